This design comes from an exercise in tuning for small area on the open sky130 flow, not from production work.
Where RTL was checked, it was by simulation tests only, not by an equivalence proof against the original.
The runs stand in the order in which they began. Some may have run side by side, so a run need not build on the results above it, and the first need not be the original design.
Some runs may be left out. An edit can pass the tests and still lose a function that they never use.
The RTL of runs 3, 4, 6, 8 and 9 was laid out without a check of its function.
In runs 6 and 8 to 15 the design's own scripts or RTL, not TritonCTS, make the clock network.
The flow treats the clock pin as an ideal source. Dropping or thinning the clock tree relies on that and would not hold on a real chip.
Power and IR drop assume default switching activity.

===== run.sh =====
#!/bin/bash
# synth_recipe.tcl (not shown) runs the flow's synth.tcl, then flattens the netlist and writes it again
# the make line also repeats each setting of config.mk as NAME=value (left out here)
make -C /OpenROAD-flow-scripts/flow DESIGN_CONFIG=/design/flow/config.mk WORK_HOME=/design/flow/orfs CLKGATE_MAP_FILE= SYNTH_SCRIPT=/design/flow/synth_recipe.tcl finish

===== config.mk =====
export PLATFORM = sky130hd
export DESIGN_NAME = digital_takvim
export DESIGN_NICKNAME = digital_takvim
export VERILOG_FILES = /design/flow/design.v
export SDC_FILE = /design/flow/constraint.sdc
export NUM_CORES = 4
export LEC_CHECK = 0
export CAP_MARGIN = 20
export CORE_MARGIN = 2
export CORE_UTILIZATION = 40
export SLEW_MARGIN = 20

===== constraint.sdc =====
create_clock -name core_clock -period 16.0 [get_ports {clk}]
set_input_delay 3.2000 -clock core_clock [delete_from_list [all_inputs] [get_ports {clk}]]
set_output_delay 3.2000 -clock core_clock [all_outputs]
set_load 0.01 [all_outputs]

===== design.v =====
`timescale 1ns / 1ps
module seven_segment_display (
    input wire [3:0] num,
    output reg [6:0] segments
);
    always @(*) begin
        case (num)
            4'b0000: segments = 7'b1000000;  
            4'b0001: segments = 7'b1111001;  
            4'b0010: segments = 7'b0100100;  
            4'b0011: segments = 7'b0110000;  
            4'b0100: segments = 7'b0011001;  
            4'b0101: segments = 7'b0010010;  
            4'b0110: segments = 7'b0000010;  
            4'b0111: segments = 7'b1111000;  
            4'b1000: segments = 7'b0000000;  
            4'b1001: segments = 7'b0010000;  
            default: segments = 7'b1111111;
        endcase
    end
endmodule
`timescale 1ns / 1ps
module debouncer (
    input clk,           
    input reset,
    input btn_in,         
    output reg btn_out    
);
    localparam BEKLE = 16'd31;
    reg [15:0] counter;   
    reg btn_sync_0, btn_sync_1; 
    always @(posedge clk or posedge reset) begin
        if (reset) begin
            btn_sync_0 <= 0;
            btn_sync_1 <= 0;
        end else begin
            btn_sync_0 <= btn_in;
            btn_sync_1 <= btn_sync_0;
        end
    end
    always @(posedge clk or posedge reset) begin
        if (reset) begin
            counter <= 0;
            btn_out <= 0;
        end else if (btn_sync_1 == btn_out) begin
            counter <= 0; 
        end else begin
            counter <= counter + 1; 
            if (counter == BEKLE) begin
                btn_out <= ~btn_out; 
            end
        end
    end
endmodule
`timescale 1ns / 1ps
module saniye(
    input clk,
    input reset,
    input [5:0] ledSwitch,
    input stop,
    input speed,
    output reg dakika_arttir,
    output reg [5:0] saniye
    );
    localparam YAVAS_YARIM = 600;
    localparam HIZLI_YARIM = 10;
    reg [5:0] saniye_next;
    reg ledSwitch_before;
    reg [31:0] sayac;
    reg saniye_clk;
    reg saniye_tick;     
    always@* begin
        if(!speed) begin
            saniye_tick = (sayac >= YAVAS_YARIM) && !saniye_clk;
        end else begin
            saniye_tick = (sayac >= HIZLI_YARIM) && !saniye_clk;
        end
    end
    always@ (posedge clk or posedge reset) begin
        if(reset) begin
            sayac <= 0;
            saniye_clk <= 0;
        end else if(!speed) begin
            if(sayac >= YAVAS_YARIM) begin     
                sayac <= 1;
                saniye_clk <= ~saniye_clk;
            end else begin
                sayac <= sayac + 1;
            end
        end else begin
            if(sayac >= HIZLI_YARIM) begin     
                sayac <= 1;
                saniye_clk <= ~saniye_clk;
            end else begin
                sayac <= sayac + 1;
            end
        end
    end
    always@* begin
        saniye_next = saniye;
        dakika_arttir = 0;
        if(stop) begin
            if( ledSwitch!=0 ) begin
                saniye_next = ledSwitch;
            end
        end else begin
            if(saniye >= 59) begin
                saniye_next = 0;
                dakika_arttir = 1;
            end
            else begin
                saniye_next = saniye + 1;
            end
        end
    end
    always@ (posedge clk or posedge reset) begin
        if(reset) begin
            saniye <= 0;
        end else if(saniye_tick) begin
            saniye <= saniye_next;
        end
    end
endmodule
`timescale 1ns / 1ps
module dakika(
    input clk,
    input dakika_arttir,
    input reset,
    input stop,
    input arttir_buton,
    input azalt_buton,
    output reg saat_arttir,
    output reg saat_azalt,
    output reg [5:0] dakika
    );
    reg [5:0] dakika_next;
    reg kontrol, kontrol_next;
    always@* begin
        dakika_next = dakika;
        saat_arttir = 0;
        saat_azalt = 0;
        kontrol_next=kontrol;
        if(stop) begin
            if(arttir_buton && !azalt_buton && kontrol) begin
                if(dakika>=59)begin
                    dakika_next = 0;
                    saat_arttir = 1;
                end else begin
                    dakika_next = dakika + 1;
                end
                kontrol_next =0;
            end
            else if(azalt_buton && !arttir_buton && kontrol) begin
                if(dakika<=0)begin
                    dakika_next = 59;
                    saat_azalt = 1;
                end else begin
                    dakika_next = dakika - 1;
                end
                kontrol_next=0;
            end 
        end
         if(dakika_arttir && kontrol) begin
            if(dakika>=59)begin
                dakika_next = 0;
                saat_arttir = 1;
            end else begin
                dakika_next = dakika + 1;
            end
            kontrol_next=0;            
        end 
        if(!arttir_buton && !azalt_buton && !dakika_arttir) begin
            kontrol_next=1;
        end
    end
    always@(posedge clk or posedge reset) begin   
        if(reset) begin
            dakika <= 30;
            kontrol <= 1;
        end else begin
            dakika <= dakika_next;
            kontrol <= kontrol_next;
        end
    end
endmodule
`timescale 1ns / 1ps
module saat(
    input clk,
    input saat_arttir,
    input saat_azalt,
    input reset,
    input stop,
    input arttir_buton,
    input azalt_buton,
    output reg gun_arttir,
    output reg gun_azalt,
    output reg [5:0] saat
    );
    reg [5:0]saat_next;
    reg kontrol, kontrol_next;
    always@* begin
        saat_next = saat;
        gun_arttir = 0;
        gun_azalt = 0;
        kontrol_next = kontrol;
        if(stop) begin
            if(arttir_buton && !azalt_buton && kontrol) begin
                if(saat>=23)begin
                    saat_next = 0;
                    gun_arttir = 1;
                end else begin
                    saat_next = saat + 1;
                end
                kontrol_next=0;
            end
            if(((azalt_buton && !arttir_buton) || saat_azalt) && kontrol) begin
                if(saat<=0)begin
                    saat_next = 23;
                    gun_azalt = 1;
                end else begin
                    saat_next = saat - 1;
                end
                kontrol_next=0;
            end
        end
         if(saat_arttir && kontrol) begin
            if(saat>=23)begin
                saat_next = 0;
                gun_arttir = 1;
            end else begin
                saat_next = saat + 1;
            end
            kontrol_next=0;
        end
        if(!arttir_buton && !azalt_buton && !saat_arttir && !saat_azalt) begin
            kontrol_next=1;
        end
    end
    always@(posedge clk or posedge reset) begin     
        if(reset) begin
            saat <= 18;
            kontrol <= 1;
        end else begin
            saat <= saat_next;
            kontrol <= kontrol_next;
        end
    end
endmodule
`timescale 1ns / 1ps
module gun(
    input clk,
    input reset,
    input stop,
    input gun_azalt,
    input gun_arttir,
    output reg ay_arttir,
    output reg ay_azalt,
    output reg [5:0]gun
    );
    reg [5:0] gun_next;
    reg kontrol, kontrol_next;
    always @* begin
        kontrol_next = kontrol;
        gun_next = gun;
        ay_arttir = 0;
        ay_azalt = 0;
        if(gun_arttir && kontrol) begin
            if(gun>=30)begin
                gun_next = 1;
                ay_arttir = 1;
            end else begin
                gun_next = gun + 1;
            end
            kontrol_next=0;            
        end 
         if(gun_azalt && kontrol) begin
            if(gun<=1)begin
                gun_next = 30;
                ay_azalt = 1;
            end else begin
                gun_next = gun - 1;
            end
            kontrol_next=0;            
        end 
        if(!gun_arttir && !gun_azalt) begin
            kontrol_next=1;
        end
    end
    always @(posedge clk or posedge reset) begin
        if(reset) begin
            kontrol <= 1;
            gun <= 1;
        end
        else begin
            kontrol <= kontrol_next;
            gun <= gun_next;
        end
    end
endmodule
`timescale 1ns / 1ps
module ay( 
    input clk,
    input reset,
    input stop,
    input ay_azalt,
    input ay_arttir,
    output reg yil_arttir,
    output reg yil_azalt,
    output reg [5:0] ay
    );
    reg [5:0] ay_next;
    reg kontrol, kontrol_next;
    always @* begin
        kontrol_next = kontrol;
        ay_next = ay;
        yil_arttir = 0;
        yil_azalt = 0;
        if(ay_arttir && kontrol) begin
            if(ay>=12)begin
                ay_next = 1;
                yil_arttir = 1;
            end else begin
                ay_next = ay + 1;
            end
            kontrol_next=0;            
        end 
         if(ay_azalt && kontrol) begin
            if(ay<=1)begin
                ay_next = 12;
                yil_azalt = 1;
            end else begin
                ay_next = ay - 1;
            end
            kontrol_next=0;            
        end 
        if(!ay_arttir && !ay_azalt) begin
            kontrol_next=1;
        end
    end
    always @(posedge clk or posedge reset) begin
        if(reset) begin
            kontrol <= 1;
            ay <= 1;
        end
        else begin
            kontrol <= kontrol_next;
            ay <= ay_next;
        end
    end
endmodule
`timescale 1ns / 1ps
module yil(
    input clk,
    input reset,
    input stop,
    input yil_azalt,
    input yil_arttir,
    output reg [15:0] yil
    );
    reg [15:0] yil_next;
    reg kontrol, kontrol_next;
    always @* begin
        kontrol_next = kontrol;
        yil_next = yil;
        if(yil_arttir && kontrol) begin
                yil_next = yil + 1;
                kontrol_next=0;            
        end 
         if(yil_azalt && kontrol) begin
                yil_next = yil - 1;
                kontrol_next=0;            
        end 
        if(!yil_arttir && !yil_azalt) begin
            kontrol_next=1;
        end
    end
    always @(posedge clk or posedge reset) begin
        if(reset) begin
            kontrol <= 1;
            yil <= 1;
        end
        else begin
            kontrol <= kontrol_next;
            yil <= yil_next;
        end
    end
endmodule
`timescale 1ns / 1ps
module digital_takvim(
    input clk,
    input reset,
    input [5:0] LedSwitch,
    input speed,
    input Stop_buton,
    input Dakika_arttir_buton,
    input Dakika_azalt_buton,
    input Saat_arttir_buton,
    input Saat_azalt_buton,
    output reg [6:0] segment,
    output [3:0] sayac,
    output [5:0] saniye
    );
    wire [5:0] dakika, saat, gun, ay; 
    wire [15:0]yil;
    reg stop, stop_next, kontrol, kontrol_next;
    wire Dar, Sar, Saz, Gar, Gaz, Aar, Aaz, Yar, Yaz;
    reg [3:0] bcd_dakika [1:0];
    reg [3:0] bcd_saat [1:0];
    wire Saat_azalt_buton_c, Saat_arttir_buton_c, Dakika_azalt_buton_c, Dakika_arttir_buton_c, Stop_buton_c;
    saniye u_saniye(
        .clk(clk),
        .reset(reset),
        .ledSwitch(LedSwitch),
        .stop(stop),
        .speed(speed),
        .dakika_arttir(Dar),
        .saniye(saniye)
        );
    dakika u_dakika(
        .clk(clk),
        .dakika_arttir(Dar),
        .reset(reset),
        .stop(stop),
        .arttir_buton(Dakika_arttir_buton_c),
        .azalt_buton(Dakika_azalt_buton_c),
        .saat_arttir(Sar),
        .saat_azalt(Saz),
        .dakika(dakika)
        );
    saat u_saat(
        .clk(clk),
        .saat_arttir(Sar),
        .saat_azalt(Saz),
        .reset(reset),
        .stop(stop),
        .arttir_buton(Saat_arttir_buton_c),
        .azalt_buton(Saat_azalt_buton_c),
        .gun_arttir(Gar),
        .gun_azalt(Gaz),
        .saat(saat)
        );
    gun u_gun(
        .clk(clk),
        .reset(reset),
        .stop(stop),
        .gun_azalt(Gaz),
        .gun_arttir(Gar),
        .ay_arttir(Aar),
        .ay_azalt(Aaz),
        .gun(gun)
        );
    ay u_ay(
        .clk(clk),
        .reset(reset),
        .stop(stop),
        .ay_azalt(Aaz),
        .ay_arttir(Aar),
        .yil_arttir(Yar),
        .yil_azalt(Yaz),
        .ay(ay)
        );
    yil u_yil(
        .clk(clk),
        .reset(reset),
        .stop(stop),
        .yil_azalt(Yaz),
        .yil_arttir(Yar),
        .yil(yil)
        );
    wire [6:0] segD0, segD1, segS0, segS1;
    reg [3:0] sayac_next;
    reg [31:0] milisayac, milisayac_next;
    reg [3:0] sayac_r;
    assign sayac = ~sayac_r;
    seven_segment_display D0(
        .num( bcd_dakika[0] ),
        .segments(segD0)
    );
    seven_segment_display D1(
        .num( bcd_dakika[1] ),
        .segments(segD1)
    );
    seven_segment_display S0(
        .num( bcd_saat[0] ),
        .segments(segS0)
    );
    seven_segment_display S1(
        .num( bcd_saat[1] ),
        .segments(segS1)
    );
    debouncer d1(
        .clk(clk),           
        .reset(reset),
        .btn_in(Stop_buton),         
        . btn_out(Stop_buton_c)
    );
    debouncer d2(
        .clk(clk),           
        .reset(reset),
        .btn_in(Dakika_arttir_buton),         
        . btn_out(Dakika_arttir_buton_c)
    );
    debouncer d3(
        .clk(clk),           
        .reset(reset),
        .btn_in(Dakika_azalt_buton),         
        . btn_out(Dakika_azalt_buton_c)
    );
    debouncer d4(
        .clk(clk),           
        .reset(reset),
        .btn_in(Saat_arttir_buton),         
        . btn_out(Saat_arttir_buton_c)
    );
    debouncer d5(
        .clk(clk),           
        .reset(reset),
        .btn_in(Saat_azalt_buton),         
        . btn_out(Saat_azalt_buton_c)
    );
    localparam MILI = 50;
    always@* begin
        milisayac_next = milisayac;
        stop_next = stop;
        kontrol_next = kontrol;
        sayac_next = sayac_r;
        if(Stop_buton_c && kontrol) begin
            stop_next = ~stop;
            kontrol_next = 0;
        end
        else if(!Stop_buton_c) begin
            kontrol_next = 1;
        end
        bcd_dakika[0] = dakika%10;
        bcd_dakika[1] = (dakika - (dakika%10))/10;
        bcd_saat[0] = saat%10;
        bcd_saat[1] = (saat - (saat%10))/10;
        case(sayac_r)
            1:segment = segD0;
            2:segment = segD1;
            4:segment = segS0;
            8:segment = segS1;
            default:segment = 7'b1111111;
        endcase
        if(milisayac >= MILI)begin
            milisayac_next = 1;
        end else begin
            milisayac_next = milisayac + 1;
        end
        if(sayac_r==8 && milisayac == 1)begin
            sayac_next = 1;
        end else if(milisayac == 1) begin
            sayac_next = sayac_r*2;
        end
    end
    always@(posedge clk or posedge reset) begin
        if(reset) begin
            milisayac <= 1;
            stop <= 0;
            kontrol <= 1;
            sayac_r <= 1;
        end else begin
            milisayac <= milisayac_next;
            stop <= stop_next;
            kontrol <= kontrol_next;
            sayac_r <= sayac_next;
        end
    end
endmodule

==> results of run 1 <==
[worst max-delay path, delay by kind of cell, from the launching register on]
kind,cells,cell delay (ps)
buffers and inverters,4,830
adder cells (fa/ha/maj),6,1980
XOR/XNOR,1,400
AO/OA/AOI/OAI,13,3810
multiplexers,2,640
flip-flops,1,790
AND/OR/NAND/NOR,7,2380
[Yosys cell counts (8+ instances only)]
master | number | share of area [%]
nand3_1 | 78 | 2.9
and3_1 | 31 | 1.4
buf_2 | 13 | 0.48
nand2b_1 | 16 | 0.75
dfstp_2 | 11 | 2.2
nor3_1 | 34 | 1.3
clkbuf_1 | 45 | 1.3
xor2_1 | 63 | 4.1
a211oi_1 | 24 | 1.3
nand2_1 | 149 | 4.2
a21boi_0 | 9 | 0.50
dfrtp_1 | 175 | 33
xnor2_1 | 61 | 4.0
a21o_1 | 8 | 0.45
o21ai_0 | 75 | 2.8
or3_1 | 11 | 0.51
and2_1 | 10 | 0.47
o31ai_1 | 11 | 0.62
a21oi_1 | 86 | 3.2
a22oi_1 | 11 | 0.62
nor4_1 | 37 | 1.7
nor2_1 | 193 | 5.4
a31oi_1 | 21 | 0.98
or2_2 | 11 | 0.51
nand4_1 | 22 | 1.0
o21a_1 | 9 | 0.50
o211ai_1 | 15 | 0.84
inv_1 | 60 | 1.7
o22ai_1 | 13 | 0.61
o21ai_1 | 11 | 0.41
o31a_1 | 8 | 0.52
ha_1 | 61 | 5.7
nor2b_1 | 20 | 0.93
a211o_1 | 8 | 0.52
o221ai_1 | 12 | 0.78
mux2i_1 | 10 | 0.75
[metrics by stage]
step / utilization (%) / setup slack, ps
after detailed placement: 42.9 / 2060
after floorplan: - / 4280
after global routing: 44.8 / 674
final: 44.8 / 1530
after global placement: 42.9 / 2380
after CTS: 44.7 / 1600
[routing by layer]
layer  GRT usage [%]  share of wire (%)
met3            2.01                3.5
met4            3.82                1.0
met2            27.4                 45
met1            24.5                 50
met5               0                  0
[kinds of logic after synthesis]
kind of cell,Yosys count
AO/OA/AOI/OAI,429
XOR/XNOR,124
adder cells (fa/ha/maj),65
buffers and inverters,127
flip-flops,186
multiplexers,18
other,1
AND/OR/NAND/NOR,636
[sequential cells by signal, summed over array words and instances, names as in the netlist, 4 cells and up]
register	count
d1.counter	16
d2.counter	16
d3.counter	16
d4.counter	16
d5.counter	16
milisayac	32
sayac_r	4
u_dakika.dakika	6
u_saat.saat	6
u_saniye.saniye	6
u_saniye.sayac	32
[how the worst max path moves through the flow]
| stage | end | startpoint | slack [ps] | depth (start not counted) |
|---|---|---|---|---|
| after floorplan | segment[4] | u_dakika.dakika[4]$_DFFE_PP1P_ | 4280 | 36 |
| after global placement | segment[4] | u_dakika.dakika[3]$_DFFE_PP1P_ | 2380 | 33 |
| after detailed placement | segment[4] | u_dakika.dakika[3]$_DFFE_PP1P_ | 2060 | 33 |
| after CTS | segment[4] | u_dakika.dakika[3]$_DFFE_PP1P_ | 1600 | 33 |
| after global routing | segment[4] | u_dakika.dakika[3]$_DFFE_PP1P_ | 670 | 34 |
| final | segment[4] | u_dakika.dakika[3]$_DFFE_PP1P_ | 1530 | 33 |
[area by class of cell]
class | count | area [um2] | area share, %
clock buffer | 19 | 453 | 3.04
timing repair buffer | 45 | 413 | 2.77
tap | 448 | 561 | 3.76
multi-input combinational | 1320 | 8420 | 56.5
inverter | 60 | 233 | 1.56
sequential | 186 | 4670 | 31.3
clock inverter | 13 | 154 | 1.03
==> flow_metrics.tcl, run 1 <==
set metrics [dict create \
    clockRootBuffer "clkbuf_16" \
    synth_top_family_by_area "compound AO/OA/AOI/OAI gates" \
    cts_buffer_depth 2 \
    cts_setup_buffers 0 \
    ys_seq_area_share_pct 34.8 \
    worst_pin_slew_ps 1080 \
    vias 11505 \
    yosys.area_share.simple_pct 22.6 \
    ctsResizeCount 0 \
    rsz0062_at_grt "no" \
    hp-start "d1.btn_sync_0$_DFF_PP0_" \
    final_cell_area_um2 14900 \
    path_class "reg -> out" \
    layout_commonest_cell "nor2_1" \
    synth_mux_area_share_pct 1.42 \
    hold_buffers 0 \
    port_buffers 30 \
    grt_max_degree 142 \
    maxSlewViolCount 0 \
    synth_edf_count 0 \
    placed_area_um2 14300 \
    wirelength_um 29000 \
    synth-compound-area-share_pct 23.2 \
    yosysWarnings 13 \
    drt_iter0_drc 855 \
    synthToLayoutAreaGrowth_pct 11.0 \
    crit_path_start_kind "flip-flop" \
    grt_pass1_vias 10962 \
    antenna_found_initial 0 \
    reg2reg_from "u_saniye.saniye[0]$_DFFE_PP0P_" \
    clkLatencyLatePin_ps 420 \
    synthFlopType "dfrtp_1" \
    cts_tree "done" \
    place.gp.congestion 0.853 \
    critPathMaxStageDelay_ps 790 \
    reg2reg_to "u_saat.saat[3]$_DFFE_PP0P_" \
    status "complete, no violations" \
    cts_sinks 186 \
    ant_nets 0 \
    finalCritPeriodShare_pct 90.4 \
    yosys.area_share.adder_pct 6.01 \
    end_kind "output pin" \
    die-height_um 187 \
    cts_buffers 17 \
    layout_common_cells "nor2_1, dfrtp_1, nand2_1" \
    fmax_ghz 0.0691 \
    drt_first_pass_iters 5 \
    synth-xor-area-share_pct 8.10 \
    hold_viol 0 \
    finalCriticalPeriod_ps 14470 \
    synth_seq_cells 186 \
    htreeDepth 4 \
    drc 0 \
    timing.critical_path.mode_cell "ha_1" \
    whs_ps 349 \
    die_width_um 187 \
    hold_class "reg -> reg" \
    wl_per_cell_um 13.9 \
    r2r_slack_ps 12580 \
    drv_cap 0 \
    gr-total-overflow 0 \
    slowest_stage "dfstp_2" \
    nets 1705 \
    placed_cells 2059 \
    crit_required_ps 12800 \
    rr_worst_depth 11 \
    cp_max_fo 24 \
    antennaDiodeCount 0 \
    async_reset_ff_share_pct 100 \
    hpwl_um 20800 \
    row_count 67 \
    finalNonFillerCells 2091 \
    avgViaCountPerCell 5.50 \
    setup_tns_ps 0 \
    grt_pass1_wl_um 51800 \
    coreArea_um2 33300 \
    die_area_um2 35000 \
    grt_usage_pct 17.0 \
    relSlewSlack_pct 27.7 \
    whs_path_depth 0 \
    ys_types 101 \
    start_util_pct 40.3 \
    skew_ps 8.32 \
    clkTransAtPathRegs_ps 70 \
    drive_gt1_share_pct 6.94 \
    setup_viol 0 \
    io_pins 31 \
    syn-instance-count 1586 \
    min_to "d1.btn_sync_1$_DFF_PP0_" \
    worstPathArrival_ps 11270 \
    fillers 3259 \
    syn-mean-instance-area_um2 8.46 \
    syn_area_um2 13400 \
]
Power of run 1 is left out: the tool's default activity adds up to more than one toggle a clock period on the data nets, which glitch-free logic cannot reach.
==> run 2: changes to the inputs <==
==> design.v (replaced) <==
`timescale 1ns / 1ps
module debouncer (
    input clk,
    input reset,
    input btn_in,
    output reg btn_out
);
    reg btn_sync_0, btn_sync_1;
    reg [15:0] q;    
    wire clr = (btn_sync_1 == btn_out);
    wire [15:0] b = q ^ 16'hAAAA;
    wire fb = b[15] ^ b[13] ^ b[12] ^ b[10] ^ (b[14:0] == 15'd0);
    wire hit = (q == 16'hABEF);
    always @(posedge clk or posedge reset) begin
        if (reset) begin
            btn_sync_0 <= 0;
            btn_sync_1 <= 0;
            btn_out <= 0;
        end else begin
            btn_sync_0 <= btn_in;
            btn_sync_1 <= btn_sync_0;
            if (!clr && hit)
                btn_out <= ~btn_out;
        end
    end
    always @(posedge clk) begin
        q[0] <= ~clr & fb;
        q[15:1] <= ~({15{clr}} | q[14:0]);
    end
endmodule
`timescale 1ns / 1ps
module digital_takvim(
    input clk,
    input reset,
    input [5:0] LedSwitch,
    input speed,
    input Stop_buton,
    input Dakika_arttir_buton,
    input Dakika_azalt_buton,
    input Saat_arttir_buton,
    input Saat_azalt_buton,
    output reg [6:0] segment,
    output [3:0] sayac,
    output reg [5:0] saniye
    );
    wire stop_c, dA, dZ, hA, hZ;
    debouncer d1(.clk(clk), .reset(reset), .btn_in(Stop_buton),          .btn_out(stop_c));
    debouncer d2(.clk(clk), .reset(reset), .btn_in(Dakika_arttir_buton), .btn_out(dA));
    debouncer d3(.clk(clk), .reset(reset), .btn_in(Dakika_azalt_buton),  .btn_out(dZ));
    debouncer d4(.clk(clk), .reset(reset), .btn_in(Saat_arttir_buton),   .btn_out(hA));
    debouncer d5(.clk(clk), .reset(reset), .btn_in(Saat_azalt_buton),    .btn_out(hZ));
    reg stop, stop_prev;
    always @(posedge clk or posedge reset)
        if (reset) begin
            stop <= 0;
            stop_prev <= 0;
        end else begin
            stop <= stop ^ (stop_c & ~stop_prev);
            stop_prev <= stop_c;
        end
    reg [9:0] pre;
    reg half;
    wire ge600 = pre[9] & pre[6] & pre[4] & pre[3];    
    wire ge10 = (|pre[9:4]) | (pre[3] & (pre[2] | pre[1]));
    wire wrap = speed ? ge10 : ge600;
    wire tick = wrap & ~half;
    always @(posedge clk or posedge reset)
        if (reset) begin
            pre <= 0;
            half <= 0;
        end else begin
            pre <= wrap ? 10'd1 : pre + 10'd1;
            half <= half ^ wrap;
        end
    wire sec_hi = (saniye >= 6'd59);
    wire Dar = ~stop & sec_hi;
    always @(posedge clk or posedge reset)
        if (reset)
            saniye <= 0;
        else if (tick) begin
            if (stop) begin
                if (LedSwitch != 0) saniye <= LedSwitch;
            end else
                saniye <= sec_hi ? 6'd0 : saniye + 6'd1;
        end
    reg [2:0] mt;
    reg [3:0] mu;
    reg kd;
    wire d_inc = kd & (stop ? (dA & ~dZ) : Dar);
    wire d_dec = kd & stop & dZ & ~dA;
    wire mu9 = mu[3] & mu[0];
    wire mu0 = ~|mu;
    wire d_max = mu9 & mt[2] & mt[0];
    wire d_zero = mu0 & ~|mt;
    wire Sar = d_inc & d_max;
    wire Saz = d_dec & d_zero;
    always @(posedge clk or posedge reset)
        if (reset) begin
            mt <= 3'd3;
            mu <= 4'd0;
            kd <= 1;
        end else begin
            if (d_inc) begin
                mu <= mu9 ? 4'd0 : mu + 4'd1;
                if (mu9) mt <= d_max ? 3'd0 : mt + 3'd1;
            end else if (d_dec) begin
                mu <= mu0 ? 4'd9 : mu - 4'd1;
                if (mu0) mt <= d_zero ? 3'd5 : mt - 3'd1;
            end
            kd <= ~(dA | dZ | Dar) | (kd & ~(d_inc | d_dec));
        end
    reg [1:0] ht;
    reg [3:0] hu;
    reg kh;
    wire h_inc = kh & (Sar | (stop & hA & ~hZ & ~Saz));
    wire h_dec = kh & ~Sar & stop & ((hZ & ~hA) | Saz);
    wire hu9 = hu[3] & hu[0];
    wire hu0 = ~|hu;
    wire h_max = ht[1] & hu[1] & hu[0];
    wire h_zero = hu0 & ~|ht;
    always @(posedge clk or posedge reset)
        if (reset) begin
            ht <= 2'd1;
            hu <= 4'd8;
            kh <= 1;
        end else begin
            if (h_inc) begin
                if (h_max) begin
                    ht <= 2'd0; hu <= 4'd0;
                end else begin
                    hu <= hu9 ? 4'd0 : hu + 4'd1;
                    if (hu9) ht <= ht + 2'd1;
                end
            end else if (h_dec) begin
                if (h_zero) begin
                    ht <= 2'd2; hu <= 4'd3;
                end else begin
                    hu <= hu0 ? 4'd9 : hu - 4'd1;
                    if (hu0) ht <= ht - 2'd1;
                end
            end
            kh <= ~(hA | hZ | Sar | Saz) | (kh & ~(h_inc | h_dec));
        end
    reg [5:0] m;
    reg [1:0] sel;
    wire m_wrap = (m == 6'd49);
    always @(posedge clk or posedge reset)
        if (reset) begin
            m <= 6'd49;
            sel <= 0;
        end else begin
            m <= m_wrap ? 6'd0 : m + 6'd1;
            if (m_wrap) sel <= sel + 2'd1;
        end
    assign sayac = ~(4'b0001 << sel);
    reg [3:0] digit;
    always @* begin
        case (sel)
            2'd0: digit = mu;
            2'd1: digit = {1'b0, mt};
            2'd2: digit = hu;
            default: digit = {2'b0, ht};
        endcase
        case (digit)
            4'd0: segment = 7'b1000000;
            4'd1: segment = 7'b1111001;
            4'd2: segment = 7'b0100100;
            4'd3: segment = 7'b0110000;
            4'd4: segment = 7'b0011001;
            4'd5: segment = 7'b0010010;
            4'd6: segment = 7'b0000010;
            4'd7: segment = 7'b1111000;
            4'd8: segment = 7'b0000000;
            default: segment = 7'b0010000;
        endcase
    end
endmodule
==> run 2 against run 1 <==
  * Setup slack better by 8300 ps
  * Sequential share of layout area is 14 points higher
  * Global-route usage shrank 1.9 points
  * Area after synthesis fell by 58%
  * Flip-flop and latch count is 49 lower
==> flow_metrics.tcl, run 2 <==
set metrics [dict create \
    vias 4131 \
    ctsResizeCount 0 \
    ys_types 54 \
    grt_pass1_vias 4054 \
    synthToLayoutAreaGrowth_pct 19.8 \
    wirelength_um 10400 \
    gr-total-overflow 0 \
    fmax_ghz 0.163 \
    layout_common_cells "nor2_1, dfxtp_1, dfrtp_1" \
    io_pins 31 \
    fillers 1308 \
    cts_buffers 17 \
    total_power_uw 1040 \
    hold_class "reg -> reg" \
    drv_cap 0 \
    setup_viol 0 \
    rsz0062_at_grt "no" \
    critPathCapture "segment[1]" \
    ys_seq_area_share_pct 54.1 \
    r2r_slack_ps 13300 \
    clkTransAtPathRegs_ps 50 \
    cts_setup_buffers 0 \
    drc 0 \
    layout_commonest_cell "nor2_1" \
    relSlewSlack_pct 39.6 \
    cts_sinks 137 \
    syn-mean-instance-area_um2 9.67 \
    yosysWarnings 2 \
    wl_per_cell_um 12.8 \
    drt_iter0_drc 215 \
    maxSlewViolCount 0 \
    clockRootBuffer "clkbuf_16" \
    nets 651 \
    yosys.area.top_type "dfxtp_1" \
    die_area_um2 15000 \
    crit_required_ps 12800 \
    syn-instance-count 581 \
    setup_tns_ps 0 \
    finalCriticalPeriod_ps 6140 \
    grt_pass1_wl_um 17900 \
    rr_worst_depth 5 \
    finalCritPeriodShare_pct 38.4 \
    synthFlopType "dfxtp_1" \
    start_util_pct 40.8 \
    skew_ps 6.18 \
    fin_util_pct 48.9 \
    row_count 43 \
    grt_max_degree 58 \
    place.gp.congestion 0.772 \
    status "complete, no violations" \
    critPathMaxStageDelay_ps 570 \
    drive_gt1_share_pct 9.55 \
    cts_tree "done" \
    synth_most_common_cell "nor2_1" \
    synth_edf_count 0 \
    syn_area_um2 5620 \
    synth_top_area_share_pct 28.5 \
    worst_pin_slew_ps 902 \
    finalNonFillerCells 808 \
    antenna_found_initial 0 \
    ant_nets 0 \
    slowest_stage "clkdlybuf4s50_1" \
    end_kind "output pin" \
    synth_area_leaders "dfxtp_1, dfrtp_1, nor2_1" \
    reg2reg_from "stop$_DFF_PP0_" \
    final_cell_area_um2 6730 \
    drt_first_pass_iters 5 \
    clkLatencyLatePin_ps 410 \
    synth_seq_cells 137 \
    vdd_drop_max_mv 0.0717 \
    coreArea_um2 13800 \
    grt_usage_pct 15.2 \
    hold_viol 0 \
    path_class "reg -> out" \
    async_reset_ff_share_pct 41.6 \
    port_buffers 30 \
    htreeDepth 4 \
    avgViaCountPerCell 5.11 \
    placed_area_um2 6080 \
    reg2reg_to "hu[2]$_DFFE_PP0P_" \
    p_leak_uw 0.00284 \
    hold_buffers 0 \
    synth_common_cells "nor2_1, dfxtp_1, dfrtp_1" \
    hpwl_um 7120 \
    crit_path_start_kind "flip-flop" \
    cts_buffer_depth 2 \
    placed_cells 776 \
    cellPowerDensity_nw_per_um2 154 \
    crit_start "sel[0]$_DFFE_PP0N_" \
    die-height_um 123 \
    die_width_um 123 \
    antennaDiodeCount 0 \
    cp_max_fo 5 \
    crit_chain "inv_1 -> ha_1 -> a222oi_1 -> mux2_2 -> inv_1 -> ha_1 -> nor3b_1 -> clkdlybuf4s50_1" \
    worstPathArrival_ps 2940 \
]
run 2: changes by cell type after synthesis, moves of 55 or more:
cell / previous run / this run
nand3_1: 78 / 23
a21oi_1: 86 / 28
dfxtp_1: 0 / 80
dfrtp_1: 175 / 48
nor2_1: 193 / 118
o21ai_0: 75 / 19
nand2_1: 149 / 30
run 2: through the flow:
stage	worst slack, ps	hold slack, ps
after global placement	10380	332
after detailed placement	10310	335
after global routing	9620	357
after floorplan	10910	331
after CTS	9830	347
final	9860	346
run 2: cell families after synthesis:
group / share of synthesized area [%]
muxes: 1.92
adders and majority gates: 4.90
and+or+nand+nor: 20.2
buffers and inverters: 3.25
DFF: 54.1
xor gates and xnor gates: 4.99
AOI/OAI and AO/OA: 10.6
run 2: worst min-delay path by stage:
stage	startpoint	endpoint	slack (ps)	cells after the start
3_5_place_dp	d2.btn_sync_0$_DFF_PP0_	d2.btn_sync_1$_DFF_PP0_	330	0
3_3_place_gp	d1.btn_sync_0$_DFF_PP0_	d1.btn_sync_1$_DFF_PP0_	330	0
4_1_cts	d2.btn_sync_0$_DFF_PP0_	d2.btn_sync_1$_DFF_PP0_	350	0
2_1_floorplan	d1.btn_sync_0$_DFF_PP0_	d1.btn_sync_1$_DFF_PP0_	330	0
6_report	d2.btn_sync_0$_DFF_PP0_	d2.btn_sync_1$_DFF_PP0_	350	0
5_1_grt	d5.btn_sync_0$_DFF_PP0_	d5.btn_sync_1$_DFF_PP0_	360	0
run 2: report_power, final:
part | switching (uW) | total (uW) | leakage, uW | internal (uW)
clock network | 140 | 390 | 0.000300 | 251
logic | 110 | 214 | 0.00116 | 104
registers | 47.3 | 434 | 0.00138 | 387
total | 297 | 1040 | 0.00284 | 742
run 2: worst max-delay path: cells and delay by family (launching register included):
| family | cells | cell delay (ps) |
|---|---|---|
| buffers and inverters | 3 | 740 |
| multiplexers | 1 | 250 |
| AND/OR/NAND/NOR | 1 | 200 |
| adder cells (fa/ha/maj) | 2 | 560 |
| AO/OA/AOI/OAI | 1 | 380 |
| flip-flops | 1 | 400 |
run 2: area by class of cell:
| class | instances | area, um2 | share of cell area (%) |
|---|---|---|---|
| Inverter | 29 | 109 | 1.62 |
| Tap cell | 180 | 225 | 3.35 |
| Sequential cell | 137 | 3040 | 45.1 |
| Clock buffer | 23 | 498 | 7.40 |
| Multi-Input combinational cell | 398 | 2430 | 36.1 |
| Clock inverter | 9 | 113 | 1.67 |
| Timing Repair Buffer | 32 | 315 | 4.68 |
run 2: metal layers:
layer,vias to the layer above,GRT usage [%],wire (um)
met4,0,6.11,42
met1,1992,18.5,4900
met5,-,0,0
li1,2080,-,-
met2,57,24.6,5010
met3,2,5.11,408
==> run 3: changes to the inputs <==
--- a/design.v
+++ b/design.v
@@ -5,12 +5,14 @@
     input btn_in,
     output reg btn_out
 );
+    localparam [15:0] P = 16'hAA4A;
     reg btn_sync_0, btn_sync_1;
     reg [15:0] q;    
     wire clr = (btn_sync_1 == btn_out);
-    wire [15:0] b = q ^ 16'hAAAA;
-    wire fb = b[15] ^ b[13] ^ b[12] ^ b[10] ^ (b[14:0] == 15'd0);
-    wire hit = (q == 16'hABEF);
+    wire [15:0] b = q ^ P;
+    wire z = (b[14:0] == 15'd0);
+    wire f = b[15] ^ b[13] ^ b[8] ^ b[0] ^ z;
+    wire hit = z & ~b[15];
     always @(posedge clk or posedge reset) begin
         if (reset) begin
             btn_sync_0 <= 0;
@@ -23,10 +25,8 @@
                 btn_out <= ~btn_out;
         end
     end
-    always @(posedge clk) begin
-        q[0] <= ~clr & fb;
-        q[15:1] <= ~({15{clr}} | q[14:0]);
-    end
+    always @(posedge clk)
+        q <= clr ? 16'd0 : ({b[14:0], f} ^ P);
 endmodule
 `timescale 1ns / 1ps
 module digital_takvim(
@@ -83,63 +83,68 @@
             end else
                 saniye <= sec_hi ? 6'd0 : saniye + 6'd1;
         end
+    reg [3:0] mu;
     reg [2:0] mt;
-    reg [3:0] mu;
-    reg kd;
+    reg [3:0] hu;
+    reg [1:0] ht;
+    reg kd, kh;
     wire d_inc = kd & (stop ? (dA & ~dZ) : Dar);
     wire d_dec = kd & stop & dZ & ~dA;
+    wire d_any = d_inc | d_dec;
+    wire mu_up1 = mu[0] & ~mu[3];
+    wire mu_up2 = mu[0] & mu[1];
+    wire mu_up3 = mu[0] & ((mu[1] & mu[2]) | mu[3]);
+    wire mu_dn1 = ~mu[0] & (mu[1] | mu[2] | mu[3]);
+    wire mu_dn2 = ~mu[0] & ~mu[1] & (mu[2] | mu[3]);
+    wire mu_dn3 = ~mu[0] & ~mu[1] & ~mu[2];
     wire mu9 = mu[3] & mu[0];
-    wire mu0 = ~|mu;
-    wire d_max = mu9 & mt[2] & mt[0];
-    wire d_zero = mu0 & ~|mt;
-    wire Sar = d_inc & d_max;
-    wire Saz = d_dec & d_zero;
+    wire mu0 = mu_dn3 & ~mu[3];
+    wire mc = d_inc & mu9;           
+    wire mb = d_dec & mu0;           
+    wire mt_up1 = mt[0] & ~mt[2];
+    wire mt_up2 = (mt[0] & mt[1]) | (mt[0] & mt[2]);
+    wire mt_dn1 = ~mt[0] & (mt[1] | mt[2]);
+    wire mt_dn2 = ~mt[0] & ~mt[1];
+    wire Sar = mc & mt[2] & mt[0];
+    wire Saz = mb & ~mt[2] & ~mt[1] & ~mt[0];
+    wire h_inc = kh & (Sar | (stop & hA & ~hZ & ~Saz));
+    wire h_dec = kh & ~Sar & stop & ((hZ & ~hA) | Saz);
+    wire h_any = h_inc | h_dec;
+    wire h23 = ht[1] & hu[1] & hu[0];
+    wire h00 = ~ht[1] & ~ht[0] & ~hu[0] & ~hu[1] & ~hu[2] & ~hu[3];
+    wire hu_up1 = hu[0] & ~hu[3];
+    wire hu_up2 = hu[0] & hu[1];
+    wire hu_up3 = hu[0] & ((hu[1] & hu[2]) | hu[3]);
+    wire hu_dn1 = ~hu[0] & (hu[1] | hu[2] | hu[3]);
+    wire hu_dn2 = ~hu[0] & ~hu[1] & (hu[2] | hu[3]);
+    wire hu_dn3 = ~hu[0] & ~hu[1] & ~hu[2];
+    wire hu9 = hu[3] & hu[0];
+    wire hu0 = hu_dn3 & ~hu[3];
     always @(posedge clk or posedge reset)
         if (reset) begin
-            mt <= 3'd3;
-            mu <= 4'd0;
-            kd <= 1;
+            mt <= 3'd3; mu <= 4'd0; kd <= 1;
+            ht <= 2'd1; hu <= 4'd8; kh <= 1;
         end else begin
-            if (d_inc) begin
-                mu <= mu9 ? 4'd0 : mu + 4'd1;
-                if (mu9) mt <= d_max ? 3'd0 : mt + 3'd1;
-            end else if (d_dec) begin
-                mu <= mu0 ? 4'd9 : mu - 4'd1;
-                if (mu0) mt <= d_zero ? 3'd5 : mt - 3'd1;
+            mu[0] <= mu[0] ^ d_any;
+            mu[1] <= mu[1] ^ ((d_inc & mu_up1) | (d_dec & mu_dn1));
+            mu[2] <= mu[2] ^ ((d_inc & mu_up2) | (d_dec & mu_dn2));
+            mu[3] <= mu[3] ^ ((d_inc & mu_up3) | (d_dec & mu_dn3));
+            mt[0] <= mt[0] ^ (mc | mb);
+            mt[1] <= mt[1] ^ ((mc & mt_up1) | (mb & mt_dn1));
+            mt[2] <= mt[2] ^ ((mc & mt_up2) | (mb & mt_dn2));
+            kd <= ~(dA | dZ | Dar) | (kd & ~d_any);
+            if (h_inc & h23) begin
+                ht <= 2'd0; hu <= 4'd0;
+            end else if (h_dec & h00) begin
+                ht <= 2'd2; hu <= 4'd3;
+            end else begin
+                hu[0] <= hu[0] ^ h_any;
+                hu[1] <= hu[1] ^ ((h_inc & hu_up1) | (h_dec & hu_dn1));
+                hu[2] <= hu[2] ^ ((h_inc & hu_up2) | (h_dec & hu_dn2));
+                hu[3] <= hu[3] ^ ((h_inc & hu_up3) | (h_dec & hu_dn3));
+                ht <= ht + {1'b0, h_inc & hu9} - {1'b0, h_dec & hu0};
             end
-            kd <= ~(dA | dZ | Dar) | (kd & ~(d_inc | d_dec));
-        end
-    reg [1:0] ht;
-    reg [3:0] hu;
-    reg kh;
-    wire h_inc = kh & (Sar | (stop & hA & ~hZ & ~Saz));
-    wire h_dec = kh & ~Sar & stop & ((hZ & ~hA) | Saz);
-    wire hu9 = hu[3] & hu[0];
-    wire hu0 = ~|hu;
-    wire h_max = ht[1] & hu[1] & hu[0];
-    wire h_zero = hu0 & ~|ht;
-    always @(posedge clk or posedge reset)
-        if (reset) begin
-            ht <= 2'd1;
-            hu <= 4'd8;
-            kh <= 1;
-        end else begin
-            if (h_inc) begin
-                if (h_max) begin
-                    ht <= 2'd0; hu <= 4'd0;
-                end else begin
-                    hu <= hu9 ? 4'd0 : hu + 4'd1;
-                    if (hu9) ht <= ht + 2'd1;
-                end
-            end else if (h_dec) begin
-                if (h_zero) begin
-                    ht <= 2'd2; hu <= 4'd3;
-                end else begin
-                    hu <= hu0 ? 4'd9 : hu - 4'd1;
-                    if (hu0) ht <= ht - 2'd1;
-                end
-            end
-            kh <= ~(hA | hZ | Sar | Saz) | (kh & ~(h_inc | h_dec));
+            kh <= ~(hA | hZ | Sar | Saz) | (kh & ~h_any);
         end
     reg [5:0] m;
     reg [1:0] sel;
--- a/config.mk
+++ b/config.mk
@@ -7,5 +7,6 @@
 export LEC_CHECK = 0
 export CAP_MARGIN = 20
 export CORE_MARGIN = 2
-export CORE_UTILIZATION = 40
+export CORE_UTILIZATION = 60
+export CTS_BUF_LIST = sky130_fd_sc_hd__clkbuf_2 sky130_fd_sc_hd__clkbuf_4 sky130_fd_sc_hd__clkbuf_8
 export SLEW_MARGIN = 20
==> run 3 against run 2 <==
  * Clock skew up 6.1 ps
  * Maximum frequency down 1.1%
  * Via count down 6.0%
  * Critical endpoint is now segment[3]
  * Highest routed layer unchanged
==> flow_metrics.tcl, run 3 <==
set metrics [dict create \
    clkPwrFrac_pct 36.5 \
    vias 3882 \
    setup_viol 0 \
    top_layer "met4" \
    drive_gt1_share_pct 10.8 \
    min_to "d1.btn_sync_1$_DFF_PP0_" \
    nets 608 \
    syn-instance-count 543 \
    total_power_uw 776 \
    layout_common_cells "nor2_1, dfxtp_1, dfrtp_1" \
    p_switching_uw 214 \
    synth-xor-area-share_pct 5.32 \
    crit_path_start_kind "flip-flop" \
    hold_viol 0 \
    finalCritPeriodShare_pct 38.8 \
    ant_nets 0 \
    worstPathArrival_ps 3000 \
    grt_max_degree 58 \
    synthToLayoutAreaGrowth_pct 15.0 \
    syn-mean-instance-area_um2 10.0 \
    fmax_ghz 0.161 \
    htreeDepth 4 \
    fin_util_pct 71.2 \
    rsz0062_at_grt "no" \
    met2_length_um 4650 \
    reg2reg_to "ht[1]$_DFF_PP0_" \
    end_kind "output pin" \
    whs_ps 356 \
    status "complete, no violations" \
    cts_setup_buffers 0 \
    skew_ps 12.3 \
    r2r_slack_ps 12780 \
    cts_sinks 137 \
    cts_buffers 17 \
    intPower_uw 561 \
    die_width_um 99.1 \
    antennaDiodeCount 0 \
    finalCriticalPeriod_ps 6200 \
    hold_buffers 0 \
    yosys.area_share.simple_pct 21.0 \
    drt_first_pass_iters 5 \
    comb_power_share_pct 11.3 \
    async_reset_ff_share_pct 41.6 \
    vdd_drop_max_mv 0.0949 \
    rr_worst_depth 11 \
    drt_iter0_drc 191 \
    synth_seq_cells 137 \
    avgViaCountPerCell 5.56 \
    p_leak_uw 0.00273 \
    layout_commonest_cell "nor2_1" \
    ctsResizeCount 0 \
    die-height_um 99.1 \
    maxSlewViolCount 0 \
    synth-compound-area-share_pct 9.54 \
    whs_path_depth 0 \
    synth_mux_area_share_pct 1.80 \
    swShare_pct 27.6 \
    relSlewSlack_pct 39.5 \
    synth_edf_count 0 \
    grt_usage_pct 22.0 \
    yosysWarnings 2 \
    row_count 34 \
    clkTransAtPathRegs_ps 90 \
    clkLatencyLatePin_ps 430 \
    crit_required_ps 12800 \
    synth_top_family_by_area "simple AND/OR/NAND/NOR gates" \
    die_area_um2 9830 \
    wl_met1_um 4670 \
    syn_area_um2 5430 \
    synth_most_common_cell "nor2_1" \
    synth_area_leaders "dfxtp_1, dfrtp_1, nor2_1" \
    wirelength_um 9870 \
    hp-start "d1.btn_sync_0$_DFF_PP0_" \
    hold_class "reg -> reg" \
    yosys.area.top_type "dfxtp_1" \
    worst_pin_slew_ps 904 \
    drc 0 \
    start_util_pct 62.0 \
    path_class "reg -> out" \
    synth_common_cells "nor2_1, dfxtp_1, dfrtp_1" \
    cts_buffer_depth 2 \
    antenna_found_initial 0 \
    drv_cap 0 \
    clockRootBuffer "clkbuf_8" \
    reg2reg_from "stop$_DFF_PP0_" \
    grt_pass1_wl_um 17400 \
    io_pins 31 \
    place.gp.congestion 0.854 \
    synthFlopType "dfxtp_1" \
    cellPowerDensity_nw_per_um2 124 \
    ys_types 58 \
    grt_pass1_vias 3797 \
    dr_wl_met3_um 400 \
    coreArea_um2 8760 \
    gr-total-overflow 0 \
    ys_seq_area_share_pct 56.0 \
    p_seq_share_pct 52.2 \
    hpwl_um 6480 \
    fillers 671 \
    port_buffers 30 \
    cp_max_fo 5 \
    cts_tree "done" \
    wl_per_cell_um 14.1 \
    setup_tns_ps 0 \
    synth_top_area_share_pct 29.5 \
    yosys.area_share.adder_pct 3.69 \
]
[run 3: cell types whose count changed after synthesis, moves of 6 or more]
cell	change
nand4b_1	+6
a21oi_1	-12
nor2b_1	+13
nor2_1	-13
nand3_1	-7
nand2_1	+7
inv_1	-9
ha_1	-6
and3_1	-9
[run 3: cell families after synthesis]
family,Yosys count
AO/OA/AOI/OAI,78
XOR/XNOR,33
adder cells (fa/ha/maj),16
buffers and inverters,36
flip-flops,137
multiplexers,9
AND/OR/NAND/NOR,234
[run 3: worst max-delay path: stages (launching register included)]
cell and delay (ps):
dfrtp_1 410, inv_1 110, ha_1 270, a222oi_1 330, nand2_1 90, o21ai_0 140
inv_1 140, ha_1 320, nand2_1 60, a21oi_1 160, clkdlybuf4s50_1 550
[run 3: routing by layer]
metal,global-route usage (%),up-vias
met5,0,-
met4,7.69,0
met3,6.39,15
met2,34.8,101
met1,29.1,1836
li1,-,1930
[run 3: per-stage QoR]
stage / cells / setup WS [ps] / area [um2]
floorplan: 543 / 10910 / 5430
global placement: 667 / 10420 / 5810
detailed placement: 667 / 10270 / 5810
CTS: 698 / 9780 / 6200
global route: 698 / 9540 / 6240
finish: 698 / 9800 / 6240
[run 3: how the worst max path moves through the flow]
stage                        from    endpoint  slack, ps  cells past startpoint
5_1_grt        sel[1]$_DFFE_PP0N_  segment[3]       9540                     10
3_3_place_gp   sel[0]$_DFFE_PP0N_  segment[3]      10420                     10
4_1_cts        sel[0]$_DFFE_PP0N_  segment[3]       9780                     10
2_1_floorplan  sel[1]$_DFFE_PP0N_  segment[1]      10910                      8
6_report       sel[0]$_DFFE_PP0N_  segment[3]       9800                     10
3_5_place_dp   sel[0]$_DFFE_PP0N_  segment[3]      10270                     10
[run 3: cell type report]
type | count | area [um2] | area share (%)
Timing Repair Buffer | 32 | 315 | 5.05
Clock buffer | 17 | 234 | 3.75
Sequential cell | 137 | 3040 | 48.7
Multi-Input combinational cell | 370 | 2280 | 36.6
Clock inverter | 14 | 161 | 2.59
Tap cell | 108 | 135 | 2.16
Inverter | 20 | 75.1 | 1.20
[run 3: power groups by stage]
stage	Combinational [uW]	Clock (uW)	Sequential [uW]
detailed placement	88.1	0	411
floorplan	60.7	0	405
global route	102	305	410
CTS	89.1	290	404
global placement	84.5	0	410
finish	88.0	283	405
==> run 4: changes to the inputs <==
--- a/config.mk
+++ b/config.mk
@@ -8,5 +8,6 @@
 export CAP_MARGIN = 20
 export CORE_MARGIN = 2
 export CORE_UTILIZATION = 60
-export CTS_BUF_LIST = sky130_fd_sc_hd__clkbuf_2 sky130_fd_sc_hd__clkbuf_4 sky130_fd_sc_hd__clkbuf_8
+export CTS_BUF_LIST = sky130_fd_sc_hd__clkbuf_8
+export CTS_CLUSTER_SIZE = 30
 export SLEW_MARGIN = 20
==> run 4 against run 3 <==
  * Still clean
  * Routed wire length is the same
  * Global-route usage is the same
  * Cell count is the same
  * Maximum frequency is the same
  * Setup slack is the same
  * Utilization is the same
  * Non-clock buffer count is the same
  * Combinational power is essentially flat
  * Largest cell class unchanged
  * Highest routed layer unchanged
==> flow_metrics.tcl, run 4 <==
set metrics [dict create \
    status "complete, no violations" \
    gr-total-overflow 0 \
    setup_viol 0 \
    syn-instance-count 543 \
    synthToLayoutAreaGrowth_pct 15.0 \
    wirelength_um 9870 \
    worstPathArrival_ps 3000 \
    yosysWarnings 2 \
    synth_top_area_share_pct 29.5 \
    rsz0062_at_grt "no" \
    vias 3882 \
    avgViaCountPerCell 5.56 \
    layout_common_cells "nor2_1, dfxtp_1, dfrtp_1" \
    synth_seq_cells 137 \
    antenna_found_initial 0 \
    hp-start "d1.btn_sync_0$_DFF_PP0_" \
    end_kind "output pin" \
    synth_edf_count 0 \
    grt_pass1_vias 3797 \
    ctsResizeCount 0 \
    io_pins 31 \
    p_leak_uw 0.00273 \
    cts_sinks 137 \
    cts_buffer_depth 2 \
    rr_worst_depth 11 \
    ys_seq_area_share_pct 56.0 \
    finalCriticalPeriod_ps 6200 \
    grt_max_degree 58 \
    hpwl_um 6480 \
    cellPowerDensity_nw_per_um2 124 \
    wl_per_cell_um 14.1 \
    hold_class "reg -> reg" \
    clkLatencyLatePin_ps 430 \
    reg2reg_to "ht[1]$_DFF_PP0_" \
    clkPwrFrac_pct 36.5 \
    vdd_drop_max_mv 0.0949 \
    hold_viol 0 \
    synth_area_leaders "dfxtp_1, dfrtp_1, nor2_1" \
    crit_required_ps 12800 \
    grt_pass1_wl_um 17400 \
    port_buffers 30 \
    syn-mean-instance-area_um2 10.0 \
    cp_max_fo 5 \
    htreeDepth 4 \
    yosys.area.top_type "dfxtp_1" \
    finalCritPeriodShare_pct 38.8 \
    grt_usage_pct 22.0 \
    layout_commonest_cell "nor2_1" \
    fin_util_pct 71.2 \
    drc 0 \
    drt_iter0_drc 191 \
    synthFlopType "dfxtp_1" \
    path_class "reg -> out" \
    coreArea_um2 8760 \
    nets 608 \
    p_switching_uw 214 \
    swShare_pct 27.6 \
    drt_first_pass_iters 5 \
    relSlewSlack_pct 39.5 \
    drive_gt1_share_pct 10.8 \
    async_reset_ff_share_pct 41.6 \
    start_util_pct 62.0 \
    crit_path_start_kind "flip-flop" \
    drv_cap 0 \
    hold_buffers 0 \
    crit_start "sel[0]$_DFFE_PP0N_" \
    clkTransAtPathRegs_ps 90 \
    ys_types 58 \
    r2r_slack_ps 12780 \
    place.gp.congestion 0.854 \
    fmax_ghz 0.161 \
    setup_tns_ps 0 \
    cts_setup_buffers 0 \
    whs_path_depth 0 \
    cts_buffers 17 \
    ant_nets 0 \
    fillers 671 \
    die_area_um2 9830 \
    reg2reg_from "stop$_DFF_PP0_" \
    intPower_uw 561 \
    worst_pin_slew_ps 904 \
    cts_tree "done" \
    synth_common_cells "nor2_1, dfxtp_1, dfrtp_1" \
    maxSlewViolCount 0 \
    row_count 34 \
    comb_power_share_pct 11.3 \
    die-height_um 99.1 \
    min_to "d1.btn_sync_1$_DFF_PP0_" \
    skew_ps 12.3 \
    clockRootBuffer "clkbuf_8" \
    die_width_um 99.1 \
    syn_area_um2 5430 \
    antennaDiodeCount 0 \
    synth_most_common_cell "nor2_1" \
    p_seq_share_pct 52.2 \
]
run 4: cell counts in the layout (fill, tap and decap cells not counted):
Identical to the previous run, type by type.
run 4: worst max-delay path: stages, from the launching register on:
cell and delay, ps:
dfrtp_1 410, inv_1 110, ha_1 270, a222oi_1 330, nand2_1 90, o21ai_0 140, inv_1 140, ha_1 320
nand2_1 60, a21oi_1 160, clkdlybuf4s50_1 550
run 4: area by class of cell:
class / instances / area (um2) / share of cell area (%)
sequential: 137 / 3040 / 48.7
clock inverter: 14 / 161 / 2.59
tap: 108 / 135 / 2.16
timing repair buffer: 32 / 315 / 5.05
inverter: 20 / 75.1 / 1.20
multi-input combinational: 370 / 2280 / 36.6
clock buffer: 17 / 234 / 3.75
run 4: power groups by stage:
stage	Sequential, uW	Clock, uW	Combinational [uW]
2_1_floorplan	405	0	60.7
5_1_grt	410	305	102
3_5_place_dp	411	0	88.1
6_report	405	283	88.0
3_3_place_gp	410	0	84.5
4_1_cts	404	290	89.1
run 4: worst max path at each step:
stage,to,slack (ps),cells past startpoint
5_1_grt,segment[3],9540,10
3_5_place_dp,segment[3],10270,10
4_1_cts,segment[3],9780,10
2_1_floorplan,segment[1],10910,8
6_report,segment[3],9800,10
3_3_place_gp,segment[3],10420,10
run 4: per-layer routing:
layer | vias up | global-route usage [%] | routed length, um
met3 | 15 | 6.39 | 400
met2 | 101 | 34.8 | 4650
met5 | - | 0 | 0
li1 | 1930 | - | -
met1 | 1836 | 29.1 | 4670
met4 | 0 | 7.69 | 150
run 4: through the flow:
| step | area [um2] | setup slack (ps) | total power (uW) | hold WS, ps | std cells |
|---|---|---|---|---|---|
| finish | 6240 | 9800 | 776 | 356 | 698 |
| CTS | 6200 | 9780 | 784 | 358 | 698 |
| floorplan | 5430 | 10910 | 466 | 331 | 543 |
| detailed placement | 5810 | 10270 | 499 | 337 | 667 |
| global placement | 5810 | 10420 | 495 | 334 | 667 |
| global route | 6240 | 9540 | 817 | 360 | 698 |
run 4: kinds of logic (layout without fill, tap and decap cells):
logic type / count (synthesis) / count (layout) / synth area share [%]
flops: 137 / 137 / 56.0
fa+ha+maj: 16 / 16 / 3.69
compound gates: 78 / 78 / 9.54
buf+inv: 36 / 83 / 2.70
simple gates: 234 / 234 / 21.0
xor+xnor: 33 / 33 / 5.32
mux: 9 / 9 / 1.80
==> run 5: changes to the inputs <==
--- a/design.v
+++ b/design.v
@@ -146,15 +146,17 @@
             end
             kh <= ~(hA | hZ | Sar | Saz) | (kh & ~h_any);
         end
+    localparam [5:0] MP = 6'b101010;
     reg [5:0] m;
     reg [1:0] sel;
-    wire m_wrap = (m == 6'd49);
+    wire [5:0] ml = m ^ MP;
+    wire m_wrap = (m == 6'b000111);
     always @(posedge clk or posedge reset)
         if (reset) begin
-            m <= 6'd49;
+            m <= 6'b000111;
             sel <= 0;
         end else begin
-            m <= m_wrap ? 6'd0 : m + 6'd1;
+            m <= m_wrap ? 6'd0 : ({ml[4:0], ml[5] ^ ml[4]} ^ MP);
             if (m_wrap) sel <= sel + 2'd1;
         end
     assign sayac = ~(4'b0001 << sel);
--- a/config.mk
+++ b/config.mk
@@ -9,5 +9,4 @@
 export CORE_MARGIN = 2
 export CORE_UTILIZATION = 60
 export CTS_BUF_LIST = sky130_fd_sc_hd__clkbuf_8
-export CTS_CLUSTER_SIZE = 30
 export SLEW_MARGIN = 20
==> run 5 against run 4 <==
  * Still clean on timing, DRC and antenna
  * Utilization down 0.23 points
  * Maximum frequency up 0.45%
  * First-iteration DRC count up 5.8%
  * Global-route usage down 1.4 points
  * Non-clock buffer count up 1
  * Die area down 1.0%
  * Critical path depth down 1
==> flow_metrics.tcl, run 5 <==
set metrics [dict create \
    synth_edf_count 0 \
    hold_viol 0 \
    syn-instance-count 536 \
    cts_buffer_depth 2 \
    die_area_um2 9730 \
    reg2reg_from "stop$_DFF_PP0_" \
    gr-total-overflow 0 \
    status "complete, no violations" \
    synthToLayoutAreaGrowth_pct 15.2 \
    rsz0062_at_grt "no" \
    drt_iter0_drc 202 \
    hold_class "reg -> reg" \
    syn_area_um2 5370 \
    ant_nets 0 \
    die_width_um 98.6 \
    yosysWarnings 2 \
    end_kind "output pin" \
    ys_seq_area_share_pct 56.6 \
    hold_buffers 0 \
    io_pins 31 \
    min_to "d3.btn_sync_1$_DFF_PP0_" \
    comb_power_share_pct 11.7 \
    layout_common_cells "nor2_1, dfxtp_1, dfrtp_1" \
    placed_area_um2 5760 \
    ys_types 61 \
    worstPathArrival_ps 2980 \
    clkPwrFrac_pct 36.3 \
    drive_gt1_share_pct 11.1 \
    whs_path_depth 0 \
    ctsResizeCount 0 \
    maxSlewViolCount 0 \
    avgViaCountPerCell 5.45 \
    synth_seq_cells 137 \
    rr_worst_depth 11 \
    total_power_uw 778 \
    async_reset_ff_share_pct 41.6 \
    yosys.area.top_type "dfxtp_1" \
    setup_viol 0 \
    htreeDepth 4 \
    antennaDiodeCount 0 \
    cp_max_fo 5 \
    fin_ws_ps 9820 \
    cellPowerDensity_nw_per_um2 126 \
    nets 601 \
    finalCritPeriodShare_pct 38.6 \
    start_util_pct 61.6 \
    syn-mean-instance-area_um2 10.0 \
    p_leak_uw 0.00274 \
    relSlewSlack_pct 51.7 \
    crit_path_start_kind "flip-flop" \
    finalCriticalPeriod_ps 6180 \
    crit_required_ps 12800 \
    place.gp.congestion 0.846 \
    intPower_uw 565 \
    fillers 682 \
    grt_pass1_wl_um 16300 \
    clkTransAtPathRegs_ps 80 \
    synth_most_common_cell "nor2_1" \
    port_buffers 30 \
    clkLatencyLatePin_ps 420 \
    skew_ps 13.5 \
    pre_cts_slack_ps 10270 \
    cts_buffers 17 \
    drc 0 \
    grt_usage_pct 20.6 \
    reg2reg_to "ht[1]$_DFF_PP0_" \
    hp-start "d3.btn_sync_0$_DFF_PP0_" \
    drv_cap 0 \
    cts_setup_buffers 0 \
    synth_top_area_share_pct 29.8 \
    grt_pass1_vias 3635 \
    drt_first_pass_iters 5 \
    path_class "reg -> out" \
    grt_max_degree 58 \
    setup_tns_ps 0 \
    hpwl_um 6430 \
    vdd_drop_max_mv 0.0916 \
    p_seq_share_pct 51.9 \
    crit_start "sel[0]$_DFFE_PP0P_" \
    die-height_um 98.6 \
    row_count 34 \
    wirelength_um 9320 \
    wl_per_cell_um 13.4 \
    antenna_found_initial 0 \
    synth_area_leaders "dfxtp_1, dfrtp_1, nor2_1" \
    fmax_ghz 0.162 \
    synthFlopType "dfxtp_1" \
    worst_pin_slew_ps 724 \
    final_cell_area_um2 6190 \
    swShare_pct 27.3 \
    vias 3781 \
    coreArea_um2 8720 \
    cts_tree "done" \
    r2r_slack_ps 12530 \
    cts_sinks 137 \
    p_switching_uw 212 \
    clockRootBuffer "clkbuf_8" \
    layout_commonest_cell "nor2_1" \
    synth_common_cells "nor2_1, dfxtp_1, dfrtp_1" \
]
==> run 5: cells by family after synthesis <==
| logic type | synth area share (%) |
|---|---|
| buffers and inverters | 2.89 |
| flip-flops | 56.6 |
| AO/OA/AOI/OAI | 8.45 |
| XOR/XNOR | 5.22 |
| adder cells (fa/ha/maj) | 3.26 |
| multiplexers | 2.00 |
| AND/OR/NAND/NOR | 21.6 |
==> run 5: final cells by class <==
type	instances	area [um2]	share of cell area (%)
clock inverter	15	161	2.61
inverter	22	82.6	1.33
clock buffer	17	234	3.78
multi-input combinational	362	2220	35.8
tap	108	135	2.18
sequential	137	3040	49.1
timing repair buffer	33	323	5.21
==> run 5: through the flow <==
stage / hold slack, ps / utilization, % / cells
6_report: 357 / 71.0 / 694
5_1_grt: 362 / 71.0 / 694
4_1_cts: 360 / 70.6 / 694
3_5_place_dp: 339 / 66.0 / 662
3_3_place_gp: 333 / 66.0 / 662
2_1_floorplan: 331 / - / 536
==> run 5: layer usage <==
metal,track usage (%),part of all wire [%],vias up
li1,-,-,1903
met1,27.6,49,1816
met2,33.0,47,55
met3,6.45,3.2,7
met4,4.95,0.92,0
met5,0,0,-
==> run 5: worst max-delay path by stage <==
stage	endpoint	slack [ps]	depth (start not counted)
after floorplan	segment[1]	10880	8
after global placement	segment[3]	10360	10
after detailed placement	segment[1]	10270	9
after CTS	segment[1]	9800	9
after global routing	segment[1]	9570	9
final	segment[1]	9820	9
==> run 5: power by group through the flow <==
stage / Clock [uW] / Sequential [uW] / Combinational [uW]
after floorplan: 0 / 405 / 62.2
final: 283 / 404 / 91.1
after CTS: 288 / 404 / 92.4
after global placement: 0 / 410 / 88.8
after detailed placement: 0 / 411 / 91.4
after global routing: 303 / 409 / 104
==> run 5: critical path, stage by stage, from the launching register on <==
cell,delay (ps)
dfrtp_1,400
inv_1,100
ha_1,260
a222oi_1,350
nand2_1,90
o21ai_0,150
inv_1,140
ha_1,310
nor3b_1,200
clkdlybuf4s50_1,560
==> run 6: changes to the inputs <==
--- a/design.v
+++ b/design.v
@@ -51,13 +51,12 @@
     debouncer d5(.clk(clk), .reset(reset), .btn_in(Saat_azalt_buton),    .btn_out(hZ));
     reg stop, stop_prev;
     always @(posedge clk or posedge reset)
-        if (reset) begin
+        if (reset)
             stop <= 0;
-            stop_prev <= 0;
-        end else begin
+        else
             stop <= stop ^ (stop_c & ~stop_prev);
-            stop_prev <= stop_c;
-        end
+    always @(posedge clk)
+        stop_prev <= stop_c;
     reg [9:0] pre;
     reg half;
     wire ge600 = pre[9] & pre[6] & pre[4] & pre[3];    
@@ -122,8 +121,8 @@
     wire hu0 = hu_dn3 & ~hu[3];
     always @(posedge clk or posedge reset)
         if (reset) begin
-            mt <= 3'd3; mu <= 4'd0; kd <= 1;
-            ht <= 2'd1; hu <= 4'd8; kh <= 1;
+            mt <= 3'd3; mu <= 4'd0;
+            ht <= 2'd1; hu <= 4'd8;
         end else begin
             mu[0] <= mu[0] ^ d_any;
             mu[1] <= mu[1] ^ ((d_inc & mu_up1) | (d_dec & mu_dn1));
@@ -132,7 +131,6 @@
             mt[0] <= mt[0] ^ (mc | mb);
             mt[1] <= mt[1] ^ ((mc & mt_up1) | (mb & mt_dn1));
             mt[2] <= mt[2] ^ ((mc & mt_up2) | (mb & mt_dn2));
-            kd <= ~(dA | dZ | Dar) | (kd & ~d_any);
             if (h_inc & h23) begin
                 ht <= 2'd0; hu <= 4'd0;
             end else if (h_dec & h00) begin
@@ -144,8 +142,11 @@
                 hu[3] <= hu[3] ^ ((h_inc & hu_up3) | (h_dec & hu_dn3));
                 ht <= ht + {1'b0, h_inc & hu9} - {1'b0, h_dec & hu0};
             end
-            kh <= ~(hA | hZ | Sar | Saz) | (kh & ~h_any);
         end
+    always @(posedge clk) begin
+        kd <= ~(dA | dZ | Dar) | (kd & ~d_any);
+        kh <= ~(hA | hZ | Sar | Saz) | (kh & ~h_any);
+    end
     localparam [5:0] MP = 6'b101010;
     reg [5:0] m;
     reg [1:0] sel;
==> flow/run.sh (new file) <==
#!/bin/bash
# The standard layout with these changes:
#  - synthesis is ORFS's own (flow/synth_area.tcl wraps it like synth_recipe.tcl)
#    but ABC maps with the area-oriented script flow/area.abc;
#  - the port buffers are buf_1 cells;
#  - CTS is a two-level tree built by flow/cts_tree.tcl (one root buffer,
#    CTS_NLEAF leaf buffers over k-means clusters of the flip-flops).
# Output of the ORFS run goes to standard.log; ORFS keeps per-step logs
# under orfs/logs.
set -euo pipefail
F=$(pwd)/flow
export MY_ABC_SCRIPT=$F/area.abc
export BUFFER_PORTS_ARGS="-buffer_cell sky130_fd_sc_hd__buf_1"
export PRE_CTS_TCL=$F/cts_tree.tcl
export CTS_NLEAF=8
export CTS_LEAF_BUF=sky130_fd_sc_hd__clkbuf_8
export CTS_ROOT_BUF=sky130_fd_sc_hd__clkbuf_8
bash standard.sh SYNTH_SCRIPT=$F/synth_area.tcl finish > standard.log 2>&1
==> flow/area.abc (new file) <==
strash
&get -n
&fraig -x
&put
scorr
dc2
strash
&get -n
&dch -f
&nf -a -R 1000
&put
topo
==> flow/cts_tree.tcl (new file) <==
# Sourced by ORFS's cts.tcl as its PRE CTS hook. It replaces the
# clock_tree_synthesis command with a small two-level tree: the clock port
# drives one root buffer, which drives CTS_NLEAF leaf buffers, each driving
# one cluster of clock sinks found by balanced k-means on their positions.
# Everything else in cts.tcl (legalisation, timing repair, writing the
# results) runs unchanged.

proc clock_tree_synthesis {args} {
  set block [ord::get_db_block]
  set db [ord::get_db]
  set clknet [$block findNet clk]
  set nleaf $::env(CTS_NLEAF)
  set leaf_master [$db findMaster $::env(CTS_LEAF_BUF)]
  set root_master [$db findMaster $::env(CTS_ROOT_BUF)]

  set sinks {}
  foreach it [$clknet getITerms] {
    set loc [[$it getInst] getLocation]
    lappend sinks [list $it [lindex $loc 0] [lindex $loc 1]]
  }
  set n [llength $sinks]
  puts "manual CTS: $n sinks, $nleaf leaves"

  # initial centres: sinks spread along x
  set sorted [lsort -integer -index 1 $sinks]
  set cx {}; set cy {}
  for {set k 0} {$k < $nleaf} {incr k} {
    set s [lindex $sorted [expr {int(($k + 0.5) * $n / $nleaf)}]]
    lappend cx [lindex $s 1]; lappend cy [lindex $s 2]
  }
  set cap [expr {int(ceil(double($n) / $nleaf)) + 1}]
  for {set iter 0} {$iter < 40} {incr iter} {
    # balanced assignment: nearest centre first, with a size cap
    set pairs {}
    set i 0
    foreach s $sinks {
      for {set k 0} {$k < $nleaf} {incr k} {
        set d [expr {abs([lindex $s 1] - [lindex $cx $k]) + abs([lindex $s 2] - [lindex $cy $k])}]
        lappend pairs [list $d $i $k]
      }
      incr i
    }
    set pairs [lsort -integer -index 0 $pairs]
    set assign [lrepeat $n -1]
    set cnt [lrepeat $nleaf 0]
    foreach p $pairs {
      lassign $p d i k
      if {[lindex $assign $i] >= 0 || [lindex $cnt $k] >= $cap} continue
      lset assign $i $k
      lset cnt $k [expr {[lindex $cnt $k] + 1}]
    }
    set sx [lrepeat $nleaf 0]; set sy [lrepeat $nleaf 0]
    for {set i 0} {$i < $n} {incr i} {
      set k [lindex $assign $i]
      lset sx $k [expr {[lindex $sx $k] + [lindex $sinks $i 1]}]
      lset sy $k [expr {[lindex $sy $k] + [lindex $sinks $i 2]}]
    }
    for {set k 0} {$k < $nleaf} {incr k} {
      set c [lindex $cnt $k]
      if {$c > 0} {
        lset cx $k [expr {[lindex $sx $k] / $c}]
        lset cy $k [expr {[lindex $sy $k] / $c}]
      }
    }
  }
  puts "manual CTS: cluster sizes $cnt"

  set root [odb::dbInst_create $block $root_master "clkbuf_root"]
  set rootnet [odb::dbNet_create $block "clknet_root"]
  $rootnet setSigType CLOCK
  [$root findITerm A] connect $clknet
  [$root findITerm X] connect $rootnet
  set rx 0; set ry 0
  for {set k 0} {$k < $nleaf} {incr k} {
    set inst [odb::dbInst_create $block $leaf_master "clkbuf_leaf_$k"]
    $inst setLocation [lindex $cx $k] [lindex $cy $k]
    $inst setPlacementStatus PLACED
    set net [odb::dbNet_create $block "clknet_leaf_$k"]
    $net setSigType CLOCK
    [$inst findITerm A] connect $rootnet
    [$inst findITerm X] connect $net
    set leafnet($k) $net
    set rx [expr {$rx + [lindex $cx $k]}]; set ry [expr {$ry + [lindex $cy $k]}]
  }
  $root setLocation [expr {$rx / $nleaf}] [expr {$ry / $nleaf}]
  $root setPlacementStatus PLACED
  for {set i 0} {$i < $n} {incr i} {
    set it [lindex $sinks $i 0]
    $it disconnect
    $it connect $leafnet([lindex $assign $i])
  }
  $clknet setSigType CLOCK
  set_propagated_clock [all_clocks]
}
==> flow/synth_area.tcl (new file) <==
proc synth {args} { yosys synth -nofsm -noshare {*}$args }
# ABC with an area-oriented script in place of ORFS's speed script
proc abc {args} {
  set out {}
  set skip 0
  foreach a $args {
    if {$skip} { set skip 0; continue }
    if {$a eq "-script" || $a eq "-D" || $a eq "-constr"} { set skip 1; continue }
    lappend out $a
  }
  if {[info exists ::env(MY_ABC_SCRIPT)] && $::env(MY_ABC_SCRIPT) ne ""} {
    yosys abc -script $::env(MY_ABC_SCRIPT) {*}$out
  } else {
    yosys abc {*}$out
  }
}
source $::env(SCRIPTS_DIR)/synth.tcl
# left out here: clear keep_hierarchy, flatten, clean up, hide names made inside functions, write 1_2_yosys.v
==> standard.sh (new file) <==
#!/bin/bash
# synth_recipe.tcl (not shown) runs the flow's synth.tcl, then flattens the netlist and writes it again
# the make line also repeats each setting of config.mk as NAME=value (left out here)
make -C /OpenROAD-flow-scripts/flow DESIGN_CONFIG=/design/flow/config.mk WORK_HOME=/design/flow/orfs CLKGATE_MAP_FILE= SYNTH_SCRIPT=/design/flow/synth_recipe.tcl "${@:-finish}"
removed: run.sh
==> run 6 against run 5 <==
  * Still clean on timing, DRC and antenna
  * Cell area decreased by 12%
  * Sequential share of layout area increased by 6.3 points
  * Synthesized cell count decreased by 8.0%
  * Critical path depth increased by 1
  * Global-route usage decreased by 2.5 points
  * Critical path type unchanged
==> flow_metrics.tcl, run 6 <==
set metrics [dict create \
    synthToLayoutAreaGrowth_pct 8.35 \
    vias 3441 \
    synth_top_area_share_pct 33.0 \
    drt_iter0_drc 146 \
    swShare_pct 27.3 \
    ff_latch_area_um2 3020 \
    syn-instance-count 493 \
    crit_chain "clkinv_1 -> ha_1 -> a222oi_1 -> nor2_1 -> a21oi_1 -> clkinv_1 -> ha_1 -> nor2_1 -> and2_0 -> buf_1" \
    drive_gt1_share_pct 4.49 \
    layout_commonest_cell "nor2_1" \
    end_kind "output pin" \
    grt_pass1_vias 3173 \
    reg2reg_from "saniye[0]$_DFFE_PP0P_" \
    grt_pass1_wl_um 13900 \
    finalCriticalPeriod_ps 6020 \
    antennaDiodeCount 0 \
    fin_ws_ps 9980 \
    crit_family "compound AO/OA/AOI/OAI gates" \
    clkLatencyLatePin_ps 380 \
    skew_ps 12.0 \
    cellPowerDensity_nw_per_um2 118 \
    yosys.area.top_type "dfxtp_1" \
    whs_ps 360 \
    crit_required_ps 12800 \
    ys_seq_area_share_pct 60.0 \
    yosysWarnings 2 \
    multi_input_area_um2 1960 \
    die_width_um 95.6 \
    fillers 685 \
    ys_types 44 \
    intPower_uw 470 \
    crit_buf_inv 3 \
    syn-mean-instance-area_um2 10.2 \
    p_switching_uw 176 \
    p_seq_share_pct 62.8 \
    placed_area_um2 5290 \
    clkPwrFrac_pct 22.0 \
    avgViaCountPerCell 5.38 \
    grt_usage_pct 18.1 \
    io_pins 31 \
    drt_first_pass_iters 4 \
    p_leak_uw 0.00239 \
    ant_nets 0 \
    crit_start "sel[0]$_DFFE_PP0P_" \
    pre_cts_slack_ps 10420 \
    slowest_stage "dfrtp_1" \
    clkTransAtPathRegs_ps 100 \
    rsz0062_at_grt "no" \
    relSlewSlack_pct 52.3 \
    setup_viol 0 \
    hold_viol 0 \
    start_util_pct 61.6 \
    gr-total-overflow 0 \
    comb_power_share_pct 15.2 \
    ctsResizeCount 0 \
    nets 564 \
    syn_area_um2 5030 \
    wl_per_cell_um 12.3 \
    critPathMaxStageDelay_ps 420 \
    coreArea_um2 8180 \
    total_power_uw 646 \
    path_class "reg -> out" \
    synth_seq_cells 137 \
    place.gp.congestion 0.800 \
    die-height_um 95.6 \
    row_count 33 \
    fmax_ghz 0.166 \
    drv_cap 0 \
    hold_class "reg -> reg" \
    die_area_um2 9140 \
    finalCritPeriodShare_pct 37.7 \
    hpwl_um 5670 \
    synth_most_common_cell "nor2_1" \
    synth_area_leaders "dfxtp_1, dfrtp_1, nor2_1" \
    port_buffers 30 \
    wirelength_um 7870 \
    setup_tns_ps 0 \
    cts_setup_buffers 0 \
    grt_max_degree 55 \
    async_reset_ff_share_pct 39.4 \
    hold_buffers 0 \
    final_cell_area_um2 5450 \
    crit_path_start_kind "flip-flop" \
    drc 0 \
    synth_common_cells "nor2_1, dfxtp_1, dfrtp_1" \
    synth_edf_count 0 \
    worstPathArrival_ps 2820 \
    antenna_found_initial 0 \
    maxSlewViolCount 0 \
    cp_max_fo 5 \
    synthFlopType "dfxtp_1" \
    hp-start "d3.btn_sync_0$_DFF_PP0_" \
    layout_common_cells "nor2_1, dfxtp_1, dfrtp_1" \
    worst_pin_slew_ps 712 \
    vdd_drop_max_mv 0.116 \
    status "complete, no violations" \
]
==> run 6: path summary, 6_finish.rpt <==
kind,slack [ps],to,depth (start not counted)
min,360,d3.btn_sync_1$_DFF_PP0_,0
max in group asynchronous,12590,ht[1]$_DFF_PP0_,3
min in group asynchronous,2960,pre[5]$_DFF_PP0_,3
max,9980,segment[1],10
min reg2reg,360,d3.btn_sync_1$_DFF_PP0_,0
max reg2reg,12020,ht[1]$_DFF_PP0_,17
==> run 6: cell type report <==
type,instances,area share [%]
buffer,9,2.27
inverter,24,1.65
multi-input combinational,332,35.9
sequential,137,55.4
tap,105,2.41
timing repair buffer,32,2.34
==> run 6: cells by family after synthesis <==
group | share of synthesized area, %
simple gates | 19.6
flops | 60.0
compound gates | 9.05
xor+xnor | 4.70
buf+inv | 1.79
fa+ha+maj | 3.48
mux | 1.32
==> run 6: routing by layer <==
metal	wire (um)	global-route usage [%]	share of wire (%)	vias up
met5	0	0	0	-
met4	145	2.98	1.8	0
met3	337	1.90	4.3	13
met2	3400	28.3	43	66
met1	3990	27.7	51	1603
li1	-	-	-	1759
==> run 6: power by group through the flow <==
stage          registers, uW  logic, uW  clock network [uW]
3_5_place_dp             412       99.5                   0
6_report                 405       98.4                 142
3_3_place_gp             411       95.3                   0
4_1_cts                  405       99.6                 149
2_1_floorplan            407       73.5                   0
5_1_grt                  411        117                 161
==> run 6: metrics by stage <==
| step | utilization (%) | std cells |
|---|---|---|
| after CTS | 66.3 | 639 |
| after global placement | 64.7 | 630 |
| final | 66.7 | 639 |
| after floorplan | - | 493 |
| after detailed placement | 64.7 | 630 |
| after global routing | 66.7 | 639 |
==> run 7: changes to the inputs <==
--- a/design.v
+++ b/design.v
@@ -51,12 +51,13 @@
     debouncer d5(.clk(clk), .reset(reset), .btn_in(Saat_azalt_buton),    .btn_out(hZ));
     reg stop, stop_prev;
     always @(posedge clk or posedge reset)
-        if (reset)
+        if (reset) begin
             stop <= 0;
-        else
+            stop_prev <= 0;
+        end else begin
             stop <= stop ^ (stop_c & ~stop_prev);
-    always @(posedge clk)
-        stop_prev <= stop_c;
+            stop_prev <= stop_c;
+        end
     reg [9:0] pre;
     reg half;
     wire ge600 = pre[9] & pre[6] & pre[4] & pre[3];    
@@ -121,8 +122,8 @@
     wire hu0 = hu_dn3 & ~hu[3];
     always @(posedge clk or posedge reset)
         if (reset) begin
-            mt <= 3'd3; mu <= 4'd0;
-            ht <= 2'd1; hu <= 4'd8;
+            mt <= 3'd3; mu <= 4'd0; kd <= 1;
+            ht <= 2'd1; hu <= 4'd8; kh <= 1;
         end else begin
             mu[0] <= mu[0] ^ d_any;
             mu[1] <= mu[1] ^ ((d_inc & mu_up1) | (d_dec & mu_dn1));
@@ -131,6 +132,7 @@
             mt[0] <= mt[0] ^ (mc | mb);
             mt[1] <= mt[1] ^ ((mc & mt_up1) | (mb & mt_dn1));
             mt[2] <= mt[2] ^ ((mc & mt_up2) | (mb & mt_dn2));
+            kd <= ~(dA | dZ | Dar) | (kd & ~d_any);
             if (h_inc & h23) begin
                 ht <= 2'd0; hu <= 4'd0;
             end else if (h_dec & h00) begin
@@ -142,11 +144,8 @@
                 hu[3] <= hu[3] ^ ((h_inc & hu_up3) | (h_dec & hu_dn3));
                 ht <= ht + {1'b0, h_inc & hu9} - {1'b0, h_dec & hu0};
             end
+            kh <= ~(hA | hZ | Sar | Saz) | (kh & ~h_any);
         end
-    always @(posedge clk) begin
-        kd <= ~(dA | dZ | Dar) | (kd & ~d_any);
-        kh <= ~(hA | hZ | Sar | Saz) | (kh & ~h_any);
-    end
     localparam [5:0] MP = 6'b101010;
     reg [5:0] m;
     reg [1:0] sel;
==> flow/run.sh (replaced) <==
#!/bin/bash
# The standard layout with three changes:
#  - synthesis is ORFS's own (flow/synth_area.tcl wraps it like synth_recipe.tcl)
#    but ABC maps with the area-oriented script flow/area.abc;
#  - the port buffers are buf_1 cells;
#  - CTS inserts no dummy loads.
set -euo pipefail
F=$(pwd)/flow
export MY_ABC_SCRIPT=$F/area.abc
export BUFFER_PORTS_ARGS="-buffer_cell sky130_fd_sc_hd__buf_1"
export CTS_ARGS="-sink_clustering_enable -repair_clock_nets -buf_list sky130_fd_sc_hd__clkbuf_8 -dont_use_dummy_load"
bash standard.sh SYNTH_SCRIPT=$F/synth_area.tcl finish > standard.log 2>&1
removed: flow/cts_tree.tcl
==> run 7 against run 6 <==
  * Critical path depth is the same
  * Largest power group unchanged
  * Worst hold slack got worse by 12 ps
  * Global-route usage is 1.9 points higher
  * Flip-flop and latch count stayed put
  * Utilization up 1.6 points
  * Cell area increased by 2.4%
  * Area after synthesis up 0.40%
  * Setup slack worse by 28 ps
  * Sequential share of layout area down 0.98 points
  * Routed wire length up 6.6%
  * Register-to-register slack got worse by 90 ps
  * Clock power up 37%
  * Critical path type unchanged
==> flow_metrics.tcl, run 7 <==
set metrics [dict create \
    status "complete, no violations" \
    yosys.area.top_type "dfxtp_1" \
    ys_seq_area_share_pct 60.1 \
    setup_tns_ps 0 \
    path_class "reg -> out" \
    crit_required_ps 12800 \
    vdd_drop_max_mv 0.0954 \
    coreArea_um2 8180 \
    worst_pin_slew_ps 746 \
    finalCriticalPeriod_ps 6050 \
    die-height_um 95.8 \
    fillers 651 \
    p_switching_uw 189 \
    p_leak_uw 0.00247 \
    synth_common_cells "nor2_1, dfxtp_1, dfrtp_1" \
    cts_setup_buffers 0 \
    drive_gt1_share_pct 6.26 \
    fmax_ghz 0.165 \
    layout_commonest_cell "nor2_1" \
    row_count 33 \
    ys_types 43 \
    crit_buf_inv 3 \
    gr-total-overflow 0 \
    clockRootBuffer "clkbuf_8" \
    place.gp.congestion 0.797 \
    io_pins 31 \
    start_util_pct 61.8 \
    crit_path_start_kind "flip-flop" \
    drv_cap 0 \
    die_width_um 95.8 \
    layout_common_cells "nor2_1, dfxtp_1, dfrtp_1" \
    crit_chain "clkinv_1 -> ha_1 -> a222oi_1 -> nor2_1 -> a21oi_1 -> clkinv_1 -> ha_1 -> nor2_1 -> and2_0 -> buf_1" \
    ant_nets 0 \
    synthFlopType "dfxtp_1" \
    cellPowerDensity_nw_per_um2 126 \
    synth_area_leaders "dfxtp_1, dfrtp_1, nor2_1" \
    wl_per_cell_um 12.9 \
    hold_buffers 0 \
    antenna_found_initial 0 \
    vias 3457 \
    cp_max_fo 5 \
    intPower_uw 513 \
    ff_latch_area_um2 3040 \
    drc 0 \
    syn-instance-count 494 \
    fin_util_pct 68.3 \
    comb_power_share_pct 14.2 \
    grt_pass1_wl_um 14100 \
    swShare_pct 26.9 \
    crit_family "compound AO/OA/AOI/OAI gates" \
    rsz0062_at_grt "no" \
    cts_buffer_depth 2 \
    maxSlewViolCount 0 \
    wirelength_um 8390 \
    clkTransAtPathRegs_ps 50 \
    clkPwrFrac_pct 27.9 \
    worstPathArrival_ps 2850 \
    placed_cells 631 \
    synth_top_area_share_pct 31.7 \
    synth_edf_count 0 \
    nets 573 \
    grt_max_degree 58 \
    synth_seq_cells 137 \
    grt_pass1_vias 3306 \
    grt_usage_pct 19.9 \
    cts_sinks 137 \
    synthToLayoutAreaGrowth_pct 10.5 \
    hold_viol 0 \
    finalNonFillerCells 648 \
    async_reset_ff_share_pct 41.6 \
    skew_ps 33.1 \
    hpwl_um 5820 \
    port_buffers 30 \
    cts_buffers 17 \
    clkLatencyLatePin_ps 420 \
    multi_input_area_um2 1960 \
    avgViaCountPerCell 5.33 \
    synth_most_common_cell "nor2_1" \
    yosysWarnings 2 \
    drt_iter0_drc 130 \
    p_seq_share_pct 57.9 \
    ctsResizeCount 0 \
    antennaDiodeCount 0 \
    relSlewSlack_pct 49.9 \
    syn_area_um2 5050 \
    die_area_um2 9170 \
    hold_class "reg -> reg" \
    setup_viol 0 \
    htreeDepth 4 \
    finalCritPeriodShare_pct 37.8 \
    slowest_stage "dfrtp_1" \
    end_kind "output pin" \
    cts_tree "done" \
    drt_first_pass_iters 4 \
    syn-mean-instance-area_um2 10.2 \
    critPathMaxStageDelay_ps 410 \
]
-- run 7: cell types whose count changed after synthesis, sizes merged --
| cell | before | now |
|---|---|---|
| a311oi | 1 | 0 |
| dfstp | 7 | 9 |
| nor3 | 17 | 18 |
| and3 | 12 | 13 |
| dfrtp | 47 | 48 |
| dfxtp | 83 | 80 |
-- run 7: stage by stage --
stage / hold slack [ps] / cell area, um2 / power [uW] / worst slack [ps]
2_1_floorplan: 331 / 5050 / 480 / 10720
3_3_place_gp: 333 / 5310 / 507 / 10540
3_5_place_dp: 335 / 5310 / 512 / 10360
4_1_cts: 352 / 5550 / 709 / 9920
5_1_grt: 360 / 5580 / 743 / 9730
6_report: 348 / 5580 / 702 / 9950
-- run 7: worst register-to-register path, stage by stage (launching register included) --
cell	delay, ps
dfrtp_1	430
ha_1	260
o2111ai_1	350
nand2b_1	180
and3_1	220
and2_0	220
and3_1	220
and2_0	200
a211oi_1	180
nand3_1	170
or3_1	400
nor3_1	230
ha_1	280
clkinv_1	50
ha_1	140
xor2_1	200
a21o_1	160
a21oi_1	40
-- run 7: cells by family after synthesis --
family / after synthesis / share of synthesized area (%)
AOI/OAI and AO/OA: 73 / 8.84
buffers and inverters: 24 / 1.78
and+or+nand+nor: 213 / 19.8
adders and majority gates: 14 / 3.47
DFF: 137 / 60.1
muxes: 6 / 1.31
xor gates and xnor gates: 27 / 4.68
-- run 7: power groups by stage --
stage | Combinational [uW] | Clock, uW | Sequential, uW
after floorplan | 73.6 | 0 | 407
after global placement | 96.2 | 0 | 411
after detailed placement | 100 | 0 | 412
after CTS | 101 | 202 | 406
after global routing | 116 | 216 | 412
final | 99.8 | 195 | 406
-- run 7: path summary, 6_finish.rpt --
kind | from | end | slack [ps] | depth (start not counted)
min | d5.btn_sync_0$_DFF_PP0_ | d5.btn_sync_1$_DFF_PP0_ | 350 | 0
max reg2reg | saniye[0]$_DFFE_PP0P_ | ht[1]$_DFF_PP0_ | 11930 | 17
max | sel[0]$_DFFE_PP0P_ | segment[1] | 9950 | 10
min in group asynchronous | reset | pre[0]$_DFF_PP0_ | 2940 | 3
max in group asynchronous | reset | hu[2]$_DFF_PP0_ | 12560 | 3
min reg2reg | d5.btn_sync_0$_DFF_PP0_ | d5.btn_sync_1$_DFF_PP0_ | 350 | 0
-- run 7: layer usage --
metal / GRT usage, % / wire (um)
met3: 5.32 / 303
met2: 32.3 / 3880
met4: 9.05 / 111
met1: 25.1 / 4090
met5: 0 / 0
-- run 7: cell type report --
type                            count  area share [%]
Inverter                           24            1.61
Tap cell                          105            2.35
Sequential cell                   137            54.4
Timing Repair Buffer               32            2.29
Multi-Input combinational cell    333            35.1
Clock buffer                       17            4.19
==> run 8: changes to the inputs <==
--- a/design.v
+++ b/design.v
@@ -39,7 +39,7 @@
     input Dakika_azalt_buton,
     input Saat_arttir_buton,
     input Saat_azalt_buton,
-    output reg [6:0] segment,
+    output [6:0] segment,
     output [3:0] sayac,
     output reg [5:0] saniye
     );
@@ -51,13 +51,12 @@
     debouncer d5(.clk(clk), .reset(reset), .btn_in(Saat_azalt_buton),    .btn_out(hZ));
     reg stop, stop_prev;
     always @(posedge clk or posedge reset)
-        if (reset) begin
+        if (reset)
             stop <= 0;
-            stop_prev <= 0;
-        end else begin
+        else
             stop <= stop ^ (stop_c & ~stop_prev);
-            stop_prev <= stop_c;
-        end
+    always @(posedge clk)
+        stop_prev <= stop_c;
     reg [9:0] pre;
     reg half;
     wire ge600 = pre[9] & pre[6] & pre[4] & pre[3];    
@@ -122,8 +121,8 @@
     wire hu0 = hu_dn3 & ~hu[3];
     always @(posedge clk or posedge reset)
         if (reset) begin
-            mt <= 3'd3; mu <= 4'd0; kd <= 1;
-            ht <= 2'd1; hu <= 4'd8; kh <= 1;
+            mt <= 3'd3; mu <= 4'd0;
+            ht <= 2'd1; hu <= 4'd8;
         end else begin
             mu[0] <= mu[0] ^ d_any;
             mu[1] <= mu[1] ^ ((d_inc & mu_up1) | (d_dec & mu_dn1));
@@ -132,20 +131,17 @@
             mt[0] <= mt[0] ^ (mc | mb);
             mt[1] <= mt[1] ^ ((mc & mt_up1) | (mb & mt_dn1));
             mt[2] <= mt[2] ^ ((mc & mt_up2) | (mb & mt_dn2));
-            kd <= ~(dA | dZ | Dar) | (kd & ~d_any);
-            if (h_inc & h23) begin
-                ht <= 2'd0; hu <= 4'd0;
-            end else if (h_dec & h00) begin
-                ht <= 2'd2; hu <= 4'd3;
-            end else begin
-                hu[0] <= hu[0] ^ h_any;
-                hu[1] <= hu[1] ^ ((h_inc & hu_up1) | (h_dec & hu_dn1));
-                hu[2] <= hu[2] ^ ((h_inc & hu_up2) | (h_dec & hu_dn2));
-                hu[3] <= hu[3] ^ ((h_inc & hu_up3) | (h_dec & hu_dn3));
-                ht <= ht + {1'b0, h_inc & hu9} - {1'b0, h_dec & hu0};
-            end
-            kh <= ~(hA | hZ | Sar | Saz) | (kh & ~h_any);
+            hu[0] <= hu[0] ^ h_any;
+            hu[1] <= hu[1] ^ ((h_inc & hu_up1) | (h_dec & (hu_dn1 | h00)));
+            hu[2] <= hu[2] ^ ((h_inc & hu_up2 & ~ht[1]) | (h_dec & hu_dn2));
+            hu[3] <= hu[3] ^ ((h_inc & hu_up3) | (h_dec & hu_dn3 & ~h00));
+            ht[0] <= ht[0] ^ ((h_inc & hu9) | (h_dec & hu0 & ~h00));
+            ht[1] <= ht[1] ^ ((h_inc & ((hu9 & ht[0]) | h23)) | (h_dec & ((hu0 & ht[1]) | h00)));
         end
+    always @(posedge clk) begin
+        kd <= ~(dA | dZ | Dar) | (kd & ~d_any);
+        kh <= ~(hA | hZ | Sar | Saz) | (kh & ~h_any);
+    end
     localparam [5:0] MP = 6'b101010;
     reg [5:0] m;
     reg [1:0] sel;
@@ -159,26 +155,21 @@
             m <= m_wrap ? 6'd0 : ({ml[4:0], ml[5] ^ ml[4]} ^ MP);
             if (m_wrap) sel <= sel + 2'd1;
         end
-    assign sayac = ~(4'b0001 << sel);
-    reg [3:0] digit;
-    always @* begin
-        case (sel)
-            2'd0: digit = mu;
-            2'd1: digit = {1'b0, mt};
-            2'd2: digit = hu;
-            default: digit = {2'b0, ht};
-        endcase
-        case (digit)
-            4'd0: segment = 7'b1000000;
-            4'd1: segment = 7'b1111001;
-            4'd2: segment = 7'b0100100;
-            4'd3: segment = 7'b0110000;
-            4'd4: segment = 7'b0011001;
-            4'd5: segment = 7'b0010010;
-            4'd6: segment = 7'b0000010;
-            4'd7: segment = 7'b1111000;
-            4'd8: segment = 7'b0000000;
-            default: segment = 7'b0010000;
-        endcase
-    end
+    assign sayac[0] = sel[1] | sel[0];
+    assign sayac[1] = sel[1] | ~sel[0];
+    assign sayac[2] = ~sel[1] | sel[0];
+    assign sayac[3] = ~sel[1] | ~sel[0];
+    wire [3:0] dg;
+    assign dg[0] = sel[0] ? (sel[1] ? ht[0] : mt[0]) : (sel[1] ? hu[0] : mu[0]);
+    assign dg[1] = sel[0] ? (sel[1] ? ht[1] : mt[1]) : (sel[1] ? hu[1] : mu[1]);
+    assign dg[2] = sel[0] ? (~sel[1] & mt[2]) : (sel[1] ? hu[2] : mu[2]);
+    assign dg[3] = ~sel[0] & (sel[1] ? hu[3] : mu[3]);
+    wire D = dg[3], C = dg[2], B = dg[1], A = dg[0];
+    assign segment[0] = ~(D | B | (C & A) | (~C & ~A));
+    assign segment[1] = ~(~C | (B & A) | (~B & ~A));
+    assign segment[2] = ~(C | ~B | A);
+    assign segment[3] = ~(D | (~C & ~A) | (B & ~A) | (~C & B) | (C & ~B & A));
+    assign segment[4] = ~((~C & ~A) | (B & ~A));
+    assign segment[5] = ~(D | (~B & ~A) | (C & ~B) | (C & ~A));
+    assign segment[6] = ~(D | (C & ~B) | (~C & B) | (B & ~A));
 endmodule
==> flow/run.sh (replaced) <==
#!/bin/bash
# The standard layout with these changes:
#  - synthesis is ORFS's own (flow/synth_area.tcl wraps it like synth_recipe.tcl)
#    but ABC maps with the area-oriented script flow/area.abc;
#  - the port buffers are buf_1 cells;
#  - CTS is a two-level tree built by flow/cts_tree.tcl (one root buffer,
#    CTS_NLEAF leaf buffers over k-means clusters of the flip-flops).
# Output of the ORFS run goes to standard.log; ORFS keeps per-step logs
# under orfs/logs.
set -euo pipefail
F=$(pwd)/flow
export MY_ABC_SCRIPT=$F/area.abc
export BUFFER_PORTS_ARGS="-buffer_cell sky130_fd_sc_hd__buf_1"
export PRE_CTS_TCL=$F/cts_tree.tcl
export CTS_NLEAF=8
export CTS_LEAF_BUF=sky130_fd_sc_hd__clkbuf_8
export CTS_ROOT_BUF=sky130_fd_sc_hd__clkbuf_8
bash standard.sh SYNTH_SCRIPT=$F/synth_area.tcl finish > standard.log 2>&1
==> flow/cts_tree.tcl: back to that of run 6 <==
==> config.mk (replaced) <==
export PLATFORM = sky130hd
export DESIGN_NAME = digital_takvim
export DESIGN_NICKNAME = digital_takvim
export VERILOG_FILES = /design/flow/design.v
export SDC_FILE = /design/flow/constraint.sdc
export NUM_CORES = 4
export LEC_CHECK = 0
export CAP_MARGIN = 5
export CORE_MARGIN = 2
export CORE_UTILIZATION = 60
export SLEW_MARGIN = 5
==> run 8 against run 7 <==
  * Sequential share of layout area up 2.1 points
  * Synthesized cell count down 2.2%
  * First-iteration DRC count down 20%
  * Sequential power about the same
  * Cell area down 4.3%
  * Highest routed layer unchanged
  * Die area down 1.7%
  * Clock skew down 19 ps
  * Utilization down 2.6 points
  * Maximum frequency up 9.3%
  * Routed wire length down 2.0%
  * Critical path depth down 2
  * Via count down 1.4%
==> flow_metrics.tcl, run 8 <==
set metrics [dict create \
    path_class "reg -> out" \
    crit_buf_inv 4 \
    port_buffers 30 \
    start_util_pct 61.0 \
    pre_cts_slack_ps 10960 \
    fin_util_pct 65.7 \
    hold_buffers 0 \
    p_leak_uw 0.00226 \
    synth_area_leaders "dfxtp_1, dfrtp_1, nor2_1" \
    vdd_drop_max_mv 0.0993 \
    cts_setup_buffers 0 \
    setup_tns_ps 0 \
    gr-total-overflow 0 \
    rr_worst_depth 11 \
    finalCriticalPeriod_ps 5540 \
    maxSlewViolCount 0 \
    drt_iter0_drc 104 \
    die_area_um2 9010 \
    grt_pass1_vias 3154 \
    whs_path_depth 0 \
    relSlewSlack_pct 21.3 \
    crit_family "compound AO/OA/AOI/OAI gates" \
    drc 0 \
    clkTransAtPathRegs_ps 110 \
    hold_class "reg -> reg" \
    die_width_um 94.9 \
    grt_max_degree 34 \
    slowest_stage "dfrtp_1" \
    wl_per_cell_um 13.1 \
    synthFlopType "dfxtp_1" \
    row_count 33 \
    crit_chain "clkinv_1 -> a21oi_1 -> a211oi_1 -> clkinv_1 -> nor2_1 -> clkinv_1 -> a21oi_1 -> buf_1" \
    skew_ps 14.6 \
    cellPowerDensity_nw_per_um2 121 \
    synth_edf_count 0 \
    crit_start "sel[1]$_DFFE_PP0P_" \
    reg2reg_to "ht[0]$_DFF_PP1_" \
    synth_common_cells "nor2_1, dfxtp_1, dfrtp_1" \
    worst_pin_slew_ps 1170 \
    layout_commonest_cell "nor2_1" \
    drv_cap 0 \
    fin_ws_ps 10460 \
    ant_nets 0 \
    cp_max_fo 8 \
    die-height_um 94.9 \
    reg2reg_from "saniye[0]$_DFFE_PP0P_" \
    drt_first_pass_iters 6 \
    ys_types 39 \
    hp-start "d4.btn_sync_0$_DFF_PP0_" \
    finalNonFillerCells 629 \
    setup_viol 0 \
    synth_most_common_cell "nor2_1" \
    status "complete, no violations" \
    critPathMaxStageDelay_ps 500 \
    r2r_slack_ps 12670 \
    yosys.area.top_type "dfxtp_1" \
    synth_top_area_share_pct 33.5 \
    worstPathArrival_ps 2340 \
    antennaDiodeCount 0 \
    syn-instance-count 483 \
    antenna_found_initial 0 \
    place.gp.congestion 0.807 \
    fmax_ghz 0.181 \
    grt_pass1_wl_um 13900 \
    end_kind "output pin" \
    ys_seq_area_share_pct 60.9 \
    async_reset_ff_share_pct 39.4 \
    vias 3409 \
    ctsResizeCount 0 \
    syn_area_um2 4960 \
    min_to "d4.btn_sync_1$_DFF_PP0_" \
    avgViaCountPerCell 5.42 \
    crit_required_ps 12800 \
    crit_path_start_kind "flip-flop" \
    hpwl_um 5890 \
    coreArea_um2 8130 \
    clkLatencyLatePin_ps 390 \
    grt_usage_pct 18.7 \
    rsz0062_at_grt "no" \
    wirelength_um 8220 \
    timing.critical_path.mode_cell "clkinv_1" \
    syn-mean-instance-area_um2 10.3 \
    io_pins 31 \
    synth_seq_cells 137 \
    whs_ps 354 \
    yosysWarnings 2 \
    nets 547 \
    drive_gt1_share_pct 4.01 \
    hold_viol 0 \
    placed_cells 620 \
    synthToLayoutAreaGrowth_pct 7.72 \
    fillers 693 \
    finalCritPeriodShare_pct 34.6 \
    layout_common_cells "nor2_1, dfxtp_1, dfrtp_1" \
]
## run 8: changes by cell type after synthesis, sizes merged, moves of 4 or more
cell	previous run	this run
and2	5	1
ha	14	7
nor2	98	94
xnor2	16	21
## run 8: report_power, final
group	total, uW	internal, uW	switching [uW]
clock network	145	51.0	94.0
registers	407	375	31.6
logic	97.3	42.1	55.2
total	649	468	181
## run 8: worst reg2reg max path, stage by stage, from the launching register on
cell	delay (ps)
dfrtp_1	450
ha_1	270
o2111ai_1	380
nand2b_1	180
and3_1	260
and3_1	220
and3_1	210
nand3b_1	150
a211oi_1	470
o2111ai_1	260
o21ai_0	260
xnor2_1	150
## run 8: worst max-delay path by stage
stage	end	depth (start not counted)
2_1_floorplan	saniye[5]$_DFFE_PP0P_	6
3_3_place_gp	segment[1]	8
3_5_place_dp	segment[1]	8
4_1_cts	segment[1]	8
5_1_grt	segment[1]	8
6_report	segment[1]	8
## run 8: layer usage
metal	up-vias	GRT usage, %	wire (um)
met5	-	0	0
met4	0	2.66	112
met3	11	2.71	349
met2	62	32.0	3810
met1	1605	26.0	3950
li1	1731	-	-
## run 8: area by class of cell
type / count / area (um2) / area share (%)
buffer: 9 / 124 / 2.32
tap: 105 / 131 / 2.46
timing repair buffer: 32 / 128 / 2.39
multi-input combinational: 320 / 1840 / 34.5
inverter: 26 / 97.6 / 1.83
sequential: 137 / 3020 / 56.5
## run 8: per-stage QoR
step | area [um2] | power [uW]
floorplan | 4960 | 478
global placement | 5220 | 507
detailed placement | 5220 | 512
CTS | 5350 | 657
global route | 5350 | 689
finish | 5350 | 649
## run 8: cells by family after synthesis
kind of cell,synth area share (%)
AO/OA/AOI/OAI,7.54
buffers and inverters,1.97
AND/OR/NAND/NOR,19.7
adder cells (fa/ha/maj),1.76
multiplexers,2.62
XOR/XNOR,5.47
flip-flops,60.9
==> run 9: changes to the inputs <==
--- a/config.mk
+++ b/config.mk
@@ -5,7 +5,8 @@
 export SDC_FILE = /design/flow/constraint.sdc
 export NUM_CORES = 4
 export LEC_CHECK = 0
-export CAP_MARGIN = 5
+export CAP_MARGIN = 20
 export CORE_MARGIN = 2
-export CORE_UTILIZATION = 60
-export SLEW_MARGIN = 5
+export CORE_UTILIZATION = 75
+export PLACE_DENSITY = 0.8
+export SLEW_MARGIN = 20
==> run 9 against run 8 <==
  * Critical endpoint is now segment[3]
  * Clock power hardly changed
  * Largest power group unchanged
  * Cell count is 4.5% lower
  * Flip-flop and latch count stayed put
==> flow_metrics.tcl, run 9 <==
set metrics [dict create \
    status "complete, no violations" \
    ys_types 39 \
    worstPathArrival_ps 2210 \
    r2r_slack_ps 12570 \
    die-height_um 85.3 \
    port_buffers 30 \
    fillers 371 \
    crit_chain "clkinv_1 -> a21oi_1 -> a211oi_1 -> nand2_1 -> xnor2_1 -> nor3_1 -> buf_1" \
    place.gp.congestion 0.841 \
    grt_max_degree 35 \
    setup_viol 0 \
    wl_per_cell_um 14.3 \
    grt_usage_pct 24.2 \
    drive_gt1_share_pct 4.96 \
    end_kind "output pin" \
    vdd_drop_max_mv 0.115 \
    synth_most_common_cell "nor2_1" \
    gr-total-overflow 0 \
    layout_common_cells "nor2_1, dfxtp_1, dfrtp_1" \
    syn-instance-count 483 \
    antennaDiodeCount 0 \
    synth_area_leaders "dfxtp_1, dfrtp_1, nor2_1" \
    final_cell_area_um2 5360 \
    synth_top_area_share_pct 33.5 \
    layout_commonest_cell "nor2_1" \
    avgViaCountPerCell 5.80 \
    crit_path_start_kind "flip-flop" \
    syn_area_um2 4960 \
    drv_cap 0 \
    die_area_um2 7280 \
    drc 0 \
    setup_tns_ps 0 \
    ctsResizeCount 0 \
    grt_pass1_wl_um 14800 \
    synth_common_cells "nor2_1, dfxtp_1, dfrtp_1" \
    clkLatencyLatePin_ps 380 \
    die_width_um 85.3 \
    row_count 29 \
    path_class "reg -> out" \
    fin_util_pct 83.9 \
    wirelength_um 8600 \
    multi_input_area_um2 1880 \
    crit_family "compound AO/OA/AOI/OAI gates" \
    ff_latch_area_um2 3020 \
    vias 3488 \
    p_leak_uw 0.00229 \
    rsz0062_at_grt "no" \
    finalCritPeriodShare_pct 33.8 \
    cellPowerDensity_nw_per_um2 121 \
    maxSlewViolCount 0 \
    synthFlopType "dfxtp_1" \
    syn-mean-instance-area_um2 10.3 \
    fmax_ghz 0.185 \
    async_reset_ff_share_pct 39.4 \
    worst_pin_slew_ps 703 \
    ant_nets 0 \
    hold_class "reg -> reg" \
    start_util_pct 77.7 \
    hold_viol 0 \
    placed_area_um2 5200 \
    hpwl_um 6210 \
    crit_buf_inv 2 \
    synth_edf_count 0 \
    cts_setup_buffers 0 \
    critPathMaxStageDelay_ps 490 \
    finalCriticalPeriod_ps 5410 \
    slowest_stage "dfrtp_1" \
    coreArea_um2 6390 \
    nets 547 \
    grt_pass1_vias 3367 \
    yosysWarnings 2 \
    drt_first_pass_iters 4 \
    cp_max_fo 8 \
    io_pins 31 \
    drt_iter0_drc 132 \
    yosys.area.top_type "dfxtp_1" \
    hold_buffers 0 \
    antenna_found_initial 0 \
    synth_seq_cells 137 \
    total_power_uw 651 \
    relSlewSlack_pct 52.9 \
    crit_required_ps 12800 \
    synthToLayoutAreaGrowth_pct 8.02 \
    ys_seq_area_share_pct 60.9 \
    skew_ps 20.0 \
    clkTransAtPathRegs_ps 100 \
]
run 9: cell counts after synthesis:
No cell type changed its count.
run 9: where the power goes:
group | internal, uW | total, uW | switching (uW)
Clock | 51.0 | 144 | 92.5
Sequential | 375 | 407 | 31.7
Combinational | 42.7 | 100 | 57.4
run 9: cell families after synthesis:
kind of cell,count (synthesis),share of synthesized area (%)
AO/OA/AOI/OAI,62,7.54
AND/OR/NAND/NOR,210,19.7
flip-flops,137,60.9
multiplexers,10,2.62
buffers and inverters,26,1.97
adder cells (fa/ha/maj),7,1.76
XOR/XNOR,31,5.47
run 9: cell type report:
class / instances / share of cell area (%)
sequential: 137 / 56.4
timing repair buffer: 32 / 2.61
tap: 77 / 1.80
buffer: 9 / 2.31
inverter: 26 / 1.82
multi-input combinational: 320 / 35.1
run 9: final timing paths:
| check | to | from | depth (start not counted) |
|---|---|---|---|
| setup reg to reg | ht[0]$_DFF_PP1_ | saniye[0]$_DFFE_PP0P_ | 11 |
| hold / removal | d4.btn_sync_1$_DFF_PP0_ | d4.btn_sync_0$_DFF_PP0_ | 0 |
| max in group asynchronous | mt[0]$_DFF_PP1_ | reset | 3 |
| min in group asynchronous | d5.btn_sync_0$_DFF_PP0_ | reset | 2 |
| hold reg to reg | d4.btn_sync_1$_DFF_PP0_ | d4.btn_sync_0$_DFF_PP0_ | 0 |
| setup / recovery | segment[3] | sel[1]$_DFFE_PP0P_ | 7 |
run 9: stage by stage:
step	cells	setup WS, ps	hold slack [ps]
CTS	601	10580	348
finish	601	10590	350
floorplan	483	11050	331
detailed placement	592	11020	336
global route	601	10300	366
global placement	591	11100	334
run 9: per-layer routing:
| metal | GRT usage, % | routed length, um | vias up |
|---|---|---|---|
| li1 | - | - | 1743 |
| met1 | 33.8 | 3840 | 1640 |
| met2 | 42.3 | 4250 | 95 |
| met3 | 2.82 | 422 | 10 |
| met4 | 3.32 | 93 | 0 |
| met5 | 0 | 0 | - |
==> run 10: changes to the inputs <==
--- a/design.v
+++ b/design.v
@@ -71,17 +71,17 @@
             pre <= wrap ? 10'd1 : pre + 10'd1;
             half <= half ^ wrap;
         end
-    wire sec_hi = (saniye >= 6'd59);
+    wire sec_hi = saniye[5] & saniye[4] & saniye[3] & (saniye[2] | (saniye[1] & saniye[0]));
     wire Dar = ~stop & sec_hi;
+    wire s_load = tick & stop & (|LedSwitch);
+    wire s_cnt = tick & ~stop;
+    wire [5:0] s_carry = {&saniye[4:0], &saniye[3:0], &saniye[2:0], &saniye[1:0], saniye[0], 1'b1};
+    wire [5:0] s_tog = sec_hi ? saniye : s_carry;
     always @(posedge clk or posedge reset)
         if (reset)
             saniye <= 0;
-        else if (tick) begin
-            if (stop) begin
-                if (LedSwitch != 0) saniye <= LedSwitch;
-            end else
-                saniye <= sec_hi ? 6'd0 : saniye + 6'd1;
-        end
+        else
+            saniye <= s_load ? LedSwitch : (saniye ^ ({6{s_cnt}} & s_tog));
     reg [3:0] mu;
     reg [2:0] mt;
     reg [3:0] hu;
==> config.mk (replaced) <==
export PLATFORM = sky130hd
export DESIGN_NAME = digital_takvim
export DESIGN_NICKNAME = digital_takvim
export VERILOG_FILES = /design/flow/design.v
export SDC_FILE = /design/flow/constraint.sdc
export NUM_CORES = 4
export LEC_CHECK = 0
export CAP_MARGIN = 5
export CORE_MARGIN = 2
export CORE_UTILIZATION = 60
export SLEW_MARGIN = 5
==> run 10 against run 9 <==
  * Clock power about the same
  * Via count decreased by 4.8%
  * First-iteration DRC count fell by 45%
==> flow_metrics.tcl, run 10 <==
set metrics [dict create \
    synth_most_common_cell "nor2_1" \
    crit_start "sel[1]$_DFFE_PP0P_" \
    fin_util_pct 65.6 \
    synth_top_area_share_pct 33.7 \
    drt_iter0_drc 73 \
    avgViaCountPerCell 5.34 \
    coreArea_um2 8090 \
    clkTransAtPathRegs_ps 110 \
    drv_cap 0 \
    crit_path_start_kind "flip-flop" \
    fillers 693 \
    p_leak_uw 0.00227 \
    syn-mean-instance-area_um2 10.4 \
    antenna_found_initial 0 \
    worst_pin_slew_ps 1160 \
    status "complete, no violations" \
    worstPathArrival_ps 2140 \
    hold_viol 0 \
    synth_edf_count 0 \
    r2r_slack_ps 13000 \
    swShare_pct 25.6 \
    end_kind "output pin" \
    grt_pass1_vias 3122 \
    hpwl_um 5540 \
    synth_area_leaders "dfxtp_1, dfrtp_1, nor2_1" \
    reg2reg_to "ht[0]$_DFF_PP1_" \
    hold_class "reg -> reg" \
    antennaDiodeCount 0 \
    reg2reg_from "mu[3]$_DFF_PP0_" \
    syn-instance-count 476 \
    relSlewSlack_pct 22.2 \
    grt_pass1_wl_um 13200 \
    crit_required_ps 12800 \
    port_buffers 30 \
    synthFlopType "dfxtp_1" \
    clkPwrFrac_pct 23.5 \
    synth_common_cells "nor2_1, dfxtp_1, dfrtp_1" \
    grt_max_degree 46 \
    place.gp.congestion 0.775 \
    gr-total-overflow 0 \
    vdd_drop_max_mv 0.0872 \
    setup_tns_ps 0 \
    yosys.area.top_type "dfxtp_1" \
    grt_usage_pct 17.4 \
    vias 3319 \
    wl_per_cell_um 12.2 \
    wirelength_um 7600 \
    p_switching_uw 157 \
    met2_usage_pct 29.8 \
    async_reset_ff_share_pct 39.4 \
    layout_common_cells "nor2_1, dfxtp_1, dfrtp_1" \
    fmax_ghz 0.187 \
    final_cell_area_um2 5310 \
    cellPowerDensity_nw_per_um2 115 \
    grtUsageMet1_pct 24.7 \
    path_class "reg -> out" \
    rsz0062_at_grt "no" \
    placed_area_um2 5180 \
    drc 0 \
    syn_area_um2 4930 \
    ctsResizeCount 0 \
    p_seq_share_pct 65.5 \
    start_util_pct 61.0 \
    synthToLayoutAreaGrowth_pct 7.61 \
    setup_viol 0 \
    cts_setup_buffers 0 \
    cp_max_fo 10 \
    top_usage_layer "met2" \
    yosysWarnings 2 \
    layout_commonest_cell "nor2_1" \
    clkLatencyLatePin_ps 380 \
    maxSlewViolCount 0 \
    ys_types 44 \
    comb_power_share_pct 11.0 \
    met3_usage_pct 1.76 \
    die_area_um2 8960 \
    finalCriticalPeriod_ps 5340 \
    io_pins 31 \
    intPower_uw 455 \
    ys_seq_area_share_pct 61.2 \
    rr_worst_depth 9 \
    ant_nets 0 \
    die_width_um 94.7 \
    row_count 33 \
    synth_seq_cells 137 \
    hp-start "d3.btn_sync_0$_DFF_PP0_" \
    die-height_um 94.7 \
    min_to "d3.btn_sync_1$_DFF_PP0_" \
    hold_buffers 0 \
    drive_gt1_share_pct 3.68 \
    whs_path_depth 0 \
    nets 538 \
    skew_ps 35.3 \
    finalCritPeriodShare_pct 33.4 \
    drt_first_pass_iters 4 \
]
## run 10: changes by cell type after synthesis, sizes merged, moves of 3 or more
| cell | delta |
|---|---|
| nand2 | +8 |
| a31oi | +3 |
| a21oi | -4 |
| mux2i | -3 |
| o31ai | +5 |
| clkinv | -8 |
| o2111ai | -3 |
| nor2 | -5 |
## run 10: kinds of logic after synthesis
group / after synthesis / synth area share, %
buffers and inverters: 18 / 1.37
and+or+nand+nor: 212 / 20.1
adders and majority gates: 6 / 1.52
DFF: 137 / 61.2
muxes: 8 / 2.03
AOI/OAI and AO/OA: 63 / 8.07
xor gates and xnor gates: 32 / 5.68
## run 10: area by class of cell
cell class              count  area, um2  area share (%)
inverters                  18       67.6            1.27
well taps                 105        131            2.47
repair buffers             31        120            2.26
multi-input cells         321       1840            34.7
flip-flops and latches    137       3020            56.9
plain buffers               9        124            2.33
## run 10: metal layers
metal	share of wire, %	vias to the layer above
li1	-	1706
met3	2.9	12
met5	0	-
met1	49	1563
met2	47	38
met4	1.6	0
## run 10: worst max-delay path by stage
stage	end	slack (ps)	cells past startpoint
2_1_floorplan	saniye[4]$_DFF_PP0_	11110	9
6_report	segment[3]	10660	7
5_1_grt	segment[3]	10370	7
3_3_place_gp	saniye[4]$_DFF_PP0_	10760	10
3_5_place_dp	saniye[4]$_DFF_PP0_	10680	10
4_1_cts	segment[3]	10640	7
## run 10: metrics by stage
stage                     hold slack [ps]  power (uW)  cells  worst slack (ps)
after floorplan                       331         454    476             11110
after global placement                331         473    612             10760
after detailed placement              335         476    612             10680
after CTS                             356         618    621             10640
after global routing                  362         644    621             10370
final                                 355         612    621             10660
## run 10: worst max-delay path, stage by stage, from the launching register on
cell and delay, ps:
dfrtp_1 500, clkinv_1 160, a21oi_1 80, nor3_1 410
a21oi_1 150, and3_1 190, a21o_1 150, buf_1 120
## run 10: power by group through the flow
| stage | logic (uW) | registers (uW) | clock network, uW |
|---|---|---|---|
| after floorplan | 50.4 | 404 | 0 |
| after global placement | 66.3 | 407 | 0 |
| after detailed placement | 68.5 | 407 | 0 |
| after CTS | 68.5 | 401 | 149 |
| after global routing | 77.9 | 405 | 162 |
| final | 67.4 | 401 | 144 |
==> run 11: changes to the inputs <==
--- a/flow/run.sh
+++ b/flow/run.sh
@@ -1,7 +1,8 @@
 #!/bin/bash
 # The standard layout with these changes:
 #  - synthesis is ORFS's own (flow/synth_area.tcl wraps it like synth_recipe.tcl)
-#    but ABC maps with the area-oriented script flow/area.abc;
+#    but ABC maps with the area-oriented script flow/area.abc (a few
+#    rounds of &deepsyn, then area-recovering mapping);
 #  - the port buffers are buf_1 cells;
 #  - CTS is a two-level tree built by flow/cts_tree.tcl (one root buffer,
 #    CTS_NLEAF leaf buffers over k-means clusters of the flip-flops).
@@ -14,5 +15,5 @@
 export PRE_CTS_TCL=$F/cts_tree.tcl
 export CTS_NLEAF=8
 export CTS_LEAF_BUF=sky130_fd_sc_hd__clkbuf_8
-export CTS_ROOT_BUF=sky130_fd_sc_hd__clkbuf_8
+export CTS_ROOT_BUF=sky130_fd_sc_hd__clkbuf_4
 bash standard.sh SYNTH_SCRIPT=$F/synth_area.tcl finish > standard.log 2>&1
==> flow/area.abc (replaced) <==
strash
&get -n
&fraig -x
&put
scorr
dc2
strash
&get -n
&deepsyn -T 20 -S 1
&deepsyn -T 20 -S 2
&deepsyn -T 20 -S 3
&deepsyn -T 20 -S 4
&put
strash
&get -n
&dch -f
&nf -a -R 1000
&put
topo
==> run 11 against run 10 <==
  * Still clean
  * Cell area is 1.5% lower
  * Routed wire length is 7.0% higher
  * Total power is 0.77% higher
  * Utilization is 1.7 points higher
  * Setup slack worse by 840 ps
  * Register-to-register slack worse by 1100 ps
  * Critical path type unchanged
==> flow_metrics.tcl, run 11 <==
set metrics [dict create \
    ys_types 39 \
    vdd_drop_max_mv 0.104 \
    r2r_slack_ps 11860 \
    path_class "reg -> out" \
    grt_max_degree 55 \
    cts_setup_buffers 0 \
    status "complete, no violations" \
    layout_common_cells "nor2_1, dfxtp_1, dfrtp_1" \
    grt_pass1_vias 3255 \
    worst_pin_slew_ps 1130 \
    worstPathArrival_ps 2980 \
    synth_common_cells "nor2_1, dfxtp_1, dfrtp_1" \
    syn-instance-count 471 \
    multi_input_area_um2 1770 \
    place.gp.congestion 0.830 \
    drt_iter0_drc 115 \
    synthToLayoutAreaGrowth_pct 7.68 \
    avgViaCountPerCell 5.41 \
    drc 0 \
    drv_cap 0 \
    hold_buffers 0 \
    p_leak_uw 0.00223 \
    skew_ps 23.8 \
    port_buffers 30 \
    antenna_found_initial 0 \
    finalNonFillerCells 614 \
    vias 3324 \
    synth_area_leaders "dfxtp_1, dfrtp_1, nor2_1" \
    async_reset_ff_share_pct 39.4 \
    grt_usage_pct 19.3 \
    drt_first_pass_iters 5 \
    rr_worst_depth 16 \
    antennaDiodeCount 0 \
    coreArea_um2 7770 \
    placed_cells 605 \
    fillers 632 \
    whs_path_depth 0 \
    pre_cts_slack_ps 10400 \
    cp_max_fo 7 \
    synth_edf_count 0 \
    synth_top_area_share_pct 34.2 \
    setup_tns_ps 0 \
    die-height_um 94.0 \
    setup_viol 0 \
    final_cell_area_um2 5230 \
    wl_per_cell_um 13.2 \
    synthFlopType "dfxtp_1" \
    synth_seq_cells 137 \
    cellPowerDensity_nw_per_um2 118 \
    yosys.area.top_type "dfxtp_1" \
    row_count 32 \
    finalCritPeriodShare_pct 38.6 \
    gr-total-overflow 0 \
    maxSlewViolCount 0 \
    crit_required_ps 12800 \
    drive_gt1_share_pct 3.71 \
    ctsResizeCount 0 \
    syn_area_um2 4860 \
    ff_latch_area_um2 3020 \
    ant_nets 0 \
    wirelength_um 8130 \
    fin_ws_ps 9820 \
    grt_pass1_wl_um 14300 \
    die_area_um2 8830 \
    placed_area_um2 5110 \
    clkTransAtPathRegs_ps 100 \
    end_kind "output pin" \
    hold_class "reg -> reg" \
    rsz0062_at_grt "no" \
    fmax_ghz 0.162 \
    syn-mean-instance-area_um2 10.3 \
    clkLatencyLatePin_ps 470 \
    ys_seq_area_share_pct 62.2 \
    finalCriticalPeriod_ps 6180 \
    die_width_um 94.0 \
    nets 534 \
    crit_path_start_kind "flip-flop" \
    layout_commonest_cell "nor2_1" \
    io_pins 31 \
    relSlewSlack_pct 24.4 \
    yosysWarnings 2 \
    hpwl_um 5750 \
    hold_viol 0 \
    start_util_pct 62.5 \
    synth_most_common_cell "nor2_1" \
]
## run 11: changes by cell type after synthesis, moves of 3 or more
cell,change
nor2_1,+6
nand3_1,-3
a31oi_1,-4
nand2_1,-3
o31ai_1,-5
o21ai_0,+10
xor2_1,-5
nand3b_1,+6
o21bai_1,-6
a22oi_1,+3
## run 11: stage by stage
step | total power (uW) | util, % | hold slack (ps)
after global placement | 480 | 65.8 | 333
after detailed placement | 483 | 65.8 | 336
after floorplan | 458 | - | 331
final | 617 | 67.3 | 358
after global routing | 651 | 67.3 | 370
after CTS | 622 | 67.3 | 360
## run 11: area by class of cell
| cell class | count | share of cell area [%] |
|---|---|---|
| inverters | 18 | 1.29 |
| repair buffers | 32 | 2.44 |
| multi-input cells | 316 | 33.8 |
| flip-flops and latches | 137 | 57.8 |
| plain buffers | 9 | 2.25 |
| well taps | 102 | 2.44 |
## run 11: cell families (layout without fill, tap and decap cells)
logic type      after synthesis  count (layout)  share of synthesized area [%]
xor+xnor                     25              25                           4.51
flops                       137             137                           62.2
fa+ha+maj                     6               6                           1.55
buf+inv                      18              59                           1.39
simple gates                219             219                           21.5
mux                           6               6                           1.39
compound gates               60              60                           7.44
## run 11: worst max-delay path: stages (launching register included)
cell	delay (ps)
dfrtp_1	460
clkinv_1	130
nor2_1	80
a221o_1	350
a21oi_1	220
clkinv_1	160
nor3_1	280
o21ai_0	150
a21boi_0	160
nor3_1	250
nand2b_1	130
buf_1	150
## run 11: where the power goes
part | switching (uW) | internal, uW
Clock | 94.1 | 47.6
Sequential | 27.3 | 376
Combinational | 39.5 | 32.4
Total | 161 | 456
## run 11: per-layer routing
layer / routed length (um) / GRT usage, % / vias up
li1: - / - / 1685
met1: 3820 / 26.4 / 1560
met5: 0 / 0 / -
met4: 205 / 4.35 / 0
met3: 349 / 2.49 / 18
met2: 3760 / 33.0 / 61
## run 11: worst paths after layout
check	end	start
max in group asynchronous	half$_DFF_PP0_	reset
worst min register to register	d2.btn_sync_1$_DFF_PP0_	d2.btn_sync_0$_DFF_PP0_
worst min-delay path	d2.btn_sync_1$_DFF_PP0_	d2.btn_sync_0$_DFF_PP0_
worst max-delay path	segment[3]	sel[0]$_DFFE_PP0P_
worst max register to register	ht[1]$_DFF_PP0_	stop$_DFF_PP0_
min in group asynchronous	pre[0]$_DFF_PP0_	reset
==> run 12: changes to the inputs <==
--- a/design.v
+++ b/design.v
@@ -57,18 +57,24 @@
             stop <= stop ^ (stop_c & ~stop_prev);
     always @(posedge clk)
         stop_prev <= stop_c;
-    reg [9:0] pre;
+    localparam [3:0] LP = 4'b1010;
+    reg [3:0] pl;
+    reg [5:0] ph;
     reg half;
-    wire ge600 = pre[9] & pre[6] & pre[4] & pre[3];    
-    wire ge10 = (|pre[9:4]) | (pre[3] & (pre[2] | pre[1]));
+    wire [3:0] ll = pl ^ LP;
+    wire l10 = (pl == 4'b1000);
+    wire ge10 = (|ph) | l10;
+    wire ge600 = l10 & (&ph[5:3]) & ph[1] & ph[0];    
     wire wrap = speed ? ge10 : ge600;
     wire tick = wrap & ~half;
     always @(posedge clk or posedge reset)
         if (reset) begin
-            pre <= 0;
+            pl <= 4'b0111;
+            ph <= 0;
             half <= 0;
         end else begin
-            pre <= wrap ? 10'd1 : pre + 10'd1;
+            pl <= (l10 | wrap) ? 4'd0 : ({ll[2:0], ll[3] ^ ll[2]} ^ LP);
+            ph <= wrap ? 6'd0 : ph + {5'd0, l10};
             half <= half ^ wrap;
         end
     wire sec_hi = saniye[5] & saniye[4] & saniye[3] & (saniye[2] | (saniye[1] & saniye[0]));
--- a/flow/area.abc
+++ b/flow/area.abc
@@ -14,6 +14,6 @@
 strash
 &get -n
 &dch -f
-&nf -a -R 1000
+&nf -a -R 1000 -p -C 32 -F 8 -A 8
 &put
 topo
==> run 12 against run 11 <==
  * Register-to-register slack better by 440 ps
  * Cell area barely moved
  * Critical endpoint is now segment[6]
  * Total power about the same
  * Sequential power hardly changed
  * First-iteration DRC count is 19% lower
  * Combinational power hardly changed
  * Global-route usage is 1.1 points lower
  * Largest power group unchanged
==> flow_metrics.tcl, run 12 <==
set metrics [dict create \
    drive_gt1_share_pct 4.34 \
    ctsResizeCount 0 \
    setup_tns_ps 0 \
    path_class "reg -> out" \
    layout_commonest_cell "nor2_1" \
    io_pins 31 \
    skew_ps 27.6 \
    synth_top_area_share_pct 34.2 \
    clkPwrFrac_pct 22.8 \
    grtUsageMet1_pct 25.2 \
    die_width_um 94.0 \
    intPower_uw 460 \
    final_cell_area_um2 5230 \
    die-height_um 94.0 \
    placed_area_um2 5110 \
    hold_class "reg -> reg" \
    worst_pin_slew_ps 1210 \
    wirelength_um 7720 \
    met3_usage_pct 1.85 \
    crit_path_start_kind "flip-flop" \
    avgViaCountPerCell 5.30 \
    ys_types 40 \
    setup_viol 0 \
    grt_pass1_vias 3149 \
    synthFlopType "dfxtp_1" \
    hold_viol 0 \
    rr_worst_depth 16 \
    finalNonFillerCells 609 \
    fin_util_pct 66.9 \
    rsz0062_at_grt "no" \
    ant_nets 0 \
    end_kind "output pin" \
    syn-instance-count 467 \
    syn_area_um2 4860 \
    crit_required_ps 12800 \
    finalCriticalPeriod_ps 5760 \
    comb_power_share_pct 11.7 \
    place.gp.congestion 0.848 \
    grt_usage_pct 18.2 \
    p_switching_uw 156 \
    vias 3227 \
    fmax_ghz 0.174 \
    nets 531 \
    hold_buffers 0 \
    synth_common_cells "nor2_1, dfxtp_1, dfrtp_1" \
    swShare_pct 25.4 \
    finalCritPeriodShare_pct 36.0 \
    wl_per_cell_um 12.7 \
    async_reset_ff_share_pct 39.4 \
    cts_setup_buffers 0 \
    synth_edf_count 0 \
    row_count 32 \
    port_buffers 30 \
    maxSlewViolCount 0 \
    synth_seq_cells 137 \
    start_util_pct 62.3 \
    hpwl_um 5550 \
    cellPowerDensity_nw_per_um2 118 \
    met2_usage_pct 32.1 \
    coreArea_um2 7810 \
    clkTransAtPathRegs_ps 110 \
    drt_first_pass_iters 4 \
    p_seq_share_pct 65.5 \
    antenna_found_initial 0 \
    status "complete, no violations" \
    yosysWarnings 2 \
    syn-mean-instance-area_um2 10.4 \
    drc 0 \
    worstPathArrival_ps 2560 \
    grt_pass1_wl_um 13600 \
    vdd_drop_max_mv 0.108 \
    layout_common_cells "nor2_1, dfxtp_1, dfrtp_1" \
    top_usage_layer "met2" \
    whs_path_depth 0 \
    ys_seq_area_share_pct 62.2 \
    clkLatencyLatePin_ps 480 \
    cp_max_fo 7 \
    synthToLayoutAreaGrowth_pct 7.52 \
    gr-total-overflow 0 \
    synth_area_leaders "dfxtp_1, dfrtp_1, nor2_1" \
    yosys.area.top_type "dfxtp_1" \
    grt_max_degree 55 \
    drv_cap 0 \
    p_leak_uw 0.00227 \
    synth_most_common_cell "nor2_1" \
    drt_iter0_drc 93 \
    placed_cells 600 \
    die_area_um2 8840 \
    relSlewSlack_pct 18.8 \
    antennaDiodeCount 0 \
]
-- run 12: cell types whose count changed after synthesis, moves of 3 or more --
cell / previous run / this run
dfstp_2: 7 / 10
nand4b_1: 2 / 5
a21oi_1: 18 / 12
nor3_1: 16 / 10
nor4b_1: 3 / 0
nand2_1: 36 / 40
nand3b_1: 6 / 2
nor2_1: 95 / 99
and3_1: 8 / 4
nor2b_1: 15 / 18
dfrtp_1: 47 / 44
-- run 12: cell families after synthesis --
group	after synthesis	share of synthesized area, %
simple gates	219	21.4
fa+ha+maj	8	2.06
flops	137	62.2
compound gates	50	6.15
buf+inv	20	1.54
xor+xnor	24	4.32
mux	9	2.29
-- run 12: power by group through the flow --
| stage | Combinational (uW) | Clock [uW] | Sequential, uW |
|---|---|---|---|
| final | 72.0 | 141 | 403 |
| after global routing | 84.0 | 158 | 408 |
| after CTS | 73.8 | 147 | 403 |
| after detailed placement | 73.6 | 0 | 410 |
| after global placement | 70.7 | 0 | 410 |
| after floorplan | 53.1 | 0 | 407 |
-- run 12: worst paths after layout --
| check | endpoint | start | slack [ps] |
|---|---|---|---|
| max | segment[6] | sel[0]$_DFFE_PP0P_ | 10240 |
| min | d5.btn_sync_1$_DFF_PP0_ | d5.btn_sync_0$_DFF_PP0_ | 350 |
| max reg2reg | hu[3]$_DFF_PP1_ | d2.btn_out$_DFFE_PP0P_ | 12300 |
| min reg2reg | d5.btn_sync_1$_DFF_PP0_ | d5.btn_sync_0$_DFF_PP0_ | 350 |
| max in group asynchronous | saniye[3]$_DFF_PP0_ | reset | 12690 |
| min in group asynchronous | pl[3]$_DFF_PP0_ | reset | 2850 |
-- run 12: worst max-delay path: stages, from the launching register on --
cell	delay (ps)
dfrtp_1	480
clkinv_1	130
nor2_1	60
a221oi_1	530
a21oi_1	180
a21o_1	210
nor2b_1	140
nand2_1	90
o21ai_0	80
buf_1	160
-- run 12: through the flow --
| stage | hold slack, ps | total power (uW) | setup WS [ps] |
|---|---|---|---|
| after global routing | 369 | 650 | 9950 |
| after CTS | 355 | 624 | 10180 |
| after detailed placement | 335 | 484 | 10610 |
| after global placement | 333 | 481 | 10730 |
| final | 353 | 616 | 10240 |
| after floorplan | 331 | 460 | 10840 |
-- run 12: routing by layer --
| layer | share of wire (%) | routed length (um) |
|---|---|---|
| met1 | 49 | 3780 |
| met2 | 47 | 3620 |
| met3 | 2.4 | 188 |
| met4 | 1.6 | 125 |
| met5 | 0 | 0 |
-- run 12: final cells by class --
cell class / count / area [um2]
Buffer: 9 / 118
Sequential cell: 137 / 3030
Fill cell: 649 / 2580
Tap cell: 102 / 128
Inverter: 20 / 75.1
Timing Repair Buffer: 31 / 120
Multi-Input combinational cell: 310 / 1760
==> run 13: changes to the inputs <==
==> flow/run.sh (replaced) <==
#!/bin/bash
# The standard layout with these changes:
#  - synthesis is ORFS's own (flow/synth_area.tcl wraps it like synth_recipe.tcl)
#    but ABC maps with the area-oriented script flow/area.abc (a few
#    rounds of &deepsyn, then area-recovering mapping);
#  - the port buffers are buf_1 cells;
set -euo pipefail
F=$(pwd)/flow
export MY_ABC_SCRIPT=$F/area.abc
export BUFFER_PORTS_ARGS="-buffer_cell sky130_fd_sc_hd__buf_1"
export PRE_CTS_TCL=$F/cts_tree.tcl
export CTS_NLEAF=4
export CTS_LEAF_BUF=sky130_fd_sc_hd__clkbuf_16
export CTS_ROOT_BUF=none
bash standard.sh SYNTH_SCRIPT=$F/synth_area.tcl finish > standard.log 2>&1
--- a/flow/cts_tree.tcl
+++ b/flow/cts_tree.tcl
@@ -1,7 +1,8 @@
 # Sourced by ORFS's cts.tcl as its PRE CTS hook. It replaces the
-# clock_tree_synthesis command with a small two-level tree: the clock port
-# drives one root buffer, which drives CTS_NLEAF leaf buffers, each driving
-# one cluster of clock sinks found by balanced k-means on their positions.
+# clock_tree_synthesis command with a small tree: CTS_NLEAF leaf buffers,
+# each driving one cluster of clock sinks found by balanced k-means on their
+# positions, driven by the clock port directly (4 leaves or fewer) or through
+# one root buffer.
 # Everything else in cts.tcl (legalisation, timing repair, writing the
 # results) runs unchanged.
 
@@ -11,7 +12,7 @@
   set clknet [$block findNet clk]
   set nleaf $::env(CTS_NLEAF)
   set leaf_master [$db findMaster $::env(CTS_LEAF_BUF)]
-  set root_master [$db findMaster $::env(CTS_ROOT_BUF)]
+  if {$nleaf > 4} { set root_master [$db findMaster $::env(CTS_ROOT_BUF)] }
 
   set sinks {}
   foreach it [$clknet getITerms] {
@@ -65,11 +66,15 @@
   }
   puts "manual CTS: cluster sizes $cnt"
 
-  set root [odb::dbInst_create $block $root_master "clkbuf_root"]
-  set rootnet [odb::dbNet_create $block "clknet_root"]
-  $rootnet setSigType CLOCK
-  [$root findITerm A] connect $clknet
-  [$root findITerm X] connect $rootnet
+  if {$nleaf > 4} {
+    set root [odb::dbInst_create $block $root_master "clkbuf_root"]
+    set rootnet [odb::dbNet_create $block "clknet_root"]
+    $rootnet setSigType CLOCK
+    [$root findITerm A] connect $clknet
+    [$root findITerm X] connect $rootnet
+  } else {
+    set rootnet $clknet
+  }
   set rx 0; set ry 0
   for {set k 0} {$k < $nleaf} {incr k} {
     set inst [odb::dbInst_create $block $leaf_master "clkbuf_leaf_$k"]
@@ -82,8 +87,10 @@
     set leafnet($k) $net
     set rx [expr {$rx + [lindex $cx $k]}]; set ry [expr {$ry + [lindex $cy $k]}]
   }
-  $root setLocation [expr {$rx / $nleaf}] [expr {$ry / $nleaf}]
-  $root setPlacementStatus PLACED
+  if {$nleaf > 4} {
+    $root setLocation [expr {$rx / $nleaf}] [expr {$ry / $nleaf}]
+    $root setPlacementStatus PLACED
+  }
   for {set i 0} {$i < $n} {incr i} {
     set it [lindex $sinks $i 0]
     $it disconnect
--- a/config.mk
+++ b/config.mk
@@ -7,5 +7,6 @@
 export LEC_CHECK = 0
 export CAP_MARGIN = 5
 export CORE_MARGIN = 2
-export CORE_UTILIZATION = 60
+export CORE_UTILIZATION = 75
+export PLACE_DENSITY = 0.8
 export SLEW_MARGIN = 5
==> run 13 against run 12 <==
  * First-iteration DRC count up 80%
  * Die area down 19%
  * Cell area down 1.1%
  * Worst hold slack better by 2.3 ps
  * Clock power down 9%
  * Utilization up 15 points
  * Combinational power up 0.7%
  * Synthesized cell count unchanged
  * Setup slack better by 220 ps
  * Global-route usage up 3.8 points
  * Largest power group unchanged
==> flow_metrics.tcl, run 13 <==
set metrics [dict create \
    reg2reg_from "stop$_DFF_PP0_" \
    clkTransAtPathRegs_ps 120 \
    row_count 29 \
    drt_first_pass_iters 4 \
    grt_max_degree 55 \
    reg2reg_to "hu[3]$_DFF_PP1_" \
    synth_edf_count 0 \
    pre_cts_slack_ps 10660 \
    yosys.area.top_type "dfxtp_1" \
    drive_gt1_share_pct 3.19 \
    die-height_um 84.5 \
    ys_seq_area_share_pct 62.2 \
    antenna_found_initial 0 \
    path_class "reg -> out" \
    r2r_slack_ps 12290 \
    hold_viol 0 \
    whs_path_depth 0 \
    crit_chain "clkinv_1 -> nor2_1 -> a221oi_1 -> o21ai_0 -> a21oi_1 -> a21o_1 -> nor2b_1 -> nand2_1 -> o21ai_0 -> buf_1" \
    drc 0 \
    async_reset_ff_share_pct 39.4 \
    io_pins 31 \
    end_kind "output pin" \
    worst_pin_slew_ps 1190 \
    min_to "d4.btn_sync_1$_DFF_PP0_" \
    die_width_um 84.5 \
    setup_tns_ps 0 \
    synthToLayoutAreaGrowth_pct 6.36 \
    layout_commonest_cell "nor2_1" \
    critPathMaxStageDelay_ps 570 \
    fin_ws_ps 10460 \
    ys_types 40 \
    syn-mean-instance-area_um2 10.4 \
    grt_pass1_wl_um 13400 \
    synth_top_area_share_pct 34.2 \
    hold_buffers 0 \
    hpwl_um 5670 \
    fillers 396 \
    layout_common_cells "nor2_1, dfxtp_1, dfrtp_1" \
    hp-start "d4.btn_sync_0$_DFF_PP0_" \
    grt_usage_pct 22.0 \
    synthFlopType "dfxtp_1" \
    drv_cap 0 \
    placed_cells 574 \
    crit_path_start_kind "flip-flop" \
    yosysWarnings 2 \
    syn_area_um2 4860 \
    cts_setup_buffers 0 \
    port_buffers 30 \
    finalNonFillerCells 578 \
    maxSlewViolCount 0 \
    die_area_um2 7140 \
    start_util_pct 77.0 \
    antennaDiodeCount 0 \
    slowest_stage "a221oi_1" \
    wl_per_cell_um 13.4 \
    cellPowerDensity_nw_per_um2 117 \
    nets 525 \
    synth_seq_cells 137 \
    rr_worst_depth 16 \
    coreArea_um2 6310 \
    finalCritPeriodShare_pct 34.6 \
    ant_nets 0 \
    crit_required_ps 12800 \
    fin_util_pct 81.9 \
    placed_area_um2 5070 \
    vias 3227 \
    synth_common_cells "nor2_1, dfxtp_1, dfrtp_1" \
    synth_area_leaders "dfxtp_1, dfrtp_1, nor2_1" \
    ctsResizeCount 0 \
    vdd_drop_max_mv 0.127 \
    place.gp.congestion 0.794 \
    status "complete, no violations" \
    skew_ps 13.2 \
    drt_iter0_drc 167 \
    avgViaCountPerCell 5.58 \
    syn-instance-count 467 \
    timing.critical_path.mode_cell "o21ai_0" \
    fmax_ghz 0.180 \
    p_leak_uw 0.00225 \
    setup_viol 0 \
    cp_max_fo 7 \
    gr-total-overflow 0 \
    rsz0062_at_grt "no" \
    grt_pass1_vias 3058 \
    synth_most_common_cell "nor2_1" \
    relSlewSlack_pct 20.4 \
    finalCriticalPeriod_ps 5540 \
    clkLatencyLatePin_ps 180 \
    hold_class "reg -> reg" \
    worstPathArrival_ps 2340 \
    final_cell_area_um2 5170 \
    wirelength_um 7750 \
]
==> run 13: metrics by stage <==
stage / power (uW) / hold WS (ps)
floorplan: 460 / 331
global placement: 479 / 333
detailed placement: 484 / 335
CTS: 606 / 359
global route: 630 / 373
finish: 605 / 355
==> run 13: worst max path at each step <==
stage	start	endpoint	slack, ps	cells after the start
2_1_floorplan	sel[0]$_DFFE_PP0P_	segment[6]	10840	8
3_3_place_gp	speed	saniye[4]$_DFF_PP0_	10770	10
3_5_place_dp	speed	saniye[4]$_DFF_PP0_	10660	10
4_1_cts	sel[0]$_DFFE_PP0P_	segment[6]	10480	10
5_1_grt	sel[0]$_DFFE_PP0P_	segment[6]	10160	10
6_report	sel[0]$_DFFE_PP0P_	segment[6]	10460	10
==> run 13: metal layers <==
layer	GRT usage (%)	share of wire, %
met1	30.8	48
met2	39.9	49
met3	1.57	2.2
met4	1.44	0.79
met5	0	0
==> run 13: area by class of cell <==
type,count,area [um2],share of cell area [%]
well taps,77,96.3,1.86
repair buffers,30,113,2.18
plain buffers,4,100,1.94
inverters,20,75.1,1.45
multi-input cells,310,1760,34.1
flip-flops and latches,137,3030,58.5
==> run 13: report_power, final <==
part,switching [uW],total [uW],internal [uW]
Sequential,24.7,404,379
Combinational,39.7,72.5,32.8
Clock,81.2,128,46.9
Total,146,605,459
==> run 13: critical path: cells and delay by family (launching register included) <==
family                 cells  cell delay, ps
DFF                        1             470
buffers and inverters      2             260
AOI/OAI and AO/OA          5            1240
and+or+nand+nor            3             210
==> run 13: cell families after synthesis <==
family,Yosys count,share of synthesized area [%]
flip-flops,137,62.2
XOR/XNOR,24,4.32
AND/OR/NAND/NOR,219,21.4
adder cells (fa/ha/maj),8,2.06
AO/OA/AOI/OAI,50,6.15
buffers and inverters,20,1.54
multiplexers,9,2.29
==> run 14: changes to the inputs <==
--- a/flow/run.sh
+++ b/flow/run.sh
@@ -2,7 +2,8 @@
 # The standard layout with these changes:
 #  - synthesis is ORFS's own (flow/synth_area.tcl wraps it like synth_recipe.tcl)
 #    but ABC maps with the area-oriented script flow/area.abc (a few
-#    rounds of &deepsyn, then area-recovering mapping);
+#    rounds of &deepsyn, then area-recovering mapping), and adders are not
+#    mapped to half/full-adder cells beforehand;
 #  - the port buffers are buf_1 cells;
 set -euo pipefail
 F=$(pwd)/flow
--- a/flow/synth_area.tcl
+++ b/flow/synth_area.tcl
@@ -14,5 +14,7 @@
     yosys abc {*}$out
   }
 }
+# no separate half/full-adder mapping: ABC maps the adders with the rest
+set ::env(ADDER_MAP_FILE) ""
 source $::env(SCRIPTS_DIR)/synth.tcl
 # left out here: clear keep_hierarchy, flatten, clean up, hide names made inside functions, write 1_2_yosys.v
==> run 14 against run 13 <==
  * Still clean
  * Critical path type unchanged
  * Cell area shrank 1.1%
  * Global-route usage grew 0.68 points
  * Critical endpoint unchanged
  * Highest routed layer unchanged
  * Cell count up 0.52%
  * Sequential power is essentially flat
  * Area after synthesis fell by 1.5%
  * Largest power group unchanged
  * Via count increased by 2.8%
==> flow_metrics.tcl, run 14 <==
set metrics [dict create \
    synthToLayoutAreaGrowth_pct 6.77 \
    intPower_uw 454 \
    synth_edf_count 0 \
    nets 520 \
    relSlewSlack_pct 20.6 \
    crit_buf_inv 2 \
    cts_setup_buffers 0 \
    crit_path_start_kind "flip-flop" \
    rsz0062_at_grt "no" \
    crit_required_ps 12800 \
    timing.critical_path.mode_cell "nor3_1" \
    yosys.area_share.adder_pct 0 \
    syn-instance-count 468 \
    row_count 29 \
    synthFlopType "dfxtp_1" \
    finalCritPeriodShare_pct 34.7 \
    drt_first_pass_iters 4 \
    skew_ps 13.8 \
    synth_top_family_by_area "simple AND/OR/NAND/NOR gates" \
    hp-start "d1.btn_sync_0$_DFF_PP0_" \
    synth-xor-area-share_pct 3.84 \
    p_seq_share_pct 68.1 \
    synth_seq_cells 137 \
    clkLatencyLatePin_ps 180 \
    yosys.area.top_type "dfxtp_1" \
    synth_mux_area_share_pct 1.62 \
    grt_usage_pct 22.7 \
    reg2reg_from "stop$_DFF_PP0_" \
    status "complete, no violations" \
    vias 3317 \
    swShare_pct 23.7 \
    setup_viol 0 \
    r2r_slack_ps 12150 \
    clkPwrFrac_pct 20.7 \
    wl_met1_um 3600 \
    maxSlewViolCount 0 \
    path_class "reg -> out" \
    start_util_pct 76.3 \
    final_cell_area_um2 5110 \
    antennaDiodeCount 0 \
    synth_area_leaders "dfxtp_1, dfrtp_1, nor2_1" \
    ys_seq_area_share_pct 63.2 \
    reg2reg_to "hu[1]$_DFF_PP0_" \
    hold_buffers 0 \
    vdd_drop_max_mv 0.151 \
    synth_top_area_share_pct 34.7 \
    cellPowerDensity_nw_per_um2 117 \
    end_kind "output pin" \
    coreArea_um2 6280 \
    wl_per_cell_um 13.7 \
    hpwl_um 5810 \
    top_layer "met4" \
    drt_iter0_drc 91 \
    die_area_um2 7040 \
    yosysWarnings 2 \
    synth-compound-area-share_pct 7.29 \
    fin_util_pct 81.4 \
    crit_chain "nand2b_1 -> clkinv_1 -> a222oi_1 -> nor3_1 -> nor2b_1 -> nor2_1 -> nor3_1 -> buf_1" \
    yosys.area_share.simple_pct 23.2 \
    drv_cap 0 \
    layout_commonest_cell "nor2_1" \
    worst_pin_slew_ps 1180 \
    wirelength_um 7940 \
    ctsResizeCount 0 \
    rr_worst_depth 14 \
    place.gp.congestion 0.873 \
    drc 0 \
    clkTransAtPathRegs_ps 120 \
    ys_types 37 \
    die-height_um 83.9 \
    met2_length_um 4010 \
    layout_common_cells "nor2_1, dfxtp_1, dfrtp_1" \
    whs_ps 362 \
    crit_family "simple AND/OR/NAND/NOR gates" \
    hold_viol 0 \
    min_to "d1.btn_sync_1$_DFF_PP0_" \
    async_reset_ff_share_pct 39.4 \
    finalCriticalPeriod_ps 5550 \
    synth_most_common_cell "nor2_1" \
    setup_tns_ps 0 \
    port_buffers 30 \
    synth_common_cells "nor2_1, dfxtp_1, dfrtp_1" \
    placed_area_um2 5000 \
    grt_max_degree 55 \
    syn-mean-instance-area_um2 10.2 \
    die_width_um 83.9 \
    grt_pass1_vias 3173 \
    gr-total-overflow 0 \
    drive_gt1_share_pct 3.37 \
    cp_max_fo 7 \
    critPathMaxStageDelay_ps 700 \
    antenna_found_initial 0 \
    p_switching_uw 141 \
    p_leak_uw 0.00217 \
    ant_nets 0 \
    slowest_stage "a222oi_1" \
    avgViaCountPerCell 5.71 \
    fmax_ghz 0.180 \
    dr_wl_met3_um 193 \
    comb_power_share_pct 11.2 \
    whs_path_depth 0 \
    hold_class "reg -> reg" \
    syn_area_um2 4790 \
    grt_pass1_wl_um 13600 \
    io_pins 31 \
    worstPathArrival_ps 2350 \
]
run 14: cell count changes after synthesis, sizes merged, moves of 8 or more:
cell | before | now
o21ai | 19 | 11
nor3 | 10 | 24
ha | 8 | 0
clkinv | 20 | 11
run 14: cell type report:
class | instances | area (um2)
Timing Repair Buffer | 32 | 128
Tap cell | 77 | 96.3
Sequential cell | 137 | 3030
Fill cell | 397 | 1160
Multi-Input combinational cell | 320 | 1720
Inverter | 11 | 41.3
Buffer | 4 | 100
run 14: worst max path at each step:
stage          slack, ps  cells past startpoint          to               start
6_report           10450                      8  segment[6]  sel[1]$_DFFE_PP0P_
5_1_grt            10200                      8  segment[6]  sel[1]$_DFFE_PP0P_
4_1_cts            10490                      8  segment[6]  sel[1]$_DFFE_PP0P_
3_5_place_dp       10710                      8  segment[6]  sel[0]$_DFFE_PP0P_
3_3_place_gp       10870                      8  segment[6]  sel[0]$_DFFE_PP0P_
2_1_floorplan      10730                      7  segment[6]  sel[1]$_DFFE_PP0P_
run 14: metal layers:
| layer | up-vias | global-route usage [%] |
|---|---|---|
| met2 | 51 | 42.3 |
| met1 | 1584 | 29.9 |
| met4 | 0 | 3.37 |
| met5 | - | 0 |
| met3 | 14 | 1.48 |
| li1 | 1668 | - |
run 14: kinds of logic (layout without fill, tap and decap cells):
kind of cell / Yosys count / in the layout
simple gates: 238 / 238
xor+xnor: 21 / 21
buf+inv: 11 / 47
mux: 7 / 7
compound gates: 54 / 54
flops: 137 / 137
run 14: power groups by stage:
stage | registers, uW | logic [uW] | clock network (uW)
after floorplan | 408 | 47.7 | 0
after global placement | 411 | 63.2 | 0
after detailed placement | 412 | 67.1 | 0
after CTS | 405 | 67.2 | 126
after global routing | 410 | 75.1 | 136
final | 406 | 66.6 | 123
run 14: per-stage QoR:
step | power (uW) | setup WS [ps] | std cells
2_1_floorplan | 456 | 10730 | 468
3_3_place_gp | 474 | 10870 | 576
3_5_place_dp | 479 | 10710 | 576
4_1_cts | 599 | 10490 | 580
5_1_grt | 621 | 10200 | 581
6_report | 596 | 10450 | 581
==> run 15: changes to the inputs <==
--- a/design.v
+++ b/design.v
@@ -62,7 +62,7 @@
     reg [5:0] ph;
     reg half;
     wire [3:0] ll = pl ^ LP;
-    wire l10 = (pl == 4'b1000);
+    wire l10 = pl[3] & ~pl[0];    
     wire ge10 = (|ph) | l10;
     wire ge600 = l10 & (&ph[5:3]) & ph[1] & ph[0];    
     wire wrap = speed ? ge10 : ge600;
@@ -152,7 +152,7 @@
     reg [5:0] m;
     reg [1:0] sel;
     wire [5:0] ml = m ^ MP;
-    wire m_wrap = (m == 6'b000111);
+    wire m_wrap = (m[4:0] == 5'b00111);    
     always @(posedge clk or posedge reset)
         if (reset) begin
             m <= 6'b000111;
==> run 15 against run 14 <==
  * Still clean on timing, DRC and antenna
  * Global-route usage increased by 2.5 points
  * Cell count decreased by 2.8%
  * Clock power about the same
  * Register-to-register slack improved by 400 ps
  * Combinational power increased by 55%
  * Flip-flop and latch count unchanged
  * Total power increased by 7.8%
  * Cell area about the same
  * Worst hold slack got worse by 16 ps
  * Maximum frequency increased by 5.1%
  * Die area decreased by 0.19%
  * Sequential power increased by 1%
  * Critical path type unchanged
  * Largest power group unchanged
  * Highest routed layer unchanged
==> flow_metrics.tcl, run 15 <==
set metrics [dict create \
    layout_commonest_cell "nor2_1" \
    synth_common_cells "nor2_1, dfxtp_1, dfrtp_1" \
    path_class "reg -> out" \
    crit_path_start_kind "flip-flop" \
    gr-total-overflow 0 \
    die-height_um 83.8 \
    grt_pass1_wl_um 14900 \
    hold_buffers 0 \
    drt_first_pass_iters 4 \
    synthFlopType "dfxtp_1" \
    cellPowerDensity_nw_per_um2 126 \
    io_pins 31 \
    ant_nets 0 \
    synthToLayoutAreaGrowth_pct 6.94 \
    place.gp.congestion 0.849 \
    rsz0062_at_grt "no" \
    worst_pin_slew_ps 1150 \
    wl_per_cell_um 14.9 \
    avgViaCountPerCell 5.64 \
    port_buffers 30 \
    yosys.area.top_type "dfxtp_1" \
    syn-mean-instance-area_um2 10.6 \
    drt_iter0_drc 155 \
    layout_common_cells "nor2_1, dfxtp_1, dfrtp_1" \
    placed_area_um2 4990 \
    crit_required_ps 12800 \
    clkTransAtPathRegs_ps 120 \
    finalNonFillerCells 565 \
    synth_most_common_cell "nor2_1" \
    drc 0 \
    fmax_ghz 0.189 \
    async_reset_ff_share_pct 39.4 \
    ctsResizeCount 0 \
    yosysWarnings 2 \
    hold_class "reg -> reg" \
    drv_cap 0 \
    synth_top_area_share_pct 34.8 \
    setup_viol 0 \
    crit_buf_inv 1 \
    wirelength_um 8440 \
    relSlewSlack_pct 23.0 \
    finalCriticalPeriod_ps 5280 \
    syn-instance-count 452 \
    coreArea_um2 6240 \
    maxSlewViolCount 0 \
    grt_max_degree 55 \
    status "complete, no violations" \
    grt_usage_pct 25.2 \
    r2r_slack_ps 12550 \
    die_width_um 83.8 \
    whs_ps 346 \
    ys_types 41 \
    die_area_um2 7030 \
    antennaDiodeCount 0 \
    vias 3184 \
    grt_pass1_vias 3344 \
    end_kind "output pin" \
    start_util_pct 76.6 \
    critPathMaxStageDelay_ps 600 \
    fin_util_pct 81.9 \
    p_leak_uw 0.00215 \
    nets 504 \
    clkLatencyLatePin_ps 180 \
    syn_area_um2 4780 \
    slowest_stage "mux4_2" \
    synth_seq_cells 137 \
    hpwl_um 6060 \
    skew_ps 18.0 \
    synth_area_leaders "dfxtp_1, dfrtp_1, nor2_1" \
    worstPathArrival_ps 2080 \
    setup_tns_ps 0 \
    placed_cells 560 \
    vdd_drop_max_mv 0.127 \
    ys_seq_area_share_pct 63.3 \
    hold_viol 0 \
    cts_setup_buffers 0 \
    antenna_found_initial 0 \
    crit_chain "mux4_2 -> nand2b_1 -> nor2b_1 -> nor4_1 -> buf_1" \
    synth_edf_count 0 \
    row_count 29 \
    cp_max_fo 7 \
    crit_family "simple AND/OR/NAND/NOR gates" \
    drive_gt1_share_pct 4.10 \
    final_cell_area_um2 5110 \
    finalCritPeriodShare_pct 33.0 \
]
run 15: path summary, 6_finish.rpt:
check / from / to / cells past startpoint
setup / recovery: sel[1]$_DFFE_PP0P_ / segment[0] / 5
hold / removal: d4.btn_sync_0$_DFF_PP0_ / d4.btn_sync_1$_DFF_PP0_ / 0
setup reg to reg: stop$_DFF_PP0_ / ht[0]$_DFF_PP1_ / 14
hold reg to reg: d4.btn_sync_0$_DFF_PP0_ / d4.btn_sync_1$_DFF_PP0_ / 0
max in group asynchronous: reset / mu[2]$_DFF_PP0_ / 3
min in group asynchronous: reset / d1.btn_sync_1$_DFF_PP0_ / 3
run 15: layer usage:
metal	vias up	GRT usage, %	part of all wire, %
met5	-	0	0
met4	0	3.67	1.2
met3	11	1.48	2.3
met2	47	46.6	52
met1	1517	33.8	44
li1	1609	-	-
run 15: layout make-up:
| type | count | area [um2] |
|---|---|---|
| Multi-Input combinational cell | 301 | 1710 |
| Inverter | 14 | 52.6 |
| Fill cell | 372 | 1130 |
| Buffer | 4 | 100 |
| Sequential cell | 137 | 3030 |
| Tap cell | 77 | 96.3 |
| Timing Repair Buffer | 32 | 128 |
run 15: per-stage QoR:
step,setup WS [ps],power [uW]
floorplan,11030,488
global placement,10940,515
detailed placement,10810,523
CTS,10710,645
global route,10530,675
finish,10720,642
run 15: cells by family (layout without fill, tap and decap cells):
family	Yosys count	count (layout)	share of synthesized area (%)
xor gates and xnor gates	23	23	4.22
muxes	9	9	2.59
DFF	137	137	63.3
AOI/OAI and AO/OA	51	51	6.49
buffers and inverters	14	50	1.10
and+or+nand+nor	218	218	22.3
run 15: report_power, final:
| part | switching [uW] | internal [uW] | leakage (uW) |
|---|---|---|---|
| clock network | 79.4 | 46.8 | 0.0000493 |
| registers | 30.1 | 382 | 0.00137 |
| logic | 59.3 | 44.0 | 0.000731 |

-- port drivers added, routing unchanged --
Ports are ideal in the flow. The routed layouts listed here were re-timed in OpenROAD. Step 1, drivers: a clkbuf_16 drives clk and a buf_2 each remaining input, both assumed. Step 2 times the ports against the registers' clock, not the clock port: input delays grow and output delays shrink by t, the midpoint of the rising clock arrivals with the driver on. a / b / c = ideal / step 1 / step 2; a / b = the first two.
| run | t (ns) | slack for setup (ns) | slew at the worst register clock pin (ns) | pins driven straight from the clock port |
|---|---|---|---|---|
| run 1 | 0.465 | 1.535 / 1.489 / 1.953 | 0.07 / 0.07 | 1 |
| run 2 | 0.451 | 9.861 / 9.822 / 10.273 | 0.06 / 0.06 | 1 |
| run 3 | 0.461 | 9.795 / 9.760 / 10.221 | 0.09 / 0.09 | 1 |
| run 4 | 0.461 | 9.795 / 9.760 / 10.221 | 0.09 / 0.09 | 1 |
| run 5 | 0.450 | 9.823 / 9.789 / 10.239 | 0.09 / 0.09 | 1 |
| run 6 | 0.407 | 9.975 / 9.943 / 10.351 | 0.10 / 0.10 | 1 |
| run 7 | 0.439 | 9.947 / 9.913 / 10.352 | 0.08 / 0.08 | 1 |
| run 8 | 0.412 | 10.462 / 10.431 / 10.843 | 0.11 / 0.11 | 1 |
| run 9 | 0.397 | 10.587 / 10.558 / 10.955 | 0.10 / 0.10 | 1 |
| run 10 | 0.394 | 10.657 / 10.628 / 10.671 | 0.11 / 0.11 | 1 |
| run 11 | 0.482 | 9.820 / 9.794 / 10.276 | 0.11 / 0.11 | 1 |
| run 12 | 0.492 | 10.240 / 10.214 / 10.616 | 0.11 / 0.11 | 1 |
| run 13 | 0.247 | 10.457 / 10.382 / 10.611 | 0.12 / 0.12 | 4 |
| run 14 | 0.243 | 10.446 / 10.372 / 10.615 | 0.12 / 0.12 | 4 |
| run 15 | 0.243 | 10.716 / 10.643 / 10.758 | 0.12 / 0.12 | 4 |
After both steps setup and hold are still met in every run listed.
